From an optimization exercise on the open Yosys and OpenROAD flow, aimed at small area; shortcuts taken in it are not production practice.
In this exercise RTL edits were held to simulation tests only and were not proved equivalent to the original.
Runs are listed by start time; runs that overlapped did not see each other's results, and the first one shown may already differ from the original design.
Not every run is shown, and edits may drop behaviour that the tests do not exercise.
Power and IR drop assume default switching activity.

`design.v`:
```
`timescale 1ns / 1ps
module shr(
   input        clk,
   input        rst,
   input        din,      
   input        sh,       
   input        ld,       
   input  [7:0] ld_data,  
   output       dout,     
   output [7:0] dstr      
);
reg [7:0] shr;
always @ (posedge clk)
begin
   if(rst)
      shr <= 8'b0;
   else if(ld)
      shr <= ld_data;
   else if(sh)
      shr <= {din, shr[7:1]};
end
assign dstr = {din, shr[7:1]};
assign dout = shr[0];
endmodule
`timescale 1ns / 1ps
module srl_fifo #(
   parameter WIDTH=8
   ) (
   input              clk,
   input              rst,
   input              wr,
   input              rd,
   input  [WIDTH-1:0] din,
   output [WIDTH-1:0] dout,
   output             empty,
   output             full
) ;
integer i;
reg [WIDTH-1:0] srl_shr[15:0];
always @ (posedge clk)
begin
   if(wr) begin
      for (i=15; i>0; i=i-1) begin
         srl_shr[i] <= srl_shr[i-1];
      end
      srl_shr[0] <= din;
   end
end
reg [4:0] srl_dcnt;
always @ (posedge clk)
begin
   if (rst) begin
      srl_dcnt <= 0;
   end
   else begin
      if (wr & ~rd)
         srl_dcnt <= srl_dcnt + 1'b1;
      else if (~wr & rd)
         srl_dcnt <= srl_dcnt - 1'b1;
   end
end
reg [4:0] srl_addr;
always @ (posedge clk)
begin
   if (rst) begin
      srl_addr <= 5'h1F;
   end
   else begin
      if (wr & ~rd)
         srl_addr <= srl_addr + 1'b1;
      else if (~wr & rd)
         srl_addr <= srl_addr - 1'b1;
   end
end
assign empty = srl_addr[4];
assign full  = srl_dcnt[4];
assign dout = srl_shr[srl_addr[3:0]];
endmodule
`timescale 1ns / 1ps
module spi_if(
   input         clk,       
   input         rst,       
   input  [10:0] din,      
   input         cmd,      
   input         wr,       
   input         rd,       
   output [ 8:0] dout,     
   output        ack,      
   output        spi_mosi,
   output        spi_sck,
   output        spi_ss,
   input         spi_miso
);
reg [1:0] spi_mode;        
reg       spi_endianness;  
reg [7:0] spi_baudrate;    
always @ (posedge clk)
begin
   if(rst) begin
      spi_mode       <= 2'b0;
      spi_endianness <= 1'b0;
      spi_baudrate   <= 8'b0;
   end
   else if(cmd) begin
      spi_mode       <= din[ 1:0];
      spi_endianness <= din[ 2:2];
      spi_baudrate   <= din[10:3];
   end
end
wire sck_cntr_en;
assign sck_cntr_en = ~spi_ss;
reg [7:0] sck_cntr;
always @ (posedge clk)
begin
   if (rst)
      sck_cntr <= 8'b0;
   else if(sck_cntr == spi_baudrate)
      sck_cntr <= 8'b0;
   else if(sck_cntr_en)
      sck_cntr <= sck_cntr + 1'b1;
end
reg spi_sck_reg;
always @ (posedge clk)
begin
   if (rst)
      spi_sck_reg <= 1'b0;
   else if(~sck_cntr_en)
      spi_sck_reg <= 1'b0;
   else if(sck_cntr == spi_baudrate)
      spi_sck_reg <= ~spi_sck_reg;
end
assign spi_sck = (spi_mode[1] == 1'b0) ? (spi_sck_reg & ~spi_ss) : (~spi_sck_reg & spi_ss);
wire spi_sck_rise, spi_sck_fall;
assign spi_sck_rise = (~spi_sck_reg) & (sck_cntr == spi_baudrate) & (sck_cntr_en);
assign spi_sck_fall = ( spi_sck_reg) & (sck_cntr == spi_baudrate) & (sck_cntr_en);
reg [3:0] state;
parameter S_IDLE = 4'b0000;    
parameter S_DATA = 4'b0001;    
parameter S_ZERO = 4'b0010;    
parameter S_LAST = 4'b1001;    
parameter S_STOP = 4'b1010;    
parameter S_WAIT = 4'b1011;    
wire start_tx, stop_tx, next_tx, read_rx, spi_load;
assign start_tx = ( (state == S_IDLE) & ~wr_fifo_empty & wr_fifo_dout[8] );
assign stop_tx  = (spi_mode[0]) ? ( (state == S_LAST) & spi_sck_rise & spi_tx_stop )
                                : ( (state == S_STOP) & spi_sck_rise );
assign next_tx  = (spi_mode[0]) ? ( (state == S_LAST) & spi_sck_rise & ~wr_fifo_empty & ~spi_tx_stop )
                                : ( (state == S_LAST) & spi_sck_fall & ~wr_fifo_empty & ~spi_tx_stop );
assign read_rx  = (spi_mode[0]) ? ( (state == S_LAST) & spi_sck_rise )
                                : ( (state == S_LAST) & spi_sck_fall );
assign spi_load = (start_tx | next_tx);
always @ (posedge clk)
begin
   if(rst)
      state <= S_IDLE;
   else begin
      case(state)
         S_IDLE: begin
            if( start_tx ) begin
               if (spi_mode[0] == 1'b0)
                  state <= S_ZERO;
               else
                  state <= S_DATA;
            end
         end
         S_LAST: begin
            if( spi_sck_fall & (spi_mode[0] == 1'b0) ) begin
               if ( ~wr_fifo_empty & ~spi_tx_stop )
                  state <= S_ZERO;
               else if ( wr_fifo_empty & ~spi_tx_stop )
                  state <= S_WAIT;
               else if ( spi_tx_stop )
                  state <= S_STOP;
            end
            else if( spi_sck_rise & (spi_mode[0] == 1'b1) ) begin
               if ( ~wr_fifo_empty & ~spi_tx_stop )
                  state <= S_ZERO;
               else if ( wr_fifo_empty & ~spi_tx_stop )
                  state <= S_WAIT;
               else if ( spi_tx_stop )
                  state <= S_IDLE;
            end
         end
         S_WAIT: begin
            if ( ~wr_fifo_empty )
               state <= S_ZERO;
         end
         S_STOP: begin
            if(spi_sck_rise)
               state <= S_IDLE;
         end
         default: begin
            if(( spi_sck_fall & (spi_mode[0] == 1'b0) ) |
               ( spi_sck_rise & (spi_mode[0] == 1'b1) )  )
               state <= state + 1'b1;
         end
      endcase
   end
end
wire spi_shr_sh;
assign spi_shr_sh = (state >= S_ZERO) & (state < S_LAST) &
                    ( (spi_sck_fall) & (spi_mode[0] == 1'b0) | 
                      (spi_sck_rise) & (spi_mode[0] == 1'b1)  );
wire wr_fifo_wr, wr_fifo_empty, wr_fifo_full;
wire [10:0] wr_fifo_dout;
wire [ 7:0] wr_fifo_dout_ordered;
srl_fifo #(
   .WIDTH(11)
)
wr_fifo (
   .clk(clk),
   .rst(rst),
   .wr(wr_fifo_wr),
   .rd(spi_load),
   .din(din),
   .dout(wr_fifo_dout),
   .empty(wr_fifo_empty),
   .full(wr_fifo_full)
);
assign wr_fifo_wr = (wr & ~wr_fifo_full);
assign wr_fifo_dout_ordered = (spi_endianness) ? wr_fifo_dout[7:0]
                                               : {wr_fifo_dout[0], wr_fifo_dout[1],
                                                  wr_fifo_dout[2], wr_fifo_dout[3],
                                                  wr_fifo_dout[4], wr_fifo_dout[5],
                                                  wr_fifo_dout[6], wr_fifo_dout[7]};
reg spi_tx_stop, spi_rx;
always @ (posedge clk)
begin
   if(rst) begin
      spi_tx_stop  <= 1'b0;
      spi_rx       <= 1'b0;
   end
   else if(spi_load) begin
      spi_tx_stop  <= wr_fifo_dout[ 9];
      spi_rx       <= wr_fifo_dout[10];
   end
end
wire [7:0] spi_shr_dout_ordered;
wire rd_fifo_empty, rd_fifo_full;
wire [7:0] rd_fifo_dout;
wire rd_fifo_wr;
reg  rd_fifo_rd;
srl_fifo #(
   .WIDTH(8)
)
rd_fifo (
   .clk(clk),
   .rst(rst),
   .wr(rd_fifo_wr),
   .rd(rd_fifo_rd),
   .din(spi_shr_dout_ordered),
   .dout(rd_fifo_dout),
   .empty(rd_fifo_empty),
   .full(rd_fifo_full)
);
assign rd_fifo_wr = (read_rx & ~rd_fifo_full & spi_rx);
assign dout = (~rd_fifo_empty) ? {1'b0, rd_fifo_dout} : {1'b1, 8'b0};
always @ (posedge clk)
begin
   if(rst)
      rd_fifo_rd <= 1'b0;
   else
      rd_fifo_rd <= (rd & ~rd_fifo_empty);
end
reg ack_reg;
always @ (posedge clk)
begin
   if(rst)
      ack_reg <= 1'b0;
   else
      ack_reg <= wr_fifo_wr | rd | cmd;
end
assign ack = ack_reg;
wire [7:0] spi_shr_dout;
shr spi_shr (
   .clk(clk),
   .rst(rst),
   .din(spi_miso),
   .sh(spi_shr_sh),
   .ld(spi_load),
   .ld_data(wr_fifo_dout_ordered),
   .dout(spi_mosi),
   .dstr(spi_shr_dout)
);
assign spi_shr_dout_ordered = (spi_endianness) ? spi_shr_dout[7:0]
                                               : {spi_shr_dout[0], spi_shr_dout[1],
                                                  spi_shr_dout[2], spi_shr_dout[3],
                                                  spi_shr_dout[4], spi_shr_dout[5],
                                                  spi_shr_dout[6], spi_shr_dout[7]};
reg spi_ss_reg;  
always @ (posedge clk)
begin
   if(rst)
      spi_ss_reg <= 1'b1;
   else if(stop_tx)
      spi_ss_reg <= 1'b1;
   else if(start_tx)
      spi_ss_reg <= 1'b0;
end
assign spi_ss = spi_ss_reg;
endmodule
`timescale 1ns / 1ps
module wishbone_if(
   input         clk,       
   input         rst,       
   input  [31:0] wb_addr,   
   input         wb_we,     
   input         wb_stb,   
   input         wb_cyc,   
   input  [31:0] wb_dout,   
   output [31:0] wb_din,    
   output        wb_ack,    
   output [10:0] dout,      
   output        cmd,       
   output        wr,        
   output        rd,        
   input  [ 8:0] din,       
   input         ack        
);
parameter ADDR_DATA = 32'h0000_0010;
parameter ADDR_CMD  = 32'h0000_0020;
reg [31:0] wb_din_reg;    
reg        wb_ack_reg;    
reg [10:0] dout_reg;      
reg        cmd_reg;       
reg        wr_reg;        
reg        rd_reg;        
wire select;
assign select = (wb_stb & wb_cyc);
reg [1:0] select_reg;
always @ (posedge clk)
begin
   if(rst)
      select_reg <= 2'b0;
   else
      select_reg <= {select_reg[0], select};
end
wire select_rise;
assign select_rise = ( select_reg == 2'b01 );
wire [31:0] din_ext;
assign din_ext = {23'b0, din};
assign wb_din = (select & ~wb_we & ack) ? din_ext : 32'b0;
assign wb_ack = (select) ? ack : 1'b0;
assign dout   = (select &  wb_we) ? wb_dout[10:0] : 11'b0;
assign cmd    = ((wb_addr ^ ADDR_CMD)  == 32'b0) & (select_rise) & ( wb_we);
assign wr     = ((wb_addr ^ ADDR_DATA) == 32'b0) & (select_rise) & ( wb_we);
assign rd     = ((wb_addr ^ ADDR_DATA) == 32'b0) & (select_rise) & (~wb_we);
endmodule
`timescale 1ns / 1ps
module top_level(
   input         clk,
   input         rst,
   input  [31:0] wb_addr,   
   input         wb_we,     
   input         wb_stb,   
   input         wb_cyc,   
   input  [31:0] wb_dout,   
   output [31:0] wb_din,    
   output        wb_ack,    
   output        spi_mosi,
   output        spi_sck,
   output        spi_ss,
   input         spi_miso
);
wire [10:0] dout;
wire [ 8:0] din;
wire cmd, wr, rd, ack;
wishbone_if wishbone_interface (
   .clk(clk), 
   .rst(rst), 
   .wb_addr(wb_addr), 
   .wb_we(wb_we), 
   .wb_stb(wb_stb), 
   .wb_cyc(wb_cyc), 
   .wb_dout(wb_dout), 
   .wb_din(wb_din), 
   .wb_ack(wb_ack), 
   .dout(dout), 
   .cmd(cmd), 
   .wr(wr), 
   .rd(rd), 
   .din(din), 
   .ack(ack)
);
spi_if spi_interface (
   .clk(clk),
   .rst(rst),
   .din(dout),
   .cmd(cmd),
   .wr(wr),
   .rd(rd),
   .dout(din),
   .ack(ack),
   .spi_mosi(spi_mosi),
   .spi_sck(spi_sck),
   .spi_ss(spi_ss),
   .spi_miso(spi_miso)
);
endmodule
```
`run.sh`:
```
#!/bin/bash
# synth_recipe.tcl (not shown) runs the flow's synth.tcl, then flattens the netlist and writes it again
# the make line also repeats each setting of config.mk as NAME=value (left out here)
make -C /OpenROAD-flow-scripts/flow DESIGN_CONFIG=/design/flow/config.mk WORK_HOME=/design/flow/orfs CLKGATE_MAP_FILE= SYNTH_SCRIPT=/design/flow/synth_recipe.tcl finish
```
`config.mk`:
```
export PLATFORM = sky130hd
export DESIGN_NAME = top_level
export DESIGN_NICKNAME = top_level
export VERILOG_FILES = /design/flow/design.v
export SDC_FILE = /design/flow/constraint.sdc
export NUM_CORES = 4
export LEC_CHECK = 0
export ABC_AREA = 1
export CAP_MARGIN = 20
export CORE_MARGIN = 2
export CORE_UTILIZATION = 40
export SLEW_MARGIN = 20
```
`constraint.sdc`:
```
create_clock -name core_clock -period 3.5 [get_ports {clk}]
set_input_delay 0.7000 -clock core_clock [delete_from_list [all_inputs] [get_ports {clk}]]
set_output_delay 0.7000 -clock core_clock [all_outputs]
set_load 0.01 [all_outputs]
```
==> flow_summary.json, run 1 <==
{
  "grt_max_degree": 151,
  "n_antenna_cell": 0,
  "grt_pass1_vias": 10000,
  "post-route-min-period_ps": 3230,
  "synth_edf_count": 304,
  "synth.distinct_cells": 48,
  "cts_buffer_depth": 3,
  "post-synth-top-area-cell": "edfxtp_1",
  "layout_setup_ws_ps": 269,
  "syn_avg_cell_area_um2": 10.9,
  "worstMarginPinSlew_ps": 795,
  "gp_congestion": 0.843,
  "place_area_mm2": 0.0170,
  "synthCells": 1413,
  "rsz0062_at_grt": "false",
  "end_kind": "output port",
  "worstPathRequired_ps": 2800,
  "synthTopCellsByCount": "nand2_1, edfxtp_1, inv_1, nor2_1, nand3_1",
  "grt_overflow": 0,
  "io-pin-count": 106,
  "finalHoldViolations": 0,
  "finalNetCount": 1631,
  "drive_gt1_share_pct": 11.4,
  "crit_fanout": 8,
  "use_met3_pct": 2.70,
  "hold_class": "reg2reg",
  "wirelength_um": 32500,
  "cts_tree": "done",
  "core_area_mm2": 0.0378,
  "synth_top_area_share_pct": 59.3,
  "grtUsageMet2_pct": 25.5,
  "tns_ps": 0,
  "antenna_found_initial": 0,
  "dp_slack_ps": -118,
  "root_buffer": "clkbuf_16",
  "fp.dieW_um": 200,
  "clkSlewWorstSetupHoldPaths_ps": 60,
  "cellPowerDensity_mw_per_mm2": 487,
  "io_buffers": 61,
  "postCtsSetupBuffers": 0,
  "fin_worst_skew_ps": 16.1,
  "cp.arrival_ps": 2530,
  "hpwlAfterDp_um": 22200,
  "largestRegisters": "spi_interface.wr_fifo.srl_shr (176), spi_interface.rd_fifo.srl_shr (128)",
  "syn2layout_area_growth_pct": 18.6,
  "critical_path.startpoint": "spi_interface.rd_fifo.srl_addr[0]",
  "max_cap_violations": 0,
  "dieArea_mm2": 0.0401,
  "r2r_start": "spi_interface.wr_fifo.srl_addr[2]",
  "grt_pass1_wl_um": 52400,
  "p_total_uw": 8900,
  "rows": 71,
  "initial_core_util_pct": 40.8,
  "drcViolationCount": 0,
  "cp-start-kind": "flip-flop",
  "period_share_pct": 92.3,
  "synth.most_common_cell": "nand2_1",
  "critical-path-slowest-cell": "dfxtp_2",
  "cp_cell_sequence": "inv_1 -> nor2_1 -> buf_4 -> nand2_1 -> inv_4 -> buf_4 -> nand2_1 -> nand4_1 -> a211oi_2 -> a41oi_2 -> dlygate4sd2_1",
  "regMostFlops": "spi_interface.wr_fifo.srl_shr",
  "p_leak_uw": 0.00696,
  "critical_path_class": "reg2out",
  "ys_top_cells_by_area": "edfxtp_1, nand2_1, dfxtp_1",
  "ys_ff_latch": 363,
  "syn_area_mm2": 0.0154,
  "ir_worst_vdd_mv": 0.307,
  "firstDrtPassIters": 6,
  "use_met1_pct": 22.8,
  "cts-buffers-inserted": 39,
  "die_h_um": 200,
  "slew_headroom_pct": 47.0,
  "slew_violations": 0,
  "hp-start": "spi_interface.rd_fifo.srl_shr[2][1]",
  "synth_ff_type": "edfxtp_1",
  "clock.fmax_mhz": 310,
  "top_usage_layer": "met2",
  "htreeDepth": 2,
  "vias_per_cell": 4.95,
  "wl_per_cell_um": 15.6,
  "final_area_mm2": 0.0183,
  "clkSinkCount": 363,
  "synth.yosys.seq_area_share_pct": 67.0,
  "outcome": "finished clean",
  "largest_reg_flops": 176,
  "ant_nets": 0,
  "setup_violations": 0,
  "fill_cells": 3386,
  "slowest_delay_ps": 360,
  "drt-initial-drc-count": 964,
  "fin_util_pct": 48.4,
  "yosysWarnings": 7,
  "track_usage_pct": 16.1,
  "clk_latency_ps": 530,
  "synthArstFlopShare_pct": 0,
  "num_vias": 10300
}
==> routing by layer <==
| metal | vias to the layer above | share of wire [%] |
|---|---|---|
| li1 | 5082 | - |
| met1 | 4890 | 47 |
| met2 | 260 | 46 |
| met3 | 51 | 5.0 |
| met4 | 0 | 2.2 |
| met5 | - | 0 |
==> final timing paths <==
kind                                         endpoint  slack [ps]  depth (start not counted)
hold / removal    spi_interface.rd_fifo.srl_shr[3][1]         440                          0
hold reg to reg   spi_interface.rd_fifo.srl_shr[3][1]         440                          0
setup / recovery                            wb_din[5]         270                         11
setup reg to reg    spi_interface.wr_fifo.srl_addr[4]         280                         19
==> cells by family after synthesis <==
family,Yosys count,synth area share (%)
compound gates,176,6.93
simple gates,650,17.7
fa+ha+maj,23,2.06
buf+inv,183,5.29
xor+xnor,17,0.967
flops,363,67.0
other cells,1,0.0244
==> what timing repair did <==
action	in CTS	in global routing
gates resized for setup	17	18
hold buffers	0	0
setup endpoints to repair	8	10
==> layout make-up <==
type	count	area (um^2)	area share, %
inverters	133	510	2.80
repair buffers	112	1030	5.62
flip-flops and latches	363	10300	56.5
clock buffers	51	1020	5.59
multi-input cells	889	4590	25.1
clock inverters	18	151	0.829
well taps	511	639	3.50
==> cells in the final DEF, fill, tap and decap left out, drive strengths merged, types with 51 or more instances in the layout <==
master,netlist,final
buf,39,52
nand2,401,401
nand3,66,66
dfxtp,59,59
o21ai,57,57
edfxtp,304,304
inv,128,129
a21oi,55,55
nor2,126,126
clkbuf,11,51
clkdlybuf4s50,0,53
==> report_power, final <==
part	switching, uW	internal, uW	total, uW
Sequential	19.2	4630	4650
Clock	1620	2210	3830
Combinational	257	155	412
==> stage by stage <==
stage | hold slack [ps] | std cells
finish | 437 | 2077
CTS | 442 | 2077
detailed placement | 432 | 2008
floorplan | 411 | 1435
global placement | 425 | 2008
global route | 449 | 2077
==> critical path, delay by kind of cell (launching register included) <==
| kind | cells | cell delay, ps |
|---|---|---|
| AND/OR/NAND/NOR | 4 | 400 |
| flip-flops | 1 | 360 |
| buffers and inverters | 5 | 870 |
| AO/OA/AOI/OAI | 2 | 370 |
==> run 2, diff against run 1 <==
==> design.v (replaced) <==
`timescale 1ns / 1ps
module shr(
   input        clk,
   input        rst,
   input        din,      
   input        sh,       
   input        ld,       
   input  [7:0] ld_data,  
   output       dout,     
   output [7:0] dstr      
);
reg [7:0] shr;
always @ (posedge clk)
begin
   if(rst)
      shr <= 8'b0;
   else if(ld)
      shr <= ld_data;
   else if(sh)
      shr <= {din, shr[7:1]};
end
assign dstr = {din, shr[7:1]};
assign dout = shr[0];
endmodule
`timescale 1ns / 1ps
module fifo_cell (
   input  w,
   input  wn,
   input  d,
   input  q,
   output y
);
assign y = ~((wn | d) & (w | q));
endmodule
module srl_fifo #(
   parameter WIDTH=8
   ) (
   input              clk,
   input              rst,
   input              phase,
   input              wr,
   input              rd,
   input  [WIDTH-1:0] din,
   output [WIDTH-1:0] dout,
   output             empty,
   output             full
);
wire             w  = wr;
wire             wn = ~wr;
wire [WIDTH-1:0] din_x = din ^ {WIDTH{phase}};
reg  [WIDTH-1:0] mem [15:0];
wire [WIDTH-1:0] nxt [15:0];
genvar i, b;
generate
   for (i = 0; i < 16; i = i + 1) begin : g_ent
      for (b = 0; b < WIDTH; b = b + 1) begin : g_bit
         fifo_cell u_cell (
            .w(w), .wn(wn),
            .d(i == 0 ? din_x[b] : mem[i == 0 ? 0 : i-1][b]),
            .q(mem[i][b]),
            .y(nxt[i][b])
         );
      end
      always @ (posedge clk)
         mem[i] <= nxt[i];
   end
endgenerate
reg [4:0] addr;
always @ (posedge clk)
begin
   if (rst)
      addr <= 5'h1F;
   else if (wr & ~rd)
      addr <= addr + 1'b1;
   else if (~wr & rd)
      addr <= addr - 1'b1;
end
assign empty = addr[4];
assign full  = ~addr[4] & (&addr[3:0]);
integer k;
reg [WIDTH-1:0] rdata;
always @*
begin
   rdata = {WIDTH{1'b0}};
   for (k = 0; k < 16; k = k + 1)
      rdata = rdata | (mem[k] & {WIDTH{addr[3:0] == k}});
end
assign dout = rdata ^ {WIDTH{phase}};
endmodule
`timescale 1ns / 1ps
module spi_if(
   input         clk,       
   input         rst,       
   input  [10:0] din,      
   input         cmd,      
   input         wr,       
   input         rd,       
   output [ 8:0] dout,     
   output        ack,      
   output        spi_mosi,
   output        spi_sck,
   output        spi_ss,
   input         spi_miso
);
reg [1:0] spi_mode;        
reg       spi_endianness;  
reg [7:0] spi_baudrate;    
always @ (posedge clk)
begin
   if(rst) begin
      spi_mode       <= 2'b0;
      spi_endianness <= 1'b0;
      spi_baudrate   <= 8'b0;
   end
   else if(cmd) begin
      spi_mode       <= din[ 1:0];
      spi_endianness <= din[ 2:2];
      spi_baudrate   <= din[10:3];
   end
end
reg phase;
always @ (posedge clk)
begin
   if (rst)
      phase <= 1'b0;
   else
      phase <= ~phase;
end
wire sck_cntr_en = ~spi_ss;
reg [7:0] sck_cntr;
wire sck_match = (sck_cntr == spi_baudrate);
always @ (posedge clk)
begin
   if (rst)
      sck_cntr <= 8'b0;
   else if(sck_match)
      sck_cntr <= 8'b0;
   else if(sck_cntr_en)
      sck_cntr <= sck_cntr + 1'b1;
end
reg spi_sck_reg;
always @ (posedge clk)
begin
   if (rst)
      spi_sck_reg <= 1'b0;
   else if(~sck_cntr_en)
      spi_sck_reg <= 1'b0;
   else if(sck_match)
      spi_sck_reg <= ~spi_sck_reg;
end
assign spi_sck = (spi_mode[1] == 1'b0) ? (spi_sck_reg & ~spi_ss) : (~spi_sck_reg & spi_ss);
wire sck_tick     = sck_match & sck_cntr_en;
wire spi_sck_rise = ~spi_sck_reg & sck_tick;
wire spi_sck_fall =  spi_sck_reg & sck_tick;
wire spi_step     = spi_mode[0] ? spi_sck_rise : spi_sck_fall;
reg [3:0] state;
localparam S_IDLE = 4'b0000;    
localparam S_DATA = 4'b0001;    
localparam S_ZERO = 4'b0010;    
localparam S_LAST = 4'b1001;    
localparam S_STOP = 4'b1010;    
localparam S_WAIT = 4'b1011;    
wire wr_fifo_empty, wr_fifo_full;
wire [10:0] wr_fifo_dout;
reg spi_tx_stop, spi_rx;
wire st_idle = (state == S_IDLE);
wire st_last = (state == S_LAST);
wire st_stop = (state == S_STOP);
wire start_tx = st_idle & ~wr_fifo_empty & wr_fifo_dout[8];
wire stop_tx  = spi_mode[0] ? (st_last & spi_sck_rise & spi_tx_stop)
                            : (st_stop & spi_sck_rise);
wire read_rx  = st_last & spi_step;
wire next_tx  = read_rx & ~wr_fifo_empty & ~spi_tx_stop;
wire spi_load = start_tx | next_tx;
always @ (posedge clk)
begin
   if(rst)
      state <= S_IDLE;
   else begin
      case(state)
         S_IDLE: begin
            if (start_tx)
               state <= spi_mode[0] ? S_DATA : S_ZERO;
         end
         S_LAST: begin
            if (spi_step) begin
               if (~spi_tx_stop)
                  state <= wr_fifo_empty ? S_WAIT : S_ZERO;
               else
                  state <= spi_mode[0] ? S_IDLE : S_STOP;
            end
         end
         S_WAIT: begin
            if (~wr_fifo_empty)
               state <= S_ZERO;
         end
         S_STOP: begin
            if (spi_sck_rise)
               state <= S_IDLE;
         end
         default: begin
            if (spi_step)
               state <= state + 1'b1;
         end
      endcase
   end
end
wire spi_shr_sh = (state >= S_ZERO) & (state < S_LAST) & spi_step;
wire wr_fifo_wr = wr & ~wr_fifo_full;
srl_fifo #(
   .WIDTH(11)
) wr_fifo (
   .clk(clk),
   .rst(rst),
   .phase(phase),
   .wr(wr_fifo_wr),
   .rd(spi_load),
   .din(din),
   .dout(wr_fifo_dout),
   .empty(wr_fifo_empty),
   .full(wr_fifo_full)
);
wire [7:0] wr_fifo_dout_ordered = spi_endianness ? wr_fifo_dout[7:0]
                                                 : {wr_fifo_dout[0], wr_fifo_dout[1],
                                                    wr_fifo_dout[2], wr_fifo_dout[3],
                                                    wr_fifo_dout[4], wr_fifo_dout[5],
                                                    wr_fifo_dout[6], wr_fifo_dout[7]};
always @ (posedge clk)
begin
   if(spi_load) begin
      spi_tx_stop  <= wr_fifo_dout[ 9];
      spi_rx       <= wr_fifo_dout[10];
   end
end
wire [7:0] spi_shr_dout;
wire [7:0] spi_shr_dout_ordered;
wire rd_fifo_empty, rd_fifo_full;
wire [7:0] rd_fifo_dout;
reg  rd_fifo_rd;
wire rd_fifo_wr = read_rx & ~rd_fifo_full & spi_rx;
srl_fifo #(
   .WIDTH(8)
) rd_fifo (
   .clk(clk),
   .rst(rst),
   .phase(phase),
   .wr(rd_fifo_wr),
   .rd(rd_fifo_rd),
   .din(spi_shr_dout_ordered),
   .dout(rd_fifo_dout),
   .empty(rd_fifo_empty),
   .full(rd_fifo_full)
);
assign dout = {rd_fifo_empty, rd_fifo_dout & {8{~rd_fifo_empty}}};
always @ (posedge clk)
begin
   if(rst)
      rd_fifo_rd <= 1'b0;
   else
      rd_fifo_rd <= (rd & ~rd_fifo_empty);
end
reg ack_reg;
always @ (posedge clk)
begin
   if(rst)
      ack_reg <= 1'b0;
   else
      ack_reg <= wr_fifo_wr | rd | cmd;
end
assign ack = ack_reg;
shr spi_shr (
   .clk(clk),
   .rst(rst),
   .din(spi_miso),
   .sh(spi_shr_sh),
   .ld(spi_load),
   .ld_data(wr_fifo_dout_ordered),
   .dout(spi_mosi),
   .dstr(spi_shr_dout)
);
assign spi_shr_dout_ordered = spi_endianness ? spi_shr_dout[7:0]
                                             : {spi_shr_dout[0], spi_shr_dout[1],
                                                spi_shr_dout[2], spi_shr_dout[3],
                                                spi_shr_dout[4], spi_shr_dout[5],
                                                spi_shr_dout[6], spi_shr_dout[7]};
reg spi_ss_reg;  
always @ (posedge clk)
begin
   if(rst)
      spi_ss_reg <= 1'b1;
   else if(stop_tx)
      spi_ss_reg <= 1'b1;
   else if(start_tx)
      spi_ss_reg <= 1'b0;
end
assign spi_ss = spi_ss_reg;
endmodule
`timescale 1ns / 1ps
module wishbone_if(
   input         clk,       
   input         rst,       
   input  [31:0] wb_addr,   
   input         wb_we,     
   input         wb_stb,   
   input         wb_cyc,   
   input  [31:0] wb_dout,   
   output [31:0] wb_din,    
   output        wb_ack,    
   output [10:0] dout,      
   output        cmd,       
   output        wr,        
   output        rd,        
   input  [ 8:0] din,       
   input         ack        
);
wire select = wb_stb & wb_cyc;
reg [1:0] select_reg;
always @ (posedge clk)
begin
   if(rst)
      select_reg <= 2'b0;
   else
      select_reg <= {select_reg[0], select};
end
wire select_rise = select_reg[0] & ~select_reg[1];
wire addr_base = ~(|wb_addr[31:6]) & ~(|wb_addr[3:0]);
wire addr_data = addr_base & ~wb_addr[5] &  wb_addr[4];
wire addr_cmd  = addr_base &  wb_addr[5] & ~wb_addr[4];
assign wb_din = {23'b0, din & {9{select & ~wb_we & ack}}};
assign wb_ack = select & ack;
assign dout   = wb_dout[10:0] & {11{select}};
assign cmd    = addr_cmd  & select_rise &  wb_we;
assign wr     = addr_data & select_rise &  wb_we;
assign rd     = addr_data & select_rise & ~wb_we;
endmodule
`timescale 1ns / 1ps
module top_level(
   input         clk,
   input         rst,
   input  [31:0] wb_addr,   
   input         wb_we,     
   input         wb_stb,   
   input         wb_cyc,   
   input  [31:0] wb_dout,   
   output [31:0] wb_din,    
   output        wb_ack,    
   output        spi_mosi,
   output        spi_sck,
   output        spi_ss,
   input         spi_miso
);
wire [10:0] dout;
wire [ 8:0] din;
wire cmd, wr, rd, ack;
wishbone_if wishbone_interface (
   .clk(clk), 
   .rst(rst), 
   .wb_addr(wb_addr), 
   .wb_we(wb_we), 
   .wb_stb(wb_stb), 
   .wb_cyc(wb_cyc), 
   .wb_dout(wb_dout), 
   .wb_din(wb_din), 
   .wb_ack(wb_ack), 
   .dout(dout), 
   .cmd(cmd), 
   .wr(wr), 
   .rd(rd), 
   .din(din), 
   .ack(ack)
);
spi_if spi_interface (
   .clk(clk),
   .rst(rst),
   .din(dout),
   .cmd(cmd),
   .wr(wr),
   .rd(rd),
   .dout(din),
   .ack(ack),
   .spi_mosi(spi_mosi),
   .spi_sck(spi_sck),
   .spi_ss(spi_ss),
   .spi_miso(spi_miso)
);
endmodule
==> flow/run.sh (new file) <==
#!/bin/bash
# Own flow: the standard layout, but synthesis maps logic with an
# area-oriented ABC script (flow/area.abc). Each tool's output goes to a log
# file in the work folder.
set -euo pipefail
W=$(pwd)
export OWN_WORK=$W
export OWN_ABC_SCRIPT=$W/flow/area.abc
make -C "$FLOW_HOME" DESIGN_CONFIG="$W/config.mk" WORK_HOME="$W/orfs" CLKGATE_MAP_FILE= \
  SYNTH_SCRIPT="$W/flow/own_synth.tcl" synth > "$W/own_synth.log" 2>&1
bash standard.sh > "$W/standard.log" 2>&1
==> flow/area.abc (new file) <==
strash
dch
amap
topo
==> flow/own_synth.tcl (new file) <==
proc abc {args} {
  set i [lsearch -exact $args -script]
  if {$i >= 0} { lset args [expr {$i + 1}] $::env(OWN_ABC_SCRIPT) }
  yosys abc {*}$args
}
source $::env(OWN_WORK)/synth_recipe.tcl
==> standard.sh (new file) <==
#!/bin/bash
# synth_recipe.tcl (not shown) runs the flow's synth.tcl, then flattens the netlist and writes it again
# the make line also repeats each setting of config.mk as NAME=value (left out here)
make -C /OpenROAD-flow-scripts/flow DESIGN_CONFIG=/design/flow/config.mk WORK_HOME=/design/flow/orfs CLKGATE_MAP_FILE= SYNTH_SCRIPT=/design/flow/synth_recipe.tcl "${@:-finish}"
removed: run.sh
==> run 2 against run 1 <==
The layout now fails its checks (negative setup slack). Sequential share of layout area decreased by 16 points. Maximum frequency decreased by 20%. Routed wire length increased by 9.0%. Sequential power decreased by 13%. Via count increased by 15%.
==> flow_summary.json, run 2 <==
{
  "outcome": "complete, but fails checks",
  "so_faults": "negative setup slack",
  "ir_worst_vdd_mv": 0.365,
  "core_area_mm2": 0.0317,
  "finalHoldViolations": 0,
  "layout_setup_ws_ps": -528,
  "largestRegisters": "spi_interface.wr_fifo.mem (176), spi_interface.rd_fifo.mem (128)",
  "wirelength_um": 35400,
  "hold_class": "reg2reg",
  "ys_ff_latch": 354,
  "synthArstFlopShare_pct": 0,
  "synth_edf_count": 2,
  "grt_pass1_vias": 11000,
  "syn2layout_area_growth_pct": 34.7,
  "drt-initial-drc-count": 902,
  "use_met3_pct": 2.99,
  "grtUsageMet2_pct": 33.9,
  "largest_reg_flops": 176,
  "gp_congestion": 0.808,
  "seq_area_mm2": 0.00714,
  "clock.fmax_mhz": 248,
  "rows": 65,
  "multi_input_area_mm2": 0.00625,
  "initial_core_util_pct": 40.8,
  "final_area_mm2": 0.0174,
  "cts_buffer_depth": 3,
  "cellPowerDensity_mw_per_mm2": 472,
  "cts_tree": "done",
  "antenna_found_initial": 0,
  "post-synth-top-area-cell": "dfxtp_1",
  "p_total_uw": 8220,
  "top_usage_layer": "met2",
  "wl_per_cell_um": 17.6,
  "htreeDepth": 2,
  "post-route-min-period_ps": 4030,
  "rrSetupSlack_ps": 30,
  "clk_latency_ps": 550,
  "p_leak_uw": 0.00656,
  "finalNonFillerCells": 2015,
  "finalNetCount": 1672,
  "grt_max_degree": 130,
  "synth.yosys.seq_area_share_pct": 54.9,
  "fill_cells": 2832,
  "syn_area_mm2": 0.0129,
  "synth.distinct_cells": 43,
  "cts-buffers-inserted": 38,
  "io-pin-count": 106,
  "worstHoldPathCells": 2,
  "synth_ff_type": "dfxtp_1",
  "ant_nets": 0,
  "cp-start-kind": "flip-flop",
  "end_kind": "output port",
  "io_buffers": 61,
  "critical_path_class": "reg2out",
  "slew_headroom_pct": 55.1,
  "yosysWarnings": 9,
  "place_area_mm2": 0.0156,
  "ys_top_cells_by_area": "dfxtp_1, o22ai_1, nand2_1",
  "synth_top_area_share_pct": 54.4,
  "drcViolationCount": 0,
  "synthTopCellsByCount": "dfxtp_1, o22ai_1, nand2_1, clkinv_1, nor2_1",
  "syn_avg_cell_area_um2": 9.81,
  "num_vias": 11900,
  "clkSinkCount": 354,
  "use_met1_pct": 27.7,
  "root_buffer": "clkbuf_16",
  "final_cell_mix": "dfxtp_1, o22ai_1, buf_4",
  "dp_slack_ps": -466,
  "worstMarginPinSlew_ps": 668,
  "grt_pass1_wl_um": 57200,
  "cp.arrival_ps": 3330,
  "n_antenna_cell": 0,
  "hpwlAfterDp_um": 23200,
  "clkSlewWorstSetupHoldPaths_ps": 60,
  "period_share_pct": 115,
  "max_cap_violations": 0,
  "dieArea_mm2": 0.0338,
  "setup_violations": 7,
  "fp.dieW_um": 184,
  "vias_per_cell": 5.89,
  "worstPathRequired_ps": 2800,
  "fin_worst_skew_ps": 35.0,
  "mostFrequentLayoutCell": "dfxtp_1",
  "die_h_um": 184,
  "drive_gt1_share_pct": 21.5,
  "synth.most_common_cell": "dfxtp_1",
  "track_usage_pct": 20.6,
  "dp.cells": 1923,
  "rsz0062_at_grt": "true",
  "grt_overflow": 0,
  "slew_violations": 0,
  "crit_fanout": 5,
  "regMostFlops": "spi_interface.wr_fifo.mem",
  "firstDrtPassIters": 6,
  "synthCells": 1320,
  "reg2regPathDepth": 15
}
-- run 2: changes by cell type after synthesis, sizes merged, moves of 36 or more --
cell,change
edfxtp,-302
inv,-128
nor2,-64
o22ai,+299
nand2,-280
a222oi,+38
nor4,+36
dfxtp,+293
clkinv,+63
nand3,-37
-- run 2: area by class of cell --
cell class / instances / share of cell area, %
multi-input combinational: 897 / 35.8
inverter: 68 / 1.72
clock inverter: 13 / 0.775
clock buffer: 54 / 6.31
timing repair buffer: 227 / 11.5
tap: 402 / 2.88
sequential: 354 / 40.9
-- run 2: final timing paths --
path | endpoint | from
hold reg to reg | wishbone_interface.select_reg[1] | wishbone_interface.select_reg[0]
hold / removal | wishbone_interface.select_reg[1] | wishbone_interface.select_reg[0]
setup reg to reg | spi_interface.spi_shr.shr[1] | spi_interface.wr_fifo.addr[3]
setup / recovery | wb_din[6] | spi_interface.rd_fifo.addr[1]
-- run 2: through the flow --
stage               hold WS, ps  utilization [%]  TNS (ps)
finish                      451             55.0     -2950
global route                466             55.0     -5340
CTS                         452             54.1     -2440
detailed placement          439             49.3    -30170
global placement            429             49.3    -25450
floorplan                   393                -  -2000100
-- run 2: repair_timing --
action / in CTS / in global routing
resized for setup: 84 / 42
cloned: 0 / 0
endpoints found under the setup margin: 11 / 24
pin swaps: 42 / 44
buffers inserted: 7 / 19
hold buffers: 0 / 0
-- run 2: cells by family (layout without fill, tap and decap cells) --
logic type                 after synthesis  in the layout  share of synthesized area [%]
AOI/OAI and AO/OA                      568            568                           29.9
adders and majority gates               16             16                           1.66
buffers and inverters                   91            362                           3.31
DFF                                    354            354                           54.9
other                                    1             23                         0.0290
and+or+nand+nor                        290            290                           10.2
-- run 2: per-layer routing --
| layer | vias up | part of all wire [%] |
|---|---|---|
| met4 | 0 | 2.6 |
| met1 | 5641 | 45 |
| met5 | - | 0 |
| met2 | 266 | 48 |
| li1 | 5892 | - |
| met3 | 63 | 4.5 |
-- run 2: critical path, cell delays in order, from the launching register on --
cell	delay, ps
dfxtp_4	400
nor4_4	60
buf_4	150
buf_4	130
buf_4	120
a222oi_1	290
nand4_1	190
a221o_1	300
a221o_1	260
a221o_1	270
a221oi_2	210
nor2_1	90
a211oi_1	150
buf_2	160
-- run 2: report_power, final --
| group | internal [uW] | switching (uW) | leakage, uW | total, uW |
|---|---|---|---|---|
| sequential | 4040 | 14.3 | 0.00310 | 4060 |
| combinational | 120 | 172 | 0.00284 | 291 |
| clock | 2230 | 1650 | 0.000614 | 3880 |
==> run 3, diff against run 2 <==
--- a/design.v
+++ b/design.v
@@ -33,4 +33,20 @@
 assign y = ~((wn | d) & (w | q));
 endmodule
+module fifo_rsel (
+   input  sn0,
+   input  q0,
+   input  sn1,
+   input  q1,
+   output y
+);
+assign y = ~((sn0 | q0) & (sn1 | q1));
+endmodule
+module fifo_rout (
+   input  [7:0] t,
+   input        phase,
+   output       y
+);
+assign y = ~((|t) ^ phase);
+endmodule
 module srl_fifo #(
    parameter WIDTH=8
@@ -51,7 +67,21 @@
 reg  [WIDTH-1:0] mem [15:0];
 wire [WIDTH-1:0] nxt [15:0];
+reg [4:0] addr;
+always @ (posedge clk)
+begin
+   if (rst)
+      addr <= 5'h1F;
+   else if (wr & ~rd)
+      addr <= addr + 1'b1;
+   else if (~wr & rd)
+      addr <= addr - 1'b1;
+end
+assign empty = addr[4];
+assign full  = ~addr[4] & (&addr[3:0]);
+wire [15:0] seln;
 genvar i, b;
 generate
    for (i = 0; i < 16; i = i + 1) begin : g_ent
+      assign seln[i] = ~(addr[3:0] == i);
       for (b = 0; b < WIDTH; b = b + 1) begin : g_bit
          fifo_cell u_cell (
@@ -65,26 +95,16 @@
          mem[i] <= nxt[i];
    end
+   for (b = 0; b < WIDTH; b = b + 1) begin : g_rd
+      wire [7:0] t;
+      for (i = 0; i < 8; i = i + 1) begin : g_pair
+         fifo_rsel u_sel (
+            .sn0(seln[2*i]),   .q0(mem[2*i][b]),
+            .sn1(seln[2*i+1]), .q1(mem[2*i+1][b]),
+            .y(t[i])
+         );
+      end
+      fifo_rout u_out (.t(t), .phase(phase), .y(dout[b]));
+   end
 endgenerate
-reg [4:0] addr;
-always @ (posedge clk)
-begin
-   if (rst)
-      addr <= 5'h1F;
-   else if (wr & ~rd)
-      addr <= addr + 1'b1;
-   else if (~wr & rd)
-      addr <= addr - 1'b1;
-end
-assign empty = addr[4];
-assign full  = ~addr[4] & (&addr[3:0]);
-integer k;
-reg [WIDTH-1:0] rdata;
-always @*
-begin
-   rdata = {WIDTH{1'b0}};
-   for (k = 0; k < 16; k = k + 1)
-      rdata = rdata | (mem[k] & {WIDTH{addr[3:0] == k}});
-end
-assign dout = rdata ^ {WIDTH{phase}};
 endmodule
 `timescale 1ns / 1ps
--- a/config.mk
+++ b/config.mk
@@ -11,2 +11,3 @@
 export CORE_UTILIZATION = 40
 export SLEW_MARGIN = 20
+export SYNTH_HIERARCHICAL = 1
==> run 3 against run 2 <==
Now clean on timing, DRC and antenna. Routed wire length is 9.0% lower. Clock skew is 18 ps lower. Sequential share of layout area is 3.5 points higher. First-iteration DRC count is 2.9% higher. Area after synthesis is 1.1% lower. Worst hold slack worse by 30 ps. Synthesized cell count stayed put. Via count is 5.2% lower. Clock-buffer cell count stayed put. Total power is 0.44% lower. Global-route usage is 2.1 points lower. Register-to-register slack better by 110 ps. Largest cell class unchanged.
==> flow_summary.json, run 3 <==
{
  "htreeDepth": 2,
  "clk_latency_ps": 520,
  "period_share_pct": 96.1,
  "drive_gt1_share_pct": 13.5,
  "worstHoldPathCells": 2,
  "drcViolationCount": 0,
  "finalNetCount": 1587,
  "vias_per_cell": 5.83,
  "dieArea_mm2": 0.0335,
  "cts-buffers-inserted": 38,
  "internal-power_uw": 6410,
  "p_leak_uw": 0.00582,
  "yosysWarnings": 15,
  "syn2layout_area_growth_pct": 25.1,
  "clkSinkCount": 354,
  "post-synth-top-area-cell": "dfxtp_1",
  "worstMarginPinSlew_ps": 695,
  "gp_congestion": 0.793,
  "clock.fmax_mhz": 297,
  "largest_reg_flops": 176,
  "rrSetupSlack_ps": 140,
  "synthTopCellsByCount": "o22ai_1, dfxtp_1, nand2_1, clkinv_1, nor4_1",
  "synth_ff_type": "dfxtp_1",
  "antenna_found_initial": 0,
  "cts_tree": "done",
  "cp-start-kind": "primary input",
  "hold_class": "reg2reg",
  "drt-initial-drc-count": 928,
  "crit_fanout": 3,
  "ir_worst_vdd_mv": 0.336,
  "rows": 65,
  "track_usage_pct": 18.5,
  "core_area_mm2": 0.0316,
  "clockPowerShare_pct": 46.7,
  "fin_util_pct": 50.8,
  "fin_worst_skew_ps": 17.1,
  "io_buffers": 61,
  "root_buffer": "clkbuf_16",
  "r2r_start": "spi_interface.sck_cntr[3]",
  "initial_core_util_pct": 40.6,
  "n_antenna_cell": 0,
  "switching_share_pct": 21.8,
  "syn_avg_cell_area_um2": 9.70,
  "rsz0062_at_grt": "true",
  "syn_area_mm2": 0.0128,
  "postCtsHoldBufs": 0,
  "min_to": "wishbone_interface.select_reg[1]",
  "firstDrtPassIters": 5,
  "num_vias": 11200,
  "wl_per_cell_um": 16.7,
  "slew_headroom_pct": 53.2,
  "max_cap_violations": 0,
  "cellPowerDensity_mw_per_mm2": 511,
  "finalHoldViolations": 0,
  "hp-start": "wishbone_interface.select_reg[0]",
  "end_kind": "flip-flop",
  "final_cell_mix": "o22ai_1, dfxtp_1, buf_4",
  "cts_buffer_depth": 3,
  "worstPathRequired_ps": 3910,
  "hpwlAfterDp_um": 21500,
  "ys_ff_latch": 354,
  "synth.distinct_cells": 35,
  "clkSlewWorstSetupHoldPaths_ps": 60,
  "outcome": "finished clean",
  "synth.yosys.seq_area_share_pct": 55.5,
  "fp.dieW_um": 183,
  "p_total_uw": 8190,
  "p_seq_share_pct": 49.6,
  "slew_violations": 0,
  "die_h_um": 183,
  "grt_pass1_wl_um": 51900,
  "reg2regPathDepth": 18,
  "rr_endpoint": "spi_interface.rd_fifo.addr[4]",
  "cp.arrival_ps": 3770,
  "synth_edf_count": 2,
  "mostFrequentLayoutCell": "o22ai_1",
  "grt_max_degree": 121,
  "wirelength_um": 32200,
  "critical_path_class": "in2reg",
  "ys_top_cells_by_area": "dfxtp_1, o22ai_1, nor4_1",
  "synthArstFlopShare_pct": 0,
  "post-route-min-period_ps": 3370,
  "grt_overflow": 0,
  "hold_ws_ps": 421,
  "synth_top_area_share_pct": 55.0,
  "largestRegisters": "spi_interface.wr_fifo.mem (176), spi_interface.rd_fifo.mem (128)",
  "combPwrFrac_pct": 3.7,
  "p_switching_uw": 1780,
  "setup_violations": 0,
  "synthCells": 1320,
  "regMostFlops": "spi_interface.wr_fifo.mem",
  "grt_pass1_vias": 9979,
  "ant_nets": 0,
  "synth.most_common_cell": "o22ai_1",
  "io-pin-count": 106
}
-- run 3: modules after synthesis (local to each module, per instance), excerpt --
module	area [um^2]	flip-flops and latches	cells
shr	303	8	35
wishbone_if	469	2	71
spi_if	1630	30	210
fifo_cell	6.26	0	1
fifo_rout	25.0	0	5
fifo_rsel	6.26	0	1
-- run 3: routing by layer --
metal,GRT usage (%),routed length (um),up-vias
li1,-,-,5702
met1,28.1,16600,5247
met2,27.6,13700,250
met3,2.76,1330,47
met4,4.38,555,0
met5,0,0,-
-- run 3: metrics by stage --
step,setup TNS (ps),instances,instance area (um^2),setup WS (ps)
final,0,1930,16000,135
after global routing,-179,1930,16000,-76.4
after CTS,-53.2,1925,15900,-53.2
after floorplan,-1325300,1342,13000,-4450
after global placement,-82560,1849,14600,-609
after detailed placement,-83220,1849,14600,-621
-- run 3: timing repair --
action                                  4_1_cts  5_1_grt
pin swaps                                    18       16
gates resized for setup                      30       43
setup buffers                                 9        5
endpoints found under the setup margin       10       49
-- run 3: kinds of logic (layout without fill, tap and decap cells) --
family,after synthesis,in the layout,share of synthesized area (%)
AOI/OAI and AO/OA,604,604,29.4
adders and majority gates,16,16,1.68
buffers and inverters,90,276,3.37
DFF,354,354,55.5
other,1,23,0.0293
and+or+nand+nor,255,255,10.0
-- run 3: critical path: stages --
cell	delay [ps]
clkdlybuf4s50_1	420
nor4_2	320
nand4_1	120
nor4_1	170
nand2_1	100
or4_4	450
nor2_4	130
nor2b_4	190
ha_4	160
clkinv_2	70
fa_2	340
and2_4	180
o32ai_4	210
nand2_1	70
o21ai_0	80
o21ai_1	70
-- run 3: final cells by class --
cell class / count / area, um^2
Inverter: 65 / 269
Fill cell: 2923 / 15500
Sequential cell: 354 / 7120
Tap cell: 402 / 503
Clock buffer: 54 / 1080
Timing Repair Buffer: 144 / 1320
Clock inverter: 13 / 114
Multi-Input combinational cell: 898 / 5620
-- run 3: power groups by stage --
stage / Clock, uW / Sequential, uW / Combinational, uW
6_report: 3830 / 4060 / 300
4_1_cts: 3920 / 4060 / 298
5_1_grt: 4090 / 4060 / 337
2_1_floorplan: 0 / 4150 / 197
3_5_place_dp: 0 / 4150 / 296
3_3_place_gp: 0 / 4150 / 288
-- run 3: how the worst max path moves through the flow --
stage | start | to | slack [ps] | cells past startpoint
after floorplan | wb_addr[25] | spi_interface.wr_fifo.mem[0][0] | -4450 | 9
after global placement | wb_addr[6] | spi_interface.wr_fifo.addr[4] | -610 | 16
after detailed placement | wb_addr[7] | spi_interface.wr_fifo.addr[4] | -620 | 16
after CTS | spi_interface.rd_fifo.addr[2] | wb_din[0] | -50 | 10
after global routing | spi_interface.sck_cntr[0] | spi_interface.rd_fifo.addr[4] | -80 | 18
final | wb_addr[7] | spi_interface.wr_fifo.addr[4] | 130 | 16
==> run 4, diff against run 3 <==
--- a/design.v
+++ b/design.v
@@ -1,25 +1,46 @@
 `timescale 1ns / 1ps
+module shr_cell (
+   input  cl,
+   input  l,
+   input  cs,
+   input  s,
+   input  ch,
+   input  q,
+   output y
+);
+assign y = ~((cl & l) | (cs & s) | (ch & q));
+endmodule
 module shr(
    input        clk,
    input        rst,
-   input        din,      
+   input        phase,
+   input        mx,       
    input        sh,       
    input        ld,       
-   input  [7:0] ld_data,  
+   input  [7:0] ld_x,     
    output       dout,     
-   output [7:0] dstr      
+   output [7:0] dstr_x    
 );
-reg [7:0] shr;
+reg  [7:0] r;
+wire [7:0] nxt;
+wire [7:0] sh_x = {mx, r[7:1]};
+wire cl = ld & ~rst;
+wire cs = sh & ~ld & ~rst;
+wire ch = ~sh & ~ld & ~rst;
+genvar i;
+generate
+   for (i = 0; i < 8; i = i + 1) begin : g_bit
+      shr_cell u_cell (
+         .cl(cl), .l(ld_x[i]),
+         .cs(cs), .s(sh_x[i]),
+         .ch(ch), .q(r[i]),
+         .y(nxt[i])
+      );
+   end
+endgenerate
 always @ (posedge clk)
-begin
-   if(rst)
-      shr <= 8'b0;
-   else if(ld)
-      shr <= ld_data;
-   else if(sh)
-      shr <= {din, shr[7:1]};
-end
-assign dstr = {din, shr[7:1]};
-assign dout = shr[0];
+   r <= nxt;
+assign dstr_x = sh_x;
+assign dout   = r[0] ^ phase;
 endmodule
 `timescale 1ns / 1ps
@@ -33,4 +54,15 @@
 assign y = ~((wn | d) & (w | q));
 endmodule
+module fifo_cell3 (
+   input  wa,
+   input  a,
+   input  wb,
+   input  b,
+   input  wn,
+   input  q,
+   output y
+);
+assign y = ~((wa & a) | (wb & b) | (wn & q));
+endmodule
 module fifo_rsel (
    input  sn0,
@@ -42,27 +74,28 @@
 assign y = ~((sn0 | q0) & (sn1 | q1));
 endmodule
-module fifo_rout (
+module fifo_or8 (
    input  [7:0] t,
-   input        phase,
    output       y
 );
-assign y = ~((|t) ^ phase);
+assign y = |t;
 endmodule
 module srl_fifo #(
-   parameter WIDTH=8
+   parameter WIDTH=8,
+   parameter REV=0
    ) (
    input              clk,
    input              rst,
-   input              phase,
    input              wr,
    input              rd,
-   input  [WIDTH-1:0] din,
-   output [WIDTH-1:0] dout,
+   input              rev,
+   input  [WIDTH-1:0] din_x,
+   output [WIDTH-1:0] dor,
    output             empty,
    output             full
 );
-wire             w  = wr;
-wire             wn = ~wr;
-wire [WIDTH-1:0] din_x = din ^ {WIDTH{phase}};
+wire w   = wr;
+wire wn  = ~wr;
+wire wa  = wr & ~rev;
+wire wb  = wr &  rev;
 reg  [WIDTH-1:0] mem [15:0];
 wire [WIDTH-1:0] nxt [15:0];
@@ -85,10 +118,19 @@
       assign seln[i] = ~(addr[3:0] == i);
       for (b = 0; b < WIDTH; b = b + 1) begin : g_bit
-         fifo_cell u_cell (
-            .w(w), .wn(wn),
-            .d(i == 0 ? din_x[b] : mem[i == 0 ? 0 : i-1][b]),
-            .q(mem[i][b]),
-            .y(nxt[i][b])
-         );
+         if (i == 0 && REV != 0 && b < 8) begin : g_rev
+            fifo_cell3 u_cell (
+               .wa(wa), .a(din_x[b]),
+               .wb(wb), .b(din_x[7-b]),
+               .wn(wn), .q(mem[0][b]),
+               .y(nxt[0][b])
+            );
+         end else begin : g_fwd
+            fifo_cell u_cell (
+               .w(w), .wn(wn),
+               .d(i == 0 ? din_x[b] : mem[i == 0 ? 0 : i-1][b]),
+               .q(mem[i][b]),
+               .y(nxt[i][b])
+            );
+         end
       end
       always @ (posedge clk)
@@ -104,5 +146,5 @@
          );
       end
-      fifo_rout u_out (.t(t), .phase(phase), .y(dout[b]));
+      fifo_or8 u_or (.t(t), .y(dor[b]));
    end
 endgenerate
@@ -126,16 +168,19 @@
 reg       spi_endianness;  
 reg [7:0] spi_baudrate;    
+wire        cfg_ld   = cmd & ~rst;
+wire        cfg_hold = ~cmd & ~rst;
+wire [10:0] cfg_q    = {spi_baudrate, spi_endianness, spi_mode};
+wire [10:0] cfg_d;
+genvar gi;
+generate
+   for (gi = 0; gi < 11; gi = gi + 1) begin : g_cfg
+      cfg_cell u_cfg (.c1(cfg_ld), .d(din[gi]), .c2(cfg_hold), .q(cfg_q[gi]), .y(cfg_d[gi]));
+   end
+endgenerate
 always @ (posedge clk)
 begin
-   if(rst) begin
-      spi_mode       <= 2'b0;
-      spi_endianness <= 1'b0;
-      spi_baudrate   <= 8'b0;
-   end
-   else if(cmd) begin
-      spi_mode       <= din[ 1:0];
-      spi_endianness <= din[ 2:2];
-      spi_baudrate   <= din[10:3];
-   end
+   spi_mode       <= cfg_d[ 1:0];
+   spi_endianness <= cfg_d[ 2:2];
+   spi_baudrate   <= cfg_d[10:3];
 end
 reg phase;
@@ -143,5 +188,5 @@
 begin
    if (rst)
-      phase <= 1'b0;
+      phase <= 1'b1;
    else
       phase <= ~phase;
@@ -228,4 +273,5 @@
 wire spi_shr_sh = (state >= S_ZERO) & (state < S_LAST) & spi_step;
 wire wr_fifo_wr = wr & ~wr_fifo_full;
+wire [10:0] wr_fifo_or;
 srl_fifo #(
    .WIDTH(11)
@@ -233,12 +279,14 @@
    .clk(clk),
    .rst(rst),
-   .phase(phase),
    .wr(wr_fifo_wr),
    .rd(spi_load),
-   .din(din),
-   .dout(wr_fifo_dout),
+   .rev(1'b0),
+   .din_x(din ^ {11{phase}}),
+   .dor(wr_fifo_or),
    .empty(wr_fifo_empty),
    .full(wr_fifo_full)
 );
+assign wr_fifo_dout[10:8] = ~(wr_fifo_or[10:8] ^ {3{phase}});
+assign wr_fifo_dout[7:0]  = ~wr_fifo_or[7:0];
 wire [7:0] wr_fifo_dout_ordered = spi_endianness ? wr_fifo_dout[7:0]
                                                  : {wr_fifo_dout[0], wr_fifo_dout[1],
@@ -253,24 +301,24 @@
    end
 end
-wire [7:0] spi_shr_dout;
-wire [7:0] spi_shr_dout_ordered;
+wire [7:0] spi_shr_dstr_x;
 wire rd_fifo_empty, rd_fifo_full;
-wire [7:0] rd_fifo_dout;
+wire [7:0] rd_fifo_or;
 reg  rd_fifo_rd;
 wire rd_fifo_wr = read_rx & ~rd_fifo_full & spi_rx;
 srl_fifo #(
-   .WIDTH(8)
+   .WIDTH(8),
+   .REV(1)
 ) rd_fifo (
    .clk(clk),
    .rst(rst),
-   .phase(phase),
    .wr(rd_fifo_wr),
    .rd(rd_fifo_rd),
-   .din(spi_shr_dout_ordered),
-   .dout(rd_fifo_dout),
+   .rev(~spi_endianness),
+   .din_x(spi_shr_dstr_x),
+   .dor(rd_fifo_or),
    .empty(rd_fifo_empty),
    .full(rd_fifo_full)
 );
-assign dout = {rd_fifo_empty, rd_fifo_dout & {8{~rd_fifo_empty}}};
+assign dout = {rd_fifo_empty, ~(rd_fifo_or ^ {8{phase}}) & {8{~rd_fifo_empty}}};
 always @ (posedge clk)
 begin
@@ -292,16 +340,12 @@
    .clk(clk),
    .rst(rst),
-   .din(spi_miso),
+   .phase(phase),
+   .mx(spi_miso ^ phase),
    .sh(spi_shr_sh),
    .ld(spi_load),
-   .ld_data(wr_fifo_dout_ordered),
+   .ld_x(wr_fifo_dout_ordered),
    .dout(spi_mosi),
-   .dstr(spi_shr_dout)
+   .dstr_x(spi_shr_dstr_x)
 );
-assign spi_shr_dout_ordered = spi_endianness ? spi_shr_dout[7:0]
-                                             : {spi_shr_dout[0], spi_shr_dout[1],
-                                                spi_shr_dout[2], spi_shr_dout[3],
-                                                spi_shr_dout[4], spi_shr_dout[5],
-                                                spi_shr_dout[6], spi_shr_dout[7]};
 reg spi_ss_reg;  
 always @ (posedge clk)
@@ -316,4 +360,13 @@
 assign spi_ss = spi_ss_reg;
 endmodule
+module cfg_cell (
+   input  c1,
+   input  d,
+   input  c2,
+   input  q,
+   output y
+);
+assign y = (c1 & d) | (c2 & q);
+endmodule
 `timescale 1ns / 1ps
 module wishbone_if(
==> run 4 against run 3 <==
Non-clock buffer count up 14. Worst setup slack got worse by 2.0 ps. Still clean on timing, DRC and antenna. Final cell count down 4.2%. Sequential power is essentially flat. Routed wire length fell by 1.8%. Area after synthesis down 1.8%. Combinational power grew 19%. Highest routed layer unchanged. Clock skew increased by 4.3 ps. Register-to-register slack gained 100 ps. Largest power group unchanged.
==> flow_summary.json, run 4 <==
{
  "clk_latency_ps": 520,
  "io-pin-count": 106,
  "drt-initial-drc-count": 825,
  "cp_cell_sequence": "clkinv_2 -> nand4_1 -> buf_4 -> o22ai_1 -> nor4_1 -> buf_4 -> nand2_1 -> a211oi_1 -> nor2b_1 -> dlygate4sd2_1",
  "gp_congestion": 0.796,
  "cellPowerDensity_mw_per_mm2": 527,
  "place_area_mm2": 0.0143,
  "track_usage_pct": 18.7,
  "dieArea_mm2": 0.0329,
  "slew_headroom_pct": 41.5,
  "r2r_start": "spi_interface.wr_fifo.addr[3]",
  "period_share_pct": 96.2,
  "final_cell_mix": "o22ai_1, dfxtp_1, buf_4",
  "cp.arrival_ps": 2670,
  "crit_fanout": 8,
  "die_h_um": 181,
  "grt_pass1_wl_um": 50900,
  "wirelength_um": 31600,
  "grt_max_degree": 122,
  "synthCells": 1241,
  "critical-path-slowest-cell": "dfxtp_4",
  "cp-start-kind": "flip-flop",
  "finalNetCount": 1514,
  "root_buffer": "clkbuf_16",
  "cts-buffers-inserted": 37,
  "final_area_mm2": 0.0159,
  "max_cap_violations": 0,
  "vias_per_cell": 5.90,
  "hp-start": "wishbone_interface.select_reg[0]",
  "ir_worst_vdd_mv": 0.292,
  "wl_per_cell_um": 17.1,
  "num_vias": 10900,
  "finalHoldViolations": 0,
  "hold_class": "reg2reg",
  "fp.dieW_um": 181,
  "slowest_delay_ps": 390,
  "drive_gt1_share_pct": 14.4,
  "drcViolationCount": 0,
  "crit_family": "buffers and inverters",
  "post-route-min-period_ps": 3370,
  "syn2layout_area_growth_pct": 26.6,
  "largestRegisters": "spi_interface.wr_fifo.mem (176), spi_interface.rd_fifo.mem (128)",
  "hold_ws_ps": 420,
  "clock.fmax_mhz": 297,
  "cpMostUsedCell": "buf_4",
  "critical_path_class": "reg2out",
  "fin_worst_skew_ps": 21.4,
  "crit_buf_inv": 4,
  "rr_endpoint": "spi_interface.wr_fifo.addr[3]",
  "cts_buffer_depth": 3,
  "regMostFlops": "spi_interface.wr_fifo.mem",
  "rows": 64,
  "path_depth": 10,
  "fin_util_pct": 51.8,
  "grt_pass1_vias": 9851,
  "yosysWarnings": 15,
  "min_to": "wishbone_interface.select_reg[1]",
  "initial_core_util_pct": 40.9,
  "outcome": "finished clean",
  "tns_ps": 0,
  "grt_overflow": 0,
  "clkSlewWorstSetupHoldPaths_ps": 60,
  "reg2regPathDepth": 18,
  "clkSinkCount": 354,
  "cts_tree": "done",
  "hpwlAfterDp_um": 20500,
  "worstPathRequired_ps": 2800,
  "end_kind": "output port",
  "worstMarginPinSlew_ps": 875,
  "htreeDepth": 2,
  "core_area_mm2": 0.0307,
  "mostFrequentLayoutCell": "o22ai_1",
  "setup_violations": 0,
  "ant_nets": 0,
  "p_leak_uw": 0.00605,
  "slew_violations": 0,
  "syn_avg_cell_area_um2": 10.1,
  "firstDrtPassIters": 6,
  "io_buffers": 61,
  "antenna_found_initial": 0,
  "syn_area_mm2": 0.0126,
  "worstHoldPathCells": 2,
  "n_antenna_cell": 0,
  "largest_reg_flops": 176,
  "rrSetupSlack_ps": 240,
  "p_total_uw": 8390
}
## run 4: per-stage QoR
stage	instances	setup slack, ps
after floorplan	1263	-5430
after global placement	1760	-562
after detailed placement	1760	-591
after CTS	1846	11.1
after global routing	1849	-68.3
final	1849	133
## run 4: worst max-delay path by stage
| stage | startpoint | endpoint | slack [ps] |
|---|---|---|---|
| 2_1_floorplan | spi_interface.spi_baudrate[7] | spi_interface.rd_fifo.mem[0][0] | -5430 |
| 3_3_place_gp | wb_addr[7] | spi_interface.wr_fifo.addr[4] | -560 |
| 3_5_place_dp | wb_addr[11] | spi_interface.wr_fifo.addr[4] | -590 |
| 4_1_cts | spi_interface.rd_fifo.addr[0] | wb_din[7] | 10 |
| 5_1_grt | wb_addr[17] | spi_interface.wr_fifo.addr[4] | -70 |
| 6_report | spi_interface.rd_fifo.addr[3] | wb_din[3] | 130 |
## run 4: power breakdown
part	internal, uW	switching, uW
clock network	2420	1540
logic	150	208
registers	4060	23.5
## run 4: worst reg2reg max path, delay by kind of cell, from the launching register on
kind	cells	cell delay, ps
buf+inv	4	470
simple gates	4	660
compound gates	8	1190
fa+ha+maj	2	380
flops	1	460
## run 4: repair_timing
item | 4_1_cts | 5_1_grt
setup buffers | 22 | 3
pin swaps | 21 | 26
setup endpoints to repair | 24 | 75
hold buffers | 0 | 0
gates resized for setup | 27 | 49
## run 4: per-layer routing
layer	global-route usage (%)	up-vias	share of wire, %
met5	0	-	0
met4	5.53	0	2.2
met3	3.00	44	4.2
met2	29.3	246	45
met1	26.5	5116	49
li1	-	5502	-
## run 4: cell type report
type	count	area (um^2)
well taps	396	495
clock inverters	11	134
fillers	2847	14800
clock buffers	53	1110
inverters	41	173
flip-flops and latches	354	7120
repair buffers	158	1480
multi-input cells	836	5420
==> run 5, diff against run 4 <==
--- a/design.v
+++ b/design.v
@@ -65,4 +65,22 @@
 assign y = ~((wa & a) | (wb & b) | (wn & q));
 endmodule
+module fifo_cell_in (
+   input  ca,
+   input  cb,
+   input  wn,
+   input  d,
+   input  q,
+   output y
+);
+assign y = ~((ca & d) | (cb & ~d) | (wn & q));
+endmodule
+module fifo_pick (
+   input  o,
+   input  b1,
+   input  b0,
+   output y
+);
+assign y = ~(o ? b1 : b0);
+endmodule
 module fifo_rsel (
    input  sn0,
@@ -82,5 +100,6 @@
 module srl_fifo #(
    parameter WIDTH=8,
-   parameter REV=0
+   parameter REV=0,
+   parameter BUS=0
    ) (
    input              clk,
@@ -89,4 +108,6 @@
    input              rd,
    input              rev,
+   input              sel,
+   input              phase,
    input  [WIDTH-1:0] din_x,
    output [WIDTH-1:0] dor,
@@ -98,4 +119,6 @@
 wire wa  = wr & ~rev;
 wire wb  = wr &  rev;
+wire ca  = wr & (sel ^ phase);
+wire cb  = wr & phase;
 reg  [WIDTH-1:0] mem [15:0];
 wire [WIDTH-1:0] nxt [15:0];
@@ -125,4 +148,11 @@
                .y(nxt[0][b])
             );
+         end else if (i == 0 && BUS != 0) begin : g_bus
+            fifo_cell_in u_cell (
+               .ca(ca), .cb(cb), .wn(wn),
+               .d(din_x[b]),
+               .q(mem[0][b]),
+               .y(nxt[0][b])
+            );
          end else begin : g_fwd
             fifo_cell u_cell (
@@ -155,4 +185,6 @@
    input         rst,       
    input  [10:0] din,      
+   input         sel,      
+   input         rdack,    
    input         cmd,      
    input         wr,       
@@ -168,5 +200,5 @@
 reg       spi_endianness;  
 reg [7:0] spi_baudrate;    
-wire        cfg_ld   = cmd & ~rst;
+wire        cfg_ld   = cmd & sel & ~rst;
 wire        cfg_hold = ~cmd & ~rst;
 wire [10:0] cfg_q    = {spi_baudrate, spi_endianness, spi_mode};
@@ -275,5 +307,6 @@
 wire [10:0] wr_fifo_or;
 srl_fifo #(
-   .WIDTH(11)
+   .WIDTH(11),
+   .BUS(1)
 ) wr_fifo (
    .clk(clk),
@@ -282,5 +315,7 @@
    .rd(spi_load),
    .rev(1'b0),
-   .din_x(din ^ {11{phase}}),
+   .sel(sel),
+   .phase(phase),
+   .din_x(din),
    .dor(wr_fifo_or),
    .empty(wr_fifo_empty),
@@ -315,4 +350,6 @@
    .rd(rd_fifo_rd),
    .rev(~spi_endianness),
+   .sel(1'b0),
+   .phase(phase),
    .din_x(spi_shr_dstr_x),
    .dor(rd_fifo_or),
@@ -320,5 +357,14 @@
    .full(rd_fifo_full)
 );
-assign dout = {rd_fifo_empty, ~(rd_fifo_or ^ {8{phase}}) & {8{~rd_fifo_empty}}};
+wire rd_show  = rdack & ~rd_fifo_empty;
+wire rd_show1 = ~(rd_show &  phase);
+wire rd_show0 = ~(rd_show & ~phase);
+genvar gk;
+generate
+   for (gk = 0; gk < 8; gk = gk + 1) begin : g_out
+      fifo_pick u_pick (.o(rd_fifo_or[gk]), .b1(rd_show1), .b0(rd_show0), .y(dout[gk]));
+   end
+endgenerate
+assign dout[8] = rdack & rd_fifo_empty;
 always @ (posedge clk)
 begin
@@ -378,11 +424,11 @@
    input         wb_cyc,   
    input  [31:0] wb_dout,   
-   output [31:0] wb_din,    
    output        wb_ack,    
    output [10:0] dout,      
+   output        sel,       
+   output        rdack,     
    output        cmd,       
    output        wr,        
    output        rd,        
-   input  [ 8:0] din,       
    input         ack        
 );
@@ -400,7 +446,8 @@
 wire addr_data = addr_base & ~wb_addr[5] &  wb_addr[4];
 wire addr_cmd  = addr_base &  wb_addr[5] & ~wb_addr[4];
-assign wb_din = {23'b0, din & {9{select & ~wb_we & ack}}};
 assign wb_ack = select & ack;
-assign dout   = wb_dout[10:0] & {11{select}};
+assign rdack  = select & ~wb_we & ack;
+assign dout   = wb_dout[10:0];
+assign sel    = select;
 assign cmd    = addr_cmd  & select_rise &  wb_we;
 assign wr     = addr_data & select_rise &  wb_we;
@@ -425,5 +472,6 @@
 wire [10:0] dout;
 wire [ 8:0] din;
-wire cmd, wr, rd, ack;
+wire sel, rdack, cmd, wr, rd, ack;
+assign wb_din = {23'b0, din};
 wishbone_if wishbone_interface (
    .clk(clk), 
@@ -434,11 +482,11 @@
    .wb_cyc(wb_cyc), 
    .wb_dout(wb_dout), 
-   .wb_din(wb_din), 
    .wb_ack(wb_ack), 
    .dout(dout), 
+   .sel(sel), 
+   .rdack(rdack), 
    .cmd(cmd), 
    .wr(wr), 
    .rd(rd), 
-   .din(din), 
    .ack(ack)
 );
@@ -447,4 +495,6 @@
    .rst(rst),
    .din(dout),
+   .sel(sel),
+   .rdack(rdack),
    .cmd(cmd),
    .wr(wr),
--- a/flow/run.sh
+++ b/flow/run.sh
@@ -9,3 +9,4 @@
 make -C "$FLOW_HOME" DESIGN_CONFIG="$W/config.mk" WORK_HOME="$W/orfs" CLKGATE_MAP_FILE= \
   SYNTH_SCRIPT="$W/flow/own_synth.tcl" synth > "$W/own_synth.log" 2>&1
+export BUFFER_PORTS_ARGS="-buffer_cell sky130_fd_sc_hd__buf_1"
 bash standard.sh > "$W/standard.log" 2>&1
--- a/config.mk
+++ b/config.mk
@@ -7,7 +7,10 @@
 export LEC_CHECK = 0
 export ABC_AREA = 1
-export CAP_MARGIN = 20
+export CAP_MARGIN = 0
 export CORE_MARGIN = 2
-export CORE_UTILIZATION = 40
-export SLEW_MARGIN = 20
+export CORE_UTILIZATION = 60
+export CTS_BUF_LIST = sky130_fd_sc_hd__clkbuf_16
+export CTS_CLUSTER_DIAMETER = 100
+export CTS_CLUSTER_SIZE = 30
+export SLEW_MARGIN = 0
 export SYNTH_HIERARCHICAL = 1
==> run 5 against run 4 <==
First-iteration DRC count up 4.7%. Cell area down 13%. Sequential share of layout area up 6.6 points. Still clean on timing, DRC and antenna.
==> flow_summary.json, run 5 <==
{
  "grt_overflow": 0,
  "hpwlAfterDp_um": 19400,
  "htreeDepth": 1,
  "r2r_start": "spi_interface.sck_cntr[0]",
  "n_antenna_cell": 0,
  "rows": 52,
  "firstDrtPassIters": 5,
  "rrSetupSlack_ps": 190,
  "worstPathRequired_ps": 2800,
  "hold_class": "reg2reg",
  "root_buffer": "clkbuf_16",
  "rsz0062_at_grt": "true",
  "syn_avg_cell_area_um2": 10.2,
  "postCtsHoldBufs": 0,
  "finalNetCount": 1427,
  "io-pin-count": 106,
  "max_cap_violations": 0,
  "io_buffers": 61,
  "cts_tree": "done",
  "gp_congestion": 0.819,
  "wirelength_um": 29200,
  "layout_setup_ws_ps": 154,
  "p_total_uw": 6340,
  "clkSlewWorstSetupHoldPaths_ps": 110,
  "period_share_pct": 95.6,
  "crit_fanout": 12,
  "finalNonFillerCells": 1612,
  "cts_buffer_depth": 3,
  "cp.arrival_ps": 2650,
  "cts-buffers-inserted": 15,
  "track_usage_pct": 25.7,
  "critical_path.startpoint": "spi_interface.rd_fifo.addr[1]",
  "endpoint": "wb_din[7]",
  "reg2regPathDepth": 15,
  "largestRegisters": "spi_interface.wr_fifo.mem (176), spi_interface.rd_fifo.mem (128)",
  "syn_area_mm2": 0.0125,
  "fp.dieW_um": 149,
  "worstMarginPinSlew_ps": 916,
  "largest_reg_flops": 176,
  "setup_violations": 0,
  "mostFrequentLayoutCell": "o22ai_1",
  "top_layer_used": "met4",
  "syn2layout_area_growth_pct": 10.7,
  "grt_pass1_vias": 9385,
  "synthCells": 1229,
  "drive_gt1_share_pct": 7.90,
  "drcViolationCount": 0,
  "dp.cells": 1581,
  "die_h_um": 149,
  "end_kind": "output port",
  "dp_slack_ps": -98.7,
  "tns_ps": 0,
  "p_leak_uw": 0.00494,
  "dieArea_mm2": 0.0221,
  "yosysWarnings": 15,
  "ant_nets": 0,
  "core_area_mm2": 0.0204,
  "num_vias": 10500,
  "ir_worst_vdd_mv": 0.421,
  "slew_headroom_pct": 38.5,
  "wl_met2_um": 13100,
  "outcome": "finished clean",
  "vias_per_cell": 6.52,
  "fin_worst_skew_ps": 12.7,
  "final_cell_mix": "o22ai_1, dfxtp_1, buf_1",
  "wl_met1_um": 14300,
  "post-route-min-period_ps": 3350,
  "clk_latency_ps": 500,
  "antenna_found_initial": 0,
  "wl_met3_um": 1230,
  "rr_endpoint": "spi_interface.rd_fifo.addr[4]",
  "initial_core_util_pct": 61.6,
  "clock.fmax_mhz": 299,
  "critical_path_class": "reg2out",
  "cellPowerDensity_mw_per_mm2": 457,
  "regMostFlops": "spi_interface.wr_fifo.mem",
  "drt-initial-drc-count": 864,
  "finalHoldViolations": 0,
  "slew_violations": 0,
  "grt_max_degree": 177,
  "cp-start-kind": "flip-flop",
  "clkSinkCount": 354,
  "wl_per_cell_um": 18.1,
  "grt_pass1_wl_um": 47300
}
[run 5: cell type report]
cell class	instances	area [um^2]
Fill cell	1642	6480
Clock buffer	15	375
Timing Repair Buffer	115	663
Multi-Input combinational cell	791	5120
Tap cell	270	338
Clock inverter	3	15.0
Sequential cell	354	7120
Inverter	64	256
[run 5: how the worst min path moves through the flow]
| stage | from | endpoint | cells past startpoint |
|---|---|---|---|
| 3_3_place_gp | wishbone_interface.select_reg[0] | wishbone_interface.select_reg[1] | 2 |
| 2_1_floorplan | wishbone_interface.select_reg[0] | wishbone_interface.select_reg[1] | 2 |
| 3_5_place_dp | wishbone_interface.select_reg[0] | wishbone_interface.select_reg[1] | 2 |
| 5_1_grt | wb_dout[10] | spi_interface.wr_fifo.mem[0][10] | 3 |
| 4_1_cts | wishbone_interface.select_reg[0] | wishbone_interface.select_reg[1] | 2 |
| 6_report | wishbone_interface.select_reg[0] | wishbone_interface.select_reg[1] | 2 |
[run 5: stage by stage]
step | hold WS, ps | area [um^2] | utilization, %
after floorplan | 396 | 12800 | -
after global placement | 405 | 13400 | 65.6
after detailed placement | 408 | 13400 | 65.6
after CTS | 424 | 13800 | 67.7
after global routing | 447 | 13900 | 68.2
final | 422 | 13900 | 68.2
[run 5: critical path, cell delays in order, from the launching register on]
cell      delay (ps)
dfxtp_2          500
clkinv_1         270
nand4_1          380
o22ai_1          140
nor4_1           350
nand2_1          130
o22ai_1          190
buf_1            170
[run 5: report_power, final]
part	leakage, uW	switching (uW)	total [uW]	internal, uW
sequential	0.00310	27.5	4080	4050
combinational	0.00165	187	302	115
clock	0.000196	1170	1960	786
total	0.00494	1390	6340	4950
[run 5: repair_timing]
item	CTS	global route
setup buffers	5	8
gates cloned	0	0
resized for setup	1	13
pin swaps	7	12
setup endpoints to repair	8	105
[run 5: layer usage]
layer | GRT usage (%) | vias to the layer above
li1 | - | 5236
met1 | 38.7 | 4982
met2 | 39.7 | 258
met3 | 3.04 | 38
met4 | 5.90 | 0
met5 | 0 | -
==> run 6, diff against run 5 <==
--- a/config.mk
+++ b/config.mk
@@ -9,8 +9,8 @@
 export CAP_MARGIN = 0
 export CORE_MARGIN = 2
-export CORE_UTILIZATION = 60
-export CTS_BUF_LIST = sky130_fd_sc_hd__clkbuf_16
-export CTS_CLUSTER_DIAMETER = 100
-export CTS_CLUSTER_SIZE = 30
+export CORE_UTILIZATION = 70
+export CTS_BUF_LIST = sky130_fd_sc_hd__clkbuf_8
+export CTS_CLUSTER_DIAMETER = 60
+export CTS_CLUSTER_SIZE = 18
 export SLEW_MARGIN = 0
 export SYNTH_HIERARCHICAL = 1
==> run 6 against run 5 <==
Still clean. Critical path depth grew 1. Utilization increased by 11 points. Die area shrank 14%. Routed wire length is 2.7% lower. Total power shrank 2.9%. Combinational power fell by 1%. Via count rose by 1.0%. Flip-flop and latch count stayed put. Clock power down 9%. Worst hold slack got worse by 4.6 ps. Sequential share of layout area grew 0.66 points. Synthesized cell count did not move. Largest power group unchanged.
==> flow_summary.json, run 6 <==
{
  "drt-initial-drc-count": 1086,
  "num_vias": 10600,
  "fp.dieW_um": 138,
  "crit_family": "simple AND/OR/NAND/NOR gates",
  "hpwlAfterDp_um": 19300,
  "io_buffers": 61,
  "mostFrequentLayoutCell": "o22ai_1",
  "clkSlewWorstSetupHoldPaths_ps": 110,
  "postCtsHoldBufs": 0,
  "hold_class": "in2reg",
  "clk_latency_ps": 560,
  "crit_fanout": 12,
  "rows": 48,
  "core_area_mm2": 0.0174,
  "setup_violations": 0,
  "layout_setup_ws_ps": 178,
  "syn_avg_cell_area_um2": 10.2,
  "htreeDepth": 1,
  "period_share_pct": 94.9,
  "largestRegisters": "spi_interface.wr_fifo.mem (176), spi_interface.rd_fifo.mem (128)",
  "finalHoldViolations": 0,
  "largest_reg_flops": 176,
  "cp.arrival_ps": 2620,
  "grt_overflow": 0,
  "slowest_delay_ps": 490,
  "syn2layout_area_growth_pct": 9.29,
  "yosysWarnings": 15,
  "finalNetCount": 1422,
  "synthCells": 1229,
  "crit_buf_inv": 3,
  "ir_worst_vdd_mv": 0.428,
  "clock.fmax_mhz": 301,
  "slew_headroom_pct": 39.7,
  "ant_nets": 0,
  "grt_pass1_vias": 9196,
  "regMostFlops": "spi_interface.wr_fifo.mem",
  "antenna_found_initial": 0,
  "wl_per_cell_um": 18.2,
  "n_antenna_cell": 0,
  "cellPowerDensity_mw_per_mm2": 449,
  "outcome": "finished clean",
  "critical_path_class": "reg2out",
  "cts_buffer_depth": 3,
  "gp_congestion": 0.874,
  "vias_per_cell": 6.80,
  "worstMarginPinSlew_ps": 902,
  "critical-path-slowest-cell": "nand4_1",
  "clkSinkCount": 354,
  "io-pin-count": 106,
  "drive_gt1_share_pct": 7.70,
  "drcViolationCount": 0,
  "syn_area_mm2": 0.0125,
  "firstDrtPassIters": 6,
  "final_cell_mix": "o22ai_1, dfxtp_1, buf_1",
  "slew_violations": 0,
  "fin_worst_skew_ps": 28.1,
  "fin_util_pct": 78.7,
  "root_buffer": "clkbuf_8",
  "cts_tree": "done",
  "die_h_um": 138,
  "tns_ps": 0,
  "rsz0062_at_grt": "true",
  "grt_pass1_wl_um": 44900,
  "track_usage_pct": 28.8,
  "p_leak_uw": 0.00489,
  "grt_max_degree": 167,
  "dp_slack_ps": -134,
  "worstPathRequired_ps": 2800,
  "wirelength_um": 28500,
  "cts-buffers-inserted": 23,
  "cp_cell_sequence": "buf_4 -> nand4_1 -> o22ai_1 -> nor4_1 -> nand2_1 -> clkinv_1 -> o22ai_1 -> buf_1",
  "cp-start-kind": "flip-flop",
  "fill_cells": 1219,
  "end_kind": "output port",
  "dieArea_mm2": 0.0190,
  "max_cap_violations": 0,
  "initial_core_util_pct": 72.0,
  "cpMostUsedCell": "o22ai_1",
  "post-route-min-period_ps": 3320
}
[run 6: path summary, 6_finish.rpt]
path                                                       start  cells past startpoint  slack [ps]                                to
worst max-delay path               spi_interface.rd_fifo.addr[0]                      8         180                         wb_din[1]
worst min-delay path                                      wb_cyc                      3         420  wishbone_interface.select_reg[0]
worst max register to register     spi_interface.wr_fifo.addr[1]                     17         200     spi_interface.wr_fifo.addr[4]
worst min register to register  wishbone_interface.select_reg[0]                      2         430  wishbone_interface.select_reg[1]
[run 6: per-stage QoR]
step	cells	hold slack, ps	power (uW)	area [um^2]
after floorplan	1251	396	4410	12800
after global placement	1534	404	4460	13300
after detailed placement	1534	415	4470	13300
after CTS	1561	393	6200	13600
after global routing	1563	412	6380	13700
final	1563	417	6160	13700
[run 6: per-layer routing]
metal | up-vias | GRT usage [%] | part of all wire, %
met2 | 313 | 47.0 | 47
li1 | 5223 | - | -
met5 | - | 0 | 0
met4 | 0 | 5.73 | 2.0
met1 | 5032 | 41.6 | 46
met3 | 53 | 3.51 | 5.2
[run 6: worst register-to-register path: cells and delay by family, from the launching register on]
kind                       cells  cell delay, ps
adders and majority gates      2             550
DFF                            1             390
AOI/OAI and AO/OA              7             940
and+or+nand+nor                5             970
buffers and inverters          3             350
[run 6: where the power goes]
part | internal, uW | total (uW) | switching, uW | leakage, uW
Sequential | 4050 | 4080 | 29.1 | 0.00311
Combinational | 113 | 298 | 185 | 0.00159
Clock | 623 | 1780 | 1160 | 0.000187
[run 6: final cells by class]
class | instances | area [um^2] | area share (%)
inverter | 64 | 256 | 1.87
sequential | 354 | 7120 | 51.9
multi-input combinational | 791 | 5130 | 37.4
clock inverter | 3 | 12.5 | 0.0913
timing repair buffer | 102 | 578 | 4.22
clock buffer | 24 | 330 | 2.41
tap | 225 | 282 | 2.05
[run 6: what timing repair did]
item,CTS,global route
resized for setup,1,16
setup endpoints to repair,2,93
gates cloned,0,0
buffers inserted,0,2
pin swaps,0,4
==> run 7, diff against run 6 <==
--- a/config.mk
+++ b/config.mk
@@ -13,4 +13,5 @@
 export CTS_CLUSTER_DIAMETER = 60
 export CTS_CLUSTER_SIZE = 18
+export GPL_TIMING_DRIVEN = 0
 export SLEW_MARGIN = 0
 export SYNTH_HIERARCHICAL = 1
==> run 7 against run 6 <==
The layout now fails its checks (negative setup slack). Critical path depth increased by 9. Final cell count is 5.2% higher. Clock-buffer cell count grew 2. Register-to-register slack worse by 210 ps. Clock skew is 8.4 ps higher. Synthesized cell count stayed put. Worst hold slack got worse by 87 ps.
==> flow_summary.json, run 7 <==
{
  "p_total_uw": 6500,
  "hold_class": "in2reg",
  "rows": 48,
  "fill_cells": 1013,
  "post-route-min-period_ps": 3510,
  "p_switching_uw": 1490,
  "layout_setup_ws_ps": -11.6,
  "dp_slack_ps": -2350,
  "cellPowerDensity_mw_per_mm2": 439,
  "syn_area_mm2": 0.0125,
  "so_faults": "negative setup slack",
  "combPwrFrac_pct": 5.0,
  "crit_fanout": 7,
  "internal-power_uw": 5010,
  "p_leak_uw": 0.00547,
  "hpwlAfterDp_um": 19800,
  "p_seq_share_pct": 62.7,
  "synthCells": 1229,
  "syn_avg_cell_area_um2": 10.2,
  "period_share_pct": 100,
  "slowest_delay_ps": 430,
  "grt_pass1_vias": 9964,
  "drive_gt1_share_pct": 15.2,
  "rrSetupSlack_ps": -10,
  "drcViolationCount": 0,
  "syn2layout_area_growth_pct": 18.1,
  "io_buffers": 50,
  "ir_worst_vdd_mv": 0.395,
  "drt-initial-drc-count": 1326,
  "cpMostUsedCell": "buf_4",
  "largestRegisters": "spi_interface.wr_fifo.mem (176), spi_interface.rd_fifo.mem (128)",
  "clock.fmax_mhz": 285,
  "regMostFlops": "spi_interface.wr_fifo.mem",
  "fin_worst_skew_ps": 36.5,
  "mostFrequentLayoutCell": "o22ai_1",
  "clkSlewWorstSetupHoldPaths_ps": 120,
  "switching_share_pct": 22.9,
  "htreeDepth": 1,
  "root_buffer": "clkbuf_8",
  "slew_violations": 0,
  "firstDrtPassIters": 6,
  "worstMarginPinSlew_ps": 1050,
  "cts_buffer_depth": 3,
  "antenna_found_initial": 0,
  "cts_tree": "done",
  "max_cap_violations": 0,
  "slew_headroom_pct": 30.2,
  "dieArea_mm2": 0.0190,
  "setup_violations": 1,
  "n_antenna_cell": 0,
  "cp-start-kind": "flip-flop",
  "outcome": "complete, but fails checks",
  "fp.dieW_um": 138,
  "end_kind": "flip-flop",
  "cp_cell_sequence": "buf_4 -> nand4_1 -> o22ai_1 -> nor4_2 -> nand2_1 -> buf_4 -> a211oi_4 -> a31o_2 -> clkinv_1 -> ha_2 -> inv_4 -> ha_4 -> a21o_1 -> a31oi_1 -> nor2_1 -> a21oi_1 -> o21ai_0",
  "grt_max_degree": 131,
  "num_vias": 11600,
  "wl_per_cell_um": 20.6,
  "io-pin-count": 106,
  "ant_nets": 0,
  "gp_congestion": 0.863,
  "worstPathRequired_ps": 3980,
  "critical-path-slowest-cell": "nor4_2",
  "track_usage_pct": 31.6,
  "tns_ps": -11.6,
  "wirelength_um": 33900,
  "final_cell_mix": "o22ai_1, dfxtp_1, buf_4",
  "cp.arrival_ps": 4000,
  "finalHoldViolations": 0,
  "finalNetCount": 1498,
  "grt_pass1_wl_um": 48600,
  "clk_latency_ps": 590,
  "initial_core_util_pct": 72.0,
  "clkSinkCount": 354,
  "cts-buffers-inserted": 24,
  "core_area_mm2": 0.0174,
  "grt_overflow": 0,
  "postCtsHoldBufs": 0,
  "largest_reg_flops": 176,
  "vias_per_cell": 7.08,
  "die_h_um": 138,
  "critical_path_class": "reg2reg",
  "clockPowerShare_pct": 32.3,
  "yosysWarnings": 15
}
[run 7: layer usage]
metal | routed length (um) | track usage, % | vias up
met5 | 0 | 0 | -
met4 | 1060 | 10.5 | 0
met3 | 2560 | 3.76 | 93
met2 | 16000 | 52.3 | 564
met1 | 14300 | 43.4 | 5598
li1 | - | - | 5389
[run 7: through the flow]
stage          instances  util (%)  cell area [um^2]  hold WS (ps)
5_1_grt             1644      85.1             14800           338
2_1_floorplan       1251         -             12800           396
6_report            1644      85.1             14800           331
3_5_place_dp        1538      77.1             13400           413
3_3_place_gp        1526      76.0             13200           407
4_1_cts             1600      81.9             14300           323
[run 7: worst max-delay path: cells and delay by family (launching register included)]
| kind | cells | cell delay (ps) |
|---|---|---|
| compound gates | 7 | 1170 |
| fa+ha+maj | 2 | 430 |
| flops | 1 | 390 |
| simple gates | 4 | 850 |
| buf+inv | 4 | 570 |
[run 7: layout make-up]
class,count,area (um^2),share of cell area [%]
buffer,42,315,2.13
clock buffer,26,358,2.42
clock inverter,7,88.8,0.600
inverter,64,323,2.18
multi-input combinational,792,5220,35.2
sequential,354,7140,48.2
tap,225,282,1.90
timing repair buffer,133,1080,7.30
timing repair inverter,1,11.3,0.0760
[run 7: path summary, 6_finish.rpt]
check | end | depth (start not counted) | start
worst max-delay path | spi_interface.wr_fifo.addr[3] | 17 | spi_interface.wr_fifo.addr[2]
worst min-delay path | spi_interface.wr_fifo.mem[0][10] | 2 | wb_dout[10]
worst max register to register | spi_interface.wr_fifo.addr[3] | 17 | spi_interface.wr_fifo.addr[2]
worst min register to register | wishbone_interface.select_reg[1] | 2 | wishbone_interface.select_reg[0]
[run 7: timing repair]
action | in CTS | in global routing
endpoints found under the setup margin | 313 | 32
pin swaps | 16 | 19
setup buffers | 27 | 37
resized for setup | 34 | 29
cloned | 2 | 7
[run 7: power by group through the flow]
stage | logic, uW | clock network, uW | registers (uW)
2_1_floorplan | 240 | 0 | 4170
3_3_place_gp | 302 | 0 | 4170
3_5_place_dp | 314 | 0 | 4170
4_1_cts | 318 | 2080 | 4080
5_1_grt | 365 | 2220 | 4080
6_report | 327 | 2100 | 4070
==> run 8, diff against run 7 <==
--- a/flow/run.sh
+++ b/flow/run.sh
@@ -10,3 +10,4 @@
   SYNTH_SCRIPT="$W/flow/own_synth.tcl" synth > "$W/own_synth.log" 2>&1
 export BUFFER_PORTS_ARGS="-buffer_cell sky130_fd_sc_hd__buf_1"
+export REMOVE_ABC_BUFFERS=1
 bash standard.sh > "$W/standard.log" 2>&1
--- a/config.mk
+++ b/config.mk
@@ -12,6 +12,5 @@
 export CTS_BUF_LIST = sky130_fd_sc_hd__clkbuf_8
 export CTS_CLUSTER_DIAMETER = 60
-export CTS_CLUSTER_SIZE = 18
-export GPL_TIMING_DRIVEN = 0
+export CTS_CLUSTER_SIZE = 20
 export SLEW_MARGIN = 0
 export SYNTH_HIERARCHICAL = 1
==> run 8 against run 7 <==
Now clean on timing, DRC and antenna. Cell area decreased by 6.7%. First-iteration DRC count down 8.2%. Clock skew shrank 22 ps. Area after synthesis unchanged. Global-route usage is 3.2 points lower. Via count decreased by 7.5%. Total power shrank 2.9%. Critical endpoint is now wb_din[1]. Highest routed layer unchanged.
==> flow_summary.json, run 8 <==
{
  "finalHoldViolations": 0,
  "largestRegisters": "spi_interface.wr_fifo.mem (176), spi_interface.rd_fifo.mem (128)",
  "multi_input_area_mm2": 0.00504,
  "core_area_mm2": 0.0174,
  "period_share_pct": 97.8,
  "worstPathRequired_ps": 2800,
  "htreeDepth": 1,
  "dieArea_mm2": 0.0190,
  "grt_overflow": 0,
  "clkSinkCount": 354,
  "clockPowerShare_pct": 30.7,
  "io-pin-count": 106,
  "mostFrequentLayoutCell": "o22ai_1",
  "hold_class": "in2reg",
  "rrSetupSlack_ps": 210,
  "io_buffers": 61,
  "switching_share_pct": 22.3,
  "ant_nets": 0,
  "wirelength_um": 28800,
  "drt-initial-drc-count": 1217,
  "final_cell_mix": "o22ai_1, dfxtp_1, buf_1",
  "cts_buffer_depth": 3,
  "fp.dieW_um": 138,
  "syn2layout_area_growth_pct": 10.3,
  "grt_pass1_wl_um": 44200,
  "outcome": "finished clean",
  "fill_cells": 1235,
  "cp_cell_sequence": "clkinv_1 -> nand4_1 -> o22ai_1 -> nor4_1 -> nand2_1 -> o22ai_1 -> buf_1",
  "critical-path-slowest-cell": "nor4_1",
  "end_kind": "output port",
  "initial_core_util_pct": 72.0,
  "post-route-min-period_ps": 3420,
  "ir_worst_vdd_mv": 0.500,
  "cts_tree": "done",
  "synthCells": 1229,
  "internal-power_uw": 4900,
  "regMostFlops": "spi_interface.wr_fifo.mem",
  "num_vias": 10800,
  "fin_worst_skew_ps": 14.4,
  "slowest_delay_ps": 470,
  "worstMarginPinSlew_ps": 852,
  "p_switching_uw": 1410,
  "cpMostUsedCell": "o22ai_1",
  "crit_fanout": 8,
  "yosysWarnings": 15,
  "gp_congestion": 0.917,
  "setup_violations": 0,
  "die_h_um": 138,
  "clock.fmax_mhz": 292,
  "reg2regPathDepth": 17,
  "finalNetCount": 1443,
  "clkSlewWorstSetupHoldPaths_ps": 110,
  "cts-buffers-inserted": 22,
  "max_cap_violations": 0,
  "root_buffer": "clkbuf_8",
  "wl_per_cell_um": 18.1,
  "largest_reg_flops": 176,
  "place_area_mm2": 0.0133,
  "syn_area_mm2": 0.0125,
  "cp-start-kind": "flip-flop",
  "antenna_found_initial": 0,
  "combPwrFrac_pct": 4.6,
  "vias_per_cell": 6.78,
  "seq_area_mm2": 0.00711,
  "p_leak_uw": 0.00501,
  "cellPowerDensity_mw_per_mm2": 456,
  "drcViolationCount": 0,
  "clk_latency_ps": 550,
  "grt_max_degree": 166,
  "track_usage_pct": 28.4,
  "slew_violations": 0,
  "syn_avg_cell_area_um2": 10.2,
  "postCtsHoldBufs": 0,
  "rows": 48,
  "n_antenna_cell": 0,
  "firstDrtPassIters": 9,
  "drive_gt1_share_pct": 8.43,
  "worstHoldPathCells": 3,
  "hpwlAfterDp_um": 19400,
  "slew_headroom_pct": 42.7,
  "p_total_uw": 6310,
  "p_seq_share_pct": 64.7,
  "critical_path_class": "reg2out",
  "final_area_mm2": 0.0138,
  "grt_pass1_vias": 9134,
  "cp.arrival_ps": 2720
}
## run 8: changes by cell type in the layout (fill, tap and decap cells not counted), sizes merged
cell	change
clkinvlp	-4
bufinv	-1
bufbuf	-1
buf	-44
clkinv	-3
clkbuf	-7
nor2b	-1
inv	+6
## run 8: timing repair
item | 4_1_cts | 5_1_grt
setup endpoints to repair | 5 | 123
setup buffers | 0 | 7
pin swaps | 1 | 18
cloned | 0 | 0
resized for setup | 6 | 20
## run 8: cell type report
class                           instances  area share (%)
Timing Repair Buffer                  124            5.37
Multi-Input combinational cell        791            36.4
Sequential cell                       354            51.4
Inverter                               64            1.82
Clock buffer                           25            2.49
Clock inverter                          6           0.443
Tap cell                              225            2.04
## run 8: worst max-delay path: cells and delay by family, from the launching register on
kind	cells	cell delay (ps)
AO/OA/AOI/OAI	2	320
buffers and inverters	2	430
flip-flops	1	380
AND/OR/NAND/NOR	3	1050
## run 8: power by group through the flow
stage / sequential, uW / combinational [uW] / clock, uW
6_report: 4080 / 291 / 1930
5_1_grt: 4090 / 327 / 2100
4_1_cts: 4080 / 289 / 1970
3_5_place_dp: 4170 / 287 / 0
3_3_place_gp: 4170 / 283 / 0
2_1_floorplan: 4170 / 198 / 0
## run 8: worst paths after layout
path,to,startpoint
worst max-delay path,wb_din[1],spi_interface.rd_fifo.addr[0]
worst min-delay path,spi_interface.wr_fifo.mem[0][10],wb_dout[10]
worst max register to register,spi_interface.wr_fifo.addr[4],spi_interface.wr_fifo.addr[2]
worst min register to register,wishbone_interface.select_reg[1],wishbone_interface.select_reg[0]
## run 8: per-stage QoR
stage | TNS [ps] | cells | setup WS, ps | util (%) | hold WS (ps)
2_1_floorplan | -3598480 | 1209 | -14270 | - | 396
3_3_place_gp | -412 | 1551 | -265 | 76.4 | 405
3_5_place_dp | -534 | 1551 | -353 | 76.4 | 429
4_1_cts | -49.0 | 1582 | -49.0 | 78.8 | 385
5_1_grt | -8.85 | 1589 | -8.68 | 79.4 | 403
6_report | 0 | 1589 | 78.3 | 79.4 | 403
## run 8: per-layer routing
layer	track usage [%]	wire, um	part of all wire, %
met4	7.43	633	2.2
met5	0	0	0
met1	40.7	13100	46
met3	4.39	1710	5.9
met2	45.3	13300	46
==> run 9, diff against run 8 <==
--- a/flow/run.sh
+++ b/flow/run.sh
@@ -10,4 +10,3 @@
   SYNTH_SCRIPT="$W/flow/own_synth.tcl" synth > "$W/own_synth.log" 2>&1
 export BUFFER_PORTS_ARGS="-buffer_cell sky130_fd_sc_hd__buf_1"
-export REMOVE_ABC_BUFFERS=1
 bash standard.sh > "$W/standard.log" 2>&1
--- a/config.mk
+++ b/config.mk
@@ -9,8 +9,8 @@
 export CAP_MARGIN = 0
 export CORE_MARGIN = 2
-export CORE_UTILIZATION = 70
+export CORE_UTILIZATION = 65
 export CTS_BUF_LIST = sky130_fd_sc_hd__clkbuf_8
 export CTS_CLUSTER_DIAMETER = 60
-export CTS_CLUSTER_SIZE = 20
+export CTS_CLUSTER_SIZE = 18
 export SLEW_MARGIN = 0
 export SYNTH_HIERARCHICAL = 1
==> run 9 against run 8 <==
Still clean on timing, DRC and antenna. Flip-flop and latch count did not move. Clock-buffer cell count rose by 2. Non-clock buffer count rose by 6. Combinational power rose by 2%. Sequential power barely moved. Area after synthesis did not move. Sequential share of layout area fell by 1.0 points. Critical path depth rose by 1. Routed wire length rose by 4.4%. Largest cell class unchanged. Highest routed layer unchanged.
==> flow_summary.json, run 9 <==
{
  "cp_cell_sequence": "inv_2 -> nand4_1 -> buf_4 -> o22ai_1 -> nor4_1 -> nand2_1 -> o22ai_1 -> buf_1",
  "wl_met1_um": 13600,
  "setup_violations": 0,
  "final_cell_mix": "o22ai_1, dfxtp_1, buf_4",
  "finalNetCount": 1452,
  "worstPathRequired_ps": 2800,
  "vias_per_cell": 6.60,
  "clkSlewWorstSetupHoldPaths_ps": 110,
  "io-pin-count": 106,
  "ir_worst_vdd_mv": 0.437,
  "mostFrequentLayoutCell": "o22ai_1",
  "grt_max_degree": 167,
  "wirelength_um": 30000,
  "cts_buffer_depth": 3,
  "crit_fanout": 11,
  "io_buffers": 61,
  "cp-start-kind": "flip-flop",
  "fin_util_pct": 75.0,
  "drcViolationCount": 0,
  "cellPowerDensity_mw_per_mm2": 456,
  "p_leak_uw": 0.00508,
  "yosysWarnings": 15,
  "regMostFlops": "spi_interface.wr_fifo.mem",
  "finalNonFillerCells": 1637,
  "synthCells": 1229,
  "crit_buf_inv": 3,
  "slew_violations": 0,
  "end_kind": "output port",
  "ant_nets": 0,
  "grt_pass1_vias": 9341,
  "rows": 50,
  "n_antenna_cell": 0,
  "cp.arrival_ps": 2620,
  "cpMostUsedCell": "o22ai_1",
  "largest_reg_flops": 176,
  "antenna_found_initial": 0,
  "hpwlAfterDp_um": 19500,
  "fp.dieW_um": 143,
  "clk_latency_ps": 580,
  "fill_cells": 1343,
  "firstDrtPassIters": 5,
  "drive_gt1_share_pct": 10.8,
  "core_area_mm2": 0.0188,
  "fin_worst_skew_ps": 17.2,
  "dp.cells": 1570,
  "htreeDepth": 1,
  "grt_pass1_wl_um": 47300,
  "syn2layout_area_growth_pct": 12.7,
  "drt-initial-drc-count": 936,
  "outcome": "finished clean",
  "clock.fmax_mhz": 302,
  "postCtsHoldBufs": 0,
  "wl_met3_um": 1540,
  "track_usage_pct": 28.1,
  "critical-path-slowest-cell": "dfxtp_1",
  "clkSinkCount": 354,
  "gp_congestion": 0.802,
  "crit_family": "simple AND/OR/NAND/NOR gates",
  "slowest_delay_ps": 540,
  "die_h_um": 143,
  "grt_overflow": 0,
  "finalHoldViolations": 0,
  "slew_headroom_pct": 34.5,
  "cts_tree": "done",
  "reg2regPathDepth": 16,
  "syn_avg_cell_area_um2": 10.2,
  "wl_met2_um": 14300,
  "cts-buffers-inserted": 25,
  "period_share_pct": 94.7,
  "initial_core_util_pct": 66.6,
  "syn_area_mm2": 0.0125,
  "wl_per_cell_um": 18.3,
  "worstHoldPathCells": 2,
  "critical_path_class": "reg2out",
  "dieArea_mm2": 0.0204,
  "max_cap_violations": 0,
  "root_buffer": "clkbuf_8",
  "hold_class": "in2reg",
  "post-route-min-period_ps": 3320,
  "num_vias": 10800,
  "path_depth": 8,
  "worstMarginPinSlew_ps": 975,
  "largestRegisters": "spi_interface.wr_fifo.mem (176), spi_interface.rd_fifo.mem (128)",
  "top_layer_used": "met4"
}
[run 9: cell count changes in the layout (fill, tap and decap cells not counted), sizes merged]
| cell | delta |
|---|---|
| clkinvlp | +2 |
| clkinv | +3 |
| buf | +6 |
| clkbuf | +2 |
[run 9: per-layer routing]
layer / GRT usage, % / vias up
met5: 0 / -
met4: 6.83 / 0
met3: 4.26 / 53
met2: 44.8 / 319
met1: 40.5 / 5137
li1: - / 5298
[run 9: per-stage QoR]
stage                     total power, uW  area (um^2)  setup TNS, ps  hold slack [ps]  setup WS, ps
after CTS                            6480        14000              0              300          36.8
after global placement               4460        13300          -29.0              411         -21.6
final                                6450        14100              0              326           184
after detailed placement             4470        13300           -181              415         -91.2
after global routing                 6690        14100          -51.6              349         -36.8
after floorplan                      4410        12800       -1409560              396         -5710
[run 9: repair_timing]
action	CTS	global route
endpoints found under the setup margin	8	132
setup buffers	22	7
cloned	0	0
pin swaps	10	7
gates resized for setup	2	33
[run 9: final timing paths]
path,from,endpoint,slack [ps]
setup / recovery,spi_interface.rd_fifo.addr[3],wb_din[2],180
hold / removal,rst,wishbone_interface.select_reg[1],330
setup reg to reg,spi_interface.sck_cntr[0],spi_interface.rd_fifo.addr[4],210
hold reg to reg,wishbone_interface.select_reg[0],wishbone_interface.select_reg[1],430
[run 9: cell type report]
class,count,area (um^2),area share (%)
clock buffers,27,372,2.63
clock inverters,11,95.1,0.673
inverters,64,259,1.83
multi-input cells,791,5170,36.6
flip-flops and latches,354,7120,50.4
well taps,260,325,2.30
repair buffers,130,787,5.57
[run 9: worst register-to-register path, stage by stage (launching register included)]
cell	delay, ps
dfxtp_2	350
inv_4	70
nor2_2	40
a21oi_2	90
o211ai_1	130
nor4_4	360
clkinv_2	150
a2111oi_4	390
nor4bb_4	290
ha_2	260
inv_4	60
fa_2	340
and2_4	180
o32ai_4	230
nand2_1	80
o21ai_1	90
o21ai_1	70
[run 9: power breakdown]
group	leakage [uW]	switching (uW)	internal [uW]	total [uW]
clock	0.000247	1270	799	2070
sequential	0.00311	31.0	4050	4080
combinational	0.00173	183	112	296
total	0.00508	1480	4960	6450
==> run 10, diff against run 9 <==
--- a/config.mk
+++ b/config.mk
@@ -9,8 +9,9 @@
 export CAP_MARGIN = 0
 export CORE_MARGIN = 2
-export CORE_UTILIZATION = 65
+export CORE_UTILIZATION = 70
 export CTS_BUF_LIST = sky130_fd_sc_hd__clkbuf_8
 export CTS_CLUSTER_DIAMETER = 60
 export CTS_CLUSTER_SIZE = 18
+export PLACE_DENSITY = 0.72
 export SLEW_MARGIN = 0
 export SYNTH_HIERARCHICAL = 1
==> run 10 against run 9 <==
Clock skew is 11 ps higher. Flip-flop and latch count stayed put. Routed wire length is 5.2% lower. Maximum frequency is 0.18% lower. Area after synthesis stayed put. Clock-buffer cell count is 3 lower. Total power is 4.4% lower. Non-clock buffer count is 28 lower. Clock power is 14% lower.
==> flow_summary.json, run 10 <==
{
  "track_usage_pct": 28.8,
  "synthCells": 1229,
  "grt_pass1_wl_um": 44900,
  "cts-buffers-inserted": 23,
  "dieArea_mm2": 0.0190,
  "setup_violations": 0,
  "cts_tree": "done",
  "max_cap_violations": 0,
  "rrSetupSlack_ps": 200,
  "rr_endpoint": "spi_interface.wr_fifo.addr[4]",
  "finalNetCount": 1422,
  "worstMarginPinSlew_ps": 902,
  "cpMostUsedCell": "o22ai_1",
  "seq_area_mm2": 0.00712,
  "largestRegisters": "spi_interface.wr_fifo.mem (176), spi_interface.rd_fifo.mem (128)",
  "post-route-min-period_ps": 3320,
  "worstPathRequired_ps": 2800,
  "firstDrtPassIters": 6,
  "fp.dieW_um": 138,
  "rsz0062_at_grt": "true",
  "layout_setup_ws_ps": 178,
  "r2r_start": "spi_interface.wr_fifo.addr[1]",
  "clock.fmax_mhz": 301,
  "core_area_mm2": 0.0174,
  "htreeDepth": 1,
  "dp.cells": 1534,
  "io-pin-count": 106,
  "vias_per_cell": 6.80,
  "mostFrequentLayoutCell": "o22ai_1",
  "largest_reg_flops": 176,
  "outcome": "finished clean",
  "drcViolationCount": 0,
  "ir_worst_vdd_mv": 0.428,
  "final_cell_mix": "o22ai_1, dfxtp_1, buf_1",
  "grt_pass1_vias": 9196,
  "fin_worst_skew_ps": 28.1,
  "syn_avg_cell_area_um2": 10.2,
  "critical_path_class": "reg2out",
  "ant_nets": 0,
  "wirelength_um": 28500,
  "clkSinkCount": 354,
  "hp-start": "wb_cyc",
  "reg2regPathDepth": 17,
  "wl_per_cell_um": 18.2,
  "crit_fanout": 12,
  "die_h_um": 138,
  "finalNonFillerCells": 1563,
  "regMostFlops": "spi_interface.wr_fifo.mem",
  "dp_slack_ps": -134,
  "critical_path.startpoint": "spi_interface.rd_fifo.addr[0]",
  "syn_area_mm2": 0.0125,
  "io_buffers": 61,
  "slew_violations": 0,
  "cellPowerDensity_mw_per_mm2": 449,
  "num_vias": 10600,
  "crit_family": "simple AND/OR/NAND/NOR gates",
  "multi_input_area_mm2": 0.00513,
  "fill_cells": 1219,
  "drt-initial-drc-count": 1086,
  "antenna_found_initial": 0,
  "rows": 48,
  "slew_headroom_pct": 39.7,
  "clkSlewWorstSetupHoldPaths_ps": 110,
  "cp.arrival_ps": 2620,
  "grt_overflow": 0,
  "finalHoldViolations": 0,
  "cts_buffer_depth": 3,
  "p_leak_uw": 0.00489,
  "place_area_mm2": 0.0133,
  "crit_buf_inv": 3,
  "root_buffer": "clkbuf_8",
  "gp_congestion": 0.874,
  "path_depth": 8,
  "cp_cell_sequence": "buf_4 -> nand4_1 -> o22ai_1 -> nor4_1 -> nand2_1 -> clkinv_1 -> o22ai_1 -> buf_1",
  "syn2layout_area_growth_pct": 9.29,
  "drive_gt1_share_pct": 7.70,
  "hpwlAfterDp_um": 19300,
  "end_kind": "output port",
  "grt_max_degree": 167,
  "initial_core_util_pct": 72.0,
  "slowest_delay_ps": 490,
  "endpoint": "wb_din[1]",
  "cp-start-kind": "flip-flop",
  "final_area_mm2": 0.0137,
  "hold_class": "in2reg",
  "period_share_pct": 94.9,
  "tns_ps": 0,
  "clk_latency_ps": 560,
  "critical-path-slowest-cell": "nand4_1",
  "n_antenna_cell": 0,
  "yosysWarnings": 15
}
==> run 10: per-stage QoR <==
stage,util (%),power [uW],hold slack [ps]
after floorplan,-,4410,396
after global placement,76.4,4460,404
after detailed placement,76.4,4470,415
final,78.7,6160,417
after CTS,78.3,6200,393
after global routing,78.7,6380,412
==> run 10: tightest hold or removal path, cell delays in order <==
cell and delay (ps):
buf_1 70, nand2_1 110, nor2_1 50
==> run 10: worst min-delay path by stage <==
| stage | end | slack (ps) | cells after the start |
|---|---|---|---|
| 6_report | wishbone_interface.select_reg[0] | 420 | 3 |
| 3_3_place_gp | wishbone_interface.select_reg[1] | 400 | 2 |
| 3_5_place_dp | wishbone_interface.select_reg[1] | 420 | 2 |
| 2_1_floorplan | wishbone_interface.select_reg[1] | 400 | 2 |
| 5_1_grt | spi_interface.wr_fifo.mem[0][9] | 410 | 3 |
| 4_1_cts | spi_interface.wr_fifo.mem[0][8] | 390 | 3 |
==> run 10: cell type report <==
class | count | area share [%]
Inverter | 64 | 1.87
Sequential cell | 354 | 51.9
Clock buffer | 24 | 2.41
Tap cell | 225 | 2.05
Timing Repair Buffer | 102 | 4.22
Multi-Input combinational cell | 791 | 37.4
Clock inverter | 3 | 0.0913
==> run 10: power by group <==
part | switching, uW | internal [uW]
clock | 1160 | 623
combinational | 185 | 113
sequential | 29.1 | 4050
total | 1370 | 4790
==> run 10: per-layer routing <==
layer / vias to the layer above / global-route usage (%) / routed length, um
met5: - / 0 / 0
met4: 0 / 5.73 / 568
met3: 53 / 3.51 / 1470
met2: 313 / 47.0 / 13400
met1: 5032 / 41.6 / 13000
li1: 5223 / - / -
==> run 10: what timing repair did <==
| action | 4_1_cts | 5_1_grt |
|---|---|---|
| endpoints found under the setup margin | 2 | 93 |
| pin swaps | 0 | 4 |
| resized for setup | 1 | 16 |
| buffers inserted | 0 | 2 |
| hold buffers | 0 | 0 |
| hold endpoints to repair | 0 | 0 |
==> run 11, diff against run 10 <==
--- a/config.mk
+++ b/config.mk
@@ -9,9 +9,8 @@
 export CAP_MARGIN = 0
 export CORE_MARGIN = 2
-export CORE_UTILIZATION = 70
+export CORE_UTILIZATION = 76
 export CTS_BUF_LIST = sky130_fd_sc_hd__clkbuf_8
 export CTS_CLUSTER_DIAMETER = 60
 export CTS_CLUSTER_SIZE = 18
-export PLACE_DENSITY = 0.72
 export SLEW_MARGIN = 0
 export SYNTH_HIERARCHICAL = 1
==> run 11 against run 10 <==
Still clean. Flip-flop and latch count did not move. Clock skew fell by 11 ps. Final cell count rose by 0.38%. Clock-buffer cell count did not move. Routed wire length rose by 7.3%. Critical path type is now reg2reg. Largest power group unchanged.
==> flow_summary.json, run 11 <==
{
  "grt_max_degree": 177,
  "cp.arrival_ps": 3860,
  "die_h_um": 132,
  "ir_worst_vdd_mv": 0.405,
  "htreeDepth": 1,
  "p_total_uw": 6190,
  "drt-initial-drc-count": 1579,
  "track_usage_pct": 32.5,
  "outcome": "finished clean",
  "period_share_pct": 97.6,
  "fin_worst_skew_ps": 17.2,
  "clock.fmax_mhz": 293,
  "worstMarginPinSlew_ps": 922,
  "critical-path-slowest-cell": "nor4_2",
  "rrSetupSlack_ps": 80,
  "dieArea_mm2": 0.0175,
  "gp_congestion": 0.933,
  "min_to": "spi_interface.wr_fifo.mem[0][1]",
  "root_buffer": "clkbuf_8",
  "grt_pass1_vias": 9886,
  "drcViolationCount": 0,
  "reg2regPathDepth": 17,
  "rr_endpoint": "spi_interface.wr_fifo.addr[4]",
  "synthCells": 1229,
  "combPwrFrac_pct": 4.9,
  "num_vias": 11100,
  "crit_family": "simple AND/OR/NAND/NOR gates",
  "p_seq_share_pct": 65.9,
  "crit_buf_inv": 3,
  "rows": 46,
  "syn2layout_area_growth_pct": 10.2,
  "regMostFlops": "spi_interface.wr_fifo.mem",
  "clk_latency_ps": 560,
  "final_cell_mix": "o22ai_1, dfxtp_1, buf_1",
  "tns_ps": 0,
  "ant_nets": 0,
  "grt_overflow": 0,
  "max_cap_violations": 0,
  "core_area_mm2": 0.0160,
  "internal-power_uw": 4790,
  "clkSlewWorstSetupHoldPaths_ps": 110,
  "setup_violations": 0,
  "clockPowerShare_pct": 29.2,
  "postCtsHoldBufs": 0,
  "vias_per_cell": 7.10,
  "cp_cell_sequence": "clkinv_1 -> nand4_1 -> o22ai_1 -> nor4_2 -> nand2_1 -> o21ai_1 -> a211oi_2 -> a31o_1 -> clkinv_1 -> ha_1 -> clkinv_2 -> fa_2 -> and2_4 -> o32ai_2 -> nand2_1 -> o21ai_0 -> o21ai_0",
  "wl_per_cell_um": 19.5,
  "largestRegisters": "spi_interface.wr_fifo.mem (176), spi_interface.rd_fifo.mem (128)",
  "n_antenna_cell": 0,
  "cellPowerDensity_mw_per_mm2": 448,
  "io-pin-count": 106,
  "r2r_start": "spi_interface.wr_fifo.addr[2]",
  "dp_slack_ps": -164,
  "switching_share_pct": 22.6,
  "clkSinkCount": 354,
  "crit_fanout": 8,
  "largest_reg_flops": 176,
  "yosysWarnings": 15,
  "io_buffers": 61,
  "p_leak_uw": 0.00495,
  "firstDrtPassIters": 6,
  "slew_violations": 0,
  "mostFrequentLayoutCell": "o22ai_1",
  "finalHoldViolations": 0,
  "hpwlAfterDp_um": 19400,
  "critical_path.startpoint": "spi_interface.wr_fifo.addr[2]",
  "hp-start": "wb_dout[1]",
  "syn_avg_cell_area_um2": 10.2,
  "critical_path_class": "reg2reg",
  "fin_util_pct": 86.4,
  "syn_area_mm2": 0.0125,
  "cts-buffers-inserted": 23,
  "initial_core_util_pct": 78.4,
  "p_switching_uw": 1400,
  "cts_tree": "done",
  "layout_setup_ws_ps": 82.5,
  "finalNetCount": 1436,
  "fp.dieW_um": 132,
  "worstHoldPathCells": 3,
  "grt_pass1_wl_um": 48200,
  "fill_cells": 902,
  "post-route-min-period_ps": 3420,
  "cts_buffer_depth": 3,
  "end_kind": "flip-flop",
  "antenna_found_initial": 0,
  "cp-start-kind": "flip-flop",
  "worstPathRequired_ps": 3940,
  "slowest_delay_ps": 360,
  "drive_gt1_share_pct": 8.80,
  "slew_headroom_pct": 38.4,
  "hold_class": "in2reg",
  "wirelength_um": 30500
}
[run 11: layer usage]
layer  track usage (%)  up-vias  wire length, um
met5                 0        -                0
met4              8.00        0              714
met3              3.83       80             2120
met2              53.8      549            14600
met1              45.9     5257            13100
li1                  -     5248                -
[run 11: power groups by stage]
stage	Combinational [uW]	Sequential [uW]	Clock, uW
after floorplan	240	4170	0
after global routing	337	4090	1960
after global placement	282	4170	0
after detailed placement	291	4180	0
after CTS	293	4080	1810
final	300	4080	1810
[run 11: per-stage QoR]
stage                     instances  hold slack, ps  cell area (um^2)
after detailed placement       1526             420             13300
after global placement         1526             405             13300
final                          1569             389             13800
after CTS                      1554             375             13700
after floorplan                1251             396             12800
after global routing           1569             398             13800
[run 11: repair_timing]
action                                  CTS  global route
pin swaps                                 1            15
hold endpoints to repair                  0             0
endpoints found under the setup margin    3           132
setup buffers                             0            15
gates resized for setup                   1            17
[run 11: worst register-to-register path, cell delays in order (launching register included)]
cell	delay (ps)
dfxtp_1	350
clkinv_1	250
nand4_1	230
o22ai_1	110
nor4_2	360
nand2_1	240
o21ai_1	220
a211oi_2	60
a31o_1	210
clkinv_1	50
ha_1	170
clkinv_2	100
fa_2	350
and2_4	170
o32ai_2	230
nand2_1	70
o21ai_0	70
o21ai_0	80
[run 11: area by class of cell]
class	instances	area, um^2	area share, %
Clock inverter	4	20.0	0.145
Tap cell	216	270	1.96
Timing Repair Buffer	116	696	5.03
Sequential cell	354	7110	51.5
Inverter	64	260	1.88
Multi-Input combinational cell	791	5130	37.1
Clock buffer	24	330	2.39
[run 11: how the worst max path moves through the flow]
| stage | to | slack [ps] | cells past startpoint |
|---|---|---|---|
| after floorplan | spi_interface.wr_fifo.mem[0][0] | -5710 | 12 |
| after global placement | spi_interface.wr_fifo.addr[4] | -90 | 16 |
| after detailed placement | spi_interface.wr_fifo.addr[4] | -160 | 16 |
| after CTS | wb_din[4] | 20 | 7 |
| after global routing | wb_din[0] | -40 | 8 |
| final | spi_interface.wr_fifo.addr[4] | 80 | 17 |
==> run 12, diff against run 11 <==
--- a/design.v
+++ b/design.v
@@ -123,14 +123,19 @@
 reg  [WIDTH-1:0] mem [15:0];
 wire [WIDTH-1:0] nxt [15:0];
-reg [4:0] addr;
+reg  [4:0] addr;
+wire       cnt_up = wr & ~rd;
+wire       cnt_dn = rd & ~wr;
+wire [4:0] cu, cd;
+assign cu[0] = cnt_up;
+assign cd[0] = cnt_dn;
+genvar gc;
+generate
+   for (gc = 1; gc < 5; gc = gc + 1) begin : g_cnt
+      assign cu[gc] = cu[gc-1] &  addr[gc-1];
+      assign cd[gc] = cd[gc-1] & ~addr[gc-1];
+   end
+endgenerate
 always @ (posedge clk)
-begin
-   if (rst)
-      addr <= 5'h1F;
-   else if (wr & ~rd)
-      addr <= addr + 1'b1;
-   else if (~wr & rd)
-      addr <= addr - 1'b1;
-end
+   addr <= (addr ^ (cu | cd)) | {5{rst}};
 assign empty = addr[4];
 assign full  = ~addr[4] & (&addr[3:0]);
@@ -227,13 +232,15 @@
 reg [7:0] sck_cntr;
 wire sck_match = (sck_cntr == spi_baudrate);
+wire [7:0] sck_carry;
+assign sck_carry[0] = sck_cntr_en;
+genvar gc;
+generate
+   for (gc = 1; gc < 8; gc = gc + 1) begin : g_carry
+      assign sck_carry[gc] = sck_carry[gc-1] & sck_cntr[gc-1];
+   end
+endgenerate
+wire       sck_clr   = rst | sck_match;
 always @ (posedge clk)
-begin
-   if (rst)
-      sck_cntr <= 8'b0;
-   else if(sck_match)
-      sck_cntr <= 8'b0;
-   else if(sck_cntr_en)
-      sck_cntr <= sck_cntr + 1'b1;
-end
+   sck_cntr <= (sck_cntr ^ sck_carry) & {8{~sck_clr}};
 reg spi_sck_reg;
 always @ (posedge clk)
@@ -254,14 +261,17 @@
 localparam S_IDLE = 4'b0000;    
 localparam S_DATA = 4'b0001;    
-localparam S_ZERO = 4'b0010;    
-localparam S_LAST = 4'b1001;    
-localparam S_STOP = 4'b1010;    
-localparam S_WAIT = 4'b1011;    
+localparam S_STOP = 4'b0010;    
+localparam S_WAIT = 4'b0011;    
+localparam S_ZERO = 4'b1000;    
+localparam S_LAST = 4'b1111;    
 wire wr_fifo_empty, wr_fifo_full;
 wire [10:0] wr_fifo_dout;
 reg spi_tx_stop, spi_rx;
-wire st_idle = (state == S_IDLE);
-wire st_last = (state == S_LAST);
-wire st_stop = (state == S_STOP);
+wire st_bits = state[3];
+wire st_idle = ~state[3] & ~state[1] & ~state[0];
+wire st_data = ~state[3] & ~state[1] &  state[0];
+wire st_stop = ~state[3] &  state[1] & ~state[0];
+wire st_wait = ~state[3] &  state[1] &  state[0];
+wire st_last = &state;
 wire start_tx = st_idle & ~wr_fifo_empty & wr_fifo_dout[8];
 wire stop_tx  = spi_mode[0] ? (st_last & spi_sck_rise & spi_tx_stop)
@@ -274,34 +284,32 @@
    if(rst)
       state <= S_IDLE;
-   else begin
-      case(state)
-         S_IDLE: begin
-            if (start_tx)
-               state <= spi_mode[0] ? S_DATA : S_ZERO;
-         end
-         S_LAST: begin
-            if (spi_step) begin
-               if (~spi_tx_stop)
-                  state <= wr_fifo_empty ? S_WAIT : S_ZERO;
-               else
-                  state <= spi_mode[0] ? S_IDLE : S_STOP;
-            end
-         end
-         S_WAIT: begin
-            if (~wr_fifo_empty)
-               state <= S_ZERO;
-         end
-         S_STOP: begin
-            if (spi_sck_rise)
-               state <= S_IDLE;
-         end
-         default: begin
-            if (spi_step)
-               state <= state + 1'b1;
-         end
-      endcase
+   else if (st_bits) begin
+      if (spi_step) begin
+         if (~st_last)
+            state <= state + 1'b1;
+         else if (~spi_tx_stop)
+            state <= wr_fifo_empty ? S_WAIT : S_ZERO;
+         else
+            state <= spi_mode[0] ? S_IDLE : S_STOP;
+      end
+   end
+   else if (st_idle) begin
+      if (start_tx)
+         state <= spi_mode[0] ? S_DATA : S_ZERO;
+   end
+   else if (st_data) begin
+      if (spi_step)
+         state <= S_ZERO;
+   end
+   else if (st_wait) begin
+      if (~wr_fifo_empty)
+         state <= S_ZERO;
+   end
+   else begin  
+      if (spi_sck_rise)
+         state <= S_IDLE;
    end
 end
-wire spi_shr_sh = (state >= S_ZERO) & (state < S_LAST) & spi_step;
+wire spi_shr_sh = st_bits & ~st_last & spi_step;
 wire wr_fifo_wr = wr & ~wr_fifo_full;
 wire [10:0] wr_fifo_or;
--- a/config.mk
+++ b/config.mk
@@ -9,5 +9,5 @@
 export CAP_MARGIN = 0
 export CORE_MARGIN = 2
-export CORE_UTILIZATION = 76
+export CORE_UTILIZATION = 70
 export CTS_BUF_LIST = sky130_fd_sc_hd__clkbuf_8
 export CTS_CLUSTER_DIAMETER = 60
==> run 12 against run 11 <==
First-iteration DRC count decreased by 33%. Highest routed layer is now met5. Critical path type is now reg2out. Still clean on timing, DRC and antenna. Cell area decreased by 1.9%. Register-to-register slack improved by 110 ps. Non-clock buffer count unchanged.
==> flow_summary.json, run 12 <==
{
  "outcome": "finished clean",
  "dp.cells": 1506,
  "wirelength_um": 28400,
  "r2r_start": "spi_interface.wr_fifo.addr[1]",
  "num_vias": 10500,
  "grt_pass1_vias": 8799,
  "synthCells": 1198,
  "grt_max_degree": 167,
  "endpoint": "wb_din[5]",
  "root_buffer": "clkbuf_8",
  "rrSetupSlack_ps": 190,
  "hold_class": "in2reg",
  "fill_cells": 1171,
  "postCtsHoldBufs": 0,
  "clkSlewWorstSetupHoldPaths_ps": 100,
  "final_cell_mix": "o22ai_1, dfxtp_1, buf_1",
  "io-pin-count": 106,
  "post-route-min-period_ps": 3340,
  "firstDrtPassIters": 9,
  "grt_overflow": 0,
  "critical_path_class": "reg2out",
  "cp-start-kind": "flip-flop",
  "vias_per_cell": 6.77,
  "worstMarginPinSlew_ps": 1150,
  "cts_tree": "done",
  "wl_per_cell_um": 18.3,
  "cts_buffer_depth": 3,
  "io_buffers": 61,
  "initial_core_util_pct": 71.5,
  "seq_area_mm2": 0.00711,
  "regMostFlops": "spi_interface.wr_fifo.mem",
  "finalNonFillerCells": 1546,
  "yosysWarnings": 15,
  "end_kind": "output port",
  "fp.dieW_um": 137,
  "fin_util_pct": 78.6,
  "antenna_found_initial": 1,
  "mostFrequentLayoutCell": "o22ai_1",
  "max_cap_violations": 0,
  "drt-initial-drc-count": 1065,
  "crit_fanout": 9,
  "worstPathRequired_ps": 2800,
  "rows": 48,
  "ant_nets": 0,
  "n_antenna_cell": 0,
  "largest_reg_flops": 176,
  "grt_pass1_wl_um": 43800,
  "drive_gt1_share_pct": 8.40,
  "hpwlAfterDp_um": 18300,
  "slew_headroom_pct": 23.4,
  "largestRegisters": "spi_interface.wr_fifo.mem (176), spi_interface.rd_fifo.mem (128)",
  "critical_path.startpoint": "spi_interface.rd_fifo.addr[2]",
  "slew_violations": 0,
  "die_h_um": 137,
  "syn_area_mm2": 0.0123,
  "dieArea_mm2": 0.0187,
  "core_area_mm2": 0.0172,
  "cp.arrival_ps": 2640,
  "multi_input_area_mm2": 0.00491,
  "rr_endpoint": "spi_interface.wr_fifo.addr[4]",
  "finalHoldViolations": 0,
  "fin_worst_skew_ps": 17.6,
  "syn2layout_area_growth_pct": 10.0,
  "period_share_pct": 95.5,
  "finalNetCount": 1401,
  "track_usage_pct": 28.7,
  "htreeDepth": 1,
  "clock.fmax_mhz": 299,
  "drcViolationCount": 0,
  "setup_violations": 0,
  "clkSinkCount": 354,
  "clk_latency_ps": 560,
  "reg2regPathDepth": 14,
  "gp_congestion": 0.907,
  "cts-buffers-inserted": 23,
  "syn_avg_cell_area_um2": 10.3,
  "hp-start": "wb_dout[5]"
}
-- run 12: worst max-delay path, stage by stage, from the launching register on --
cell and delay, ps:
dfxtp_2 430, clkinv_2 150, nand4_1 390, o22ai_1 140
nor4_1 470, nand2_1 150, o22ai_1 180, buf_1 170
-- run 12: cell type report --
cell class,count,area share [%]
sequential,354,52.5
multi-input combinational,766,36.2
timing repair buffer,116,5.01
clock buffer,23,2.34
tap,225,2.08
inverter,58,1.71
clock inverter,4,0.166
-- run 12: repair_timing --
| action | in CTS | in global routing |
|---|---|---|
| buffers inserted | 9 | 4 |
| setup endpoints to repair | 8 | 21 |
| cloned | 0 | 0 |
| resized for setup | 8 | 12 |
| pin swaps | 4 | 2 |
-- run 12: how the worst min path moves through the flow --
| stage | to | slack (ps) | depth (start not counted) |
|---|---|---|---|
| after global routing | spi_interface.wr_fifo.mem[0][5] | 390 | 3 |
| final | spi_interface.wr_fifo.mem[0][5] | 400 | 3 |
| after CTS | spi_interface.wr_fifo.mem[0][8] | 370 | 3 |
| after global placement | wishbone_interface.select_reg[1] | 400 | 2 |
| after detailed placement | wishbone_interface.select_reg[1] | 410 | 2 |
| after floorplan | wishbone_interface.select_reg[1] | 400 | 2 |
-- run 12: per-layer routing --
metal / GRT usage, % / routed length (um) / part of all wire (%)
met5: 0 / 13 / 0.046
met4: 7.87 / 586 / 2.1
met3: 3.67 / 1980 / 7.0
met2: 43.5 / 12700 / 45
met1: 43.3 / 13100 / 46
-- run 12: through the flow --
step / setup TNS [ps] / area (um^2) / hold slack [ps] / worst slack (ps)
2_1_floorplan: -1408050 / 12500 / 396 / -5610
3_3_place_gp: 0 / 13000 / 404 / 23.3
3_5_place_dp: -29.1 / 13000 / 413 / -29.1
4_1_cts: 0 / 13500 / 374 / 57.8
5_1_grt: -33.2 / 13600 / 392 / -33.2
6_report: 0 / 13600 / 404 / 158
Power of run 12 is not shown: the default activity estimate is doubtful for this run.
==> run 13, diff against run 12 <==
--- a/config.mk
+++ b/config.mk
@@ -9,5 +9,5 @@
 export CAP_MARGIN = 0
 export CORE_MARGIN = 2
-export CORE_UTILIZATION = 70
+export CORE_UTILIZATION = 68
 export CTS_BUF_LIST = sky130_fd_sc_hd__clkbuf_8
 export CTS_CLUSTER_DIAMETER = 60
==> run 13 against run 12 <==
Routed wire length hardly changed. Flip-flop and latch count stayed put. Cell area rose by 0.23%. Area after synthesis stayed put. Die area grew 2.9%. Final cell count rose by 0.26%. Critical path depth did not move. Clock skew increased by 5.4 ps. Sequential share of layout area down 0.12 points. Maximum frequency is 0.14% lower. Worst setup slack worse by 4.8 ps. Highest routed layer is now met4.
==> flow_summary.json, run 13 <==
{
  "critical_path_class": "reg2out",
  "yosysWarnings": 15,
  "final_cell_mix": "o22ai_1, dfxtp_1, buf_1",
  "hpwlAfterDp_um": 18200,
  "htreeDepth": 1,
  "worstHoldPathCells": 3,
  "syn2layout_area_growth_pct": 10.3,
  "clock.fmax_mhz": 299,
  "cp-start-kind": "flip-flop",
  "slew_headroom_pct": 21.6,
  "setup_violations": 0,
  "firstDrtPassIters": 6,
  "regMostFlops": "spi_interface.wr_fifo.mem",
  "io-pin-count": 106,
  "hp-start": "wb_dout[9]",
  "worstPathRequired_ps": 2800,
  "grt_pass1_vias": 9132,
  "mostFrequentLayoutCell": "o22ai_1",
  "die_h_um": 139,
  "cts-buffers-inserted": 23,
  "io_buffers": 61,
  "drive_gt1_share_pct": 8.78,
  "rrSetupSlack_ps": 220,
  "dieArea_mm2": 0.0192,
  "syn_avg_cell_area_um2": 10.3,
  "grt_max_degree": 167,
  "dp_slack_ps": 21.6,
  "rr_endpoint": "spi_interface.wr_fifo.addr[3]",
  "tns_ps": 0,
  "vias_per_cell": 6.68,
  "slew_violations": 0,
  "cts_tree": "done",
  "slowest_delay_ps": 500,
  "syn_area_mm2": 0.0123,
  "cp.arrival_ps": 2650,
  "post-route-min-period_ps": 3350,
  "clk_latency_ps": 550,
  "fin_worst_skew_ps": 23.0,
  "largestRegisters": "spi_interface.wr_fifo.mem (176), spi_interface.rd_fifo.mem (128)",
  "fill_cells": 1313,
  "hold_class": "in2reg",
  "r2r_start": "spi_interface.wr_fifo.addr[3]",
  "clkSinkCount": 354,
  "antenna_found_initial": 0,
  "root_buffer": "clkbuf_8",
  "cts_buffer_depth": 3,
  "cp_cell_sequence": "clkinv_2 -> nand3_2 -> o22ai_1 -> nor4_1 -> nand2_1 -> o22ai_1 -> buf_1",
  "cpMostUsedCell": "o22ai_1",
  "rows": 49,
  "drcViolationCount": 0,
  "wl_per_cell_um": 18.3,
  "layout_setup_ws_ps": 153,
  "period_share_pct": 95.6,
  "finalNetCount": 1402,
  "fp.dieW_um": 139,
  "drt-initial-drc-count": 805,
  "min_to": "spi_interface.wr_fifo.mem[0][9]",
  "largest_reg_flops": 176,
  "finalNonFillerCells": 1550,
  "ant_nets": 0,
  "synthCells": 1198,
  "worstMarginPinSlew_ps": 1180,
  "grt_pass1_wl_um": 46300,
  "place_area_mm2": 0.0131,
  "crit_fanout": 11,
  "gp_congestion": 0.892,
  "dp.cells": 1511,
  "num_vias": 10400,
  "outcome": "finished clean",
  "reg2regPathDepth": 17,
  "track_usage_pct": 28.4,
  "max_cap_violations": 0,
  "core_area_mm2": 0.0178,
  "end_kind": "output port",
  "final_area_mm2": 0.0136,
  "initial_core_util_pct": 69.0,
  "n_antenna_cell": 0,
  "grt_overflow": 0,
  "finalHoldViolations": 0,
  "critical-path-slowest-cell": "dfxtp_2",
  "clkSlewWorstSetupHoldPaths_ps": 110,
  "wirelength_um": 28400
}
[run 13: how the worst max path moves through the flow]
stage,from,to,cells past startpoint
4_1_cts,spi_interface.rd_fifo.addr[2],wb_din[6],8
5_1_grt,spi_interface.wr_fifo.addr[3],spi_interface.wr_fifo.addr[3],17
3_5_place_dp,wb_addr[21],spi_interface.wr_fifo.addr[4],15
3_3_place_gp,wb_addr[21],spi_interface.wr_fifo.addr[4],15
2_1_floorplan,wb_addr[25],spi_interface.wr_fifo.mem[0][0],10
6_report,spi_interface.rd_fifo.addr[1],wb_din[4],7
[run 13: worst max-delay path, delay by kind of cell, from the launching register on]
family,cells,cell delay (ps)
buffers and inverters,2,400
DFF,1,500
AOI/OAI and AO/OA,2,340
and+or+nand+nor,3,870
[run 13: repair_timing]
item | CTS | global route
buffers inserted | 6 | 7
endpoints found under the setup margin | 8 | 20
gates resized for setup | 7 | 18
endpoints found under the hold margin | 0 | 0
pin swaps | 3 | 1
hold buffers | 0 | 0
[run 13: layer usage]
layer  up-vias  global-route usage (%)  wire length, um  part of all wire [%]
met1      4865                    44.3            13800                    48
met4         0                    5.91              422                   1.5
met5         -                       0                0                     0
li1       5121                       -                -                     -
met2       339                    42.2            12400                    44
met3        32                    4.21             1850                   6.5
[run 13: area by class of cell]
| cell class | count | area (um^2) | share of cell area (%) |
|---|---|---|---|
| timing repair buffer | 117 | 687 | 5.06 |
| tap | 229 | 287 | 2.11 |
| sequential | 354 | 7110 | 52.4 |
| multi-input combinational | 766 | 4920 | 36.2 |
| clock inverter | 3 | 15.0 | 0.111 |
| inverter | 58 | 241 | 1.78 |
| clock buffer | 23 | 317 | 2.33 |
[run 13: through the flow]
step / hold WS, ps / utilization (%)
after detailed placement: 407 / 73.2
after floorplan: 396 / -
after global routing: 397 / 76.1
after global placement: 401 / 73.2
after CTS: 388 / 75.5
final: 411 / 76.1
Power of run 13 is not shown: the default activity estimate is doubtful for this run.
==> run 14, diff against run 13 <==
--- a/config.mk
+++ b/config.mk
@@ -9,5 +9,5 @@
 export CAP_MARGIN = 0
 export CORE_MARGIN = 2
-export CORE_UTILIZATION = 68
+export CORE_UTILIZATION = 72
 export CTS_BUF_LIST = sky130_fd_sc_hd__clkbuf_8
 export CTS_CLUSTER_DIAMETER = 60
==> run 14 against run 13 <==
Via count grew 3.2%. Clock-buffer cell count up 1. Area after synthesis is the same. Still clean.
==> flow_summary.json, run 14 <==
{
  "die_h_um": 135,
  "core_area_mm2": 0.0166,
  "largest_reg_flops": 176,
  "cp_cell_sequence": "clkinv_1 -> nand4_1 -> o22ai_1 -> nor4_1 -> nand2_1 -> o22ai_1 -> buf_1",
  "clock.fmax_mhz": 293,
  "finalHoldViolations": 0,
  "wl_per_cell_um": 18.7,
  "critical_path_class": "reg2out",
  "io-pin-count": 106,
  "hpwlAfterDp_um": 18800,
  "cts-buffers-inserted": 23,
  "setup_violations": 0,
  "syn_avg_cell_area_um2": 10.3,
  "rows": 47,
  "grt_pass1_wl_um": 45700,
  "clk_latency_ps": 560,
  "syn2layout_area_growth_pct": 10.3,
  "critical-path-slowest-cell": "nor4_1",
  "dieArea_mm2": 0.0182,
  "clkSlewWorstSetupHoldPaths_ps": 100,
  "fp.dieW_um": 135,
  "antenna_found_initial": 0,
  "gp_congestion": 0.891,
  "grt_max_degree": 167,
  "mostFrequentLayoutCell": "o22ai_1",
  "cp-start-kind": "flip-flop",
  "initial_core_util_pct": 74.0,
  "final_cell_mix": "o22ai_1, dfxtp_1, buf_1",
  "max_cap_violations": 0,
  "period_share_pct": 97.4,
  "wirelength_um": 28900,
  "crit_fanout": 10,
  "synthCells": 1198,
  "yosysWarnings": 15,
  "drcViolationCount": 0,
  "num_vias": 10700,
  "firstDrtPassIters": 7,
  "io_buffers": 61,
  "vias_per_cell": 6.90,
  "tns_ps": 0,
  "n_antenna_cell": 0,
  "regMostFlops": "spi_interface.wr_fifo.mem",
  "drive_gt1_share_pct": 9.10,
  "htreeDepth": 1,
  "clkSinkCount": 354,
  "track_usage_pct": 30.3,
  "finalNetCount": 1407,
  "slowest_delay_ps": 460,
  "syn_area_mm2": 0.0123,
  "cts_buffer_depth": 3,
  "slew_headroom_pct": 22.5,
  "root_buffer": "clkbuf_8",
  "fin_worst_skew_ps": 20.0,
  "hold_class": "in2reg",
  "drt-initial-drc-count": 1127,
  "slew_violations": 0,
  "grt_pass1_vias": 9392,
  "ant_nets": 0,
  "end_kind": "output port",
  "cpMostUsedCell": "o22ai_1",
  "post-route-min-period_ps": 3410,
  "outcome": "finished clean",
  "worstMarginPinSlew_ps": 1160,
  "cts_tree": "done",
  "grt_overflow": 0,
  "largestRegisters": "spi_interface.wr_fifo.mem (176), spi_interface.rd_fifo.mem (128)",
  "cp.arrival_ps": 2710,
  "worstPathRequired_ps": 2800
}
[run 14: final cells by class]
type,instances,area (um^2)
clock buffer,24,330
inverter,58,230
fill,1064,3060
multi-input combinational,766,4900
clock inverter,5,23.8
tap,220,275
timing repair buffer,122,712
sequential,354,7110
[run 14: path summary, 6_finish.rpt]
check / from / endpoint / slack (ps) / depth (start not counted)
worst max register to register: spi_interface.wr_fifo.addr[1] / spi_interface.wr_fifo.addr[3] / 300 / 15
worst max-delay path: spi_interface.rd_fifo.addr[0] / wb_din[6] / 90 / 7
worst min-delay path: wb_dout[9] / spi_interface.wr_fifo.mem[0][9] / 400 / 3
worst min register to register: wishbone_interface.select_reg[0] / wishbone_interface.select_reg[1] / 430 / 2
[run 14: worst max-delay path: cells and delay by family, from the launching register on]
family	cells	cell delay, ps
and+or+nand+nor	3	1040
DFF	1	350
AOI/OAI and AO/OA	2	310
buffers and inverters	2	450
[run 14: metrics by stage]
stage	cell area (um^2)	hold WS [ps]	cells	setup WS [ps]	utilization, %
final	13600	403	1549	90.9	81.6
after floorplan	12500	396	1220	-5610	-
after global placement	13000	404	1503	32.2	78.3
after detailed placement	13000	418	1503	-24.4	78.3
after CTS	13500	385	1545	16.0	81.2
after global routing	13600	409	1549	-0.371	81.6
[run 14: per-layer routing]
| layer | wire, um | track usage [%] | up-vias |
|---|---|---|---|
| li1 | - | - | 5162 |
| met1 | 13100 | 44.2 | 5035 |
| met2 | 13100 | 47.7 | 447 |
| met3 | 2190 | 4.77 | 49 |
| met4 | 535 | 7.37 | 0 |
| met5 | 0 | 0 | - |
[run 14: timing repair]
action	in CTS	in global routing
resized for setup	7	13
buffers inserted	13	4
pin swaps	4	1
hold buffers	0	0
endpoints found under the setup margin	8	20
Power of run 14 is not shown: the default activity estimate is doubtful for this run.
==> run 15, diff against run 14 <==
--- a/config.mk
+++ b/config.mk
@@ -9,8 +9,8 @@
 export CAP_MARGIN = 0
 export CORE_MARGIN = 2
-export CORE_UTILIZATION = 72
+export CORE_UTILIZATION = 70
 export CTS_BUF_LIST = sky130_fd_sc_hd__clkbuf_8
-export CTS_CLUSTER_DIAMETER = 60
-export CTS_CLUSTER_SIZE = 18
+export CTS_CLUSTER_DIAMETER = 45
+export CTS_CLUSTER_SIZE = 20
 export SLEW_MARGIN = 0
 export SYNTH_HIERARCHICAL = 1
==> run 15 against run 14 <==
Still clean on timing, DRC and antenna. Maximum frequency grew 2.7%. Synthesized cell count unchanged. Clock skew rose by 9.6 ps. Worst setup slack gained 91 ps. Routed wire length fell by 0.13%. Critical path type unchanged. Critical endpoint is now wb_din[5].
==> flow_summary.json, run 15 <==
{
  "critical-path-slowest-cell": "dfxtp_2",
  "cpMostUsedCell": "o22ai_1",
  "slew_violations": 0,
  "setup_violations": 0,
  "syn_area_mm2": 0.0123,
  "drcViolationCount": 0,
  "finalHoldViolations": 0,
  "finalNetCount": 1412,
  "cp_cell_sequence": "clkinv_2 -> nand4_1 -> o22ai_1 -> nor4_1 -> nand2_1 -> o22ai_1 -> buf_1",
  "worstMarginPinSlew_ps": 1180,
  "num_vias": 10600,
  "gp_congestion": 0.907,
  "crit_fanout": 9,
  "clkSinkCount": 354,
  "syn_avg_cell_area_um2": 10.3,
  "mostFrequentLayoutCell": "o22ai_1",
  "crit_family": "simple AND/OR/NAND/NOR gates",
  "cts_buffer_depth": 3,
  "io-pin-count": 106,
  "postCtsHoldBufs": 0,
  "crit_buf_inv": 2,
  "root_buffer": "clkbuf_8",
  "io_buffers": 61,
  "n_antenna_cell": 0,
  "worstHoldPathCells": 2,
  "finalNonFillerCells": 1579,
  "firstDrtPassIters": 8,
  "largest_reg_flops": 176,
  "post-route-min-period_ps": 3320,
  "vias_per_cell": 6.70,
  "antenna_found_initial": 1,
  "initial_core_util_pct": 71.5,
  "cp-start-kind": "flip-flop",
  "synthCells": 1198,
  "wirelength_um": 28900,
  "cts-buffers-inserted": 36,
  "dp.cells": 1506,
  "grt_pass1_vias": 9052,
  "hold_class": "reg2reg",
  "clk_latency_ps": 550,
  "syn2layout_area_growth_pct": 13.3,
  "rrSetupSlack_ps": 210,
  "wl_per_cell_um": 18.3,
  "core_area_mm2": 0.0172,
  "end_kind": "output port",
  "cts_tree": "done",
  "fp.dieW_um": 137,
  "htreeDepth": 2,
  "fin_util_pct": 81.0,
  "track_usage_pct": 29.9,
  "die_h_um": 137,
  "clkSlewWorstSetupHoldPaths_ps": 90,
  "max_cap_violations": 0,
  "outcome": "finished clean",
  "rr_endpoint": "spi_interface.wr_fifo.addr[4]",
  "fin_worst_skew_ps": 29.6,
  "r2r_start": "spi_interface.wr_fifo.addr[3]",
  "drive_gt1_share_pct": 10.6,
  "rows": 48,
  "clock.fmax_mhz": 301,
  "slowest_delay_ps": 440,
  "ant_nets": 0,
  "slew_headroom_pct": 21.3,
  "dieArea_mm2": 0.0187,
  "critical_path_class": "reg2out",
  "yosysWarnings": 15,
  "hp-start": "wishbone_interface.select_reg[0]",
  "reg2regPathDepth": 16,
  "final_cell_mix": "o22ai_1, dfxtp_1, buf_1",
  "grt_max_degree": 167,
  "cp.arrival_ps": 2620,
  "hpwlAfterDp_um": 18300,
  "grt_pass1_wl_um": 45300,
  "largestRegisters": "spi_interface.wr_fifo.mem (176), spi_interface.rd_fifo.mem (128)",
  "regMostFlops": "spi_interface.wr_fifo.mem",
  "period_share_pct": 94.8,
  "grt_overflow": 0,
  "min_to": "wishbone_interface.select_reg[1]",
  "tns_ps": 0,
  "drt-initial-drc-count": 1085,
  "worstPathRequired_ps": 2800
}
run 15: layout make-up:
type	count	area, um^2
clock buffer	44	606
timing repair buffer	114	664
inverter	58	231
fill	1116	3270
clock inverter	18	165
multi-input combinational	766	4900
sequential	354	7110
tap	225	282
run 15: routing by layer:
layer	vias up	part of all wire, %	track usage, %
met1	4928	45	44.3
met2	410	45	44.2
met4	2	2.2	9.78
met3	60	7.8	5.70
met5	-	0.045	0
li1	5185	-	-
run 15: worst min-delay path, stage by stage, from the launching register on:
cell and delay [ps]:
dfxtp_1 300, clkinv_1 40, nor2_1 40
run 15: through the flow:
| step | hold slack, ps | setup WS, ps | area, um^2 |
|---|---|---|---|
| floorplan | 396 | -5610 | 12500 |
| global placement | 404 | 23.3 | 13000 |
| detailed placement | 413 | -29.1 | 13000 |
| CTS | 401 | 82.6 | 13900 |
| global route | 426 | -5.48 | 14000 |
| finish | 421 | 182 | 14000 |
run 15: repair_timing:
action,CTS,global route
buffers inserted,9,2
pin swaps,5,0
hold endpoints to repair,0,0
gates resized for setup,8,11
endpoints found under the setup margin,8,22
run 15: how the worst max path moves through the flow:
| stage | from | endpoint | slack, ps | cells past startpoint |
|---|---|---|---|---|
| after detailed placement | wb_addr[21] | spi_interface.wr_fifo.addr[4] | -30 | 15 |
| after floorplan | wb_addr[25] | spi_interface.wr_fifo.mem[0][0] | -5610 | 10 |
| after CTS | spi_interface.rd_fifo.addr[2] | wb_din[1] | 80 | 10 |
| after global placement | wb_addr[21] | spi_interface.wr_fifo.addr[4] | 20 | 15 |
| final | spi_interface.rd_fifo.addr[2] | wb_din[5] | 180 | 7 |
| after global routing | spi_interface.rd_fifo.addr[2] | wb_din[1] | -5 | 10 |
Power of run 15 is not shown: the default activity estimate is doubtful for this run.
==> run 16, diff against run 15 <==
--- a/config.mk
+++ b/config.mk
@@ -11,6 +11,7 @@
 export CORE_UTILIZATION = 70
 export CTS_BUF_LIST = sky130_fd_sc_hd__clkbuf_8
-export CTS_CLUSTER_DIAMETER = 45
-export CTS_CLUSTER_SIZE = 20
+export CTS_CLUSTER_DIAMETER = 60
+export CTS_CLUSTER_SIZE = 18
+export GPL_ROUTABILITY_DRIVEN = 0
 export SLEW_MARGIN = 0
 export SYNTH_HIERARCHICAL = 1
==> run 16 against run 15 <==
Global-route usage decreased by 1.2 points. Sequential share of layout area increased by 1.6 points. Clock skew decreased by 12 ps. Worst setup slack got worse by 24 ps. Worst hold slack got worse by 17 ps. Synthesized cell count unchanged. Critical path type unchanged.
==> flow_summary.json, run 16 <==
{
  "hpwlAfterDp_um": 18300,
  "cp_cell_sequence": "clkinv_2 -> nand4_1 -> o22ai_1 -> nor4_1 -> nand2_1 -> o22ai_1 -> buf_1",
  "worstPathRequired_ps": 2800,
  "ant_nets": 0,
  "core_area_mm2": 0.0172,
  "crit_buf_inv": 2,
  "outcome": "finished clean",
  "track_usage_pct": 28.7,
  "syn_area_mm2": 0.0123,
  "regMostFlops": "spi_interface.wr_fifo.mem",
  "use_met3_pct": 3.67,
  "critical-path-slowest-cell": "nor4_1",
  "firstDrtPassIters": 9,
  "clk_latency_ps": 560,
  "grt_max_degree": 167,
  "use_met1_pct": 43.3,
  "n_antenna_cell": 0,
  "period_share_pct": 95.5,
  "rows": 48,
  "cts_buffer_depth": 3,
  "largest_reg_flops": 176,
  "end_kind": "output port",
  "fp.dieW_um": 137,
  "fill_cells": 1171,
  "grt_pass1_wl_um": 43800,
  "cp-start-kind": "flip-flop",
  "slowest_delay_ps": 470,
  "crit_family": "simple AND/OR/NAND/NOR gates",
  "cp.arrival_ps": 2640,
  "critical_path.startpoint": "spi_interface.rd_fifo.addr[2]",
  "post-route-min-period_ps": 3340,
  "die_h_um": 137,
  "slew_violations": 0,
  "antenna_found_initial": 1,
  "setup_violations": 0,
  "grtUsageMet2_pct": 43.5,
  "slew_headroom_pct": 23.4,
  "dieArea_mm2": 0.0187,
  "drive_gt1_share_pct": 8.40,
  "syn_avg_cell_area_um2": 10.3,
  "drt-initial-drc-count": 1065,
  "rrSetupSlack_ps": 190,
  "worstMarginPinSlew_ps": 1150,
  "root_buffer": "clkbuf_8",
  "clkSinkCount": 354,
  "r2r_start": "spi_interface.wr_fifo.addr[1]",
  "cts_tree": "done",
  "finalHoldViolations": 0,
  "drcViolationCount": 0,
  "wirelength_um": 28400,
  "num_vias": 10500,
  "postCtsHoldBufs": 0,
  "max_cap_violations": 0,
  "hold_class": "in2reg",
  "top_usage_layer": "met2",
  "syn2layout_area_growth_pct": 10.0,
  "synthCells": 1198,
  "clock.fmax_mhz": 299,
  "vias_per_cell": 6.77,
  "cts-buffers-inserted": 23,
  "final_cell_mix": "o22ai_1, dfxtp_1, buf_1",
  "yosysWarnings": 15,
  "clkSlewWorstSetupHoldPaths_ps": 100,
  "finalNetCount": 1401,
  "grt_pass1_vias": 8799,
  "io-pin-count": 106,
  "wl_per_cell_um": 18.3,
  "grt_overflow": 0,
  "htreeDepth": 1,
  "crit_fanout": 9,
  "mostFrequentLayoutCell": "o22ai_1",
  "io_buffers": 61,
  "cpMostUsedCell": "o22ai_1",
  "hold_ws_ps": 404,
  "initial_core_util_pct": 71.5,
  "hp-start": "wb_dout[5]",
  "largestRegisters": "spi_interface.wr_fifo.mem (176), spi_interface.rd_fifo.mem (128)",
  "critical_path_class": "reg2out",
  "fin_worst_skew_ps": 17.6
}
run 16: through the flow:
step	cell area (um^2)	util [%]	cells	worst slack, ps	TNS (ps)
2_1_floorplan	12500	-	1220	-5610	-1408050
3_3_place_gp	13000	75.7	1506	23.3	0
5_1_grt	13600	78.6	1546	-33.2	-33.2
3_5_place_dp	13000	75.7	1506	-29.1	-29.1
6_report	13600	78.6	1546	158	0
4_1_cts	13500	78.2	1542	57.8	0
run 16: routing by layer:
| metal | vias up | wire, um |
|---|---|---|
| li1 | 5127 | - |
| met1 | 4880 | 13100 |
| met2 | 405 | 12700 |
| met3 | 52 | 1980 |
| met4 | 2 | 586 |
| met5 | - | 13 |
run 16: cell type report:
| class | instances | area, um^2 | share of cell area [%] |
|---|---|---|---|
| Timing Repair Buffer | 116 | 679 | 5.01 |
| Clock inverter | 4 | 22.5 | 0.166 |
| Inverter | 58 | 231 | 1.71 |
| Tap cell | 225 | 282 | 2.08 |
| Multi-Input combinational cell | 766 | 4910 | 36.2 |
| Clock buffer | 23 | 317 | 2.34 |
| Sequential cell | 354 | 7110 | 52.5 |
run 16: worst min-delay path: stages:
cell and delay [ps]:
buf_1 110, clkinv_1 50, a222oi_1 50
run 16: what timing repair did:
item	in CTS	in global routing
setup endpoints to repair	8	21
gates resized for setup	8	12
pin swaps	4	2
endpoints found under the hold margin	0	0
buffers inserted	9	4
gates cloned	0	0
run 16: final timing paths:
check / end / cells after the start
max: wb_din[5] / 7
min: spi_interface.wr_fifo.mem[0][5] / 3
max reg2reg: spi_interface.wr_fifo.addr[4] / 14
min reg2reg: wishbone_interface.select_reg[1] / 2
Power of run 16 is not shown: the default activity estimate is doubtful for this run.
==> run 17, diff against run 16 <==
--- a/flow/run.sh
+++ b/flow/run.sh
@@ -10,3 +10,4 @@
   SYNTH_SCRIPT="$W/flow/own_synth.tcl" synth > "$W/own_synth.log" 2>&1
 export BUFFER_PORTS_ARGS="-buffer_cell sky130_fd_sc_hd__buf_1"
+export GPL_KEEP_OVERFLOW=0
 bash standard.sh > "$W/standard.log" 2>&1
--- a/config.mk
+++ b/config.mk
@@ -13,5 +13,4 @@
 export CTS_CLUSTER_DIAMETER = 60
 export CTS_CLUSTER_SIZE = 18
-export GPL_ROUTABILITY_DRIVEN = 0
 export SLEW_MARGIN = 0
 export SYNTH_HIERARCHICAL = 1
==> run 17 against run 16 <==
Still clean on timing, DRC and antenna. Maximum frequency is 0.76% lower. Sequential share of layout area is 1.6 points lower. Clock skew up 7.5 ps. Critical path depth rose by 2. Worst hold slack lost 13 ps. Global-route usage up 2.3 points. Via count increased by 3.5%. Flip-flop and latch count did not move. Critical endpoint is now wb_din[7].
==> flow_summary.json, run 17 <==
{
  "rows": 48,
  "regMostFlops": "spi_interface.wr_fifo.mem",
  "post-route-min-period_ps": 3370,
  "initial_core_util_pct": 71.5,
  "worstMarginPinSlew_ps": 1190,
  "critical-path-slowest-cell": "dfxtp_2",
  "crit_family": "simple AND/OR/NAND/NOR gates",
  "period_share_pct": 96.2,
  "gp_congestion": 0.865,
  "mostFrequentLayoutCell": "o22ai_1",
  "syn_area_mm2": 0.0123,
  "ant_nets": 0,
  "io_buffers": 61,
  "outcome": "finished clean",
  "reg2regPathDepth": 16,
  "cpMostUsedCell": "o22ai_1",
  "yosysWarnings": 15,
  "root_buffer": "clkbuf_8",
  "htreeDepth": 1,
  "antenna_found_initial": 0,
  "cp-start-kind": "flip-flop",
  "drcViolationCount": 0,
  "vias_per_cell": 7.01,
  "slew_headroom_pct": 20.5,
  "fp.dieW_um": 137,
  "rrSetupSlack_ps": 160,
  "track_usage_pct": 31.0,
  "end_kind": "output port",
  "grt_max_degree": 67,
  "hp-start": "wb_dout[6]",
  "cp_cell_sequence": "clkinvlp_4 -> nor2_4 -> nand3_2 -> o22ai_1 -> nor4_4 -> nand2_1 -> clkinv_1 -> o22ai_1 -> buf_1",
  "drive_gt1_share_pct": 10.8,
  "worstPathRequired_ps": 2800,
  "largest_reg_flops": 176,
  "core_area_mm2": 0.0172,
  "n_antenna_cell": 0,
  "fin_util_pct": 81.2,
  "cp.arrival_ps": 2670,
  "synthCells": 1198,
  "r2r_start": "spi_interface.rd_fifo.addr[3]",
  "clock.fmax_mhz": 297,
  "setup_violations": 0,
  "final_cell_mix": "o22ai_1, dfxtp_1, buf_1",
  "dp_slack_ps": -1760,
  "grt_pass1_wl_um": 46900,
  "clkSinkCount": 354,
  "hpwlAfterDp_um": 18400,
  "num_vias": 10800,
  "min_to": "spi_interface.wr_fifo.mem[0][6]",
  "firstDrtPassIters": 9,
  "clkSlewWorstSetupHoldPaths_ps": 110,
  "crit_fanout": 8,
  "cts-buffers-inserted": 23,
  "finalHoldViolations": 0,
  "max_cap_violations": 0,
  "io-pin-count": 106,
  "grt_pass1_vias": 9349,
  "fin_worst_skew_ps": 25.1,
  "crit_buf_inv": 3,
  "die_h_um": 137,
  "syn_avg_cell_area_um2": 10.3,
  "clk_latency_ps": 570,
  "rr_endpoint": "spi_interface.rd_fifo.addr[4]",
  "drt-initial-drc-count": 1286,
  "cts_buffer_depth": 3,
  "critical_path_class": "reg2out",
  "worstHoldPathCells": 3,
  "grt_overflow": 0,
  "wirelength_um": 31000,
  "slew_violations": 0,
  "slowest_delay_ps": 420,
  "hold_class": "in2reg",
  "dieArea_mm2": 0.0187,
  "cts_tree": "done",
  "wl_per_cell_um": 20.0,
  "largestRegisters": "spi_interface.wr_fifo.mem (176), spi_interface.rd_fifo.mem (128)",
  "layout_setup_ws_ps": 132,
  "finalNetCount": 1400,
  "syn2layout_area_growth_pct": 13.6
}
-- run 17: routing by layer --
layer	vias up	GRT usage, %	wire (um)
met1	5115	44.7	13700
li1	5115	-	-
met4	0	10.5	840
met3	91	4.81	2490
met2	511	47.7	14000
met5	-	0	0
-- run 17: final cells by class --
type | count | area [um^2]
Inverter | 58 | 277
Sequential cell | 354 | 7130
Clock inverter | 4 | 23.8
Timing Repair Buffer | 114 | 852
Multi-Input combinational cell | 766 | 5100
Tap cell | 225 | 282
Timing Repair inverter | 1 | 16.3
Fill cell | 1085 | 3250
Clock buffer | 23 | 317
-- run 17: timing repair --
action / 4_1_cts / 5_1_grt
cloned: 2 / 3
gates resized for setup: 47 / 29
hold buffers: 0 / 0
setup endpoints to repair: 281 / 45
pin swaps: 13 / 7
setup buffers: 27 / 12
endpoints found under the hold margin: 0 / 0
-- run 17: worst max-delay path by stage --
stage | startpoint | endpoint | slack [ps] | cells after the start
floorplan | wb_addr[25] | spi_interface.wr_fifo.mem[0][0] | -5610 | 10
global placement | wb_addr[21] | spi_interface.wr_fifo.mem[0][0] | -9190 | 11
detailed placement | wb_addr[21] | spi_interface.wr_fifo.mem[0][6] | -1760 | 14
CTS | spi_interface.wr_fifo.addr[3] | spi_interface.wr_fifo.addr[4] | 0.7 | 18
global route | spi_interface.rd_fifo.addr[3] | spi_interface.rd_fifo.addr[4] | -70 | 16
finish | spi_interface.rd_fifo.addr[3] | wb_din[7] | 130 | 9
-- run 17: per-stage QoR --
stage	cell area [um^2]	hold slack, ps	instances	TNS (ps)
6_report	14000	391	1545	0
5_1_grt	14000	395	1545	-85.8
4_1_cts	13700	380	1531	0
3_5_place_dp	12900	408	1475	-187080
3_3_place_gp	12700	405	1464	-2402700
2_1_floorplan	12500	396	1220	-1408050
-- run 17: worst reg2reg max path, stage by stage, from the launching register on --
cell	delay (ps)
dfxtp_2	420
clkinvlp_4	190
nor2_4	250
nand3_4	230
nor2_1	250
nor4b_4	80
buf_4	170
buf_12	150
buf_12	170
clkinv_16	130
ha_1	220
clkinv_1	70
nor3_1	240
o22a_1	200
o21ai_0	160
a21oi_1	170
o21ai_0	120
Power of run 17 is not shown: the default activity estimate is doubtful for this run.
==> run 18, diff against run 17 <==
--- a/flow/run.sh
+++ b/flow/run.sh
@@ -10,4 +10,4 @@
   SYNTH_SCRIPT="$W/flow/own_synth.tcl" synth > "$W/own_synth.log" 2>&1
 export BUFFER_PORTS_ARGS="-buffer_cell sky130_fd_sc_hd__buf_1"
-export GPL_KEEP_OVERFLOW=0
+export REMOVE_ABC_BUFFERS=1
 bash standard.sh > "$W/standard.log" 2>&1
==> run 18 against run 17 <==
Register-to-register slack improved by 130 ps. Die area unchanged. Largest cell class unchanged. Worst hold slack improved by 9.6 ps. Final cell count is 0.26% higher. Still clean. Clock-buffer cell count is the same. Maximum frequency grew 0.39%. Flip-flop and latch count unchanged.
==> flow_summary.json, run 18 <==
{
  "clkSinkCount": 354,
  "vias_per_cell": 6.81,
  "finalNetCount": 1406,
  "postCtsHoldBufs": 0,
  "crit_buf_inv": 2,
  "grt_max_degree": 167,
  "largestRegisters": "spi_interface.wr_fifo.mem (176), spi_interface.rd_fifo.mem (128)",
  "post-route-min-period_ps": 3350,
  "firstDrtPassIters": 6,
  "synthCells": 1198,
  "hpwlAfterDp_um": 18700,
  "worstMarginPinSlew_ps": 772,
  "regMostFlops": "spi_interface.wr_fifo.mem",
  "max_cap_violations": 0,
  "mostFrequentLayoutCell": "o22ai_1",
  "drive_gt1_share_pct": 8.08,
  "grt_pass1_wl_um": 45300,
  "end_kind": "output port",
  "clk_latency_ps": 550,
  "clock.fmax_mhz": 298,
  "slowest_delay_ps": 550,
  "final_area_mm2": 0.0135,
  "drcViolationCount": 0,
  "slew_violations": 0,
  "htreeDepth": 1,
  "initial_core_util_pct": 71.5,
  "syn2layout_area_growth_pct": 9.88,
  "hold_class": "in2reg",
  "final_cell_mix": "o22ai_1, dfxtp_1, buf_1",
  "critical-path-slowest-cell": "nor4_1",
  "outcome": "finished clean",
  "place_area_mm2": 0.0130,
  "cpMostUsedCell": "o22ai_1",
  "cp.arrival_ps": 2650,
  "period_share_pct": 95.9,
  "fp.dieW_um": 137,
  "syn_area_mm2": 0.0123,
  "slew_headroom_pct": 48.3,
  "crit_family": "simple AND/OR/NAND/NOR gates",
  "die_h_um": 137,
  "yosysWarnings": 15,
  "track_usage_pct": 29.9,
  "crit_fanout": 10,
  "io-pin-count": 106,
  "cts_buffer_depth": 3,
  "n_antenna_cell": 0,
  "setup_violations": 0,
  "worstPathRequired_ps": 2800,
  "cp-start-kind": "flip-flop",
  "wirelength_um": 28700,
  "grt_pass1_vias": 9021,
  "dieArea_mm2": 0.0187,
  "io_buffers": 61,
  "root_buffer": "clkbuf_8",
  "rsz0062_at_grt": "false",
  "cp_cell_sequence": "clkinv_1 -> nand3_2 -> o22ai_1 -> nor4_1 -> nand2_1 -> o22ai_1 -> buf_1",
  "cts-buffers-inserted": 23,
  "wl_per_cell_um": 18.5,
  "finalHoldViolations": 0,
  "ant_nets": 0,
  "fin_worst_skew_ps": 19.2,
  "rows": 48,
  "critical_path_class": "reg2out",
  "tns_ps": 0,
  "cts_tree": "done",
  "antenna_found_initial": 0,
  "core_area_mm2": 0.0172,
  "num_vias": 10500,
  "grt_overflow": 0,
  "gp_congestion": 0.896,
  "syn_avg_cell_area_um2": 10.3,
  "hold_ws_ps": 401,
  "largest_reg_flops": 176,
  "clkSlewWorstSetupHoldPaths_ps": 110,
  "drt-initial-drc-count": 1082
}
-- run 18: path summary, 6_finish.rpt --
check,to,slack (ps),cells past startpoint,startpoint
setup / recovery,wb_din[0],150,7,spi_interface.rd_fifo.addr[0]
hold / removal,spi_interface.wr_fifo.mem[0][10],400,3,wb_dout[10]
setup reg to reg,spi_interface.wr_fifo.addr[4],290,17,spi_interface.wr_fifo.addr[1]
hold reg to reg,wishbone_interface.select_reg[1],420,2,wishbone_interface.select_reg[0]
-- run 18: metal layers --
metal	GRT usage [%]	vias up	wire, um
met1	44.9	4986	13400
met2	46.2	392	12700
met4	6.94	0	562
li1	-	5122	-
met3	3.52	48	2010
met5	0	-	0
-- run 18: cell type report --
type,count,area [um^2]
repair buffers,121,729
clock inverters,2,12.5
multi-input cells,766,4850
flip-flops and latches,354,7110
clock buffers,23,317
well taps,225,282
fillers,1184,3700
inverters,58,230
-- run 18: worst register-to-register path, delay by kind of cell (launching register included) --
kind / cells / cell delay (ps)
adder cells (fa/ha/maj): 1 / 140
flip-flops: 1 / 390
buffers and inverters: 4 / 570
AND/OR/NAND/NOR: 5 / 1070
AO/OA/AOI/OAI: 7 / 930
-- run 18: what timing repair did --
| action | 4_1_cts | 5_1_grt |
|---|---|---|
| setup buffers | 1 | 14 |
| endpoints found under the setup margin | 8 | 33 |
| endpoints found under the hold margin | 0 | 0 |
| pin swaps | 4 | 8 |
| resized for setup | 9 | 16 |
| cloned | 0 | 0 |
-- run 18: metrics by stage --
| stage | setup slack (ps) | util, % | instances |
|---|---|---|---|
| 6_report | 145 | 78.5 | 1549 |
| 5_1_grt | 10.6 | 78.5 | 1549 |
| 4_1_cts | 12.2 | 77.6 | 1535 |
| 3_5_place_dp | -13.2 | 75.4 | 1509 |
| 3_3_place_gp | 56.0 | 75.4 | 1509 |
| 2_1_floorplan | -14980 | - | 1178 |
Power of run 18 is not shown: the default activity estimate is doubtful for this run.
==> run 19, diff against run 18 <==
--- a/design.v
+++ b/design.v
@@ -83,4 +83,11 @@
 assign y = ~(o ? b1 : b0);
 endmodule
+module fifo_sel (
+   input  a,
+   input  b,
+   output yn
+);
+assign yn = ~(a & b);
+endmodule
 module fifo_rsel (
    input  sn0,
@@ -141,8 +148,17 @@
 assign full  = ~addr[4] & (&addr[3:0]);
 wire [15:0] seln;
+wire [3:0]  dec_lo, dec_hi;
+assign dec_lo[0] = ~addr[1] & ~addr[0];
+assign dec_lo[1] = ~addr[1] &  addr[0];
+assign dec_lo[2] =  addr[1] & ~addr[0];
+assign dec_lo[3] =  addr[1] &  addr[0];
+assign dec_hi[0] = ~addr[3] & ~addr[2];
+assign dec_hi[1] = ~addr[3] &  addr[2];
+assign dec_hi[2] =  addr[3] & ~addr[2];
+assign dec_hi[3] =  addr[3] &  addr[2];
 genvar i, b;
 generate
    for (i = 0; i < 16; i = i + 1) begin : g_ent
-      assign seln[i] = ~(addr[3:0] == i);
+      fifo_sel u_seln (.a(dec_lo[i % 4]), .b(dec_hi[i / 4]), .yn(seln[i]));
       for (b = 0; b < WIDTH; b = b + 1) begin : g_bit
          if (i == 0 && REV != 0 && b < 8) begin : g_rev
--- a/flow/run.sh
+++ b/flow/run.sh
@@ -10,4 +10,3 @@
   SYNTH_SCRIPT="$W/flow/own_synth.tcl" synth > "$W/own_synth.log" 2>&1
 export BUFFER_PORTS_ARGS="-buffer_cell sky130_fd_sc_hd__buf_1"
-export REMOVE_ABC_BUFFERS=1
 bash standard.sh > "$W/standard.log" 2>&1
==> run 19 against run 18 <==
Die area is essentially flat. Synthesized cell count increased by 1.3%. Sequential share of layout area increased by 0.88 points. Global-route usage down 1.9 points. Worst setup slack gained 22 ps. Critical path depth rose by 2. Final cell count shrank 0.77%. Clock-buffer cell count stayed put. Maximum frequency rose by 0.67%. Worst hold slack improved by 13 ps.
==> flow_summary.json, run 19 <==
{
  "finalHoldViolations": 0,
  "drive_gt1_share_pct": 6.02,
  "final_cell_mix": "o22ai_1, dfxtp_1, nand2_1",
  "postCtsSetupBuffers": 0,
  "grt_pass1_vias": 8883,
  "max_cap_violations": 0,
  "rows": 48,
  "synthCells": 1214,
  "drt-initial-drc-count": 1029,
  "hold_class": "in2reg",
  "hpwlAfterDp_um": 18400,
  "htreeDepth": 1,
  "cts_buffer_depth": 3,
  "seq_area_mm2": 0.00711,
  "io-pin-count": 106,
  "multi_input_area_mm2": 0.00488,
  "worstMarginPinSlew_ps": 1170,
  "core_area_mm2": 0.0172,
  "gp_congestion": 0.878,
  "num_vias": 10300,
  "tns_ps": 0,
  "drcViolationCount": 0,
  "fin_util_pct": 77.2,
  "post-route-min-period_ps": 3330,
  "syn2layout_area_growth_pct": 8.06,
  "clkSlewWorstSetupHoldPaths_ps": 110,
  "largest_reg_flops": 176,
  "wirelength_um": 27300,
  "vias_per_cell": 6.69,
  "regMostFlops": "spi_interface.wr_fifo.mem",
  "postCtsHoldBufs": 0,
  "worstPathRequired_ps": 2800,
  "track_usage_pct": 28.0,
  "firstDrtPassIters": 6,
  "fin_worst_skew_ps": 18.1,
  "finalNetCount": 1393,
  "crit_fanout": 8,
  "yosysWarnings": 15,
  "cp.arrival_ps": 2630,
  "ant_nets": 0,
  "slew_violations": 0,
  "clkSinkCount": 354,
  "place_area_mm2": 0.0129,
  "syn_area_mm2": 0.0123,
  "end_kind": "output port",
  "grt_overflow": 0,
  "grt_pass1_wl_um": 43100,
  "fp.dieW_um": 137,
  "rsz0062_at_grt": "false",
  "critical_path_class": "reg2out",
  "cts-buffers-inserted": 23,
  "antenna_found_initial": 0,
  "io_buffers": 61,
  "fill_cells": 1260,
  "root_buffer": "clkbuf_8",
  "dieArea_mm2": 0.0187,
  "clock.fmax_mhz": 300,
  "cts_tree": "done",
  "mostFrequentLayoutCell": "o22ai_1",
  "final_area_mm2": 0.0133,
  "grt_max_degree": 166,
  "syn_avg_cell_area_um2": 10.1,
  "clk_latency_ps": 550,
  "outcome": "finished clean",
  "n_antenna_cell": 0,
  "die_h_um": 137,
  "initial_core_util_pct": 71.4,
  "period_share_pct": 95.2,
  "largestRegisters": "spi_interface.wr_fifo.mem (176), spi_interface.rd_fifo.mem (128)",
  "wl_per_cell_um": 17.7,
  "cp-start-kind": "flip-flop",
  "slew_headroom_pct": 21.8,
  "setup_violations": 0
}
## run 19: changes by cell type in the layout (fill, tap and decap cells not counted), moves of 3 or more
cell	delta
o21ai_1	+8
inv_2	-3
nor2_2	+7
nand3_2	-4
nand4_1	-16
nand2_1	+37
o21ai_0	-5
buf_4	-27
nor4_1	-3
nand3_1	-12
nor2_1	+5
## run 19: per-layer routing
| layer | up-vias | wire (um) | track usage (%) |
|---|---|---|---|
| met5 | - | 0 | 0 |
| met4 | 0 | 762 | 7.87 |
| met3 | 50 | 1190 | 3.11 |
| met2 | 282 | 12400 | 44.4 |
| met1 | 4869 | 12900 | 40.7 |
| li1 | 5084 | - | - |
## run 19: through the flow
stage | worst slack [ps] | instances | hold slack (ps)
6_report | 167 | 1537 | 414
5_1_grt | 3.51 | 1537 | 414
4_1_cts | 75.9 | 1537 | 391
3_5_place_dp | 182 | 1511 | 417
3_3_place_gp | 252 | 1511 | 404
2_1_floorplan | -5610 | 1236 | 396
## run 19: area by class of cell
class	count	area share [%]
timing repair buffer	92	3.66
tap	225	2.12
clock buffer	23	2.38
multi-input combinational	784	36.7
inverter	56	1.63
sequential	354	53.4
clock inverter	3	0.113
## run 19: critical path: stages, from the launching register on
cell,delay (ps)
dfxtp_1,440
clkinv_1,220
nor2_2,260
nand2_1,260
o22ai_1,270
nor4_1,100
nand2_1,100
clkinv_1,60
o22ai_1,170
buf_1,190
## run 19: worst paths after layout
check / slack [ps] / startpoint / endpoint / cells past startpoint
min reg2reg: 430 / wishbone_interface.select_reg[0] / wishbone_interface.select_reg[1] / 2
min: 410 / wb_dout[8] / spi_interface.wr_fifo.mem[0][8] / 3
max: 170 / spi_interface.rd_fifo.addr[0] / wb_din[1] / 9
max reg2reg: 260 / spi_interface.wr_fifo.addr[1] / spi_interface.wr_fifo.addr[4] / 15
## run 19: repair_timing
action | CTS | global route
setup endpoints to repair | 1 | 19
pin swaps | 0 | 0
resized for setup | 1 | 14
Power of run 19 is not shown: the default activity estimate is doubtful for this run.
==> run 20, diff against run 19 <==
--- a/design.v
+++ b/design.v
@@ -147,5 +147,5 @@
 assign empty = addr[4];
 assign full  = ~addr[4] & (&addr[3:0]);
-wire [15:0] seln;
+wire [15:0] seln, selm;
 wire [3:0]  dec_lo, dec_hi;
 assign dec_lo[0] = ~addr[1] & ~addr[0];
@@ -161,4 +161,9 @@
    for (i = 0; i < 16; i = i + 1) begin : g_ent
       fifo_sel u_seln (.a(dec_lo[i % 4]), .b(dec_hi[i / 4]), .yn(seln[i]));
+      if (WIDTH > 8) begin : g_selm
+         fifo_sel u_selm (.a(dec_lo[i % 4]), .b(dec_hi[i / 4]), .yn(selm[i]));
+      end else begin : g_nselm
+         assign selm[i] = seln[i];
+      end
       for (b = 0; b < WIDTH; b = b + 1) begin : g_bit
          if (i == 0 && REV != 0 && b < 8) begin : g_rev
@@ -192,6 +197,6 @@
       for (i = 0; i < 8; i = i + 1) begin : g_pair
          fifo_rsel u_sel (
-            .sn0(seln[2*i]),   .q0(mem[2*i][b]),
-            .sn1(seln[2*i+1]), .q1(mem[2*i+1][b]),
+            .sn0(WIDTH > 8 && b >= WIDTH/2 ? selm[2*i]   : seln[2*i]),   .q0(mem[2*i][b]),
+            .sn1(WIDTH > 8 && b >= WIDTH/2 ? selm[2*i+1] : seln[2*i+1]), .q1(mem[2*i+1][b]),
             .y(t[i])
          );
==> run 20 against run 19 <==
Still clean on timing, DRC and antenna. Worst hold slack worse by 20 ps. Register-to-register slack gained 70 ps. Final cell count is 1.4% higher. First-iteration DRC count down 1.7%. Routed wire length is 3.1% higher.
==> flow_summary.json, run 20 <==
{
  "outcome": "finished clean",
  "cts-buffers-inserted": 23,
  "drive_gt1_share_pct": 6.60,
  "syn2layout_area_growth_pct": 8.62,
  "die_h_um": 137,
  "clock.fmax_mhz": 298,
  "worstMarginPinSlew_ps": 1070,
  "postCtsSetupBuffers": 0,
  "wl_per_cell_um": 18.0,
  "core_area_mm2": 0.0173,
  "grt_max_degree": 166,
  "syn_area_mm2": 0.0124,
  "dieArea_mm2": 0.0188,
  "finalNetCount": 1415,
  "post-route-min-period_ps": 3350,
  "mostFrequentLayoutCell": "o22ai_1",
  "grt_overflow": 0,
  "end_kind": "output port",
  "gp_congestion": 0.926,
  "n_antenna_cell": 0,
  "max_cap_violations": 0,
  "rrSetupSlack_ps": 330,
  "wirelength_um": 28100,
  "critical_path_class": "reg2out",
  "postCtsHoldBufs": 0,
  "largest_reg_flops": 176,
  "hp-start": "wb_dout[4]",
  "clkSlewWorstSetupHoldPaths_ps": 110,
  "clkSinkCount": 354,
  "clk_latency_ps": 550,
  "num_vias": 10500,
  "drcViolationCount": 0,
  "fp.dieW_um": 137,
  "seq_area_mm2": 0.00711,
  "cts_buffer_depth": 3,
  "ant_nets": 0,
  "hpwlAfterDp_um": 19200,
  "io-pin-count": 106,
  "vias_per_cell": 6.73,
  "grt_pass1_wl_um": 43300,
  "cts_resized": 1,
  "cp.arrival_ps": 2650,
  "htreeDepth": 1,
  "slew_violations": 0,
  "critical_path.startpoint": "spi_interface.rd_fifo.addr[2]",
  "worstPathRequired_ps": 2800,
  "r2r_start": "spi_interface.wr_fifo.addr[1]",
  "rr_endpoint": "spi_interface.wr_fifo.addr[4]",
  "slew_headroom_pct": 28.5,
  "rows": 48,
  "fin_worst_skew_ps": 12.3,
  "cp-start-kind": "flip-flop",
  "track_usage_pct": 28.3,
  "largestRegisters": "spi_interface.wr_fifo.mem (176), spi_interface.rd_fifo.mem (128)",
  "final_cell_mix": "o22ai_1, dfxtp_1, nand2_1",
  "yosysWarnings": 15,
  "tns_ps": 0,
  "root_buffer": "clkbuf_8",
  "multi_input_area_mm2": 0.00493,
  "finalHoldViolations": 0,
  "regMostFlops": "spi_interface.wr_fifo.mem",
  "firstDrtPassIters": 9,
  "hold_class": "in2reg",
  "syn_avg_cell_area_um2": 10.1,
  "crit_fanout": 8,
  "period_share_pct": 95.8,
  "cts_tree": "done",
  "drt-initial-drc-count": 1011,
  "fill_cells": 1261,
  "io_buffers": 61,
  "synthCells": 1230,
  "initial_core_util_pct": 71.5,
  "reg2regPathDepth": 15,
  "endpoint": "wb_din[1]",
  "antenna_found_initial": 0,
  "grt_pass1_vias": 8922,
  "setup_violations": 0
}
## run 20: layout make-up
| class | count | share of cell area [%] |
|---|---|---|
| clock inverters | 2 | 0.251 |
| multi-input cells | 800 | 36.7 |
| flip-flops and latches | 354 | 52.9 |
| well taps | 225 | 2.09 |
| clock buffers | 24 | 2.46 |
| repair buffers | 98 | 3.96 |
| inverters | 56 | 1.61 |
## run 20: how the worst min path moves through the flow
stage,end,slack (ps),depth (start not counted)
floorplan,wishbone_interface.select_reg[1],400,2
global placement,wishbone_interface.select_reg[1],410,2
detailed placement,wishbone_interface.select_reg[1],420,2
CTS,spi_interface.wr_fifo.mem[0][4],370,3
global route,spi_interface.wr_fifo.mem[0][4],380,3
finish,spi_interface.wr_fifo.mem[0][4],390,3
## run 20: metrics by stage
stage	setup slack (ps)	std cells	hold slack (ps)	utilization, %	area, um^2
6_report	146	1559	393	77.7	13400
5_1_grt	-13.0	1559	379	77.7	13400
4_1_cts	71.8	1559	372	77.5	13400
3_5_place_dp	100	1533	417	75.4	13000
3_3_place_gp	276	1533	408	75.4	13000
2_1_floorplan	-5610	1252	396	-	12500
## run 20: critical path: stages (launching register included)
cell and delay [ps]:
dfxtp_1 450, clkinv_1 200, nor2_2 270, nand2_1 270, o22ai_1 260, nor4_1 110
nand2_1 150, clkinv_1 80, o22ai_1 130, buf_1 170
## run 20: routing by layer
layer	up-vias	global-route usage (%)	routed length, um
li1	5128	-	-
met1	4992	39.1	12500
met2	319	45.8	13200
met3	59	4.85	1650
met4	0	8.36	742
met5	-	0	0
Power of run 20 is not shown: the default activity estimate is doubtful for this run.
==> run 21, diff against run 20 <==
--- a/design.v
+++ b/design.v
@@ -147,5 +147,5 @@
 assign empty = addr[4];
 assign full  = ~addr[4] & (&addr[3:0]);
-wire [15:0] seln, selm;
+wire [15:0] seln;
 wire [3:0]  dec_lo, dec_hi;
 assign dec_lo[0] = ~addr[1] & ~addr[0];
@@ -161,9 +161,4 @@
    for (i = 0; i < 16; i = i + 1) begin : g_ent
       fifo_sel u_seln (.a(dec_lo[i % 4]), .b(dec_hi[i / 4]), .yn(seln[i]));
-      if (WIDTH > 8) begin : g_selm
-         fifo_sel u_selm (.a(dec_lo[i % 4]), .b(dec_hi[i / 4]), .yn(selm[i]));
-      end else begin : g_nselm
-         assign selm[i] = seln[i];
-      end
       for (b = 0; b < WIDTH; b = b + 1) begin : g_bit
          if (i == 0 && REV != 0 && b < 8) begin : g_rev
@@ -197,6 +192,6 @@
       for (i = 0; i < 8; i = i + 1) begin : g_pair
          fifo_rsel u_sel (
-            .sn0(WIDTH > 8 && b >= WIDTH/2 ? selm[2*i]   : seln[2*i]),   .q0(mem[2*i][b]),
-            .sn1(WIDTH > 8 && b >= WIDTH/2 ? selm[2*i+1] : seln[2*i+1]), .q1(mem[2*i+1][b]),
+            .sn0(seln[2*i]),   .q0(mem[2*i][b]),
+            .sn1(seln[2*i+1]), .q1(mem[2*i+1][b]),
             .y(t[i])
          );
--- a/flow/run.sh
+++ b/flow/run.sh
@@ -10,3 +10,4 @@
   SYNTH_SCRIPT="$W/flow/own_synth.tcl" synth > "$W/own_synth.log" 2>&1
 export BUFFER_PORTS_ARGS="-buffer_cell sky130_fd_sc_hd__buf_1"
+export REMOVE_ABC_BUFFERS=1
 bash standard.sh > "$W/standard.log" 2>&1
==> run 21 against run 20 <==
Still clean on timing, DRC and antenna. Clock skew grew 5.4 ps. Cell area shrank 1.1%. Final cell count shrank 1.3%. Area after synthesis shrank 0.49%.
==> flow_summary.json, run 21 <==
{
  "syn2layout_area_growth_pct": 7.93,
  "initial_core_util_pct": 71.4,
  "io-pin-count": 106,
  "grt_pass1_vias": 8565,
  "clkSinkCount": 354,
  "synthCells": 1214,
  "cts_buffer_depth": 3,
  "mostFrequentLayoutCell": "o22ai_1",
  "drive_gt1_share_pct": 5.41,
  "cts_tree": "done",
  "clk_latency_ps": 560,
  "gp_congestion": 0.907,
  "dieArea_mm2": 0.0187,
  "fin_worst_skew_ps": 17.6,
  "worstPathRequired_ps": 2800,
  "drt-initial-drc-count": 1163,
  "grt_pass1_wl_um": 42700,
  "antenna_found_initial": 0,
  "tns_ps": 0,
  "fill_cells": 1218,
  "finalNetCount": 1393,
  "rsz0062_at_grt": "true",
  "yosysWarnings": 15,
  "rows": 48,
  "htreeDepth": 1,
  "slew_headroom_pct": 22.7,
  "n_antenna_cell": 0,
  "post-route-min-period_ps": 3380,
  "outcome": "finished clean",
  "grt_overflow": 0,
  "clock.fmax_mhz": 296,
  "cp.arrival_ps": 2680,
  "die_h_um": 137,
  "crit_fanout": 8,
  "ant_nets": 0,
  "clkSlewWorstSetupHoldPaths_ps": 110,
  "wl_per_cell_um": 17.9,
  "finalHoldViolations": 0,
  "max_cap_violations": 0,
  "syn_area_mm2": 0.0123,
  "final_cell_mix": "o22ai_1, dfxtp_1, nand2_1",
  "hold_class": "in2reg",
  "root_buffer": "clkbuf_8",
  "setup_violations": 0,
  "cp-start-kind": "flip-flop",
  "slew_violations": 0,
  "num_vias": 10200,
  "cts-buffers-inserted": 23,
  "wirelength_um": 27500,
  "hpwlAfterDp_um": 18400,
  "fp.dieW_um": 137,
  "largest_reg_flops": 176,
  "grt_max_degree": 166,
  "place_area_mm2": 0.0129,
  "vias_per_cell": 6.64,
  "largestRegisters": "spi_interface.wr_fifo.mem (176), spi_interface.rd_fifo.mem (128)",
  "firstDrtPassIters": 7,
  "worstMarginPinSlew_ps": 1160,
  "period_share_pct": 96.6,
  "regMostFlops": "spi_interface.wr_fifo.mem",
  "core_area_mm2": 0.0172,
  "track_usage_pct": 27.8,
  "end_kind": "output port",
  "drcViolationCount": 0,
  "final_area_mm2": 0.0133,
  "io_buffers": 61,
  "critical_path_class": "reg2out",
  "syn_avg_cell_area_um2": 10.1
}
==> run 21: area by class of cell <==
class | count | area (um^2) | area share [%]
Clock inverter | 3 | 41.3 | 0.311
Clock buffer | 24 | 330 | 2.49
Multi-Input combinational cell | 784 | 4820 | 36.2
Timing Repair Buffer | 92 | 499 | 3.76
Tap cell | 225 | 282 | 2.12
Inverter | 56 | 214 | 1.61
Sequential cell | 354 | 7110 | 53.5
==> run 21: critical path, stage by stage, from the launching register on <==
cell      delay (ps)
dfxtp_1          380
clkinv_1         140
nor2_4            80
nand2_1          270
o22ai_1          150
nor4_1           520
nand2_1          220
o22ai_1          210
buf_1            170
==> run 21: through the flow <==
step	util, %	instances	worst slack (ps)	hold slack, ps
6_report	77.1	1538	118	394
3_5_place_dp	74.7	1511	111	414
4_1_cts	76.9	1538	76.9	372
3_3_place_gp	74.7	1511	261	400
5_1_grt	77.1	1538	-64.7	399
2_1_floorplan	-	1194	-14890	396
==> run 21: worst paths after layout <==
check / cells past startpoint / to / from / slack (ps)
setup / recovery: 8 / wb_din[2] / spi_interface.rd_fifo.addr[0] / 120
hold / removal: 3 / spi_interface.wr_fifo.mem[0][4] / wb_dout[4] / 390
setup reg to reg: 14 / spi_interface.wr_fifo.addr[4] / spi_interface.wr_fifo.addr[0] / 290
hold reg to reg: 2 / wishbone_interface.select_reg[1] / wishbone_interface.select_reg[0] / 420
==> run 21: layer usage <==
layer | vias to the layer above | track usage (%) | share of wire (%)
met3 | 29 | 3.33 | 5.0
li1 | 5083 | - | -
met5 | - | 0 | 0
met4 | 0 | 4.40 | 1.4
met1 | 4810 | 41.5 | 48
met2 | 285 | 44.5 | 46
==> run 21: timing repair <==
item	in CTS	in global routing
setup endpoints to repair	6	23
gates resized for setup	2	11
setup buffers	0	0
hold buffers	0	0
Power of run 21 is not shown: the default activity estimate is doubtful for this run.
==> run 22, diff against run 21 <==
--- a/config.mk
+++ b/config.mk
@@ -9,5 +9,5 @@
 export CAP_MARGIN = 0
 export CORE_MARGIN = 2
-export CORE_UTILIZATION = 70
+export CORE_UTILIZATION = 72
 export CTS_BUF_LIST = sky130_fd_sc_hd__clkbuf_8
 export CTS_CLUSTER_DIAMETER = 60
==> run 22 against run 21 <==
Synthesized cell count did not move. Register-to-register slack got worse by 20 ps. Routed wire length rose by 1.2%. Critical path depth rose by 1. Highest routed layer unchanged. Still clean. Critical endpoint is now wb_din[5]. Worst hold slack improved by 2.9 ps. Utilization rose by 2.5 points. Cell area fell by 0.28%. Global-route usage rose by 1.5 points. Maximum frequency rose by 0.50%. Flip-flop and latch count did not move. Clock skew rose by 1.5 ps.
==> flow_summary.json, run 22 <==
{
  "cts_buffer_depth": 3,
  "hold_ws_ps": 397,
  "clkSlewWorstSetupHoldPaths_ps": 110,
  "largestRegisters": "spi_interface.wr_fifo.mem (176), spi_interface.rd_fifo.mem (128)",
  "cp-start-kind": "flip-flop",
  "clkSinkCount": 354,
  "syn2layout_area_growth_pct": 7.62,
  "grt_max_degree": 166,
  "mostFrequentLayoutCell": "o22ai_1",
  "outcome": "finished clean",
  "largest_reg_flops": 176,
  "syn_avg_cell_area_um2": 10.1,
  "syn_area_mm2": 0.0123,
  "num_vias": 10300,
  "ant_nets": 0,
  "regMostFlops": "spi_interface.wr_fifo.mem",
  "io_buffers": 61,
  "clk_latency_ps": 560,
  "worstMarginPinSlew_ps": 748,
  "initial_core_util_pct": 74.0,
  "n_antenna_cell": 0,
  "finalHoldViolations": 0,
  "antenna_found_initial": 0,
  "critical_path_class": "reg2out",
  "hpwlAfterDp_um": 18800,
  "final_cell_mix": "o22ai_1, dfxtp_1, nand2_1",
  "fin_util_pct": 79.6,
  "htreeDepth": 1,
  "track_usage_pct": 29.4,
  "drt-initial-drc-count": 1008,
  "max_cap_violations": 0,
  "hold_class": "in2reg",
  "drive_gt1_share_pct": 5.48,
  "die_h_um": 135,
  "period_share_pct": 96.1,
  "layout_setup_ws_ps": 135,
  "crit_fanout": 8,
  "synthCells": 1214,
  "place_area_mm2": 0.0129,
  "vias_per_cell": 6.75,
  "wirelength_um": 27800,
  "gp_congestion": 0.882,
  "worstPathRequired_ps": 2800,
  "root_buffer": "clkbuf_8",
  "post-route-min-period_ps": 3370,
  "final_area_mm2": 0.0133,
  "cts_tree": "done",
  "grt_pass1_wl_um": 44300,
  "grt_overflow": 0,
  "firstDrtPassIters": 6,
  "postCtsHoldBufs": 0,
  "grt_pass1_vias": 9033,
  "cp.arrival_ps": 2670,
  "rsz0062_at_grt": "true",
  "wl_per_cell_um": 18.2,
  "dieArea_mm2": 0.0182,
  "slew_violations": 0,
  "fp.dieW_um": 135,
  "finalNetCount": 1393,
  "end_kind": "output port",
  "fin_worst_skew_ps": 19.1,
  "drcViolationCount": 0,
  "slew_headroom_pct": 49.7,
  "io-pin-count": 106,
  "rows": 47,
  "fill_cells": 1112,
  "setup_violations": 0,
  "dp_slack_ps": 193,
  "yosysWarnings": 15,
  "core_area_mm2": 0.0166,
  "cts-buffers-inserted": 23,
  "clock.fmax_mhz": 297
}
## run 22: layer usage
| layer | GRT usage [%] | routed length [um] | vias up |
|---|---|---|---|
| li1 | - | - | 5081 |
| met1 | 42.6 | 12800 | 4863 |
| met2 | 47.1 | 12900 | 357 |
| met3 | 4.80 | 1720 | 44 |
| met4 | 5.50 | 484 | 0 |
| met5 | 0 | 0 | - |
## run 22: metrics by stage
step,TNS (ps),cells
detailed placement,0,1506
floorplan,-3715100,1194
global placement,0,1506
finish,0,1533
CTS,0,1533
global route,-19.7,1533
## run 22: worst max-delay path, cell delays in order, from the launching register on
cell and delay [ps]:
dfxtp_1 460, clkinv_1 180, nor2_2 330, nand2_1 270
o22ai_1 240, nor4_1 100, nand2_1 140, clkinv_1 80
o22ai_1 120, buf_1 170
## run 22: path summary, 6_finish.rpt
| kind | from | to | slack [ps] | cells after the start |
|---|---|---|---|---|
| setup / recovery | spi_interface.rd_fifo.addr[3] | wb_din[5] | 130 | 9 |
| hold / removal | wb_dout[10] | spi_interface.wr_fifo.mem[0][10] | 400 | 3 |
| setup reg to reg | spi_interface.wr_fifo.addr[0] | spi_interface.wr_fifo.addr[4] | 270 | 14 |
| hold reg to reg | wishbone_interface.select_reg[0] | wishbone_interface.select_reg[1] | 430 | 2 |
## run 22: cell type report
class                           count  area (um^2)  area share [%]
Clock buffer                       23          317            2.39
Sequential cell                   354         7110            53.6
Clock inverter                      4         18.8           0.142
Inverter                           56          214            1.61
Multi-Input combinational cell    784         4820            36.4
Timing Repair Buffer               92          499            3.77
Tap cell                          220          275            2.08
## run 22: timing repair
action | in CTS | in global routing
resized for setup | 1 | 15
pin swaps | 0 | 0
setup buffers | 0 | 0
endpoints found under the setup margin | 8 | 29
Power of run 22 is not shown: the default activity estimate is doubtful for this run.
==> run 23, diff against run 22 <==
--- a/config.mk
+++ b/config.mk
@@ -9,5 +9,5 @@
 export CAP_MARGIN = 0
 export CORE_MARGIN = 2
-export CORE_UTILIZATION = 72
+export CORE_UTILIZATION = 74
 export CTS_BUF_LIST = sky130_fd_sc_hd__clkbuf_8
 export CTS_CLUSTER_DIAMETER = 60
==> run 23 against run 22 <==
Maximum frequency down 0.28%. Cell area up 0.53%. Sequential share of layout area down 0.26 points. Non-clock buffer count up 1.
==> flow_summary.json, run 23 <==
{
  "layout_setup_ws_ps": 126,
  "grt_overflow": 0,
  "syn_area_mm2": 0.0123,
  "rrSetupSlack_ps": 330,
  "clkSinkCount": 354,
  "syn2layout_area_growth_pct": 8.19,
  "hold_class": "in2reg",
  "cts_resized": 2,
  "setup_violations": 0,
  "cts-buffers-inserted": 24,
  "cts_buffer_depth": 3,
  "regMostFlops": "spi_interface.wr_fifo.mem",
  "core_area_mm2": 0.0164,
  "mostFrequentLayoutCell": "o22ai_1",
  "rows": 47,
  "antenna_found_initial": 0,
  "initial_core_util_pct": 75.0,
  "fill_cells": 1081,
  "gp_congestion": 0.950,
  "worstMarginPinSlew_ps": 860,
  "seq_area_mm2": 0.00711,
  "post-route-min-period_ps": 3370,
  "critical-path-slowest-cell": "dfxtp_1",
  "max_cap_violations": 0,
  "track_usage_pct": 30.3,
  "firstDrtPassIters": 6,
  "finalHoldViolations": 0,
  "grt_max_degree": 166,
  "die_h_um": 133,
  "grt_pass1_wl_um": 44800,
  "dp_slack_ps": 173,
  "largestRegisters": "spi_interface.wr_fifo.mem (176), spi_interface.rd_fifo.mem (128)",
  "hpwlAfterDp_um": 18500,
  "htreeDepth": 1,
  "endpoint": "wb_din[6]",
  "slew_violations": 0,
  "drcViolationCount": 0,
  "rr_endpoint": "spi_interface.wr_fifo.addr[4]",
  "n_antenna_cell": 0,
  "fp.dieW_um": 133,
  "slowest_delay_ps": 440,
  "drive_gt1_share_pct": 6.08,
  "slew_headroom_pct": 42.7,
  "outcome": "finished clean",
  "io-pin-count": 106,
  "ant_nets": 0,
  "cp.arrival_ps": 2670,
  "finalNetCount": 1395,
  "clk_latency_ps": 570,
  "worstHoldPathCells": 3,
  "multi_input_area_mm2": 0.00484,
  "drt-initial-drc-count": 1383,
  "critical_path_class": "reg2out",
  "clock.fmax_mhz": 296,
  "rsz0062_at_grt": "true",
  "cp-start-kind": "flip-flop",
  "period_share_pct": 96.4,
  "r2r_start": "spi_interface.wr_fifo.addr[1]",
  "cts_tree": "done",
  "syn_avg_cell_area_um2": 10.1,
  "grt_pass1_vias": 9155,
  "fin_util_pct": 81.2,
  "crit_fanout": 8,
  "fin_worst_skew_ps": 29.3,
  "end_kind": "output port",
  "postCtsHoldBufs": 0,
  "num_vias": 10400,
  "largest_reg_flops": 176,
  "reg2regPathDepth": 15,
  "dieArea_mm2": 0.0177,
  "vias_per_cell": 6.77,
  "root_buffer": "clkbuf_8",
  "worstPathRequired_ps": 2800,
  "yosysWarnings": 15,
  "cp_cell_sequence": "clkinv_1 -> nor2_2 -> nand2_1 -> o22ai_1 -> nor4_1 -> nand2_1 -> clkinv_1 -> o22ai_1 -> buf_1",
  "critical_path.startpoint": "spi_interface.rd_fifo.addr[1]",
  "final_cell_mix": "o22ai_1, dfxtp_1, nand2_1",
  "postCtsSetupBuffers": 0,
  "synthCells": 1214,
  "clkSlewWorstSetupHoldPaths_ps": 100,
  "io_buffers": 61,
  "wl_per_cell_um": 18.3,
  "wirelength_um": 28100
}
[run 23: cell types whose count changed in the layout (fill, tap and decap cells not counted), moves of 2 or more]
cell,previous run,this run
clkbuf_8,23,25
nand2_1,64,66
dfxtp_2,0,2
nand2_2,4,2
nor2_4,2,4
dfxtp_1,352,350
nor2_1,30,28
[run 23: layout make-up]
| class | instances | share of cell area, % |
|---|---|---|
| multi-input cells | 784 | 36.3 |
| clock buffers | 25 | 2.58 |
| repair buffers | 93 | 3.80 |
| well taps | 220 | 2.07 |
| flip-flops and latches | 354 | 53.4 |
| inverters | 56 | 1.63 |
| clock inverters | 4 | 0.244 |
[run 23: critical path, delay by kind of cell (launching register included)]
kind,cells,cell delay [ps]
AOI/OAI and AO/OA,2,380
and+or+nand+nor,4,790
DFF,1,440
buffers and inverters,3,480
[run 23: metrics by stage]
step | TNS [ps] | std cells | hold WS (ps) | cell area [um^2]
floorplan | -3715100 | 1194 | 396 | 12100
global placement | 0 | 1507 | 404 | 12900
detailed placement | 0 | 1507 | 416 | 12900
CTS | 0 | 1536 | 355 | 13300
global route | -31.4 | 1536 | 387 | 13300
finish | 0 | 1536 | 382 | 13300
[run 23: how the worst min path moves through the flow]
stage | from | endpoint
after floorplan | wishbone_interface.select_reg[0] | wishbone_interface.select_reg[1]
after global routing | wb_dout[8] | spi_interface.wr_fifo.mem[0][8]
after detailed placement | wishbone_interface.select_reg[0] | wishbone_interface.select_reg[1]
after CTS | wb_dout[7] | spi_interface.wr_fifo.mem[0][7]
final | wb_dout[6] | spi_interface.wr_fifo.mem[0][6]
after global placement | wishbone_interface.select_reg[0] | wishbone_interface.select_reg[1]
[run 23: per-layer routing]
metal	global-route usage, %	vias up	wire length (um)
met1	43.5	4912	12700
met3	4.71	43	1890
met4	6.87	0	413
met2	48.8	360	13100
li1	-	5088	-
met5	0	-	0
Power of run 23 is not shown: the default activity estimate is doubtful for this run.
==> run 24, diff against run 23 <==
--- a/config.mk
+++ b/config.mk
@@ -9,5 +9,5 @@
 export CAP_MARGIN = 0
 export CORE_MARGIN = 2
-export CORE_UTILIZATION = 74
+export CORE_UTILIZATION = 71
 export CTS_BUF_LIST = sky130_fd_sc_hd__clkbuf_8
 export CTS_CLUSTER_DIAMETER = 60
==> run 24 against run 23 <==
Still clean. Utilization fell by 3.5 points. Area after synthesis did not move. Global-route usage fell by 1.8 points. Critical path depth did not move. Final cell count rose by 0.20%. Clock skew fell by 12 ps. Cell area fell by 0.21%. Worst setup slack got worse by 71 ps. Non-clock buffer count rose by 1. Maximum frequency fell by 2.1%. Critical endpoint is now wb_din[3].
==> flow_summary.json, run 24 <==
{
  "largest_reg_flops": 176,
  "ant_nets": 0,
  "drcViolationCount": 0,
  "hold_class": "in2reg",
  "final_cell_mix": "o22ai_1, dfxtp_1, nand2_1",
  "fp.dieW_um": 136,
  "cp-start-kind": "flip-flop",
  "root_buffer": "clkbuf_8",
  "postCtsHoldBufs": 0,
  "dieArea_mm2": 0.0184,
  "io-pin-count": 106,
  "hpwlAfterDp_um": 18600,
  "num_vias": 10300,
  "hold_ws_ps": 402,
  "grt_overflow": 0,
  "clkSinkCount": 354,
  "die_h_um": 136,
  "period_share_pct": 98.4,
  "cts-buffers-inserted": 23,
  "end_kind": "output port",
  "largestRegisters": "spi_interface.wr_fifo.mem (176), spi_interface.rd_fifo.mem (128)",
  "cts_tree": "done",
  "drive_gt1_share_pct": 5.48,
  "finalNonFillerCells": 1539,
  "grt_max_degree": 166,
  "antenna_found_initial": 0,
  "grt_pass1_vias": 8621,
  "critical_path_class": "reg2out",
  "clkSlewWorstSetupHoldPaths_ps": 110,
  "multi_input_area_mm2": 0.00481,
  "gp_congestion": 0.887,
  "grt_pass1_wl_um": 43000,
  "cp.arrival_ps": 2750,
  "htreeDepth": 1,
  "core_area_mm2": 0.0171,
  "syn2layout_area_growth_pct": 7.97,
  "wirelength_um": 27600,
  "seq_area_mm2": 0.00711,
  "cts_resized": 2,
  "finalHoldViolations": 0,
  "yosysWarnings": 15,
  "n_antenna_cell": 0,
  "tns_ps": 0,
  "cts_buffer_depth": 3,
  "dp.cells": 1513,
  "io_buffers": 61,
  "syn_area_mm2": 0.0123,
  "synthCells": 1214,
  "track_usage_pct": 28.5,
  "finalNetCount": 1395,
  "mostFrequentLayoutCell": "o22ai_1",
  "setup_violations": 0,
  "outcome": "finished clean",
  "worstMarginPinSlew_ps": 833,
  "fin_worst_skew_ps": 17.0,
  "layout_setup_ws_ps": 54.9,
  "syn_avg_cell_area_um2": 10.1,
  "vias_per_cell": 6.67,
  "firstDrtPassIters": 6,
  "fill_cells": 1269,
  "clock.fmax_mhz": 290,
  "worstPathRequired_ps": 2800,
  "slew_violations": 0,
  "postCtsSetupBuffers": 0,
  "clk_latency_ps": 550,
  "post-route-min-period_ps": 3450,
  "rows": 48,
  "crit_fanout": 8,
  "slew_headroom_pct": 44.5,
  "initial_core_util_pct": 71.9,
  "drt-initial-drc-count": 1049,
  "max_cap_violations": 0,
  "wl_per_cell_um": 17.9,
  "dp_slack_ps": 146,
  "regMostFlops": "spi_interface.wr_fifo.mem"
}
==> run 24: cell type report <==
cell class              instances  area share (%)
clock buffers                  24            2.48
clock inverters                 2           0.254
inverters                      56            1.61
multi-input cells             784            36.2
flip-flops and latches        354            53.5
well taps                     225            2.12
repair buffers                 94            3.87
==> run 24: final timing paths <==
path,cells past startpoint,slack (ps),start,to
worst max-delay path,9,50,spi_interface.rd_fifo.addr[1],wb_din[3]
worst max register to register,11,230,spi_interface.sck_cntr[7],spi_interface.rd_fifo.mem[0][6]
worst min register to register,2,420,wishbone_interface.select_reg[0],wishbone_interface.select_reg[1]
worst min-delay path,3,400,wb_dout[6],spi_interface.wr_fifo.mem[0][6]
==> run 24: worst max-delay path, cell delays in order (launching register included) <==
cell	delay, ps
dfxtp_1	430
clkinv_1	210
nor2_2	320
nand2_1	300
o22ai_1	260
nor4_1	120
nand2_1	150
clkinv_1	80
o22ai_1	140
buf_1	190
==> run 24: per-layer routing <==
layer / vias up / part of all wire [%] / global-route usage, %
met4: 0 / 1.3 / 5.15
met5: - / 0 / 0
met3: 26 / 4.6 / 3.07
li1: 5094 / - / -
met2: 269 / 47 / 45.7
met1: 4873 / 47 / 42.4
==> run 24: metrics by stage <==
step	area (um^2)	utilization, %
final	13300	77.7
after global routing	13300	77.7
after CTS	13300	77.5
after detailed placement	12900	75.3
after global placement	12900	75.3
after floorplan	12100	-
Power of run 24 is not shown: the default activity estimate is doubtful for this run.
==> run 25, diff against run 24 <==
--- a/config.mk
+++ b/config.mk
@@ -9,5 +9,5 @@
 export CAP_MARGIN = 0
 export CORE_MARGIN = 2
-export CORE_UTILIZATION = 71
+export CORE_UTILIZATION = 73
 export CTS_BUF_LIST = sky130_fd_sc_hd__clkbuf_8
 export CTS_CLUSTER_DIAMETER = 60
==> run 25 against run 24 <==
Still clean. Global-route usage rose by 1.2 points. Clock-buffer cell count fell by 1. Worst hold slack got worse by 3.0 ps. Utilization rose by 2.7 points. Maximum frequency rose by 2.0%. Die area fell by 2.7%. Via count rose by 1.0%. Highest routed layer unchanged.
==> flow_summary.json, run 25 <==
{
  "die_h_um": 134,
  "grt_pass1_vias": 9077,
  "cp_cell_sequence": "clkinv_1 -> nor2_2 -> nand2_1 -> o22ai_1 -> nor4_1 -> nand2_1 -> clkinv_1 -> o22ai_1 -> buf_1",
  "slew_violations": 0,
  "finalHoldViolations": 0,
  "rows": 47,
  "n_antenna_cell": 0,
  "end_kind": "output port",
  "cts-buffers-inserted": 23,
  "syn_avg_cell_area_um2": 10.1,
  "cp-start-kind": "flip-flop",
  "drive_gt1_share_pct": 5.64,
  "outcome": "finished clean",
  "clock.fmax_mhz": 296,
  "slowest_delay_ps": 470,
  "grt_pass1_wl_um": 44500,
  "hold_class": "in2reg",
  "setup_violations": 0,
  "cts_tree": "done",
  "htreeDepth": 1,
  "firstDrtPassIters": 6,
  "track_usage_pct": 29.7,
  "wl_per_cell_um": 17.9,
  "seq_area_mm2": 0.00711,
  "slew_headroom_pct": 49.3,
  "num_vias": 10400,
  "ant_nets": 0,
  "multi_input_area_mm2": 0.00482,
  "grt_max_degree": 166,
  "drcViolationCount": 0,
  "critical-path-slowest-cell": "dfxtp_1",
  "root_buffer": "clkbuf_8",
  "period_share_pct": 96.5,
  "cts_buffer_depth": 3,
  "core_area_mm2": 0.0165,
  "hpwlAfterDp_um": 18400,
  "worstMarginPinSlew_ps": 753,
  "syn2layout_area_growth_pct": 7.80,
  "syn_area_mm2": 0.0123,
  "mostFrequentLayoutCell": "o22ai_1",
  "rsz0062_at_grt": "false",
  "finalNetCount": 1395,
  "critical_path_class": "reg2out",
  "synthCells": 1214,
  "wirelength_um": 27400,
  "clkSlewWorstSetupHoldPaths_ps": 100,
  "postCtsHoldBufs": 0,
  "post-route-min-period_ps": 3380,
  "grt_overflow": 0,
  "crit_fanout": 8,
  "fp.dieW_um": 134,
  "dieArea_mm2": 0.0179,
  "io_buffers": 61,
  "postCtsSetupBuffers": 0,
  "antenna_found_initial": 0,
  "gp_congestion": 0.967,
  "initial_core_util_pct": 74.5,
  "io-pin-count": 106,
  "final_cell_mix": "o22ai_1, dfxtp_1, nand2_1",
  "hold_ws_ps": 399,
  "vias_per_cell": 6.76,
  "crit_buf_inv": 3,
  "yosysWarnings": 15,
  "drt-initial-drc-count": 1134,
  "worstPathRequired_ps": 2800,
  "largest_reg_flops": 176,
  "fill_cells": 1096,
  "fin_util_pct": 80.3,
  "largestRegisters": "spi_interface.wr_fifo.mem (176), spi_interface.rd_fifo.mem (128)",
  "max_cap_violations": 0,
  "cp.arrival_ps": 2680,
  "clk_latency_ps": 560,
  "fin_worst_skew_ps": 26.7,
  "clkSinkCount": 354,
  "regMostFlops": "spi_interface.wr_fifo.mem",
  "crit_family": "simple AND/OR/NAND/NOR gates"
}
run 25: final timing paths:
kind | endpoint | start | slack, ps | depth (start not counted)
max | wb_din[3] | spi_interface.rd_fifo.addr[3] | 120 | 9
min | spi_interface.wr_fifo.mem[0][10] | wb_dout[10] | 400 | 3
max reg2reg | spi_interface.rd_fifo.mem[0][7] | spi_interface.sck_cntr[7] | 210 | 11
min reg2reg | wishbone_interface.select_reg[1] | wishbone_interface.select_reg[0] | 430 | 2
run 25: layer usage:
layer | track usage [%] | part of all wire, % | up-vias
li1 | - | - | 5089
met1 | 43.6 | 46 | 4856
met2 | 46.7 | 45 | 370
met3 | 4.61 | 6.5 | 52
met4 | 6.97 | 2.3 | 0
met5 | 0 | 0 | -
run 25: metrics by stage:
step / TNS (ps) / cells / setup slack (ps) / cell area (um^2)
2_1_floorplan: -3715100 / 1194 / -14890 / 12100
3_3_place_gp: 0 / 1508 / 279 / 12900
3_5_place_dp: 0 / 1508 / 209 / 12900
4_1_cts: 0 / 1533 / 97.4 / 13200
5_1_grt: 0 / 1533 / 1.95 / 13300
6_report: 0 / 1533 / 124 / 13300
run 25: final cells by class:
| class | count | area share (%) |
|---|---|---|
| timing repair buffer | 94 | 3.97 |
| clock inverter | 2 | 0.123 |
| multi-input combinational | 784 | 36.3 |
| inverter | 56 | 1.61 |
| tap | 220 | 2.07 |
| clock buffer | 23 | 2.38 |
| sequential | 354 | 53.5 |
run 25: tightest hold or removal path, stage by stage:
cell,delay [ps]
buf_1,100
clkinv_1,50
a222oi_1,50
run 25: repair_timing:
| item | 4_1_cts | 5_1_grt |
|---|---|---|
| setup endpoints to repair | 8 | 22 |
| resized for setup | 2 | 13 |
| cloned | 0 | 0 |
Power of run 25 is not shown: the default activity estimate is doubtful for this run.
==> run 26, diff against run 25 <==
--- a/config.mk
+++ b/config.mk
@@ -7,10 +7,10 @@
 export LEC_CHECK = 0
 export ABC_AREA = 1
-export CAP_MARGIN = 0
+export CAP_MARGIN = 20
 export CORE_MARGIN = 2
-export CORE_UTILIZATION = 73
+export CORE_UTILIZATION = 72
 export CTS_BUF_LIST = sky130_fd_sc_hd__clkbuf_8
 export CTS_CLUSTER_DIAMETER = 60
 export CTS_CLUSTER_SIZE = 18
-export SLEW_MARGIN = 0
+export SLEW_MARGIN = 20
 export SYNTH_HIERARCHICAL = 1
==> run 26 against run 25 <==
Die area grew 1.3%. First-iteration DRC count down 11%. Clock skew down 7.6 ps. Worst setup slack improved by 11 ps. Area after synthesis unchanged. Global-route usage shrank 0.35 points. Register-to-register slack gained 60 ps. Critical path depth is the same. Routed wire length rose by 1.6%. Via count is 0.21% lower. Largest cell class unchanged. Final cell count unchanged.
==> flow_summary.json, run 26 <==
{
  "hold_ws_ps": 397,
  "drive_gt1_share_pct": 5.48,
  "grt_pass1_wl_um": 44300,
  "ant_nets": 0,
  "track_usage_pct": 29.4,
  "critical_path_class": "reg2out",
  "finalNetCount": 1393,
  "rows": 47,
  "n_antenna_cell": 0,
  "clock.fmax_mhz": 297,
  "num_vias": 10300,
  "clk_latency_ps": 560,
  "grt_overflow": 0,
  "r2r_start": "spi_interface.wr_fifo.addr[0]",
  "core_area_mm2": 0.0166,
  "max_cap_violations": 0,
  "regMostFlops": "spi_interface.wr_fifo.mem",
  "critical-path-slowest-cell": "dfxtp_1",
  "final_cell_mix": "o22ai_1, dfxtp_1, nand2_1",
  "tns_ps": 0,
  "worstPathRequired_ps": 2800,
  "rsz0062_at_grt": "true",
  "synthCells": 1214,
  "io_buffers": 61,
  "slew_headroom_pct": 49.7,
  "wirelength_um": 27800,
  "gp_congestion": 0.882,
  "outcome": "finished clean",
  "firstDrtPassIters": 6,
  "initial_core_util_pct": 74.0,
  "crit_family": "simple AND/OR/NAND/NOR gates",
  "clkSinkCount": 354,
  "antenna_found_initial": 0,
  "cts_tree": "done",
  "yosysWarnings": 15,
  "wl_per_cell_um": 18.2,
  "vias_per_cell": 6.75,
  "fp.dieW_um": 135,
  "grt_max_degree": 166,
  "dieArea_mm2": 0.0182,
  "crit_buf_inv": 3,
  "fill_cells": 1112,
  "mostFrequentLayoutCell": "o22ai_1",
  "root_buffer": "clkbuf_8",
  "cts-buffers-inserted": 23,
  "syn_area_mm2": 0.0123,
  "critical_path.startpoint": "spi_interface.rd_fifo.addr[3]",
  "finalHoldViolations": 0,
  "grt_pass1_vias": 9033,
  "end_kind": "output port",
  "worstMarginPinSlew_ps": 748,
  "cp.arrival_ps": 2670,
  "period_share_pct": 96.1,
  "cts_buffer_depth": 3,
  "slowest_delay_ps": 460,
  "cp-start-kind": "flip-flop",
  "syn_avg_cell_area_um2": 10.1,
  "largestRegisters": "spi_interface.wr_fifo.mem (176), spi_interface.rd_fifo.mem (128)",
  "clkSlewWorstSetupHoldPaths_ps": 110,
  "htreeDepth": 1,
  "syn2layout_area_growth_pct": 7.62,
  "fin_util_pct": 79.6,
  "cp_cell_sequence": "clkinv_1 -> nor2_2 -> nand2_1 -> o22ai_1 -> nor4_1 -> nand2_1 -> clkinv_1 -> o22ai_1 -> buf_1",
  "hpwlAfterDp_um": 18800,
  "hold_class": "in2reg",
  "die_h_um": 135,
  "largest_reg_flops": 176,
  "setup_violations": 0,
  "slew_violations": 0,
  "postCtsHoldBufs": 0,
  "crit_fanout": 8,
  "fin_worst_skew_ps": 19.1,
  "drt-initial-drc-count": 1008,
  "post-route-min-period_ps": 3370,
  "io-pin-count": 106,
  "drcViolationCount": 0,
  "hp-start": "wb_dout[10]"
}
==> run 26: area by class of cell <==
class	instances	area (um^2)	area share, %
flip-flops and latches	354	7110	53.6
multi-input cells	784	4820	36.4
repair buffers	92	499	3.77
clock buffers	23	317	2.39
well taps	220	275	2.08
inverters	56	214	1.61
clock inverters	4	18.8	0.142
==> run 26: routing by layer <==
layer / GRT usage (%) / wire (um) / part of all wire (%) / vias up
met4: 5.50 / 484 / 1.7 / 0
met5: 0 / 0 / 0 / -
met1: 42.6 / 12800 / 46 / 4863
li1: - / - / - / 5081
met3: 4.80 / 1720 / 6.2 / 44
met2: 47.1 / 12900 / 46 / 357
==> run 26: worst reg2reg max path: stages, from the launching register on <==
cell	delay, ps
dfxtp_1	370
nor2_1	370
nand2_1	350
o22ai_1	240
nor4_1	70
nand2_1	120
nor2_1	60
a2111oi_1	390
o21bai_1	250
ha_1	200
nand2_1	70
nor3_1	260
o22ai_1	140
a21oi_1	150
o21ai_0	100
==> run 26: path summary, 6_finish.rpt <==
path / cells after the start / slack, ps / endpoint
setup reg to reg: 14 / 270 / spi_interface.wr_fifo.addr[4]
hold / removal: 3 / 400 / spi_interface.wr_fifo.mem[0][10]
setup / recovery: 9 / 130 / wb_din[5]
hold reg to reg: 2 / 430 / wishbone_interface.select_reg[1]
==> run 26: what timing repair did <==
| action | in CTS | in global routing |
|---|---|---|
| gates resized for setup | 1 | 15 |
| gates cloned | 0 | 0 |
| setup endpoints to repair | 8 | 29 |
| setup buffers | 0 | 0 |
==> run 26: stage by stage <==
stage / setup WS [ps] / area (um^2) / cells
3_3_place_gp: 237 / 12900 / 1506
4_1_cts: 30.5 / 13200 / 1533
3_5_place_dp: 193 / 12900 / 1506
2_1_floorplan: -14890 / 12100 / 1194
5_1_grt: -19.7 / 13300 / 1533
6_report: 135 / 13300 / 1533
Power of run 26 is not shown: the default activity estimate is doubtful for this run.
==> run 27, diff against run 26 <==
--- a/config.mk
+++ b/config.mk
@@ -7,5 +7,5 @@
 export LEC_CHECK = 0
 export ABC_AREA = 1
-export CAP_MARGIN = 20
+export CAP_MARGIN = 0
 export CORE_MARGIN = 2
 export CORE_UTILIZATION = 72
@@ -13,4 +13,5 @@
 export CTS_CLUSTER_DIAMETER = 60
 export CTS_CLUSTER_SIZE = 18
-export SLEW_MARGIN = 20
+export SETUP_SLACK_MARGIN = 0.03
+export SLEW_MARGIN = 0
 export SYNTH_HIERARCHICAL = 1
==> run 27 against run 26 <==
Die area did not move. Critical path depth unchanged. Sequential share of layout area shrank 0.11 points. Non-clock buffer count did not move. Via count up 0.61%. Clock-buffer cell count stayed put. Routed wire length increased by 0.48%. Register-to-register slack got worse by 40 ps. Largest cell class unchanged.
==> flow_summary.json, run 27 <==
{
  "outcome": "finished clean",
  "io_buffers": 61,
  "crit_family": "simple AND/OR/NAND/NOR gates",
  "clk_latency_ps": 560,
  "grt_pass1_vias": 9033,
  "largest_reg_flops": 176,
  "end_kind": "output port",
  "r2r_start": "spi_interface.wr_fifo.addr[1]",
  "syn2layout_area_growth_pct": 7.87,
  "cp_cell_sequence": "clkinv_1 -> nor2_4 -> nand2_2 -> o22ai_1 -> nor4_2 -> nand2_1 -> clkinv_1 -> o22ai_1 -> buf_1",
  "drt-initial-drc-count": 1081,
  "worstHoldPathCells": 3,
  "cts-buffers-inserted": 23,
  "htreeDepth": 1,
  "setup_violations": 0,
  "n_antenna_cell": 0,
  "firstDrtPassIters": 9,
  "drcViolationCount": 0,
  "finalHoldViolations": 0,
  "worstPathRequired_ps": 2800,
  "rows": 47,
  "post-route-min-period_ps": 3400,
  "num_vias": 10400,
  "syn_area_mm2": 0.0123,
  "cp.arrival_ps": 2700,
  "dieArea_mm2": 0.0182,
  "max_cap_violations": 0,
  "finalNonFillerCells": 1533,
  "fin_worst_skew_ps": 19.9,
  "synthCells": 1214,
  "path_depth": 9,
  "dp_slack_ps": 193,
  "worstMarginPinSlew_ps": 767,
  "cp-start-kind": "flip-flop",
  "final_cell_mix": "o22ai_1, dfxtp_1, buf_1",
  "gp_congestion": 0.882,
  "slew_violations": 0,
  "finalNetCount": 1393,
  "grt_pass1_wl_um": 44300,
  "root_buffer": "clkbuf_8",
  "slew_headroom_pct": 48.4,
  "critical-path-slowest-cell": "dfxtp_1",
  "core_area_mm2": 0.0166,
  "cts_buffer_depth": 3,
  "layout_setup_ws_ps": 95.7,
  "clkSinkCount": 354,
  "postCtsHoldBufs": 0,
  "fp.dieW_um": 135,
  "track_usage_pct": 29.4,
  "rr_endpoint": "spi_interface.wr_fifo.addr[4]",
  "reg2regPathDepth": 15,
  "crit_fanout": 8,
  "largestRegisters": "spi_interface.wr_fifo.mem (176), spi_interface.rd_fifo.mem (128)",
  "hpwlAfterDp_um": 18800,
  "syn_avg_cell_area_um2": 10.1,
  "dp.cells": 1506,
  "die_h_um": 135,
  "grt_max_degree": 166,
  "drive_gt1_share_pct": 6.02,
  "ant_nets": 0,
  "endpoint": "wb_din[7]",
  "grt_overflow": 0,
  "wl_per_cell_um": 18.3,
  "critical_path.startpoint": "spi_interface.rd_fifo.addr[2]",
  "cts_tree": "done",
  "mostFrequentLayoutCell": "o22ai_1",
  "antenna_found_initial": 0,
  "rrSetupSlack_ps": 230,
  "postCtsSetupBuffers": 0,
  "period_share_pct": 97.3,
  "clkSlewWorstSetupHoldPaths_ps": 110,
  "regMostFlops": "spi_interface.wr_fifo.mem",
  "initial_core_util_pct": 74.0,
  "slowest_delay_ps": 480,
  "critical_path_class": "reg2out",
  "yosysWarnings": 15,
  "clock.fmax_mhz": 294,
  "io-pin-count": 106,
  "hold_class": "in2reg",
  "rsz0062_at_grt": "true",
  "vias_per_cell": 6.79,
  "crit_buf_inv": 3,
  "wirelength_um": 28000
}
-- run 27: metal layers --
layer  wire [um]  part of all wire [%]  GRT usage [%]  up-vias
met2       13000                    46           47.1      353
met4         463                   1.7           5.50        0
met3        1600                   5.7           4.80       46
met1       12900                    46           42.6     4933
li1            -                     -              -     5076
met5           0                     0              0        -
-- run 27: layout make-up --
type	count	area, um^2
clock inverters	4	18.8
well taps	220	275
inverters	56	214
repair buffers	92	499
multi-input cells	784	4850
fillers	1105	3360
flip-flops and latches	354	7110
clock buffers	23	317
-- run 27: worst reg2reg max path, delay by kind of cell, from the launching register on --
kind,cells,cell delay (ps)
adder cells (fa/ha/maj),1,200
flip-flops,1,410
buffers and inverters,1,160
AND/OR/NAND/NOR,7,1190
AO/OA/AOI/OAI,6,1200
-- run 27: worst min-delay path by stage --
stage / startpoint / to
floorplan: wishbone_interface.select_reg[0] / wishbone_interface.select_reg[1]
global placement: wishbone_interface.select_reg[0] / wishbone_interface.select_reg[1]
detailed placement: wishbone_interface.select_reg[0] / wishbone_interface.select_reg[1]
CTS: wb_dout[10] / spi_interface.wr_fifo.mem[0][10]
global route: wb_dout[9] / spi_interface.wr_fifo.mem[0][9]
finish: wb_dout[10] / spi_interface.wr_fifo.mem[0][10]
-- run 27: repair_timing --
action | 4_1_cts | 5_1_grt
endpoints found under the setup margin | 8 | 29
hold endpoints to repair | 0 | 0
gates resized for setup | 1 | 24
-- run 27: metrics by stage --
step | cell area, um^2 | util [%] | hold slack (ps) | setup TNS [ps]
2_1_floorplan | 12100 | - | 396 | -3715100
3_3_place_gp | 12900 | 77.3 | 403 | 0
3_5_place_dp | 12900 | 77.3 | 419 | 0
4_1_cts | 13200 | 79.4 | 372 | 0
5_1_grt | 13300 | 79.8 | 414 | -22.8
6_report | 13300 | 79.8 | 393 | 0
Power of run 27 is not shown: the default activity estimate is doubtful for this run.

==> afterwards: timing with drivers on the ports <==
In the flow no input, the clock included, has a driving cell. The finished layouts below were timed again as built, in two steps.
Step 1, drivers: a clkbuf_16 drives clk and a buf_2 each remaining input, both assumed.
Step 2 moves the port delays by t, midway between the first and last clock arrival at a register: inputs arrive t later, outputs are due t later. That takes back most of the time a late clock gives input paths.
Three values: ideal ports, drivers, drivers and shift; two values: the first two.
run | shift t [ns] | setup WS [ns] | hold slack, ns | clock arrival spread, ns
run 1 | 0.568 | 0.269 / 0.221 / 0.048 | 0.437 / 0.437 / 0.437 | 0.020 / 0.020
run 2 | 0.584 | -0.528 / -0.582 / -0.309 | 0.451 / 0.451 / 0.451 | 0.036 / 0.036
run 3 | 0.564 | 0.135 / 0.089 / -0.402 | 0.421 / 0.421 / 0.421 | 0.019 / 0.019
run 4 | 0.557 | 0.133 / 0.084 / -0.381 | 0.420 / 0.420 / 0.420 | 0.022 / 0.022
run 5 | 0.535 | 0.154 / 0.108 / -0.085 | 0.422 / 0.422 / 0.422 | 0.013 / 0.012
run 6 | 0.576 | 0.178 / 0.144 / -0.110 | 0.417 / 0.408 / 0.428 | 0.029 / 0.029
run 7 | 0.603 | -0.012 / -0.012 / -0.396 | 0.331 / 0.325 / 0.426 | 0.038 / 0.038
run 8 | 0.580 | 0.078 / 0.042 / -0.143 | 0.403 / 0.391 / 0.454 | 0.016 / 0.016
run 9 | 0.611 | 0.184 / 0.140 / -0.065 | 0.326 / 0.305 / 0.426 | 0.018 / 0.018
run 10 | 0.576 | 0.178 / 0.144 / -0.110 | 0.417 / 0.408 / 0.428 | 0.029 / 0.029
run 11 | 0.581 | 0.082 / 0.067 / -0.155 | 0.389 / 0.380 / 0.435 | 0.017 / 0.017
run 12 | 0.597 | 0.158 / 0.112 / -0.027 | 0.404 / 0.377 / 0.427 | 0.018 / 0.018
run 13 | 0.583 | 0.153 / 0.107 / -0.030 | 0.411 / 0.384 / 0.418 | 0.024 / 0.024
run 14 | 0.592 | 0.091 / 0.050 / -0.043 | 0.403 / 0.384 / 0.429 | 0.020 / 0.020
run 15 | 0.574 | 0.182 / 0.140 / -0.088 | 0.421 / 0.402 / 0.421 | 0.030 / 0.029
run 16 | 0.597 | 0.158 / 0.112 / -0.027 | 0.404 / 0.377 / 0.427 | 0.018 / 0.018
run 17 | 0.603 | 0.132 / 0.091 / -0.340 | 0.391 / 0.372 / 0.423 | 0.026 / 0.026
run 18 | 0.583 | 0.145 / 0.102 / 0.053 | 0.401 / 0.377 / 0.420 | 0.022 / 0.021
run 19 | 0.583 | 0.167 / 0.129 / 0.186 | 0.414 / 0.396 / 0.431 | 0.018 / 0.018
run 20 | 0.592 | 0.146 / 0.101 / 0.035 | 0.393 / 0.380 / 0.430 | 0.012 / 0.012
run 21 | 0.583 | 0.118 / 0.085 / 0.147 | 0.394 / 0.387 / 0.423 | 0.024 / 0.024
run 22 | 0.581 | 0.135 / 0.102 / 0.200 | 0.397 / 0.386 / 0.430 | 0.019 / 0.019
run 23 | 0.591 | 0.126 / 0.090 / 0.171 | 0.382 / 0.366 / 0.425 | 0.030 / 0.030
run 24 | 0.583 | 0.055 / 0.018 / 0.211 | 0.402 / 0.387 / 0.421 | 0.017 / 0.017
run 25 | 0.585 | 0.124 / 0.088 / 0.208 | 0.399 / 0.383 / 0.430 | 0.027 / 0.027
run 26 | 0.581 | 0.135 / 0.102 / 0.200 | 0.397 / 0.386 / 0.430 | 0.019 / 0.019
run 27 | 0.582 | 0.096 / 0.062 / 0.191 | 0.393 / 0.383 / 0.430 | 0.020 / 0.020
With both steps, setup timing fails in 14 of these runs, where it was met with ideal ports. For run 3, which loses most, drivers alone change the setup slack by -0.046 ns; drivers and shift together by -0.537 ns.
